Background: an optimization exercise with open tools, aiming at small area and a short achievable clock period. Do not read the settings as production practice.
RTL that was checked went through simulation tests only; none was proved equivalent to the original.
Order is by start time. A run may have started before the one above it ended, and the first run may already hold edits.
The series may have gaps, and a smaller design here may also do less where the tests do not look.
Only the layout flow was run in runs 2 to 5, 9, 14, 15, 18, 19, 21 and 24; the RTL was not checked for function there.
Power figures rest on the tool's default switching activity, not on a simulated workload.

==> design/flow/design.v <==
module ELM_Mitchw5(
    input [15:0] x,
    input [15:0] y,
    output [31:0] p
    );
    wire [1:0] sign_factor;
    wire [16:0] PP_2;
    wire [14:0] PP_1;
    wire [27:0] PP_0;
    PP_2_gen High(
        .x1(x[15:13]),
        .y(y),
        .sign_factor(sign_factor[1]),
        .PP(PP_2)
        );
    PP_1_gen Middle(
        .x(x[13:0]),
        .y1(y[15:13]),
        .sign_factor(sign_factor[0]),
        .PP(PP_1)
        );
    PP_0_gen Low(
        .x0(x[13:0]),
        .y0(y[13:0]),
        .PP(PP_0)
        );
    PP_add Final(
        .sign_factor(sign_factor),
        .PP_2(PP_2),
        .PP_1(PP_1),
        .PP_0(PP_0),
        .p(p)
        );
endmodule
module PP_2_gen(
    input [2:0] x1,
    input [15:0] y,
    output sign_factor,
    output [16:0] PP
    );
    wire one, two, sign;
    code encode_block(
        .one(one),
        .two(two),
        .sign(sign),
        .y2(x1[2]),
        .y1(x1[1]),
        .y0(x1[0])
        );
    wire [16:0] tmp1_pp; 
    assign tmp1_pp = {y[15],y};  
    wire [17:0] out1;
    assign out1[0] = sign;
    genvar i;
    generate
        for ( i = 0; i < 17; i = i+1 )
            begin : pp_rad4_first 
            product pp_pr(tmp1_pp[i],out1[i],one,two,sign,PP[i],out1[i+1]);
            end
    endgenerate
    sgn_gen sign_gen(one,two,sign,sign_factor);
endmodule
module PP_1_gen(
    input [13:0] x,
    input [2:0] y1,
    output sign_factor,
    output [14:0] PP
    );
    wire one, two, sign;
    code encode_block(
        .one(one),
        .two(two),
        .sign(sign),
        .y2(y1[2]),
        .y1(y1[1]),
        .y0(y1[0])
        );
    wire [14:0] tmp1_pp; 
    assign tmp1_pp = {x[13],x};  
    wire [15:0] out1;
    assign out1[0] = sign;
    genvar i;
    generate
        for ( i = 0; i < 15; i = i+1 )
            begin : pp_rad4_first 
            product pp_pr(tmp1_pp[i],out1[i],one,two,sign,PP[i],out1[i+1]);
            end
    endgenerate
    sgn_gen sign_gen(one,two,sign,sign_factor);
endmodule   
module code(one,two,sign,y2,y1,y0);  
	input y2,y1,y0;                     
	output one,two,sign;                
	wire [1:0]k;                        
	xor x1(one,y0,y1);                  
	xor x2(k[1],y2,y1);                 
	not n1(k[0],one);                   
	and a1(two,k[0],k[1]);              
	assign sign=y2;                     
endmodule       
module product(x1,x0,one,two,sign,p,i);
	input x1,x0,sign,one,two;
	output p,i;
	wire [1:0] k;
	xor xo1(i,x1,sign);
	and a1(k[1],i,one);
	and a0(k[0],x0,two);
	or o1(p,k[1],k[0]);
endmodule
module sgn_gen(one,two,sign,sign_factor);
    input sign,one,two;
    output sign_factor;
    wire k;
    or o1(k,one,two);
    and a1(sign_factor,sign,k);
endmodule
module PP_0_gen(
    input signed [13:0] x0,
    input signed [13:0] y0,
    output signed [27:0] PP
    );
    wire [13:0] x0_abs;
    assign x0_abs = x0 ^ {14{x0[13]}};
    wire [13:0] k_x0;
    wire zero_x0;
    wire [13:0] x0_abs2;
	assign x0_abs2 = x0_abs;
    LOD14 lod_x0(
        .data_i(x0_abs),
        .zero_o(zero_x0),
        .data_o(k_x0));
    wire [3:0] k_x0_enc;
    PriorityEncoder_14v2 PE_x0(
        .data_i(k_x0),
        .code_o(k_x0_enc));
    wire [3:0] x_shift;
    LBarrel Lshift_x0(
        .data_i(x0_abs2),
        .shift_i(k_x0),
        .data_o(x_shift));
    wire [13:0] y0_abs;
    assign y0_abs = y0 ^ {14{y0[13]}};
    wire [13:0] k_y0;
    wire zero_y0;
    LOD14 lod_y0(
        .data_i(y0_abs),
        .zero_o(zero_y0),
        .data_o(k_y0));
	wire [13:0] y0_abs2;
	assign y0_abs2 = y0_abs;  
    wire [3:0] k_y0_enc;
    PriorityEncoder_14v2 PE_y0(
        .data_i(k_y0),
        .code_o(k_y0_enc));
    wire [3:0] y_shift;
    LBarrel Lshift_y0(
        .data_i(y0_abs2),
        .shift_i(k_y0),
        .data_o(y_shift));
    wire [8:0] x_log;
    wire [8:0] y_log;
    wire [8:0] p_log;
    assign x_log = {1'b0,k_x0_enc,x_shift};
    assign y_log = {1'b0,k_y0_enc,y_shift};
    assign p_log = x_log + y_log;
    wire [20:0] p_l1b;
    wire [4:0] l1_input;
    assign l1_input = {1'b1,p_log[3:0]};
    L1Barrel L1swhift_plog(
        .data_i(l1_input),
        .shift_i(p_log[7:4]),
        .data_o(p_l1b));
    wire [11:0] p_low;
    wire not_k_l5 = ~p_log[8];
    assign p_low = p_l1b[15:4] & {12{not_k_l5}};
    wire [4:0] p_med;
    assign p_med = p_log[8] ? p_l1b[4:0] : p_l1b[20:16];
    wire [10:0] p_high;
    assign p_high = p_l1b[15:5] & {11{p_log[8]}};
    wire [27:0] PP_abs;
    assign PP_abs = {p_high,p_med,p_low};
    wire p_sign;
    wire [27:0] PP_temp;
    assign p_sign = x0[13] ^ y0[13];
    assign PP_temp = PP_abs ^ {28{p_sign}};
    wire notZeroA, notZeroB, notZeroD;
    assign notZeroA = ~zero_x0 | x0[13] | x0[0];
    assign notZeroB = ~zero_y0 | y0[13] | y0[0];
    assign notZeroD = notZeroA & notZeroB;
    assign PP = notZeroD? PP_temp : 28'b0;
endmodule
module LOD14(
    input [13:0] data_i,
    output zero_o,
    output [13:0] data_o
    );
	 wire [13:0] z;
	 wire [3:0] zdet;
	 wire [3:0] select;
	 assign zdet[3] = |(data_i[13:12]);
	 assign zdet[2] = |(data_i[11:8]);
	 assign zdet[1] = |(data_i[7:4]);
	 assign zdet[0] = |(data_i[3:0]);
	 assign zero_o = ~( zdet[0]  | zdet[1] );
	 LOD4 lod4_1 (
		.data_i(data_i[3:0]), 
		.data_o(z[3:0])
	 );
	  LOD4 lod4_2 (
            .data_i(data_i[7:4]), 
            .data_o(z[7:4])
         );
      LOD4 lod4_3 (
           .data_i(data_i[11:8]), 
           .data_o(z[11:8])
        );
	 LOD2 lod2_4 (
                .data_i(data_i[13:12]), 
                .data_o(z[13:12])
             );
	 	LOD4 lod4_5 (
                .data_i(zdet), 
                .data_o(select)
             );
	Muxes2in1Array2 Inst_MUX214_3 (
         .data_i(z[13:12]), 
         .select_i(select[3]), 
         .data_o(data_o[13:12])
     );
	Muxes2in1Array4 Inst_MUX214_2 (
        .data_i(z[11:8]), 
        .select_i(select[2]), 
        .data_o(data_o[11:8])
    );
	 Muxes2in1Array4 Inst_MUX214_1 (
        .data_i(z[7:4]), 
        .select_i(select[1]), 
        .data_o(data_o[7:4])
    );
	 Muxes2in1Array4 Inst_MUX214_0 (
		.data_i(z[3:0]), 
		.select_i(select[0]), 
		.data_o(data_o[3:0])
    );
endmodule
module LOD4(
    input [3:0] data_i,
    output [3:0] data_o
    );
	 wire mux0;
	 wire mux1;
	 wire mux2;
	 assign mux2 = (data_i[3]==1) ? 1'b0 : 1'b1;
	 assign mux1 = (data_i[2]==1) ? 1'b0 : mux2;
	 assign mux0 = (data_i[1]==1) ? 1'b0 : mux1;
	 assign data_o[3] = data_i[3];
	 assign data_o[2] =(mux2 & data_i[2]);
	 assign data_o[1] =(mux1 & data_i[1]);
	 assign data_o[0] =(mux0 & data_i[0]);
endmodule
module LOD2(
    input [1:0] data_i,
    output [1:0] data_o
    );
	 assign data_o[1] = data_i[1];
	 assign data_o[0] =(~data_i[1] & data_i[0]);
endmodule
module Muxes2in1Array4(
    input [3:0] data_i,
    input select_i,
    output [3:0] data_o
    );
	assign data_o[3] = select_i ? data_i[3] : 1'b0;
	assign data_o[2] = select_i ? data_i[2] : 1'b0;
	assign data_o[1] = select_i ? data_i[1] : 1'b0;
	assign data_o[0] = select_i ? data_i[0] : 1'b0;
endmodule
module Muxes2in1Array2(
    input [1:0] data_i,
    input select_i,
    output [1:0] data_o
    );
	assign data_o[1] = select_i ? data_i[1] : 1'b0;
	assign data_o[0] = select_i ? data_i[0] : 1'b0;
endmodule
module PriorityEncoder_14(
    input [13:0] data_i,
    output reg [3:0] code_o
    );
	  always @*
		case (data_i)
	     14'b00000000000001 : code_o = 4'b0000;
         14'b00000000000010 : code_o = 4'b0001;
         14'b00000000000100 : code_o = 4'b0010;
         14'b00000000001000 : code_o = 4'b0011;
         14'b00000000010000 : code_o = 4'b0100;
         14'b00000000100000 : code_o = 4'b0101;
         14'b00000001000000 : code_o = 4'b0110;
         14'b00000010000000 : code_o = 4'b0111;
         14'b00000100000000 : code_o = 4'b1000;
         14'b00001000000000 : code_o = 4'b1001;
         14'b00010000000000 : code_o = 4'b1010;
         14'b00100000000000 : code_o = 4'b1011;
		 default  : code_o = 4'b1100;
		endcase		
endmodule
module PriorityEncoder_14v2(
    input [13:0] data_i,
    output [3:0] code_o
    );
	wire tmp10, tmp20,tmp30,tmp40;
	assign tmp10 = ~(~(data_i[1] | data_i[3]) & ~data_i[5]);
	assign tmp20 = ~(~(data_i[7] | data_i[9]) & ~data_i[11]);
	assign code_o[0] = tmp10 | tmp20;
	assign tmp30 = ~(~(data_i[2] | data_i[3]) & ~data_i[6]);
	assign tmp40 = ~(~(data_i[7] | data_i[10]) & ~data_i[11]);
	assign code_o[1] = tmp30 | tmp40;
	wire [1:0] tmp50, tmp60;
	wire tmp70, tmp80;
	assign tmp50 = ~ (data_i[5:4] | data_i[7:6]);
	assign tmp70 = ~&(tmp50);
	assign code_o[2] = tmp70 | data_i[12];
	assign tmp60 = ~ (data_i[9:8] | data_i[11:10]);
	assign tmp80 = ~&(tmp60);
	assign code_o[3] = tmp80 | data_i[12];
endmodule
module LBarrel(
    input [13:0] data_i,
    input [13:0] shift_i,
    output [3:0] data_o);
	wire [11:0] tmp1_l;  
	wire [5:0] tmp2_l;	 
	wire [2:0] tmp3_l;	 
	assign tmp1_l = ~(data_i[11:0] & shift_i[12:1]);
	assign tmp2_l = ~(tmp1_l[11:6] & tmp1_l[5:0]);	
    assign tmp3_l = ~(tmp2_l[5:3] | tmp2_l[2:0]);
	assign data_o[3] = 	~&tmp3_l;
	wire [11:0] tmp1_r;
	wire [5:0] tmp2_r;
	wire [2:0] tmp3_r;
	assign tmp1_r[11] = 1'b1;
	assign tmp1_r[10:0] = ~(data_i[10:0] & shift_i[12:2]);
	assign tmp2_r = ~(tmp1_r[11:6] & tmp1_r[5:0]);	
    assign tmp3_r = ~(tmp2_r[5:3] | tmp2_r[2:0]);
	assign data_o[2] = 	~&tmp3_r;
	wire [11:0] tmp1_u;
	wire [5:0] tmp2_u;
	wire [2:0] tmp3_u;
	assign tmp1_u[11] = 1'b1;
	assign tmp1_u[10] = 1'b1;
	assign tmp1_u[9:0] = ~(data_i[9:0] & shift_i[12:3]);
	assign tmp2_u = ~(tmp1_u[11:6] & tmp1_u[5:0]);	
    assign tmp3_u = ~(tmp2_u[5:3] | tmp2_u[2:0]);
	assign data_o[1] = 	~&tmp3_u;
	wire [11:0] tmp1_d;
	wire [5:0] tmp2_d;
	wire [2:0] tmp3_d;
    assign tmp1_d[11] = 1'b1;
	assign tmp1_d[10] = 1'b1;
	assign tmp1_d[9] = 1'b1;
	assign tmp1_d[8:0] = ~(data_i[8:0] & shift_i[12:4]);
	assign tmp2_d = ~(tmp1_d[11:6] & tmp1_d[5:0]);	
    assign tmp3_d = ~(tmp2_d[5:3] | tmp2_d[2:0]);
	assign data_o[0] = 	~&tmp3_d;
endmodule
module L1Barrel(
    input [4:0] data_i,
    input [3:0] shift_i,
    output reg [20:0] data_o);
    always @*
        case (shift_i)
           4'b0000: data_o = data_i;
           4'b0001: data_o = data_i << 1;
           4'b0010: data_o = data_i << 2;
           4'b0011: data_o = data_i << 3;
           4'b0100: data_o = data_i << 4;
           4'b0101: data_o = data_i << 5;
           4'b0110: data_o = data_i << 6;
           4'b0111: data_o = data_i << 7;
           4'b1000: data_o = data_i << 8;
           4'b1001: data_o = data_i << 9;
           4'b1010: data_o = data_i << 10;
           4'b1011: data_o = data_i << 11;
           4'b1100: data_o = data_i << 12;
           4'b1101: data_o = data_i << 13;
           4'b1110: data_o = data_i << 14;
           default: data_o = data_i << 15;
        endcase
endmodule
module RBarell(
    input data_i,
    input shift_i,
    output [1:0] data_o);
    assign data_o[1] = ~shift_i;
    assign data_o[0] = shift_i | data_i;
endmodule
module PP_add(
    input [1:0] sign_factor,
    input [16:0] PP_2,
    input [14:0] PP_1,
    input [27:0] PP_0,
    output [31:0] p
    );
    wire [2:0] E_MSB;
    assign E_MSB[0] = ~ PP_0[27];
    assign E_MSB[1] = ~ PP_1[14];
    assign E_MSB[2] = ~ PP_2[16];
    wire [15:0] sum00_FA;
    wire [15:0] carry00_FA;
    wire [15:0] tmp001_FA;
    wire [15:0] tmp002_FA;
    wire [15:0] tmp003_FA;
    assign tmp001_FA = {E_MSB[0],PP_0[27],PP_0[27:14]};
    assign tmp002_FA = {E_MSB[1],PP_1};
    assign tmp003_FA = {PP_2[15:0]};
    genvar i001;
    generate
        for (i001 = 0; i001 < 16; i001 = i001 + 1)
            begin : pp_fad00
            FAd pp_fad(tmp001_FA[i001],tmp002_FA[i001], tmp003_FA[i001], carry00_FA[i001],sum00_FA[i001]);
            end
    endgenerate
    wire sum00_HA, carry00_HA;
    assign carry00_HA = PP_2[16];  
    assign sum00_HA = E_MSB[2];  
    wire [31:0] tmp1_add;
    wire [31:0] tmp2_add;
    assign tmp1_add = {E_MSB[2],sum00_HA,sum00_FA,PP_0[13:0]};
    assign tmp2_add = {carry00_HA,carry00_FA,sign_factor[1],{14{sign_factor[0]}}};
    assign p = tmp1_add + tmp2_add;
endmodule
module FAd(a,b,c,cy,sm);
	input a,b,c;
	output cy,sm;
	wire x,y,z;
	xor x1(x,a,b);
	xor x2(sm,x,c);
	and a1(y,a,b);
	and a2(z,x,c);
	or o1(cy,y,z);
endmodule 
module mult_top(
    input clk,
    input  [15:0] x,
    input  [15:0] y,
    output reg [31:0] p_out
    );
    wire [31:0] P_vec;
    reg [15:0] X_vec;
    reg [15:0] Y_vec;
    ELM_Mitchw5 mult(X_vec,Y_vec,P_vec); 
    always @(posedge clk) 
    begin
        p_out <= P_vec;
        X_vec <= x;
        Y_vec <= y;
    end
endmodule 
==> design/flow/run.sh <==
#!/bin/bash
# synth_recipe.tcl (not shown) runs the flow's synth.tcl, then flattens the netlist and writes it again
# the make line also repeats each setting of config.mk as NAME=value (left out here)
make -C /OpenROAD-flow-scripts/flow DESIGN_CONFIG=/design/flow/config.mk WORK_HOME=/design/flow/orfs CLKGATE_MAP_FILE= SYNTH_SCRIPT=/design/flow/synth_recipe.tcl finish
==> design/flow/config.mk <==
export PLATFORM = sky130hd
export DESIGN_NAME = mult_top
export DESIGN_NICKNAME = mult_top
export VERILOG_FILES = /design/flow/design.v
export SDC_FILE = /design/flow/constraint.sdc
export NUM_CORES = 4
export LEC_CHECK = 0
export CAP_MARGIN = 20
export CORE_MARGIN = 2
export CORE_UTILIZATION = 40
export PLACE_DENSITY = 0.6
export SLEW_MARGIN = 20
==> design/flow/constraint.sdc <==
create_clock -name core_clock -period 10.0 [get_ports {clk}]
set_input_delay 2.0000 -clock core_clock [delete_from_list [all_inputs] [get_ports {clk}]]
set_output_delay 2.0000 -clock core_clock [all_outputs]
set_load 0.01 [all_outputs]
==> results.ini, run 1 <==
[status]
status = timing/DRC/antenna clean

[synthesis]
ys_ff_latch = 64
synth_area_per_cell_um2 = 7.36
async_flop_share_pct = 0
synthCells = 989
ys_warn_count = 2
synth-edff-count = 0
synthFlopType = dfxtp_1
syn_area_um2 = 7280
yosysSeqAreaShare_pct = 17.6
synth_nets = 1079
synth_cell_types = 81

[run]
maxCapViolCount = 0

[power_and_ir_drop]
clkPwrFrac_pct = 17.0
powerDensity_nw_per_um2 = 230
switchingPower_mw = 0.823
switching_share_pct = 43.3
power_frac_comb_pct = 63.1
leakagePower_nw = 3.22
p_seq_share_pct = 19.9
internal_power_mw = 1.08
irDropWorstVdd_mv = 0.148

[drt]
first_pass_iters = 6
vias = 7277
drc_errors = 0
drt_iter0_markers = 974
ant_nets = 0
viasPerCell = 5.89
wl_per_cell_um = 16.7
routed_wl_um = 20700

[sta]
setup_viol = 0
max_freq_mhz = 120
hold_viol = 0
period_needed_ns = 8.36
tightest_slew_ns = 0.985
maxSlewViolCount = 0
setup-tns-final_ns = 0
relSlewSlack_pct = 33.9
fin_crit_sh_pct = 83.6
rsz0062_at_grt = no
fin_ws_ns = 1.64
fin_skew_ns = 0.00433

[global_routing]
track_usage_pct = 21.4
grt.overflow.total = 0
antenna_found_initial = 0
grt_pass1_wl_um = 34000
grt_max_degree = 30
grt_pass1_vias = 6471

[worst_setup_path]
slowest_delay_ns = 0.77
crit_type = reg2reg
crit_path_frequent_cell = and2_1
worst_ep_arrival_time_ns = 8.63
cp_slowest_cell = dfxtp_1
path_max_fanout = 22
worst_setup_path_end_kind = flop
required_ns = 10.27
worstSetupStartpointType = flop

[cells_and_area]
drive_gt1_share_pct = 5.16
final_cell_count_no_fill = 1236
diodes = 0
nets = 1092
syn_to_final_growth_pct = 13.7

[floorplanning]
core.rowCount = 49
io_pins = 65
dieArea_um2 = 19300
die_h_um = 139
core_um2 = 17900
die_w_um = 139
initial_core_util_pct = 40.7

[cts]
cts-hold-fix-buffers = 0
cts_buffer_depth = 2
path_clk_slew_ns = 0.05
htreeDepth = 3
cts_setup_buffers = 0
clock-root-buffer = clkbuf_16
cts_num_sinks = 64
cts_tree = done
cts_buffers = 9
clk_latency_ns = 0.34
cts_resized = 0

[place]
placed_cells = 1220
dp_slack_ns = 1.84
dpl.hpwl_um = 15600
gp_congestion = 0.964
port_buffers = 64

[hold_path]
hold_path_class = reg2reg

synth_stat cells, drive strengths merged (19+ instances only):
cell,count,area share [%]
inv,56,2.9
o21ai,48,3.6
xnor2,64,7.8
nand2,89,4.7
mux2i,19,2.7
ha,39,6.7
a211oi,33,3.4
nand3,25,1.7
dfxtp,64,18
clkbuf,46,2.4
a21oi,76,5.4
nor2,129,6.9
buf,22,1.5
layer usage:
| layer | routed length, um | up-vias | GRT usage (%) |
|---|---|---|---|
| li1 | - | 3566 | - |
| met1 | 9490 | 3312 | 30.4 |
| met2 | 9160 | 341 | 33.0 |
| met3 | 1300 | 58 | 2.62 |
| met4 | 704 | 0 | 8.77 |
| met5 | 0 | - | 0 |
layout make-up:
class | instances | area (um^2)
tap | 229 | 287
clock inverter | 3 | 40.0
fill | 1787 | 9630
sequential | 64 | 1280
clock buffer | 13 | 260
timing repair buffer | 70 | 686
inverter | 57 | 214
multi-input combinational | 800 | 5510
power groups by stage:
stage                     clock network, mW  logic (mW)  registers (mW)
after floorplan                           0       0.854           0.393
after global placement                    0        1.19           0.385
after detailed placement                  0        1.19           0.386
after CTS                             0.334        1.20           0.381
after global routing                  0.346        1.34           0.391
final                                 0.323        1.20           0.379
layout by cell type (no fill, tap or decap), types with 6 or more instances in the layout:
cell type        Yosys  final
nor2b_1             17     17
nand2b_1            18     18
nor2_1             126    126
o31ai_1             10     10
dfxtp_1             64     64
o221ai_1            18     18
xor2_1              12     12
and2_1              10     10
inv_1               55     55
buf_4                0      6
mux2i_1             18     18
a31oi_1             12     12
fa_1                18     18
o211ai_1             6      6
a21oi_1             75     75
nand2_1             87     87
o21ai_1              8      8
a221oi_1             7      7
o22ai_1              9      9
clkbuf_16            0      9
o21a_1              12     12
clkdlybuf4s50_1      0     64
nor3_1              14     13
and3_1               9      9
a22oi_1              6      6
o21ai_0             38     38
nand3_1             25     25
nand4_1             11     11
xnor2_1             63     63
a21o_1              12     12
ha_1                39     39
a211oi_1            33     33
through the flow:
step / instance area, um^2 / utilization, % / hold slack, ns / total power, mW
after floorplan: 7280 / - / 0.836 / 1.25
after global placement: 7970 / 44.5 / 1.01 / 1.57
after detailed placement: 7970 / 44.5 / 1.02 / 1.57
after CTS: 8270 / 46.2 / 1.04 / 1.91
after global routing: 8270 / 46.2 / 1.09 / 2.08
final: 8270 / 46.2 / 1.03 / 1.90
registers in the layout (all words and copies together) (netlist names):
| register | flops |
|---|---|
| p_out | 32 |
| X_vec | 16 |
| Y_vec | 16 |
kinds of logic after synthesis:
logic type	count (synthesis)	share of synthesized area [%]
xor gates and xnor gates	78	9.85
and+or+nand+nor	343	22.2
adders and majority gates	57	11.7
DFF	64	17.6
AOI/OAI and AO/OA	299	28.6
muxes	23	3.28
buffers and inverters	125	6.82
path summary, 6_finish.rpt:
path / to / cells after the start / start / slack, ns
worst max-delay path: p_out[30] / 28 / Y_vec[12] / 1.64
worst min-delay path: p_out[14] / 4 / X_vec[14] / 1.03
worst max register to register: p_out[30] / 28 / Y_vec[12] / 1.64
worst min register to register: p_out[14] / 4 / X_vec[14] / 1.03
worst max-delay path, delay by kind of cell (launching register included):
kind | cells | cell delay [ns]
AO/OA/AOI/OAI | 11 | 2.48
AND/OR/NAND/NOR | 10 | 2.20
adder cells (fa/ha/maj) | 3 | 1.18
XOR/XNOR | 3 | 0.96
flip-flops | 1 | 0.77
multiplexers | 1 | 0.68
==> inputs of run 2 (changes only) <==
==> design/flow/design.v (replaced) <==
module ELM_lod(
    input  [13:0] x0,
    output reg [3:0] k
    );
    wire [12:0] a = x0[12:0] ^ {13{x0[13]}};
    integer i;
    always @* begin
        k = 4'd0;
        for (i = 1; i < 13; i = i + 1)
            if (a[i]) k = i;
    end
endmodule
module ELM_add #(parameter N = 18) (
    input  [N-1:0] a,
    input  [N-1:0] b,
    input          cin,
    output [N-1:0] s
    );
    localparam L = $clog2(N + 1);
    wire [N:0] g0 = {a & b, cin};
    wire [N:0] p0 = {a ^ b, 1'b0};
    wire [N:0] g [0:L];
    wire [N:0] p [0:L];
    assign g[0] = g0;
    assign p[0] = p0;
    genvar l, i;
    generate
        for (l = 0; l < L; l = l + 1) begin : lvl
            for (i = 0; i <= N; i = i + 1) begin : bit_
                if ((i >> l) & 1) begin : op
                    localparam integer J = ((i >> l) << l) - 1;
                    assign g[l+1][i] = g[l][i] | (p[l][i] & g[l][J]);
                    assign p[l+1][i] = p[l][i] & p[l][J];
                end else begin : pass
                    assign g[l+1][i] = g[l][i];
                    assign p[l+1][i] = p[l][i];
                end
            end
        end
    endgenerate
    assign s = p0[N:1] ^ g[L][N-1:0];
endmodule
module ELM_back(
    input  [15:0] x,
    input  [15:0] y,
    input  [3:0]  kx,
    input  [3:0]  ky,
    output [31:0] p
    );
    wire [16:0] tx = {x[12:0], {4{x[13]}}} >> kx;
    wire [16:0] ty = {y[12:0], {4{y[13]}}} >> ky;
    wire [3:0]  fx = tx[3:0] ^ {4{x[13]}};
    wire [3:0]  fy = ty[3:0] ^ {4{y[13]}};
    wire [4:0] fs = fx + fy;
    wire [4:0] ks = kx + ky;
    wire [5:0] m  = fs[4] ? {1'b1, fs[3:0], 1'b0} : {2'b01, fs[3:0]};
    wire [3:0] d0;
    wire [6:0] d1;
    genvar j, i;
    generate
        for (i = 0; i < 4; i = i + 1) begin : dec0
            assign d0[i] = (ks[1:0] == i);
        end
        for (i = 0; i < 7; i = i + 1) begin : dec1
            assign d1[i] = (ks[4:2] == i);
        end
    endgenerate
    wire [8:0] m1;       
    generate
        for (j = 0; j < 9; j = j + 1) begin : sh0
            wire [3:0] t;
            for (i = 0; i < 4; i = i + 1) begin : b
                if (j - i >= 0 && j - i <= 5)
                    assign t[i] = d0[i] & m[j - i];
                else
                    assign t[i] = 1'b0;
            end
            assign m1[j] = |t;
        end
    endgenerate
    wire [27:0] pabs;    
    generate
        for (j = 0; j < 28; j = j + 1) begin : sh1
            wire [6:0] t;
            for (i = 0; i < 7; i = i + 1) begin : b
                if (j + 4 - 4*i >= 0 && j + 4 - 4*i <= 8)
                    assign t[i] = d1[i] & m1[j + 4 - 4*i];
                else
                    assign t[i] = 1'b0;
            end
            assign pabs[j] = |t;
        end
    endgenerate
    wire s  = x[13] ^ y[13];
    wire nz = (x[13] | (|x[7:0])) & (y[13] | (|y[7:0]));
    wire [27:0] A = (pabs ^ {28{s}}) & {28{nz}};
    wire x_one = x[14] ^ x[13];
    wire x_two = (x[15] ^ x[14]) & ~x_one;
    wire y_one = y[14] ^ y[13];
    wire y_two = (y[15] ^ y[14]) & ~y_one;
    wire sf1 = x[15] & (x_one | x_two);
    wire sf0 = y[15] & (y_one | y_two);
    wire [16:0] ye = {y[15], y};
    wire [14:0] xe = {x[13], x[13:0]};
    wire [16:0] pp2 = ({17{x_one}} & ye | {17{x_two}} & {ye[15:0], 1'b0}) ^ {17{sf1}};
    wire [14:0] pp1 = ({15{y_one}} & xe | {15{y_two}} & {xe[13:0], 1'b0}) ^ {15{sf0}};
    wire [14:0] z;       
    generate
        for (i = 0; i < 15; i = i + 1) begin : zlo
            if (i == 0) assign z[i] = 1'b1;
            else        assign z[i] = ~|A[i-1:0];
        end
    endgenerate
    assign p[13:0] = A[13:0] ^ ({14{sf0}} & z[13:0]);
    wire cin = sf0 & ~z[14];
    wire [17:0] ha = {{4{A[27]}}, A[27:14]};
    wire [17:0] hb = {pp2[16], pp2};
    wire [17:0] hc = {{3{pp1[14]}}, pp1};
    wire [17:0] cs = ha ^ hb ^ hc;
    wire [17:0] cc = {(ha[16:0] & hb[16:0]) | (ha[16:0] & hc[16:0]) | (hb[16:0] & hc[16:0]), sf1};
    ELM_add #(.N(18)) hi_add(.a(cs), .b(cc), .cin(cin), .s(p[31:14]));
endmodule
module ELM_Mitchw5(
    input  [15:0] x,
    input  [15:0] y,
    output [31:0] p
    );
    wire [3:0] kx, ky;
    ELM_lod  lx(.x0(x[13:0]), .k(kx));
    ELM_lod  ly(.x0(y[13:0]), .k(ky));
    ELM_back b(.x(x), .y(y), .kx(kx), .ky(ky), .p(p));
endmodule
module mult_top(
    input clk,
    input  [15:0] x,
    input  [15:0] y,
    output reg [31:0] p_out
    );
    wire [3:0] kx_d, ky_d;
    reg  [15:0] X_vec, Y_vec;
    reg  [3:0]  KX_vec, KY_vec;
    ELM_lod lod_x(.x0(x[13:0]), .k(kx_d));
    ELM_lod lod_y(.x0(y[13:0]), .k(ky_d));
    wire [31:0] P_vec;
    ELM_back back(.x(X_vec), .y(Y_vec), .kx(KX_vec), .ky(KY_vec), .p(P_vec));
    always @(posedge clk)
    begin
        X_vec  <= x;
        Y_vec  <= y;
        KX_vec <= kx_d;
        KY_vec <= ky_d;
        p_out  <= P_vec;
    end
endmodule
--- a/design/flow/config.mk
+++ b/design/flow/config.mk
@@ -5,8 +5,10 @@
 export SDC_FILE = /design/flow/constraint.sdc
 export NUM_CORES = 4
 export LEC_CHECK = 0
+export ABC_AREA = 1
 export CAP_MARGIN = 20
 export CORE_MARGIN = 2
 export CORE_UTILIZATION = 40
 export PLACE_DENSITY = 0.6
+export SETUP_SLACK_MARGIN = 5
 export SLEW_MARGIN = 20
==> run 2 against run 1 <==
Area after synthesis fell by 15%. Via count decreased by 21%. Flip-flop and latch count up 8. Critical endpoint unchanged. Sequential share of layout area rose by 2.6 points. First-iteration DRC count down 61%. Clock skew increased by 0.0092 ns. Combinational power up 44%. Hold slack worse by 0.089 ns. Die area decreased by 15%. Clock power increased by 6%. Critical path type unchanged. Synthesized cell count shrank 14%. Highest routed layer unchanged.
==> results.ini, run 2 <==
[drt]
first_pass_iters = 5
wl_per_cell_um = 14.0
drc_errors = 0
ant_nets = 0
vias = 5778
viasPerCell = 5.06
routed_wl_um = 16000
drt_iter0_markers = 382

[global_routing]
grt.overflow.total = 0
grt_pass1_wl_um = 26100
grt_pass1_vias = 5386
antenna_found_initial = 0
track_usage_pct = 19.8
grt_max_degree = 27

[cts]
cts_num_sinks = 72
cts_buffer_depth = 2
htreeDepth = 3
cts_tree = done
path_clk_slew_ns = 0.06
cts-hold-fix-buffers = 0
clock-root-buffer = clkbuf_16
clk_latency_ns = 0.35
cts_buffers = 9

[synthesis]
yosysSeqAreaShare_pct = 23.4
ys_ff_latch = 72
synth_area_leader_cell = dfxtp_1
synth_top_family_by_area = simple AND/OR/NAND/NOR gates
synth-compound-area-share_pct = 14.7
async_flop_share_pct = 0
synth_area_per_cell_um2 = 7.24
synthAdderAreaFrac_pct = 12.9
synth_cell_types = 50
synthSimpleGateAreaFrac_pct = 27.7
synthCells = 852
ys_warn_count = 3
synth_xor_area_share_pct = 13.3
synth-edff-count = 0
synthFlopType = dfxtp_1
yosys.area.top_type_share_pct = 23.4
syn_area_um2 = 6170
synth_most_common_cell = nand2_1
synth_nets = 934
muxShareOfSynthArea_pct = 0
ys_top_cells_by_area = dfxtp_1 23%, nand2_1 12%, xor2_1 9.4%
synth_common_cells = 205 x nand2_1, 93 x inv_1, 72 x dfxtp_1

[hold_path]
hold_path_class = reg2reg

[floorplanning]
core_um2 = 15100
io_pins = 65
die_h_um = 128
dieArea_um2 = 16400
initial_core_util_pct = 40.7
die_w_um = 128
core.rowCount = 45

[cells_and_area]
reg_top3 = p_out: 32 flops, X_vec: 16 flops, Y_vec: 16 flops
n_fill_cell = 1452
final_cell_mix = 195 x nand2_1, 86 x inv_1, 65 x xor2_1
utilization_pct = 53.3
largest_reg_flops = 32
nets = 1031
diodes = 0
syn_to_final_growth_pct = 30.9
final_common_cell = nand2_1
top_register = p_out
drive_gt1_share_pct = 20.9

[sta]
period_needed_ns = 5.31
tightest_slew_ns = 0.925
maxSlewViolCount = 0
setup-tns-final_ns = 0
relSlewSlack_pct = 37.9
rsz0062_at_grt = yes
fin_skew_ns = 0.0136
fin_crit_sh_pct = 53.1
max_freq_mhz = 188
hold_viol = 0
setup_viol = 0
fin_ws_ns = 4.69

[worst_setup_path]
worstSetupStartpointType = flop
worst_setup_path_end_kind = flop
slowest_delay_ns = 0.50
required_ns = 10.24
path_max_fanout = 7
cp_top_family = adder cells
crit_path_frequent_cell = nand2_1
cp_slowest_cell = fa_1
worst_ep_arrival_time_ns = 5.54
path_buf_inv = 4
crit_type = reg2reg

[place]
port_buffers = 64
dpl.hpwl_um = 12000
dp_slack_ns = 4.03
gp_congestion = 0.916

[power_and_ir_drop]
leakagePower_nw = 3.68
powerDensity_nw_per_um2 = 305
irDropWorstVdd_mv = 0.136

[run]
maxCapViolCount = 0

[status]
status = timing/DRC/antenna clean

-- run 2: path summary, 6_finish.rpt --
kind	cells past startpoint	slack [ns]	endpoint	start
max	32	4.69	p_out[30]	KY_vec[0]
min	5	0.94	p_out[3]	X_vec[5]
max reg2reg	32	4.69	p_out[30]	KY_vec[0]
min reg2reg	5	0.94	p_out[3]	X_vec[5]
-- run 2: final cells by class --
| type | count | area (um^2) | share of cell area (%) |
|---|---|---|---|
| tap | 188 | 235 | 2.91 |
| sequential | 72 | 1460 | 18.1 |
| inverter | 103 | 403 | 4.99 |
| clock inverter | 6 | 75.1 | 0.929 |
| timing repair buffer | 111 | 1080 | 13.4 |
| clock buffer | 10 | 239 | 2.96 |
| multi-input combinational | 652 | 4580 | 56.7 |
-- run 2: power breakdown --
part / internal, mW / switching, mW
combinational: 0.840 / 0.892
clock: 0.204 / 0.137
sequential: 0.364 / 0.0271
total: 1.41 / 1.06
-- run 2: tightest hold or removal path, stage by stage (launching register included) --
cell	delay, ns
dfxtp_1	0.32
nor2_1	0.09
a31oi_1	0.09
buf_4	0.21
nand3_2	0.11
xor2_1	0.06
-- run 2: through the flow --
| stage | cells | cell area (um^2) | total power [mW] | hold slack (ns) |
|---|---|---|---|---|
| 6_report | 1142 | 8080 | 2.46 | 0.944 |
| 5_1_grt | 1142 | 8080 | 2.66 | 1.01 |
| 4_1_cts | 1131 | 7830 | 2.28 | 0.937 |
| 3_5_place_dp | 1084 | 7070 | 1.65 | 0.927 |
| 3_3_place_gp | 1084 | 7070 | 1.65 | 0.944 |
| 2_1_floorplan | 852 | 6300 | 1.35 | 0.676 |
-- run 2: cell families (layout without fill, tap and decap cells) --
group                    Yosys count  after routing
adder cells (fa/ha/maj)           49             49
AO/OA/AOI/OAI                    151            151
XOR/XNOR                          92             92
buffers and inverters            128            230
flip-flops                        72             72
AND/OR/NAND/NOR                  360            360
-- run 2: repair_timing --
action,in CTS,in global routing
setup buffers,30,11
gates cloned,1,0
setup endpoints to repair,16,14
hold endpoints to repair,0,0
pin swaps,30,25
resized for setup,75,49
-- run 2: per-layer routing --
metal  GRT usage [%]  wire (um)  part of all wire, %
met1            26.8       7370                   46
met2            32.7       7610                   48
met3            2.92        674                  4.2
met4            6.27        320                  2.0
met5               0          0                    0
==> inputs of run 3 (changes only) <==
==> design/flow/flow/run.sh (new file) <==
#!/bin/bash
# Standard layout, but with no full/half-adder cells in synthesis: the adders
# are left as plain gates for abc, which maps them faster than the fa/ha cells.
set -euo pipefail
export ADDER_MAP_FILE=
bash standard.sh > standard_flow.log 2>&1
==> design/flow/standard.sh (new file) <==
#!/bin/bash
# synth_recipe.tcl (not shown) runs the flow's synth.tcl, then flattens the netlist and writes it again
# the make line also repeats each setting of config.mk as NAME=value (left out here)
make -C /OpenROAD-flow-scripts/flow DESIGN_CONFIG=/design/flow/config.mk WORK_HOME=/design/flow/orfs CLKGATE_MAP_FILE= SYNTH_SCRIPT=/design/flow/synth_recipe.tcl "${@:-finish}"
--- a/design/flow/config.mk
+++ b/design/flow/config.mk
@@ -10,5 +10,4 @@
 export CORE_MARGIN = 2
 export CORE_UTILIZATION = 40
 export PLACE_DENSITY = 0.6
-export SETUP_SLACK_MARGIN = 5
 export SLEW_MARGIN = 20
removed: design/flow/run.sh
==> run 3 against run 2 <==
Still clean on timing, DRC and antenna. Cell count increased by 31%. Hold slack lost 0.29 ns. Sequential share of layout area is 0.41 points lower. Non-clock buffer count shrank 45. Power is 28% lower. Register-to-register slack improved by 0.84 ns. Largest power group unchanged. Highest routed layer unchanged.
==> results.ini, run 3 <==
[status]
status = timing/DRC/antenna clean

[worst_setup_path]
crit_path_end = p_out[30]
path_max_fanout = 18
slowest_delay_ns = 0.86
r2r_cells = 36
required_ns = 10.25
worst_setup_path_end_kind = flop
r2r_end = p_out[30]
cp_slowest_cell = dfxtp_1
timing.rr.start = X_vec[13]
worst-r2r-setup-slack_ns = 5.53
worstSetupStartpointType = flop
crit_type = reg2reg
crit_path_start = X_vec[13]
crit_path_frequent_cell = nand2_1
worst_ep_arrival_time_ns = 4.72

[drt]
first_pass_iters = 5
drc_errors = 0
ant_nets = 0
viasPerCell = 4.93
vias = 7372
routed_wl_um = 18300
drt_iter0_markers = 437
wl_per_cell_um = 12.2

[power_and_ir_drop]
powerDensity_nw_per_um2 = 218
irDropWorstVdd_mv = 0.122
leakagePower_nw = 4.33
total_power_mw = 1.78

[floorplanning]
dieArea_um2 = 18700
die_h_um = 137
core_um2 = 17200
io_pins = 65
die_w_um = 137
initial_core_util_pct = 40.9
core.rowCount = 48

[cts]
cts_buffer_depth = 2
cts_buffers = 9
cts-hold-fix-buffers = 0
clock-root-buffer = clkbuf_16
cts_resized = 0
htreeDepth = 3
cts_tree = done
clk_latency_ns = 0.35
cts_setup_buffers = 0
path_clk_slew_ns = 0.06
cts_num_sinks = 72

[synthesis]
ys_ff_latch = 72
synthCells = 1215
synth-edff-count = 0
synth_cell_types = 49
ys_warn_count = 3
synth_common_cells = 466 x nand2_1, 147 x nand3_1, 118 x inv_1
ys_top_cells_by_area = nand2_1 25%, dfxtp_1 20%, nand3_1 10%
synth_area_leader_cell = nand2_1
synth_most_common_cell = nand2_1
yosysSeqAreaShare_pct = 20.4
syn_area_um2 = 7050
async_flop_share_pct = 0
yosys.area.top_type_share_pct = 24.8
synth_area_per_cell_um2 = 5.80
synth_nets = 1248
synthFlopType = dfxtp_1

[cells_and_area]
final_cell_mix = 466 x nand2_1, 147 x nand3_1, 118 x inv_1
drive_gt1_share_pct = 9.85
utilization_pct = 47.2
largest_reg_flops = 32
syn_to_final_growth_pct = 15.4
final_cell_count_no_fill = 1494
nets = 1297
diodes = 0
n_fill_cell = 1880
top_register = p_out
final_common_cell = nand2_1
reg_top3 = p_out: 32 flops, X_vec: 16 flops, Y_vec: 16 flops

[sta]
fin_skew_ns = 0.00940
fin_crit_sh_pct = 44.7
tightest_slew_ns = 0.882
relSlewSlack_pct = 40.8
maxSlewViolCount = 0
setup-tns-final_ns = 0
fin_ws_ns = 5.53
setup_viol = 0
hold_viol = 0
max_freq_mhz = 224
period_needed_ns = 4.47
rsz0062_at_grt = no

[global_routing]
grt.overflow.total = 0
antenna_found_initial = 0
grt_pass1_wl_um = 30400
grt_pass1_vias = 6371
track_usage_pct = 20.2
grt_max_degree = 42

[hold_path]
hold_path_class = reg2reg
min_from = X_vec[15]

[place]
port_buffers = 64
dp_slack_ns = 5.58
placed_cells = 1478
gp_congestion = 0.918
dpl.hpwl_um = 14500

[run]
maxCapViolCount = 0

run 3: final cells by class:
cell class	count	area, um^2	share of cell area [%]
multi-input cells	971	4940	60.7
flip-flops and latches	72	1440	17.7
repair buffers	66	656	8.05
inverters	144	541	6.64
well taps	225	282	3.46
clock buffers	11	243	2.98
clock inverters	5	40.0	0.492
run 3: cells by family after synthesis:
family	synth area share [%]
AND/OR/NAND/NOR	50.1
buffers and inverters	9.90
AO/OA/AOI/OAI	8.32
XOR/XNOR	11.2
flip-flops	20.4
run 3: how the worst min path moves through the flow:
stage | end | slack, ns | cells past startpoint
detailed placement | p_out[31] | 0.65 | 3
finish | p_out[31] | 0.65 | 3
CTS | p_out[31] | 0.66 | 3
global placement | p_out[31] | 0.65 | 3
floorplan | p_out[31] | 0.58 | 3
global route | p_out[31] | 0.72 | 3
run 3: per-stage QoR:
stage          hold slack (ns)  instance area [um^2]
3_5_place_dp             0.650                  7860
2_1_floorplan            0.583                  7050
3_3_place_gp             0.654                  7860
6_report                 0.651                  8140
4_1_cts                  0.661                  8140
5_1_grt                  0.723                  8140
run 3: critical path: cells and delay by family (launching register included):
kind / cells / cell delay, ns
AOI/OAI and AO/OA: 1 / 0.29
DFF: 1 / 0.86
buffers and inverters: 2 / 0.35
and+or+nand+nor: 33 / 2.83
run 3: power breakdown:
part	internal (mW)	switching, mW
Clock	0.177	0.135
Combinational	0.415	0.665
Sequential	0.352	0.0324
run 3: metal layers:
| metal | GRT usage, % | routed length, um | vias up | share of wire, % |
|---|---|---|---|---|
| li1 | - | - | 3944 | - |
| met1 | 27.5 | 8830 | 3213 | 48 |
| met2 | 32.6 | 8130 | 182 | 45 |
| met3 | 3.48 | 869 | 33 | 4.8 |
| met4 | 6.19 | 425 | 0 | 2.3 |
| met5 | 0 | 0 | - | 0 |
==> inputs of run 4 (changes only) <==
--- a/design/flow/design.v
+++ b/design/flow/design.v
@@ -51,6 +51,8 @@
     wire [16:0] ty = {y[12:0], {4{y[13]}}} >> ky;
     wire [3:0]  fx = tx[3:0] ^ {4{x[13]}};
     wire [3:0]  fy = ty[3:0] ^ {4{y[13]}};
+    wire s  = x[13] ^ y[13];
+    wire nz = (x[13] | (|x[7:0])) & (y[13] | (|y[7:0]));
     wire [4:0] fs = fx + fy;
     wire [4:0] ks = kx + ky;
     wire [5:0] m  = fs[4] ? {1'b1, fs[3:0], 1'b0} : {2'b01, fs[3:0]};
@@ -62,7 +64,8 @@
             assign d0[i] = (ks[1:0] == i);
         end
         for (i = 0; i < 7; i = i + 1) begin : dec1
-            assign d1[i] = (ks[4:2] == i);
+            if (i < 6) assign d1[i] = nz & (ks[4:2] == i);
+            else       assign d1[i] = nz & ks[4] & ks[3];
         end
     endgenerate
     wire [8:0] m1;       
@@ -79,11 +82,12 @@
         end
     endgenerate
     wire [27:0] pabs;    
+    assign pabs[27:26] = 2'b00;
     generate
-        for (j = 0; j < 28; j = j + 1) begin : sh1
+        for (j = 0; j < 26; j = j + 1) begin : sh1
             wire [6:0] t;
             for (i = 0; i < 7; i = i + 1) begin : b
-                if (j + 4 - 4*i >= 0 && j + 4 - 4*i <= 8)
+                if (j + 4 - 4*i >= 0 && j + 4 - 4*i <= (i == 6 ? 5 : 8))
                     assign t[i] = d1[i] & m1[j + 4 - 4*i];
                 else
                     assign t[i] = 1'b0;
@@ -91,9 +95,7 @@
             assign pabs[j] = |t;
         end
     endgenerate
-    wire s  = x[13] ^ y[13];
-    wire nz = (x[13] | (|x[7:0])) & (y[13] | (|y[7:0]));
-    wire [27:0] A = (pabs ^ {28{s}}) & {28{nz}};
+    wire [27:0] A = pabs ^ {28{s & nz}};
     wire x_one = x[14] ^ x[13];
     wire x_two = (x[15] ^ x[14]) & ~x_one;
     wire y_one = y[14] ^ y[13];
==> design/flow/flow/run.sh (replaced) <==
#!/bin/bash
set -euo pipefail
export ADDER_MAP_FILE=
export SETUP_SLACK_MARGIN=6.5
bash standard.sh > standard_flow.log 2>&1
==> run 4 against run 3 <==
Still clean on timing, DRC and antenna. Non-clock buffer count grew 60. Power grew 19%. Die area shrank 0.77%. Global-route usage grew 2.2 points. Cell count grew 5.5%. Clock skew shrank 0.0025 ns. Fmax grew 15%. Hold slack gained 0.057 ns. Register-to-register slack gained 0.59 ns. Critical endpoint is now p_out[31].
==> results.ini, run 4 <==
[drt]
viasPerCell = 5.08
vias = 8000
wl_per_cell_um = 13.5
drc_errors = 0
first_pass_iters = 5
ant_nets = 0
routed_wl_um = 21200
drt_iter0_markers = 525

[floorplanning]
initial_core_util_pct = 40.7
die_w_um = 136
die_h_um = 136
dieArea_um2 = 18600
core_um2 = 17200
io_pins = 65
core.rowCount = 48

[synthesis]
ys_top_cells_by_area = nand2_1 26%, dfxtp_1 21%, nand3_1 11%
syn_area_um2 = 7000
async_flop_share_pct = 0
synthCells = 1236
synth_common_cells = 485 x nand2_1, 147 x nand3_1, 122 x inv_1
synth_most_common_cell = nand2_1
synth_area_per_cell_um2 = 5.66
ys_ff_latch = 72
synth_nets = 1269
synth_area_leader_cell = nand2_1
synth-edff-count = 0
synth_cell_types = 47
synthFlopType = dfxtp_1
yosysSeqAreaShare_pct = 20.6
ys_warn_count = 3
yosys.area.top_type_share_pct = 26.0

[hold_path]
hold_path_class = reg2reg
min_to = p_out[31]
hold_depth = 3
min_from = X_vec[15]

[worst_setup_path]
worst_ep_arrival_time_ns = 4.13
required_ns = 10.25
r2r_cells = 34
cp_slowest_cell = dfxtp_4
path_max_fanout = 8
worstSetupStartpointType = flop
timing.rr.start = KX_vec[0]
slowest_delay_ns = 0.44
worst_setup_path_end_kind = flop
r2r_end = p_out[31]
crit_path_frequent_cell = nand2_1
crit_type = reg2reg
worst-r2r-setup-slack_ns = 6.12

[cts]
cts_buffer_depth = 2
path_clk_slew_ns = 0.06
cts_buffers = 9
clk_latency_ns = 0.35
cts_num_sinks = 72
cts-hold-fix-buffers = 0
clock-root-buffer = clkbuf_16
cts_tree = done
htreeDepth = 3

[power_and_ir_drop]
total_power_mw = 2.11
irDropWorstVdd_mv = 0.115
powerDensity_nw_per_um2 = 221
leakagePower_nw = 4.81

[sta]
fin_skew_ns = 0.00692
rsz0062_at_grt = yes
period_needed_ns = 3.88
maxSlewViolCount = 0
max_freq_mhz = 258
hold_viol = 0
tightest_slew_ns = 0.889
setup_viol = 0
setup-tns-final_ns = 0
relSlewSlack_pct = 40.3
fin_crit_sh_pct = 38.8

[global_routing]
grt_max_degree = 37
grt_pass1_vias = 6876
antenna_found_initial = 0
track_usage_pct = 22.4
grt.overflow.total = 0
grt_pass1_wl_um = 33400

[cells_and_area]
largest_reg_flops = 32
n_fill_cell = 1738
drive_gt1_share_pct = 27.0
syn_to_final_growth_pct = 36.7
final_area_um2 = 9570
final_common_cell = nand2_1
reg_top3 = p_out: 32 flops, X_vec: 16 flops, Y_vec: 16 flops
nets = 1379
top_register = p_out
final_cell_mix = 380 x nand2_1, 116 x inv_1, 111 x nand3_1
diodes = 0

[place]
place_area_um2 = 7770
port_buffers = 64
gp_congestion = 0.923
dpl.hpwl_um = 15200

[status]
status = timing/DRC/antenna clean

[run]
maxCapViolCount = 0

run 4: cell types whose count changed in the layout (fill, tap and decap cells not counted), moves of 7 or more:
cell / delta
nand2_1: -86
nand2_2: +69
buf_4: +49
nand3_1: -36
nand2_4: +24
nand3_2: +17
dfxtp_1: -11
nand3_4: +11
nand4_1: -10
dfxtp_4: +8
nor2_2: +8
nor2_4: +8
a21oi_2: +7
o21ai_2: +7
run 4: kinds of logic (layout without fill, tap and decap cells):
group / after synthesis / after routing / share of synthesized area [%]
XOR/XNOR: 84 / 84 / 10.7
buffers and inverters: 175 / 289 / 10.2
AO/OA/AOI/OAI: 113 / 113 / 9.80
AND/OR/NAND/NOR: 792 / 793 / 48.6
flip-flops: 72 / 72 / 20.6
run 4: how the worst max path moves through the flow:
stage / from / end / slack, ns / depth (start not counted)
2_1_floorplan: KY_vec[0] / p_out[24] / 6.68 / 39
3_3_place_gp: Y_vec[13] / p_out[7] / 5.49 / 27
3_5_place_dp: Y_vec[13] / p_out[24] / 5.55 / 35
4_1_cts: Y_vec[13] / p_out[24] / 6.29 / 35
5_1_grt: KY_vec[0] / p_out[31] / 5.85 / 32
6_report: KX_vec[0] / p_out[31] / 6.12 / 34
run 4: layout make-up:
class,instances,area (um^2),area share [%]
multi-input combinational,990,5750,60.2
clock buffer,11,253,2.64
clock inverter,5,40.0,0.419
inverter,147,577,6.03
timing repair buffer,126,1180,12.4
sequential,72,1480,15.4
tap,225,282,2.94
run 4: repair_timing:
item	in CTS	in global routing
buffers inserted	39	21
resized for setup	120	163
endpoints found under the setup margin	33	29
cloned	1	0
pin swaps	37	93
run 4: worst max-delay path: cells and delay by family, from the launching register on:
family | cells | cell delay [ns]
buffers and inverters | 2 | 0.30
flip-flops | 1 | 0.44
AND/OR/NAND/NOR | 29 | 2.57
AO/OA/AOI/OAI | 2 | 0.28
XOR/XNOR | 1 | 0.17
run 4: power by group:
group | internal (mW) | switching [mW]
logic | 0.560 | 0.855
clock network | 0.183 | 0.136
registers | 0.351 | 0.0273
run 4: through the flow:
step / setup slack [ns] / util (%) / hold slack (ns) / instances
after floorplan: 6.68 / - / 0.600 / 1236
after global placement: 5.49 / 45.2 / 0.714 / 1499
after detailed placement: 5.55 / 45.2 / 0.706 / 1499
after CTS: 6.29 / 51.4 / 0.717 / 1555
after global routing: 5.85 / 55.7 / 0.767 / 1576
final: 6.12 / 55.7 / 0.707 / 1576
run 4: routing by layer:
layer | track usage, % | wire length, um
met3 | 3.84 | 1050
met4 | 6.60 | 504
met5 | 0 | 0
met2 | 37.6 | 10200
met1 | 29.5 | 9430
==> inputs of run 5 (changes only) <==
==> design/flow/flow/run.sh (replaced) <==
#!/bin/bash
set -euo pipefail
export ADDER_MAP_FILE=
export SETUP_SLACK_MARGIN=6.0
bash standard.sh > standard_flow.log 2>&1
==> run 5 against run 4 <==
First-iteration DRC count fell by 3.2%. Synthesized cell count did not move. Sequential power barely moved. Largest cell class unchanged. Largest power group unchanged.
==> results.ini, run 5 <==
[status]
status = timing/DRC/antenna clean

[cts]
cts_buffers = 9
clk_latency_ns = 0.35
cts_num_sinks = 72
path_clk_slew_ns = 0.06
clock-root-buffer = clkbuf_16
cts_buffer_depth = 2
cts_tree = done
htreeDepth = 3
cts-hold-fix-buffers = 0

[cells_and_area]
final_cell_mix = 421 x nand2_1, 128 x nand3_1, 118 x inv_1
drive_gt1_share_pct = 20.6
top_register = p_out
n_fill_cell = 1811
syn_to_final_growth_pct = 28.9
largest_reg_flops = 32
nets = 1365
diodes = 0
final_common_cell = nand2_1
reg_top3 = p_out: 32 flops, X_vec: 16 flops, Y_vec: 16 flops

[synthesis]
async_flop_share_pct = 0
ys_ff_latch = 72
ys_warn_count = 3
syn_area_um2 = 7000
synth_area_per_cell_um2 = 5.66
synth_most_common_cell = nand2_1
synthFlopType = dfxtp_1
synth_common_cells = 485 x nand2_1, 147 x nand3_1, 122 x inv_1
synth_area_leader_cell = nand2_1
synth-edff-count = 0
synth_nets = 1269
yosysSeqAreaShare_pct = 20.6
ys_top_cells_by_area = nand2_1 26%, dfxtp_1 21%, nand3_1 11%
synth_cell_types = 47
synthCells = 1236
yosys.area.top_type_share_pct = 26.0

[floorplanning]
core.rowCount = 48
die_h_um = 136
core_um2 = 17200
dieArea_um2 = 18600
die_w_um = 136
io_pins = 65
initial_core_util_pct = 40.7

[sta]
fin_ws_ns = 6.03
setup_viol = 0
fin_skew_ns = 0.00637
fin_crit_sh_pct = 39.7
relSlewSlack_pct = 41.3
tightest_slew_ns = 0.874
maxSlewViolCount = 0
setup-tns-final_ns = 0
period_needed_ns = 3.97
rsz0062_at_grt = yes
max_freq_mhz = 252
hold_viol = 0

[global_routing]
grt_util_met3_pct = 3.58
grt_pass1_vias = 6438
grt_use_met1_pct = 28.9
grt_pass1_wl_um = 31400
grt_use_met2_pct = 34.1
grt.overflow.total = 0
grt_max_degree = 37
antenna_found_initial = 0
track_usage_pct = 21.2
grt_busiest_layer = met2

[worst_setup_path]
cp_slowest_cell = dfxtp_4
slowest_delay_ns = 0.39
path_max_fanout = 7
worst_setup_path_end_kind = flop
worstSetupStartpointType = flop
crit_type = reg2reg
worst_ep_arrival_time_ns = 4.21
r2r_cells = 38
required_ns = 10.24
crit_path_frequent_cell = nand2_1

[power_and_ir_drop]
powerDensity_nw_per_um2 = 216
irDropWorstVdd_mv = 0.109
leakagePower_nw = 4.64

[hold_path]
hold_path_class = reg2reg
hold_depth = 3

[place]
dpl.hpwl_um = 15200
gp_congestion = 0.923
dp_slack_ns = 5.55
port_buffers = 64

[drt]
wl_per_cell_um = 13.0
drt_iter0_markers = 508
first_pass_iters = 7
ant_nets = 0
viasPerCell = 4.98
routed_wl_um = 20300
vias = 7772
drc_errors = 0

[run]
maxCapViolCount = 0

run 5: worst max-delay path, delay by kind of cell (launching register included):
family | cells | cell delay [ns]
buf+inv | 3 | 0.26
compound gates | 1 | 0.23
flops | 1 | 0.39
simple gates | 34 | 2.99
run 5: cell families after synthesis:
family / after synthesis / synth area share, %
buf+inv: 175 / 10.2
compound gates: 113 / 9.80
flops: 72 / 20.6
simple gates: 792 / 48.6
xor+xnor: 84 / 10.7
run 5: cell type report:
class | instances | area (um^2) | area share (%)
multi-input combinational | 990 | 5360 | 59.5
sequential | 72 | 1480 | 16.4
timing repair buffer | 112 | 1030 | 11.4
inverter | 147 | 576 | 6.38
tap | 225 | 282 | 3.12
clock buffer | 11 | 253 | 2.80
clock inverter | 5 | 40.0 | 0.444
run 5: per-stage QoR:
| stage | power [mW] | hold slack (ns) | cells | util (%) | instance area [um^2] |
|---|---|---|---|---|---|
| 2_1_floorplan | 1.17 | 0.600 | 1236 | - | 7000 |
| 3_3_place_gp | 1.43 | 0.714 | 1499 | 45.2 | 7770 |
| 3_5_place_dp | 1.44 | 0.706 | 1499 | 45.2 | 7770 |
| 4_1_cts | 1.76 | 0.717 | 1517 | 47.3 | 8120 |
| 5_1_grt | 2.12 | 0.767 | 1562 | 52.5 | 9020 |
| 6_report | 1.95 | 0.708 | 1562 | 52.5 | 9020 |
run 5: routing by layer:
metal  wire length [um]  vias up
met5                  0        -
met4                424        0
met3                985       31
met2               9460      213
met1               9460     3434
li1                   -     4094
run 5: where the power goes:
part / internal (mW) / leakage (nW) / switching [mW] / total [mW]
Sequential: 0.351 / 0.609 / 0.0280 / 0.379
Clock: 0.183 / 0.134 / 0.134 / 0.317
Combinational: 0.489 / 3.90 / 0.766 / 1.26
Total: 1.02 / 4.64 / 0.929 / 1.95
run 5: timing repair:
action / 4_1_cts / 5_1_grt
setup endpoints to repair: 21 / 22
gates cloned: 0 / 1
pin swaps: 0 / 62
gates resized for setup: 17 / 164
buffers inserted: 2 / 44
run 5: final timing paths:
kind	start	to	slack [ns]
worst min register to register	X_vec[15]	p_out[31]	0.71
worst max register to register	Y_vec[13]	p_out[31]	6.03
worst min-delay path	X_vec[15]	p_out[31]	0.71
worst max-delay path	Y_vec[13]	p_out[31]	6.03
==> inputs of run 6 (changes only) <==
--- a/design/flow/design.v
+++ b/design/flow/design.v
@@ -16,7 +16,7 @@
     input          cin,
     output [N-1:0] s
     );
-    localparam L = $clog2(N + 1);
+    localparam L = 5;    
     wire [N:0] g0 = {a & b, cin};
     wire [N:0] p0 = {a ^ b, 1'b0};
     wire [N:0] g [0:L];
==> design/flow/run.sh (new file) <==
#!/bin/bash
# synth_recipe.tcl (not shown) runs the flow's synth.tcl, then flattens the netlist and writes it again
# the make line also repeats each setting of config.mk as NAME=value (left out here)
make -C /OpenROAD-flow-scripts/flow DESIGN_CONFIG=/design/flow/config.mk WORK_HOME=/design/flow/orfs CLKGATE_MAP_FILE= SYNTH_SCRIPT=/design/flow/synth_recipe.tcl finish
--- a/design/flow/config.mk
+++ b/design/flow/config.mk
@@ -10,4 +10,5 @@
 export CORE_MARGIN = 2
 export CORE_UTILIZATION = 40
 export PLACE_DENSITY = 0.6
+export SETUP_SLACK_MARGIN = 5
 export SLEW_MARGIN = 20
removed: design/flow/flow/run.sh
removed: design/flow/standard.sh
==> run 6 against run 5 <==
Synthesized cell count is 28% lower. Routed wire length is 17% lower. Clock skew is 0.0059 ns higher.
==> results.ini, run 6 <==
[status]
status = timing/DRC/antenna clean

[global_routing]
grt_util_met3_pct = 3.21
grt_use_met1_pct = 28.0
grt_pass1_wl_um = 26800
grt_pass1_vias = 5598
grt_use_met2_pct = 33.3
grt_busiest_layer = met2
track_usage_pct = 20.7
antenna_found_initial = 0
grt_max_degree = 36
grt.overflow.total = 0

[sta]
whs_ns = 0.959
relSlewSlack_pct = 39.4
fin_skew_ns = 0.0123
setup-tns-final_ns = 0
fin_crit_sh_pct = 53.6
period_needed_ns = 5.36
maxSlewViolCount = 0
rsz0062_at_grt = yes
hold_viol = 0
max_freq_mhz = 187
setup_viol = 0
tightest_slew_ns = 0.902
fin_ws_ns = 4.64

[cts]
cts_buffer_depth = 2
cts_buffers = 9
clk_latency_ns = 0.36
path_clk_slew_ns = 0.06
cts_num_sinks = 72
cts_tree = done
htreeDepth = 3
clock-root-buffer = clkbuf_16

[power_and_ir_drop]
powerDensity_nw_per_um2 = 318
power_frac_comb_pct = 72.3
leakagePower_nw = 3.90
irDropWorstVdd_mv = 0.146
switchingPower_mw = 1.12
internal_power_mw = 1.52
clkPwrFrac_pct = 13.0
p_seq_share_pct = 14.7
switching_share_pct = 42.5

[floorplanning]
initial_core_util_pct = 41.2
core_um2 = 14600
core.rowCount = 44
die_w_um = 127
dieArea_um2 = 16100
io_pins = 65
die_h_um = 127

[hold_path]
min_to = p_out[31]
min_from = X_vec[15]
hold_path_class = reg2reg
hold_depth = 5

[cells_and_area]
drive_gt1_share_pct = 20.7
diodes = 0
largest_reg_flops = 32
nets = 1093
reg_top3 = p_out: 32 flops, X_vec: 16 flops, Y_vec: 16 flops
final_common_cell = nand2_1
syn_to_final_growth_pct = 37.1
top_register = p_out
final_cell_mix = 237 x nand2_1, 102 x inv_1, 64 x clkdlybuf4s50_1

[drt]
drc_errors = 0
vias = 5998
viasPerCell = 5.00
wl_per_cell_um = 14.1
routed_wl_um = 16900
drt_iter0_markers = 353
first_pass_iters = 5
ant_nets = 0

[synthesis]
synth_nets = 973
ys_ff_latch = 72
synth_area_leader_cell = dfxtp_1
synth_common_cells = 256 x nand2_1, 115 x inv_1, 72 x dfxtp_1
yosys.area.top_type_share_pct = 23.9
synth-edff-count = 0
syn_area_um2 = 6040
synth_cell_types = 40
ys_top_cells_by_area = dfxtp_1 24%, nand2_1 16%, xor2_1 8.8%
yosysSeqAreaShare_pct = 23.9
synth_area_per_cell_um2 = 6.78
synthFlopType = dfxtp_1
ys_warn_count = 3
async_flop_share_pct = 0
synthCells = 891
synth_most_common_cell = nand2_1

[place]
port_buffers = 64
dp_slack_ns = 4.12
gp_congestion = 0.907
dpl.hpwl_um = 12200

[worst_setup_path]
cp_slowest_cell = fa_1
worst-r2r-setup-slack_ns = 4.64
crit_path_start = KX_vec[0]
path_max_fanout = 7
worstSetupStartpointType = flop
worst_ep_arrival_time_ns = 5.60
r2r_cells = 28
timing.rr.start = KX_vec[0]
required_ns = 10.24
r2r_end = p_out[30]
cp_top_family = adder cells
crit_type = reg2reg
slowest_delay_ns = 0.46
path_buf_inv = 4
worst_setup_path_end_kind = flop

[run]
maxCapViolCount = 0

-- run 6: cell count changes in the layout (fill, tap and decap cells not counted), sizes merged, moves of 25 or more --
cell	previous run	this run
ha	0	25
inv	144	119
nand2	516	259
nand3	151	69
nor2	106	57
o21ai	36	61
-- run 6: cell type report --
| type | instances | area (um^2) |
|---|---|---|
| Fill cell | 1385 | 6360 |
| Clock buffer | 11 | 253 |
| Multi-Input combinational cell | 675 | 4560 |
| Inverter | 122 | 464 |
| Timing Repair Buffer | 131 | 1250 |
| Tap cell | 184 | 230 |
| Sequential cell | 72 | 1470 |
| Clock inverter | 5 | 62.6 |
-- run 6: stage by stage --
step / total power, mW / util [%] / instance area, um^2 / std cells
finish: 2.64 / 56.5 / 8280 / 1200
global route: 2.83 / 56.5 / 8280 / 1200
CTS: 2.25 / 53.7 / 7860 / 1182
detailed placement: 1.59 / 47.5 / 6960 / 1121
global placement: 1.58 / 47.5 / 6960 / 1121
floorplan: 1.29 / - / 6220 / 891
-- run 6: timing repair --
action | 4_1_cts | 5_1_grt
pin swaps | 35 | 44
setup buffers | 44 | 18
gates cloned | 1 | 0
hold buffers | 0 | 0
endpoints found under the setup margin | 13 | 15
resized for setup | 87 | 70
-- run 6: metal layers --
layer | wire, um | part of all wire (%)
met1 | 7900 | 47
met2 | 7820 | 46
met3 | 729 | 4.3
met4 | 415 | 2.5
met5 | 0 | 0
-- run 6: power by group through the flow --
stage / clock network, mW / logic [mW] / registers, mW
finish: 0.342 / 1.91 / 0.388
global route: 0.362 / 2.08 / 0.394
CTS: 0.349 / 1.51 / 0.389
detailed placement: 0 / 1.19 / 0.399
global placement: 0 / 1.18 / 0.399
floorplan: 0 / 0.880 / 0.413
-- run 6: logic make-up (layout without fill, tap and decap cells) --
logic type | after synthesis | count (layout) | synth area share, %
adders and majority gates | 49 | 49 | 13.1
and+or+nand+nor | 394 | 394 | 27.3
DFF | 72 | 72 | 23.9
AOI/OAI and AO/OA | 149 | 149 | 14.4
buffers and inverters | 144 | 269 | 9.30
xor gates and xnor gates | 83 | 83 | 12.0
-- run 6: tightest hold or removal path, delay by kind of cell, from the launching register on --
family	cells	cell delay (ns)
flops	1	0.32
fa+ha+maj	1	0.21
compound gates	1	0.20
simple gates	2	0.10
xor+xnor	1	0.09
-- run 6: how the worst max path moves through the flow --
stage	end	depth (start not counted)
2_1_floorplan	p_out[30]	33
3_3_place_gp	p_out[29]	28
3_5_place_dp	p_out[29]	28
4_1_cts	p_out[29]	32
5_1_grt	p_out[29]	31
6_report	p_out[30]	28
==> inputs of run 7 (changes only) <==
==> design/flow/flow/run.sh (new file) <==
#!/bin/bash
set -euo pipefail
export ADDER_MAP_FILE=
export SETUP_SLACK_MARGIN=6.0
bash standard.sh > standard_flow.log 2>&1
==> design/flow/standard.sh (new file) <==
#!/bin/bash
# synth_recipe.tcl (not shown) runs the flow's synth.tcl, then flattens the netlist and writes it again
# the make line also repeats each setting of config.mk as NAME=value (left out here)
make -C /OpenROAD-flow-scripts/flow DESIGN_CONFIG=/design/flow/config.mk WORK_HOME=/design/flow/orfs CLKGATE_MAP_FILE= SYNTH_SCRIPT=/design/flow/synth_recipe.tcl "${@:-finish}"
--- a/design/flow/config.mk
+++ b/design/flow/config.mk
@@ -10,5 +10,4 @@
 export CORE_MARGIN = 2
 export CORE_UTILIZATION = 40
 export PLACE_DENSITY = 0.6
-export SETUP_SLACK_MARGIN = 5
 export SLEW_MARGIN = 20
removed: design/flow/run.sh
==> run 7 against run 6 <==
Largest power group unchanged. Sequential share of layout area fell by 1.4 points. Clock power fell by 7.3%. Clock skew fell by 0.0059 ns. Utilization fell by 4.0 points. Design area rose by 8.9%. Still clean on timing, DRC and antenna. First-iteration DRC count rose by 44%. Routed wire length rose by 20%. Via count rose by 30%. Largest cell class unchanged. Area after synthesis rose by 16%. Power fell by 26%.
==> results.ini, run 7 <==
[synthesis]
synthFlopType = dfxtp_1
syn_area_um2 = 7000
synth_common_cells = 485 x nand2_1, 147 x nand3_1, 122 x inv_1
synthCells = 1236
ys_warn_count = 3
ys_top_cells_by_area = nand2_1 26%, dfxtp_1 21%, nand3_1 11%
yosysSeqAreaShare_pct = 20.6
synth-edff-count = 0
synth_area_leader_cell = nand2_1
ys_ff_latch = 72
synth_nets = 1269
synth_area_per_cell_um2 = 5.66
yosys.area.top_type_share_pct = 26.0
async_flop_share_pct = 0
synth_most_common_cell = nand2_1
synth_cell_types = 47

[sta]
fin_crit_sh_pct = 39.7
setup-tns-final_ns = 0
setup_viol = 0
max_freq_mhz = 252
tightest_slew_ns = 0.874
period_needed_ns = 3.97
relSlewSlack_pct = 41.3
hold_viol = 0
rsz0062_at_grt = yes
maxSlewViolCount = 0
fin_skew_ns = 0.00637
whs_ns = 0.708

[floorplanning]
die_h_um = 136
die_w_um = 136
initial_core_util_pct = 40.7
core.rowCount = 48
dieArea_um2 = 18600
core_um2 = 17200
io_pins = 65

[cells_and_area]
top_register = p_out
n_fill_cell = 1811
final_cell_mix = 421 x nand2_1, 128 x nand3_1, 118 x inv_1
largest_reg_flops = 32
final_common_cell = nand2_1
nets = 1365
diodes = 0
syn_to_final_growth_pct = 28.9
drive_gt1_share_pct = 20.6
reg_top3 = p_out: 32 flops, X_vec: 16 flops, Y_vec: 16 flops

[hold_path]
hold_path_class = reg2reg
min_to = p_out[31]
hold_depth = 3
min_from = X_vec[15]

[cts]
clock-root-buffer = clkbuf_16
cts_buffers = 9
path_clk_slew_ns = 0.06
cts_tree = done
cts-hold-fix-buffers = 0
cts_num_sinks = 72
clk_latency_ns = 0.35
cts_buffer_depth = 2
htreeDepth = 3

[status]
status = timing/DRC/antenna clean

[worst_setup_path]
crit_type = reg2reg
r2r_end = p_out[31]
worst_setup_path_end_kind = flop
worstSetupStartpointType = flop
required_ns = 10.24
worst_ep_arrival_time_ns = 4.21
path_buf_inv = 3
r2r_cells = 38
slowest_delay_ns = 0.39
crit_path_frequent_cell = nand2_1
timing.rr.start = Y_vec[13]
worst-r2r-setup-slack_ns = 6.03
path_max_fanout = 7
cp_top_family = simple AND/OR/NAND/NOR gates
cp_slowest_cell = dfxtp_4

[global_routing]
track_usage_pct = 21.2
antenna_found_initial = 0
grt_max_degree = 37
grt_pass1_vias = 6438
grt_pass1_wl_um = 31400
grt.overflow.total = 0

[drt]
drt_iter0_markers = 508
routed_wl_um = 20300
viasPerCell = 4.98
vias = 7772
drc_errors = 0
first_pass_iters = 7
ant_nets = 0
wl_per_cell_um = 13.0

[place]
gp_congestion = 0.923
dpl.hpwl_um = 15200
port_buffers = 64

[run]
maxCapViolCount = 0

[power_and_ir_drop]
leakagePower_nw = 4.64
powerDensity_nw_per_um2 = 216
irDropWorstVdd_mv = 0.109

## run 7: timing repair
item / 4_1_cts / 5_1_grt
pin swaps: 0 / 62
gates resized for setup: 17 / 164
buffers inserted: 2 / 44
endpoints found under the setup margin: 21 / 22
cloned: 0 / 1
## run 7: tightest hold or removal path: stages, from the launching register on
cell and delay, ns:
dfxtp_1 0.37, a22oi_1 0.14, nand3_1 0.10, nand2_1 0.05
## run 7: routing by layer
metal  wire, um  vias to the layer above  global-route usage (%)  part of all wire [%]
li1           -                     4094                       -                     -
met1       9460                     3434                    28.9                    47
met2       9460                      213                    34.1                    47
met3        985                       31                    3.58                   4.8
met4        424                        0                    6.77                   2.1
met5          0                        -                       0                     0
## run 7: where the power goes
group | internal (mW) | switching (mW) | total [mW]
logic | 0.489 | 0.766 | 1.26
registers | 0.351 | 0.0280 | 0.379
clock network | 0.183 | 0.134 | 0.317
total | 1.02 | 0.929 | 1.95
## run 7: cell families after synthesis
group | share of synthesized area, %
xor+xnor | 10.7
simple gates | 48.6
flops | 20.6
buf+inv | 10.2
compound gates | 9.80
## run 7: final cells by class
cell class	instances	area [um^2]	area share, %
Clock buffer	11	253	2.80
Clock inverter	5	40.0	0.444
Inverter	147	576	6.38
Multi-Input combinational cell	990	5360	59.5
Sequential cell	72	1480	16.4
Tap cell	225	282	3.12
Timing Repair Buffer	112	1030	11.4
## run 7: stage by stage
step                worst slack, ns  cell area, um^2  utilization, %  instances  total power, mW
floorplan                      6.68             7000               -       1236             1.17
global placement               5.49             7770            45.2       1499             1.43
detailed placement             5.55             7770            45.2       1499             1.44
CTS                            6.01             8120            47.3       1517             1.76
global route                   5.70             9020            52.5       1562             2.12
finish                         6.03             9020            52.5       1562             1.95
## run 7: how the worst max path moves through the flow
stage,start,endpoint,slack [ns],cells past startpoint
4_1_cts,KY_vec[1],p_out[24],6.01,35
3_3_place_gp,Y_vec[13],p_out[7],5.49,27
6_report,Y_vec[13],p_out[31],6.03,38
2_1_floorplan,KY_vec[0],p_out[24],6.68,39
5_1_grt,Y_vec[13],p_out[30],5.70,28
3_5_place_dp,Y_vec[13],p_out[24],5.55,35
==> inputs of run 8 (changes only) <==
--- a/design/flow/design.v
+++ b/design/flow/design.v
@@ -1,6 +1,7 @@
-module ELM_lod(
+module ELM_log(
     input  [13:0] x0,
-    output reg [3:0] k
+    output reg [3:0] k,
+    output [6:0] w
     );
     wire [12:0] a = x0[12:0] ^ {13{x0[13]}};
     integer i;
@@ -9,6 +10,19 @@
         for (i = 1; i < 13; i = i + 1)
             if (a[i]) k = i;
     end
+    wire [18:0] ap = {2'b00, a, 4'b0000};
+    assign w = (k[3:2] == 2'd0) ? ap[6:0] :
+               (k[3:2] == 2'd1) ? ap[10:4] :
+               (k[3:2] == 2'd2) ? ap[14:8] : ap[18:12];
+endmodule
+module ELM_frac(
+    input  [6:0] w,
+    input  [1:0] r,
+    output [3:0] f
+    );
+    assign f = (r == 2'd0) ? w[3:0] :
+               (r == 2'd1) ? w[4:1] :
+               (r == 2'd2) ? w[5:2] : w[6:3];
 endmodule
 module ELM_add #(parameter N = 18) (
     input  [N-1:0] a,
@@ -44,15 +58,17 @@
     input  [15:0] x,
     input  [15:0] y,
     input  [3:0]  kx,
+    input  [6:0]  wx,
     input  [3:0]  ky,
+    input  [6:0]  wy,
     output [31:0] p
     );
-    wire [16:0] tx = {x[12:0], {4{x[13]}}} >> kx;
-    wire [16:0] ty = {y[12:0], {4{y[13]}}} >> ky;
-    wire [3:0]  fx = tx[3:0] ^ {4{x[13]}};
-    wire [3:0]  fy = ty[3:0] ^ {4{y[13]}};
+    wire [3:0] fx, fy;
+    ELM_frac frx(.w(wx), .r(kx[1:0]), .f(fx));
+    ELM_frac fry(.w(wy), .r(ky[1:0]), .f(fy));
     wire s  = x[13] ^ y[13];
     wire nz = (x[13] | (|x[7:0])) & (y[13] | (|y[7:0]));
+    wire sn = s & nz;    
     wire [4:0] fs = fx + fy;
     wire [4:0] ks = kx + ky;
     wire [5:0] m  = fs[4] ? {1'b1, fs[3:0], 1'b0} : {2'b01, fs[3:0]};
@@ -95,7 +111,6 @@
             assign pabs[j] = |t;
         end
     endgenerate
-    wire [27:0] A = pabs ^ {28{s & nz}};
     wire x_one = x[14] ^ x[13];
     wire x_two = (x[15] ^ x[14]) & ~x_one;
     wire y_one = y[14] ^ y[13];
@@ -106,20 +121,25 @@
     wire [14:0] xe = {x[13], x[13:0]};
     wire [16:0] pp2 = ({17{x_one}} & ye | {17{x_two}} & {ye[15:0], 1'b0}) ^ {17{sf1}};
     wire [14:0] pp1 = ({15{y_one}} & xe | {15{y_two}} & {xe[13:0], 1'b0}) ^ {15{sf0}};
-    wire [14:0] z;       
+    wire [13:0] al = pabs[13:0] ^ {14{sn}};
+    wire [13:0] z;       
     generate
-        for (i = 0; i < 15; i = i + 1) begin : zlo
+        for (i = 0; i < 14; i = i + 1) begin : zlo
             if (i == 0) assign z[i] = 1'b1;
-            else        assign z[i] = ~|A[i-1:0];
+            else        assign z[i] = ~|al[i-1:0];
         end
     endgenerate
-    assign p[13:0] = A[13:0] ^ ({14{sf0}} & z[13:0]);
-    wire cin = sf0 & ~z[14];
-    wire [17:0] ha = {{4{A[27]}}, A[27:14]};
+    assign p[13:0] = al ^ ({14{sf0}} & z);
+    wire cin = sf0 & (sn | (|pabs[13:0]));
     wire [17:0] hb = {pp2[16], pp2};
     wire [17:0] hc = {{3{pp1[14]}}, pp1};
-    wire [17:0] cs = ha ^ hb ^ hc;
-    wire [17:0] cc = {(ha[16:0] & hb[16:0]) | (ha[16:0] & hc[16:0]) | (hb[16:0] & hc[16:0]), sf1};
+    wire [17:0] ph = {4'b0000, pabs[27:14]};
+    wire [17:0] ex = hb ^ hc ^ {18{sn}};
+    wire [17:0] eo = sn ? (hb & hc) : (hb | hc);    
+    wire [17:0] ea = sn ? (hb | hc) : (hb & hc);    
+    wire [17:0] cs = ph ^ ex;
+    wire [17:0] cy = (ph & eo) | (~ph & ea);
+    wire [17:0] cc = {cy[16:0], sf1};
     ELM_add #(.N(18)) hi_add(.a(cs), .b(cc), .cin(cin), .s(p[31:14]));
 endmodule
 module ELM_Mitchw5(
@@ -128,9 +148,10 @@
     output [31:0] p
     );
     wire [3:0] kx, ky;
-    ELM_lod  lx(.x0(x[13:0]), .k(kx));
-    ELM_lod  ly(.x0(y[13:0]), .k(ky));
-    ELM_back b(.x(x), .y(y), .kx(kx), .ky(ky), .p(p));
+    wire [6:0] wx, wy;
+    ELM_log  lx(.x0(x[13:0]), .k(kx), .w(wx));
+    ELM_log  ly(.x0(y[13:0]), .k(ky), .w(wy));
+    ELM_back b(.x(x), .y(y), .kx(kx), .wx(wx), .ky(ky), .wy(wy), .p(p));
 endmodule
 module mult_top(
     input clk,
@@ -139,18 +160,22 @@
     output reg [31:0] p_out
     );
     wire [3:0] kx_d, ky_d;
+    wire [6:0] wx_d, wy_d;
     reg  [15:0] X_vec, Y_vec;
     reg  [3:0]  KX_vec, KY_vec;
-    ELM_lod lod_x(.x0(x[13:0]), .k(kx_d));
-    ELM_lod lod_y(.x0(y[13:0]), .k(ky_d));
+    reg  [6:0]  WX_vec, WY_vec;
+    ELM_log log_x(.x0(x[13:0]), .k(kx_d), .w(wx_d));
+    ELM_log log_y(.x0(y[13:0]), .k(ky_d), .w(wy_d));
     wire [31:0] P_vec;
-    ELM_back back(.x(X_vec), .y(Y_vec), .kx(KX_vec), .ky(KY_vec), .p(P_vec));
+    ELM_back back(.x(X_vec), .y(Y_vec), .kx(KX_vec), .wx(WX_vec), .ky(KY_vec), .wy(WY_vec), .p(P_vec));
     always @(posedge clk)
     begin
         X_vec  <= x;
         Y_vec  <= y;
         KX_vec <= kx_d;
+        WX_vec <= wx_d;
         KY_vec <= ky_d;
+        WY_vec <= wy_d;
         p_out  <= P_vec;
     end
 endmodule
==> run 8 against run 7 <==
First-iteration DRC count fell by 27%. Flip-flop and latch count rose by 14. Hold slack improved by 0.016 ns. Worst setup slack improved by 0.32 ns. Critical path depth fell by 20. Utilization fell by 5.5 points. Cell count fell by 12%. Register-to-register slack improved by 0.32 ns. Via count fell by 18%. Count of clock-buffer cells in the layout fell by 1. Sequential share of layout area rose by 5.1 points. Power rose by 2.1%. Critical endpoint unchanged.
==> results.ini, run 8 <==
[place]
port_buffers = 64
gp_congestion = 0.901
place_area_um2 = 7730
dpl.hpwl_um = 13300

[cts]
cts_buffers = 9
htreeDepth = 3
cts_buffer_depth = 2
path_clk_slew_ns = 0.06
clk_latency_ns = 0.35
cts_num_sinks = 86
clock-root-buffer = clkbuf_16
cts_tree = done

[sta]
tightest_slew_ns = 0.790
fin_skew_ns = 0.00628
rsz0062_at_grt = yes
maxSlewViolCount = 0
setup-tns-final_ns = 0
max_freq_mhz = 274
relSlewSlack_pct = 47.0
period_needed_ns = 3.65
setup_viol = 0
fin_crit_sh_pct = 36.5
hold_viol = 0

[cells_and_area]
largest_reg_flops = 32
final_area_um2 = 8050
drive_gt1_share_pct = 11.0
syn_to_final_growth_pct = 16.1
reg_top3 = p_out: 32 flops, X_vec: 16 flops, Y_vec: 16 flops
final_cell_mix = 325 x nand2_1, 139 x inv_1, 92 x xor2_1
nets = 1173
top_register = p_out
diodes = 0
n_fill_cell = 1806
utilization_pct = 47.0
final_common_cell = nand2_1

[worst_setup_path]
crit_type = reg2reg
required_ns = 10.24
worst_setup_path_end_kind = flop
r2r_cells = 18
path_max_fanout = 43
worstSetupStartpointType = flop
worst_ep_arrival_time_ns = 3.90

[global_routing]
track_usage_pct = 18.3
grt_pass1_wl_um = 26900
grt_max_degree = 44
antenna_found_initial = 0
grt.overflow.total = 0
grt_pass1_vias = 5638

[power_and_ir_drop]
powerDensity_nw_per_um2 = 247
leakagePower_nw = 4.05
irDropWorstVdd_mv = 0.128

[drt]
drc_errors = 0
routed_wl_um = 16300
ant_nets = 0
viasPerCell = 4.65
drt_iter0_markers = 369
wl_per_cell_um = 11.9
vias = 6366
first_pass_iters = 5

[synthesis]
synth_area_per_cell_um2 = 6.38
syn_area_um2 = 6940
synthFlopType = dfxtp_1
async_flop_share_pct = 0
yosys.area.top_type_share_pct = 24.8
synth-edff-count = 0
yosysSeqAreaShare_pct = 24.8
synth_common_cells = 325 x nand2_1, 139 x inv_1, 92 x xor2_1
synth_nets = 1120
ys_top_cells_by_area = dfxtp_1 25%, nand2_1 18%, xor2_1 12%
ys_ff_latch = 86
synth_cell_types = 50
synth_most_common_cell = nand2_1
ys_warn_count = 3
synth_area_leader_cell = dfxtp_1
synthCells = 1087

[floorplanning]
core.rowCount = 48
die_w_um = 136
dieArea_um2 = 18400
die_h_um = 136
initial_core_util_pct = 40.5
core_um2 = 17100
io_pins = 65

[hold_path]
hold_path_class = reg2reg
hold_depth = 5

[run]
maxCapViolCount = 0

[status]
status = timing/DRC/antenna clean

-- run 8: cell types whose count changed after synthesis, moves of 9 or more --
cell	change
nand2_1	-160
dfxtp_1	+14
nand2_2	+12
nand3_1	-96
or2_1	+10
o21ai_1	-11
o21ai_0	+30
inv_2	-15
inv_1	+17
o221ai_1	+9
xnor2_1	+9
xor2_1	+34
-- run 8: path summary, 6_finish.rpt --
path / start / to / slack, ns
worst max-delay path: Y_vec[13] / p_out[31] / 6.35
worst min-delay path: X_vec[15] / p_out[31] / 0.72
worst max register to register: Y_vec[13] / p_out[31] / 6.35
worst min register to register: X_vec[15] / p_out[31] / 0.72
-- run 8: critical path: stages (launching register included) --
cell and delay (ns):
dfxtp_1 0.53, nor3_1 0.08, nand4_1 0.10, o31a_1 0.24
nand2_1 0.07, buf_4 0.29, inv_2 0.65, xor2_1 0.23
xor2_1 0.24, nor2_1 0.09, or2_1 0.27, nor2_2 0.12
nand2_1 0.12, nor2_1 0.15, nand2_2 0.07, nand2_2 0.09
nand2_1 0.07, nand3b_1 0.08, nand2_1 0.05
-- run 8: area by class of cell --
type / count / area [um^2] / area share [%]
Multi-Input combinational cell: 827 / 4540 / 56.4
Sequential cell: 86 / 1730 / 21.5
Timing Repair Buffer: 66 / 653 / 8.11
Inverter: 150 / 571 / 7.09
Tap cell: 225 / 282 / 3.50
Clock buffer: 10 / 229 / 2.84
Clock inverter: 6 / 46.3 / 0.575
-- run 8: kinds of logic (layout without fill, tap and decap cells) --
family / count (synthesis) / count (layout) / synth area share, %
and+or+nand+nor: 563 / 563 / 36.1
buffers and inverters: 174 / 232 / 10.2
AOI/OAI and AO/OA: 134 / 134 / 11.9
xor gates and xnor gates: 130 / 130 / 17.0
DFF: 86 / 86 / 24.8
-- run 8: repair_timing --
item	4_1_cts	5_1_grt
pin swaps	0	1
endpoints found under the setup margin	5	30
buffers inserted	0	1
hold buffers	0	0
resized for setup	3	13
-- run 8: layer usage --
metal | up-vias | track usage (%) | share of wire (%)
met5 | - | 0 | 0
met4 | 0 | 5.27 | 1.3
met2 | 130 | 29.2 | 43
met3 | 14 | 2.36 | 4.0
met1 | 2741 | 25.8 | 51
li1 | 3481 | - | -
-- run 8: where the power goes --
part           switching, mW  internal, mW  total, mW  leakage (nW)
Clock                  0.147         0.170      0.317         0.129
Sequential            0.0291         0.424      0.453         0.725
Combinational          0.740         0.482       1.22          3.19
-- run 8: stage by stage --
step	total power, mW	std cells	hold slack [ns]	setup slack, ns
floorplan	1.40	1087	0.652	6.34
global placement	1.67	1353	0.727	5.60
detailed placement	1.68	1353	0.725	5.60
CTS	2.00	1369	0.736	6.01
global route	2.18	1370	0.828	5.97
finish	1.99	1370	0.724	6.35
==> inputs of run 9 (changes only) <==
--- a/design/flow/design.v
+++ b/design/flow/design.v
@@ -54,20 +54,42 @@
     endgenerate
     assign s = p0[N:1] ^ g[L][N-1:0];
 endmodule
-module ELM_back(
+module ELM_cross(
     input  [15:0] x,
     input  [15:0] y,
+    output [17:0] u,     
+    output        sf0,   
+    output        s,     
+    output        nz     
+    );
+    assign s  = x[13] ^ y[13];
+    assign nz = (x[13] | (|x[7:0])) & (y[13] | (|y[7:0]));
+    wire x_one = x[14] ^ x[13];
+    wire x_two = (x[15] ^ x[14]) & ~x_one;
+    wire y_one = y[14] ^ y[13];
+    wire y_two = (y[15] ^ y[14]) & ~y_one;
+    wire sf1 = x[15] & (x_one | x_two);
+    assign sf0 = y[15] & (y_one | y_two);
+    wire [16:0] ye = {y[15], y};
+    wire [14:0] xe = {x[13], x[13:0]};
+    wire [16:0] pp2 = ({17{x_one}} & ye | {17{x_two}} & {ye[15:0], 1'b0}) ^ {17{sf1}};
+    wire [14:0] pp1 = ({15{y_one}} & xe | {15{y_two}} & {xe[13:0], 1'b0}) ^ {15{sf0}};
+    ELM_add #(.N(18)) u_add(.a({pp2[16], pp2}), .b({{3{pp1[14]}}, pp1}), .cin(sf1), .s(u));
+endmodule
+module ELM_back(
     input  [3:0]  kx,
     input  [6:0]  wx,
     input  [3:0]  ky,
     input  [6:0]  wy,
+    input  [17:0] u,
+    input         sf0,
+    input         s,
+    input         nz,
     output [31:0] p
     );
     wire [3:0] fx, fy;
     ELM_frac frx(.w(wx), .r(kx[1:0]), .f(fx));
     ELM_frac fry(.w(wy), .r(ky[1:0]), .f(fy));
-    wire s  = x[13] ^ y[13];
-    wire nz = (x[13] | (|x[7:0])) & (y[13] | (|y[7:0]));
     wire sn = s & nz;    
     wire [4:0] fs = fx + fy;
     wire [4:0] ks = kx + ky;
@@ -111,36 +133,17 @@
             assign pabs[j] = |t;
         end
     endgenerate
-    wire x_one = x[14] ^ x[13];
-    wire x_two = (x[15] ^ x[14]) & ~x_one;
-    wire y_one = y[14] ^ y[13];
-    wire y_two = (y[15] ^ y[14]) & ~y_one;
-    wire sf1 = x[15] & (x_one | x_two);
-    wire sf0 = y[15] & (y_one | y_two);
-    wire [16:0] ye = {y[15], y};
-    wire [14:0] xe = {x[13], x[13:0]};
-    wire [16:0] pp2 = ({17{x_one}} & ye | {17{x_two}} & {ye[15:0], 1'b0}) ^ {17{sf1}};
-    wire [14:0] pp1 = ({15{y_one}} & xe | {15{y_two}} & {xe[13:0], 1'b0}) ^ {15{sf0}};
-    wire [13:0] al = pabs[13:0] ^ {14{sn}};
+    wire [27:0] A = pabs ^ {28{sn}};
     wire [13:0] z;       
     generate
         for (i = 0; i < 14; i = i + 1) begin : zlo
             if (i == 0) assign z[i] = 1'b1;
-            else        assign z[i] = ~|al[i-1:0];
+            else        assign z[i] = ~|A[i-1:0];
         end
     endgenerate
-    assign p[13:0] = al ^ ({14{sf0}} & z);
+    assign p[13:0] = A[13:0] ^ ({14{sf0}} & z);
     wire cin = sf0 & (sn | (|pabs[13:0]));
-    wire [17:0] hb = {pp2[16], pp2};
-    wire [17:0] hc = {{3{pp1[14]}}, pp1};
-    wire [17:0] ph = {4'b0000, pabs[27:14]};
-    wire [17:0] ex = hb ^ hc ^ {18{sn}};
-    wire [17:0] eo = sn ? (hb & hc) : (hb | hc);    
-    wire [17:0] ea = sn ? (hb | hc) : (hb & hc);    
-    wire [17:0] cs = ph ^ ex;
-    wire [17:0] cy = (ph & eo) | (~ph & ea);
-    wire [17:0] cc = {cy[16:0], sf1};
-    ELM_add #(.N(18)) hi_add(.a(cs), .b(cc), .cin(cin), .s(p[31:14]));
+    ELM_add #(.N(18)) hi_add(.a({{4{A[27]}}, A[27:14]}), .b(u), .cin(cin), .s(p[31:14]));
 endmodule
 module ELM_Mitchw5(
     input  [15:0] x,
@@ -149,9 +152,12 @@
     );
     wire [3:0] kx, ky;
     wire [6:0] wx, wy;
-    ELM_log  lx(.x0(x[13:0]), .k(kx), .w(wx));
-    ELM_log  ly(.x0(y[13:0]), .k(ky), .w(wy));
-    ELM_back b(.x(x), .y(y), .kx(kx), .wx(wx), .ky(ky), .wy(wy), .p(p));
+    wire [17:0] u;
+    wire sf0, s, nz;
+    ELM_log   lx(.x0(x[13:0]), .k(kx), .w(wx));
+    ELM_log   ly(.x0(y[13:0]), .k(ky), .w(wy));
+    ELM_cross c(.x(x), .y(y), .u(u), .sf0(sf0), .s(s), .nz(nz));
+    ELM_back  b(.kx(kx), .wx(wx), .ky(ky), .wy(wy), .u(u), .sf0(sf0), .s(s), .nz(nz), .p(p));
 endmodule
 module mult_top(
     input clk,
@@ -159,23 +165,30 @@
     input  [15:0] y,
     output reg [31:0] p_out
     );
-    wire [3:0] kx_d, ky_d;
-    wire [6:0] wx_d, wy_d;
-    reg  [15:0] X_vec, Y_vec;
+    wire [3:0]  kx_d, ky_d;
+    wire [6:0]  wx_d, wy_d;
+    wire [17:0] u_d;
+    wire        sf0_d, s_d, nz_d;
     reg  [3:0]  KX_vec, KY_vec;
     reg  [6:0]  WX_vec, WY_vec;
-    ELM_log log_x(.x0(x[13:0]), .k(kx_d), .w(wx_d));
-    ELM_log log_y(.x0(y[13:0]), .k(ky_d), .w(wy_d));
+    reg  [17:0] U_vec;
+    reg         SF0_vec, S_vec, NZ_vec;
+    ELM_log   log_x(.x0(x[13:0]), .k(kx_d), .w(wx_d));
+    ELM_log   log_y(.x0(y[13:0]), .k(ky_d), .w(wy_d));
+    ELM_cross cross(.x(x), .y(y), .u(u_d), .sf0(sf0_d), .s(s_d), .nz(nz_d));
     wire [31:0] P_vec;
-    ELM_back back(.x(X_vec), .y(Y_vec), .kx(KX_vec), .wx(WX_vec), .ky(KY_vec), .wy(WY_vec), .p(P_vec));
+    ELM_back back(.kx(KX_vec), .wx(WX_vec), .ky(KY_vec), .wy(WY_vec),
+                  .u(U_vec), .sf0(SF0_vec), .s(S_vec), .nz(NZ_vec), .p(P_vec));
     always @(posedge clk)
     begin
-        X_vec  <= x;
-        Y_vec  <= y;
-        KX_vec <= kx_d;
-        WX_vec <= wx_d;
-        KY_vec <= ky_d;
-        WY_vec <= wy_d;
-        p_out  <= P_vec;
+        KX_vec  <= kx_d;
+        WX_vec  <= wx_d;
+        KY_vec  <= ky_d;
+        WY_vec  <= wy_d;
+        U_vec   <= u_d;
+        SF0_vec <= sf0_d;
+        S_vec   <= s_d;
+        NZ_vec  <= nz_d;
+        p_out   <= P_vec;
     end
 endmodule
==> run 9 against run 8 <==
First-iteration DRC count shrank 14%. Critical endpoint is now U_vec[10]. Clock skew grew 0.0033 ns. Still clean. Clock power shrank 5%. Worst setup slack lost 0.66 ns.
==> results.ini, run 9 <==
[sta]
setup_viol = 0
max_freq_mhz = 232
setup-tns-final_ns = 0
rsz0062_at_grt = yes
maxSlewViolCount = 0
fin_skew_ns = 0.00959
fin_crit_sh_pct = 43.1
hold_viol = 0
whs_ns = 0.571
period_needed_ns = 4.31
tightest_slew_ns = 0.737
fin_ws_ns = 5.69
relSlewSlack_pct = 50.8

[cts]
htreeDepth = 3
clock-root-buffer = clkbuf_16
cts_num_sinks = 75
cts_tree = done
cts_buffer_depth = 2
cts_buffers = 9
clk_latency_ns = 0.34
path_clk_slew_ns = 0.06

[cells_and_area]
reg_top3 = p_out: 32 flops, U_vec: 18 flops
nets = 1141
final_cell_count_no_fill = 1324
largest_reg_flops = 32
drive_gt1_share_pct = 17.7
final_cell_mix = 281 x nand2_1, 130 x inv_1, 92 x xor2_1
n_fill_cell = 1523
top_register = p_out
final_common_cell = nand2_1
syn_to_final_growth_pct = 29.5
diodes = 0

[power_and_ir_drop]
irDropWorstVdd_mv = 0.110
powerDensity_nw_per_um2 = 235
total_power_mw = 1.93
leakagePower_nw = 4.11

[synthesis]
yosysSeqAreaShare_pct = 23.7
synth_cell_types = 44
synthSimpleGateAreaFrac_pct = 34.6
ys_ff_latch = 75
synth_top_family_by_area = simple AND/OR/NAND/NOR gates
syn_area_um2 = 6320
async_flop_share_pct = 0
ys_warn_count = 3
synth_nets = 1039
synthAdderAreaFrac_pct = 0.317
muxShareOfSynthArea_pct = 0
synthFlopType = dfxtp_1
yosys.area.top_type_share_pct = 23.7
synth-edff-count = 0
ys_top_cells_by_area = dfxtp_1 24%, nand2_1 18%, xor2_1 13%
synth-compound-area-share_pct = 13.1
synthCells = 1006
synth_area_leader_cell = dfxtp_1
synth_common_cells = 298 x nand2_1, 134 x inv_1, 93 x xor2_1
synth_xor_area_share_pct = 18.3
synth_area_per_cell_um2 = 6.29
synth_most_common_cell = nand2_1

[floorplanning]
die_w_um = 130
die_h_um = 130
core_um2 = 15300
dieArea_um2 = 16800
io_pins = 65
core.rowCount = 45
initial_core_util_pct = 41.3

[global_routing]
track_usage_pct = 18.6
grt.overflow.total = 0
antenna_found_initial = 0
grt_max_degree = 24
grt_pass1_vias = 5451
grt_pass1_wl_um = 25300

[worst_setup_path]
crit_type = in2reg
worst_setup_path_end_kind = flop
path_max_fanout = 8
required_ns = 10.22
worst_ep_arrival_time_ns = 4.53
worstSetupStartpointType = primary input

[place]
port_buffers = 64
placed_cells = 1266
dp_slack_ns = 4.08
dpl.hpwl_um = 11900
gp_congestion = 0.921

[status]
status = timing/DRC/antenna clean

[run]
maxCapViolCount = 0

[drt]
drc_errors = 0
vias = 6164
viasPerCell = 4.66
wl_per_cell_um = 11.8
routed_wl_um = 15600
ant_nets = 0
first_pass_iters = 6
drt_iter0_markers = 317

[hold_path]
hold_path_class = reg2reg

[run 9: repair_timing]
action                     4_1_cts  5_1_grt
resized for setup               77       27
setup endpoints to repair       31       18
gates cloned                     1        0
hold buffers                     0        0
pin swaps                       25       23
buffers inserted                27       14
hold endpoints to repair         0        0
[run 9: cell type report]
cell class | count | area (um^2) | area share, %
timing repair buffer | 107 | 1040 | 12.7
inverter | 148 | 558 | 6.81
sequential | 75 | 1510 | 18.4
tap | 211 | 264 | 3.22
clock inverter | 6 | 50.0 | 0.611
clock buffer | 10 | 229 | 2.80
multi-input combinational | 767 | 4540 | 55.5
[run 9: path summary, 6_finish.rpt]
path / start / end / slack [ns] / depth (start not counted)
min: U_vec[17] / p_out[31] / 0.57 / 3
max reg2reg: KX_vec[1] / p_out[31] / 6.55 / 26
min reg2reg: U_vec[17] / p_out[31] / 0.57 / 3
max: x[14] / U_vec[10] / 5.69 / 21
[run 9: kinds of logic after synthesis]
kind of cell,after synthesis
flops,75
compound gates,133
buf+inv,164
simple gates,501
xor+xnor,131
fa+ha+maj,2
[run 9: critical path: stages]
cell	delay (ns)
buf_12	0.11
or2_4	0.27
nand2_8	0.10
nand2_8	0.08
o22ai_4	0.12
or2_1	0.15
nand3b_1	0.11
a21boi_4	0.16
a21boi_2	0.15
nand3_1	0.09
nand2_1	0.09
nand2_1	0.06
nand2_2	0.09
a21oi_4	0.07
o21ai_4	0.20
buf_4	0.14
buf_6	0.09
nand2_4	0.04
o21ai_2	0.16
o21ai_2	0.08
xor2_1	0.14
[run 9: per-stage QoR]
step / instance area (um^2) / utilization [%]
6_report: 8190 / 53.5
5_1_grt: 8190 / 53.5
4_1_cts: 7980 / 52.1
3_5_place_dp: 7280 / 47.5
3_3_place_gp: 7280 / 47.5
2_1_floorplan: 6480 / -
[run 9: routing by layer]
metal	part of all wire, %	track usage [%]	vias to the layer above
li1	-	-	3354
met1	48	25.6	2621
met2	45	29.4	160
met3	4.3	3.12	29
met4	2.4	6.39	0
met5	0	0	-
[run 9: power breakdown]
| part | switching [mW] | internal (mW) |
|---|---|---|
| Clock | 0.131 | 0.170 |
| Combinational | 0.692 | 0.490 |
| Sequential | 0.0387 | 0.406 |
==> inputs of run 10 (changes only) <==
==> design/flow/design.v: back to that of run 8 <==
==> design/flow/flow/run.sh (replaced) <==
#!/bin/bash
set -euo pipefail
export ADDER_MAP_FILE=
export SETUP_SLACK_MARGIN=6.5
bash standard.sh > standard_flow.log 2>&1
==> run 10 against run 9 <==
Critical endpoint is now p_out[31]. Sequential power is 1% higher. Utilization is 2.0 points lower. Area after synthesis is 9.7% higher. Design area is 7.5% higher. Global-route usage is 0.20 points higher. Largest cell class unchanged. Fmax is 26% higher. Flip-flop and latch count is 11 higher. Still clean. Synthesized cell count is 8.1% higher. Count of clock-buffer cells in the layout is 1 lower. Worst setup slack better by 0.88 ns.
==> results.ini, run 10 <==
[status]
status = timing/DRC/antenna clean

[cts]
clock-root-buffer = clkbuf_16
path_clk_slew_ns = 0.07
cts_num_sinks = 86
htreeDepth = 3
cts_buffer_depth = 2
cts_tree = done
cts_buffers = 9
clk_latency_ns = 0.36

[sta]
fin_skew_ns = 0.00723
rsz0062_at_grt = yes
max_freq_mhz = 292
fin_ws_ns = 6.57
tightest_slew_ns = 0.793
period_needed_ns = 3.43
whs_ns = 0.747
fin_crit_sh_pct = 34.3
hold_viol = 0
setup_viol = 0
setup-tns-final_ns = 0
maxSlewViolCount = 0
relSlewSlack_pct = 47.1

[cells_and_area]
multi_input_area_um2 = 5050
final_common_cell = nand2_1
final_cell_mix = 305 x nand2_1, 135 x inv_1, 84 x xor2_1
nets = 1193
seqCellArea_um2 = 1740
diodes = 0
reg_top3 = p_out: 32 flops, X_vec: 16 flops, Y_vec: 16 flops
top_register = p_out
n_fill_cell = 1733
drive_gt1_share_pct = 19.7
syn_to_final_growth_pct = 26.9
largest_reg_flops = 32
final_cell_count_no_fill = 1390

[global_routing]
track_usage_pct = 18.8
grt_max_degree = 44
antenna_found_initial = 0
grt_pass1_vias = 5813
grt_pass1_wl_um = 27500
grt.overflow.total = 0

[worst_setup_path]
required_ns = 10.25
crit_type = reg2reg
path_max_fanout = 7
worstSetupStartpointType = flop
worst_ep_arrival_time_ns = 3.67
worst_setup_path_end_kind = flop

[synthesis]
syn_area_um2 = 6940
synth-edff-count = 0
synthFlopType = dfxtp_1
ys_ff_latch = 86
synth_common_cells = 325 x nand2_1, 139 x inv_1, 92 x xor2_1
yosysSeqAreaShare_pct = 24.8
ys_warn_count = 3
synth_area_leader_cell = dfxtp_1
synth_cell_types = 50
ys_top_cells_by_area = dfxtp_1 25%, nand2_1 18%, xor2_1 12%
async_flop_share_pct = 0
yosys.area.top_type_share_pct = 24.8
synthCells = 1087
synth_most_common_cell = nand2_1
synth_nets = 1120
synth_area_per_cell_um2 = 6.38

[floorplanning]
die_h_um = 136
die_w_um = 136
initial_core_util_pct = 40.5
core_um2 = 17100
core.rowCount = 48
dieArea_um2 = 18400
io_pins = 65

[power_and_ir_drop]
powerDensity_nw_per_um2 = 254
leakagePower_nw = 4.34
irDropWorstVdd_mv = 0.119

[drt]
met1_length_um = 8540
viasPerCell = 4.72
met3WireLength_um = 613
drc_errors = 0
first_pass_iters = 6
top_layer_used = met4
vias = 6560
ant_nets = 0
routed_wl_um = 17100
drt_iter0_markers = 344
met2WireLength_um = 7660
wl_per_cell_um = 12.3

[place]
port_buffers = 64
gp_congestion = 0.925
dp_slack_ns = 5.59
dpl.hpwl_um = 13300
placed_cells = 1353

[run]
maxCapViolCount = 0

[hold_path]
hold_path_class = reg2reg

-- run 10: cell types whose count changed after synthesis, moves of 5 or more --
cell,previous run,this run
nor2_2,7,12
inv_1,134,139
nor2_1,81,90
or2_2,14,6
nand2_1,298,325
o21ai_0,29,46
inv_2,14,9
dfxtp_1,75,86
o21ai_1,17,6
nand2_2,21,38
nand3_1,45,51
-- run 10: critical path, stage by stage, from the launching register on --
cell and delay (ns):
dfxtp_4 0.37, buf_12 0.14, nor2_4 0.11, nand2_1 0.05, nand2_1 0.06, nor2_1 0.05, nor2_2 0.12, nand2_2 0.10
o21ai_4 0.22, nand2_4 0.11, nand2_8 0.13, buf_4 0.13, nand2_1 0.07, nand3_4 0.15, buf_4 0.13, nand2_1 0.07
nand2_2 0.10, xor2_2 0.17, nor2_1 0.08, or2_1 0.26, nor2_2 0.14, nand2_2 0.11, nor2_2 0.12, nand2_2 0.07
nand2_4 0.07, nand2_1 0.06, nand3b_1 0.07, nand2_1 0.05
-- run 10: per-layer routing --
metal	global-route usage (%)	up-vias
met5	0	-
met3	2.81	19
met1	25.9	2880
li1	-	3515
met2	29.8	146
met4	6.48	0
-- run 10: final timing paths --
path / from / endpoint / slack (ns) / depth (start not counted)
hold reg to reg: X_vec[15] / p_out[31] / 0.75 / 5
hold / removal: X_vec[15] / p_out[31] / 0.75 / 5
setup / recovery: KY_vec[0] / p_out[31] / 6.57 / 27
setup reg to reg: KY_vec[0] / p_out[31] / 6.57 / 27
-- run 10: cells by family after synthesis --
kind of cell / share of synthesized area (%)
AO/OA/AOI/OAI: 11.9
XOR/XNOR: 17.0
buffers and inverters: 10.2
flip-flops: 24.8
AND/OR/NAND/NOR: 36.1
-- run 10: layout make-up --
class	count	share of cell area (%)
multi-input combinational	827	57.4
tap	225	3.20
sequential	86	19.7
inverter	150	6.54
clock buffer	9	2.56
timing repair buffer	86	9.52
clock inverter	7	1.04
-- run 10: where the power goes --
group,leakage [nW],total (mW),switching (mW),internal (mW)
combinational,3.47,1.43,0.851,0.579
clock,0.151,0.359,0.160,0.200
sequential,0.726,0.451,0.0277,0.424
-- run 10: stage by stage --
stage                     instance area [um^2]  utilization, %  power, mW
after floorplan                           6940               -       1.40
after global placement                    7730            45.2       1.67
after detailed placement                  7730            45.2       1.68
after CTS                                 8140            47.6       2.06
after global routing                      8800            51.4       2.44
final                                     8800            51.4       2.24
-- run 10: repair_timing --
item,in CTS,in global routing
pin swaps,1,37
resized for setup,21,135
hold buffers,0,0
buffers inserted,4,17
endpoints found under the setup margin,44,35
cloned,0,0
hold endpoints to repair,0,0
==> inputs of run 11 (changes only) <==
==> design/flow/flow/run.sh (replaced) <==
#!/bin/bash
set -euo pipefail
export ADDER_MAP_FILE=
export SETUP_SLACK_MARGIN=6.0
export BUFFER_PORTS_ARGS="-buffer_cell sky130_fd_sc_hd__buf_1"
bash standard.sh > standard_flow.log 2>&1
--- a/design/flow/config.mk
+++ b/design/flow/config.mk
@@ -8,6 +8,6 @@
 export ABC_AREA = 1
 export CAP_MARGIN = 20
 export CORE_MARGIN = 2
-export CORE_UTILIZATION = 40
-export PLACE_DENSITY = 0.6
+export CORE_UTILIZATION = 60
+export PLACE_DENSITY = 0.75
 export SLEW_MARGIN = 20
==> run 11 against run 10 <==
Still clean. Die area shrank 32%. Routed wire length shrank 7.1%. Hold slack lost 0.0026 ns. Fmax shrank 7.7%. First-iteration DRC count grew 8.1%. Utilization grew 15 points. Count of clock-buffer cells in the layout grew 1. Cell count shrank 7.1%. Non-clock buffer count shrank 17. Critical endpoint is now WY_vec[4]. Largest power group unchanged.
==> results.ini, run 11 <==
[cells_and_area]
reg_top3 = p_out: 32 flops, X_vec: 16 flops, Y_vec: 16 flops
syn_to_final_growth_pct = 9.38
drive_gt1_share_pct = 11.2
final_area_um2 = 7590
nets = 1176
top_register = p_out
largest_reg_flops = 32
final_common_cell = nand2_1
diodes = 0
final_cell_mix = 324 x nand2_1, 139 x inv_1, 92 x xor2_1

[global_routing]
grt_pass1_vias = 5794
grt_max_degree = 44
antenna_found_initial = 0
track_usage_pct = 26.3
grt.overflow.total = 0
grt_pass1_wl_um = 26900

[synthesis]
synth-compound-area-share_pct = 11.9
yosysSeqAreaShare_pct = 24.8
synth_most_common_cell = nand2_1
synth-edff-count = 0
synthCells = 1087
synth_area_leader_cell = dfxtp_1
ys_warn_count = 3
synth_nets = 1120
ys_ff_latch = 86
synth_common_cells = 325 x nand2_1, 139 x inv_1, 92 x xor2_1
synthAdderAreaFrac_pct = 0
syn_area_um2 = 6940
synthFlopType = dfxtp_1
synth_area_per_cell_um2 = 6.38
async_flop_share_pct = 0
synthSimpleGateAreaFrac_pct = 36.1
yosys.area.top_type_share_pct = 24.8
muxShareOfSynthArea_pct = 0
synth_top_family_by_area = simple AND/OR/NAND/NOR gates
ys_top_cells_by_area = dfxtp_1 25%, nand2_1 18%, xor2_1 12%
synth_cell_types = 50
synth_xor_area_share_pct = 17.0

[sta]
rsz0062_at_grt = no
tightest_slew_ns = 0.898
maxSlewViolCount = 0
period_needed_ns = 3.71
relSlewSlack_pct = 40.1
fin_ws_ns = 6.29
fin_skew_ns = 0.00864
setup_viol = 0
hold_viol = 0
max_freq_mhz = 269
setup-tns-final_ns = 0
whs_ns = 0.744
fin_crit_sh_pct = 37.1

[power_and_ir_drop]
leakagePower_nw = 3.89
powerDensity_nw_per_um2 = 259
irDropWorstVdd_mv = 0.299
total_power_mw = 1.96

[cts]
cts_tree = done
cts_buffer_depth = 2
cts-hold-fix-buffers = 0
clk_latency_ns = 0.35
cts_num_sinks = 86
cts_buffers = 9
htreeDepth = 3
path_clk_slew_ns = 0.06
clock-root-buffer = clkbuf_16

[worst_setup_path]
crit_path_end = WY_vec[4]
r2r_cells = 28
worst_ep_arrival_time_ns = 3.97
worst_setup_path_end_kind = flop
worstSetupStartpointType = primary input
r2r_end = p_out[31]
worst-r2r-setup-slack_ns = 6.51
crit_path_start = y[13]
required_ns = 10.25
path_max_fanout = 14
crit_type = in2reg
timing.rr.start = KX_vec[0]

[drt]
routed_wl_um = 15900
wl_per_cell_um = 12.3
viasPerCell = 5.07
vias = 6539
drt_iter0_markers = 372
ant_nets = 0
first_pass_iters = 5
drc_errors = 0

[place]
dpl.hpwl_um = 12800
gp_congestion = 0.896
port_buffers = 64
dp_slack_ns = 5.98
place_area_um2 = 7230

[floorplanning]
dieArea_um2 = 12400
core_um2 = 11400
die_h_um = 112
io_pins = 65
die_w_um = 112
initial_core_util_pct = 61.0
core.rowCount = 39

[run]
maxCapViolCount = 0

[status]
status = timing/DRC/antenna clean

[hold_path]
hold_path_class = reg2reg
min_from = X_vec[15]

## run 11: cell counts after synthesis
Identical to the previous run, type by type.
## run 11: logic make-up (layout without fill, tap and decap cells)
group | count (synthesis) | in the layout
compound gates | 134 | 134
xor+xnor | 130 | 130
simple gates | 563 | 563
flops | 86 | 86
buf+inv | 174 | 235
## run 11: stage by stage
stage | instances | utilization (%)
final | 1291 | 66.7
after detailed placement | 1271 | 63.6
after floorplan | 1087 | -
after CTS | 1287 | 66.3
after global placement | 1271 | 63.6
after global routing | 1291 | 66.7
## run 11: layout make-up
cell class                 instances  area, um^2
multi-input combinational        827        4520
fill                            1071        3780
sequential                        86        1730
inverter                         150         571
timing repair buffer              69         278
clock buffer                      10         239
tap                              143         179
clock inverter                     6        68.8
## run 11: worst max-delay path, stage by stage
cell      delay, ns
buf_1          0.65
xnor2_1        0.25
inv_1          0.10
nor2_1         0.15
nand2_1        0.11
nor2_1         0.09
inv_1          0.07
nor2_1         0.18
inv_1          0.13
o221ai_1       0.23
## run 11: how the worst min path moves through the flow
stage	to	slack [ns]	cells after the start
after global placement	p_out[31]	0.74	5
after CTS	p_out[31]	0.75	5
final	p_out[31]	0.74	5
after global routing	p_out[31]	0.82	5
after floorplan	p_out[31]	0.65	5
after detailed placement	p_out[31]	0.74	5
## run 11: repair_timing
action,CTS,global route
setup buffers,0,4
gates resized for setup,0,11
endpoints found under the setup margin,0,19
## run 11: power breakdown
| part | total, mW | switching (mW) | internal, mW |
|---|---|---|---|
| Combinational | 1.16 | 0.745 | 0.415 |
| Sequential | 0.453 | 0.0291 | 0.424 |
| Clock | 0.350 | 0.148 | 0.202 |
| Total | 1.96 | 0.922 | 1.04 |
## run 11: metal layers
| metal | track usage [%] | routed length, um |
|---|---|---|
| met2 | 43.3 | 7040 |
| met3 | 3.16 | 903 |
| met1 | 35.3 | 7480 |
| met5 | 0 | 0 |
| met4 | 10.5 | 458 |
==> inputs of run 12 (changes only) <==
==> design/flow/flow/run.sh (replaced) <==
#!/bin/bash
# Standard layout with these changes:
# - synthesis leaves the adders as plain gates (no full/half-adder cells) and
#   maps them with flow/abc_map.script (the standard flow's synthesis script otherwise);
# - timing repair aims at a tighter setup slack than the design's settings;
# - the port buffers are plain buf_1 cells rather than delay buffers.
set -euo pipefail
here=$(pwd)
export ADDER_MAP_FILE=
export SETUP_SLACK_MARGIN=6.0
export BUFFER_PORTS_ARGS="-buffer_cell sky130_fd_sc_hd__buf_1"
export FLOW_ABC_SCRIPT=$here/flow/abc_map.script
sed "s#SYNTH_SCRIPT=[^ ]*#SYNTH_SCRIPT=$here/flow/synth_abc.tcl#" standard.sh > standard_abc.sh
bash standard_abc.sh synth > synth_flow.log 2>&1
bash standard.sh > standard_flow.log 2>&1
==> design/flow/flow/abc_map.script (new file) <==
strash
dch
map -a
topo
stime -c
buffer -c
upsize -c
dnsize -c
==> design/flow/flow/synth_abc.tcl (new file) <==
# The standard flow's synthesis script (synth_recipe.tcl) with one change: the final abc
# mapping runs flow/abc_map.script instead of ORFS's abc script.
proc synth {args} { yosys synth -nofsm -noshare {*}$args }
proc abc {args} {
  set i [lsearch -exact $args -script]
  if { $i >= 0 } { lset args [expr { $i + 1 }] $::env(FLOW_ABC_SCRIPT) }
  yosys abc {*}$args
}
source $::env(SCRIPTS_DIR)/synth.tcl
# left out here: clear keep_hierarchy, flatten, clean up, hide names made inside functions, write 1_2_yosys.v
--- a/design/flow/config.mk
+++ b/design/flow/config.mk
@@ -8,6 +8,6 @@
 export ABC_AREA = 1
 export CAP_MARGIN = 20
 export CORE_MARGIN = 2
-export CORE_UTILIZATION = 60
-export PLACE_DENSITY = 0.75
+export CORE_UTILIZATION = 40
+export PLACE_DENSITY = 0.6
 export SLEW_MARGIN = 20
==> run 12 against run 11 <==
Via count shrank 7.4%. Design area grew 6.2%. Hold slack gained 0.0096 ns. First-iteration DRC count shrank 29%. Sequential share of layout area shrank 1.3 points. Worst setup slack lost 0.79 ns. Sequential power shrank 3%. Routed wire length grew 4.8%. Register-to-register slack lost 1.0 ns. Cell count shrank 3.3%. Clock power shrank 2%. Flip-flop and latch count is the same. Critical endpoint is now p_out[26].
==> results.ini, run 12 <==
[status]
status = timing/DRC/antenna clean

[worst_setup_path]
crit_type = reg2reg
worst-r2r-setup-slack_ns = 5.50
slowest_delay_ns = 0.36
required_ns = 10.29
r2r_end = p_out[26]
path_max_fanout = 7
worst_ep_arrival_time_ns = 4.79
worstSetupStartpointType = flop
worst_setup_path_end_kind = flop
timing.rr.start = KY_vec[1]
cp_slowest_cell = dfxtp_4
r2r_cells = 33

[floorplanning]
initial_core_util_pct = 40.8
die_w_um = 128
dieArea_um2 = 16400
die_h_um = 128
core_um2 = 15100
io_pins = 65
core.rowCount = 45

[synthesis]
synthCells = 911
synthFlopType = dfxtp_1
synth_cell_types = 55
synth_area_per_cell_um2 = 6.75
ys_ff_latch = 86
async_flop_share_pct = 0
syn_area_um2 = 6150
yosys.area.top_type_share_pct = 28.0
synth_most_common_cell = nand2_1
ys_warn_count = 3
synth-edff-count = 0
yosysSeqAreaShare_pct = 28.0
synth_common_cells = 171 x nand2_1, 139 x inv_1, 128 x nor2_1
synth_nets = 944
ys_top_cells_by_area = dfxtp_1 28%, xor2_1 11%, nand2_1 10%
synth_area_leader_cell = dfxtp_1

[power_and_ir_drop]
irDropWorstVdd_mv = 0.136
leakagePower_nw = 3.71
powerDensity_nw_per_um2 = 255

[drt]
drc_errors = 0
wl_per_cell_um = 13.3
viasPerCell = 4.85
vias = 6056
ant_nets = 0
routed_wl_um = 16600
drt_iter0_markers = 265
first_pass_iters = 5

[cells_and_area]
final_common_cell = nand2_1
n_fill_cell = 1461
largest_reg_flops = 32
reg_top3 = p_out: 32 flops, X_vec: 16 flops, Y_vec: 16 flops
final_area_um2 = 8060
final_cell_mix = 151 x nand2_1, 134 x inv_1, 112 x nor2_1
seqCellArea_um2 = 1730
diodes = 0
multi_input_area_um2 = 4310
top_register = p_out
nets = 1088
syn_to_final_growth_pct = 31.0
drive_gt1_share_pct = 24.4

[cts]
cts-hold-fix-buffers = 0
cts_buffers = 9
htreeDepth = 3
clock-root-buffer = clkbuf_16
path_clk_slew_ns = 0.07
cts_buffer_depth = 2
cts_num_sinks = 86
clk_latency_ns = 0.36
cts_tree = done

[sta]
fin_crit_sh_pct = 45.0
maxSlewViolCount = 0
hold_viol = 0
fin_skew_ns = 0.0107
period_needed_ns = 4.50
relSlewSlack_pct = 40.2
fin_ws_ns = 5.50
tightest_slew_ns = 0.891
setup-tns-final_ns = 0
setup_viol = 0
rsz0062_at_grt = yes
max_freq_mhz = 222

[hold_path]
hold_depth = 3
min_from = Y_vec[15]
min_to = p_out[31]
hold_path_class = reg2reg

[global_routing]
track_usage_pct = 19.8
grt_pass1_vias = 5392
antenna_found_initial = 0
grt_max_degree = 32
grt.overflow.total = 0
grt_pass1_wl_um = 25600

[place]
dpl.hpwl_um = 11900
port_buffers = 64
gp_congestion = 0.886
dp_slack_ns = 5.39
place_area_um2 = 6650

[run]
maxCapViolCount = 0

[run 12: changes by cell type in the layout (fill, tap and decap cells not counted), moves of 11 or more]
cell,change
buf_4,+73
nand3_1,-44
xor2_1,-19
and2_1,+12
nor2_1,+24
nand2_2,-18
a21oi_1,+11
o21ai_0,-20
a22oi_2,+11
nand2_1,-173
[run 12: worst max-delay path, delay by kind of cell (launching register included)]
family          cells  cell delay [ns]
compound gates      8             1.40
xor+xnor            4             0.76
buf+inv             7             0.69
flops               1             0.36
simple gates       14             1.24
[run 12: final cells by class]
type                       instances  area share (%)
sequential                        86            21.5
multi-input combinational        658            53.5
clock inverter                     7            1.02
timing repair buffer             147            11.0
inverter                         153            7.33
tap                              188            2.92
clock buffer                       9            2.79
[run 12: repair_timing]
item | 4_1_cts | 5_1_grt
gates resized for setup | 60 | 66
pin swaps | 38 | 39
setup buffers | 56 | 22
cloned | 1 | 0
endpoints found under the setup margin | 18 | 35
[run 12: layer usage]
metal	vias to the layer above	global-route usage [%]	wire [um]
li1	3187	-	-
met1	2690	25.6	7530
met2	154	33.8	7950
met3	25	3.63	784
met4	0	5.62	392
met5	-	0	0
[run 12: kinds of logic (layout without fill, tap and decap cells)]
| group | after synthesis | after routing | synth area share [%] |
|---|---|---|---|
| buffers and inverters | 168 | 316 | 10.3 |
| flip-flops | 86 | 86 | 28.0 |
| AND/OR/NAND/NOR | 367 | 367 | 25.2 |
| AO/OA/AOI/OAI | 170 | 171 | 19.0 |
| XOR/XNOR | 120 | 120 | 17.6 |
[run 12: worst max path at each step]
| stage | slack [ns] | cells past startpoint | startpoint | end |
|---|---|---|---|---|
| floorplan | 5.93 | 31 | KX_vec[1] | p_out[30] |
| global placement | 5.48 | 30 | KX_vec[0] | p_out[13] |
| detailed placement | 5.39 | 33 | KX_vec[1] | p_out[13] |
| CTS | 5.62 | 34 | KX_vec[1] | p_out[13] |
| global route | 5.21 | 33 | KX_vec[1] | p_out[26] |
| finish | 5.50 | 33 | KY_vec[1] | p_out[26] |
[run 12: power breakdown]
part / internal (mW) / total [mW] / leakage, nW / switching [mW]
sequential: 0.417 / 0.438 / 0.726 / 0.0215
clock: 0.197 / 0.343 / 0.144 / 0.147
combinational: 0.541 / 1.27 / 2.84 / 0.730
[run 12: per-stage QoR]
stage | std cells | util (%) | hold slack (ns) | total power [mW]
final | 1248 | 53.4 | 0.754 | 2.05
after global routing | 1248 | 53.4 | 0.804 | 2.20
after CTS | 1226 | 50.7 | 0.753 | 1.91
after detailed placement | 1153 | 44.0 | 0.750 | 1.34
after global placement | 1153 | 44.0 | 0.746 | 1.34
after floorplan | 911 | - | 0.589 | 1.16
==> inputs of run 13 (changes only) <==
==> design/flow/flow/abc_map.script (replaced) <==
strash
dch
map -a
topo
stime -c
==> run 13 against run 12 <==
Global-route usage up 0.050 points. Area after synthesis shrank 3.8%. Clock power decreased by 6.1%. Synthesized cell count fell by 1.6%. Count of clock-buffer cells in the layout grew 2. Highest routed layer unchanged. Design area decreased by 0.85%. Largest cell class unchanged. Fmax is 2.1% lower. Combinational power about the same. Critical path depth fell by 1. Power decreased by 1.8%. Clock skew grew 0.0011 ns. Worst setup slack worse by 0.098 ns.
==> results.ini, run 13 <==
[status]
status = timing/DRC/antenna clean

[drt]
vias = 6013
viasPerCell = 4.83
ant_nets = 0
drt_iter0_markers = 303
drc_errors = 0
first_pass_iters = 5
wl_per_cell_um = 12.7
routed_wl_um = 15800

[cts]
cts_num_sinks = 86
clock-root-buffer = clkbuf_16
path_clk_slew_ns = 0.07
cts_buffer_depth = 2
clk_latency_ns = 0.35
cts-hold-fix-buffers = 0
cts_tree = done
htreeDepth = 3
cts_buffers = 9

[sta]
rsz0062_at_grt = yes
maxSlewViolCount = 0
setup-tns-final_ns = 0
period_needed_ns = 4.60
tightest_slew_ns = 0.973
whs_ns = 0.685
setup_viol = 0
hold_viol = 0
relSlewSlack_pct = 34.3
max_freq_mhz = 218
fin_skew_ns = 0.0119
fin_crit_sh_pct = 46.0

[power_and_ir_drop]
leakagePower_nw = 3.24
switchingPower_mw = 0.859
switching_share_pct = 42.6
internal_power_mw = 1.16
p_seq_share_pct = 21.9
clkPwrFrac_pct = 16.0
total_power_mw = 2.02
powerDensity_nw_per_um2 = 252
irDropWorstVdd_mv = 0.0982
power_frac_comb_pct = 62.2

[hold_path]
hold_path_class = reg2reg
min_from = X_vec[15]

[synthesis]
ys_warn_count = 3
synth_area_leader_cell = dfxtp_1
yosysSeqAreaShare_pct = 29.1
synth_cell_types = 33
synth_common_cells = 176 x nand2_1, 153 x clkinv_1, 136 x nor2_1
synthCells = 896
synth-edff-count = 0
synthFlopType = dfxtp_1
async_flop_share_pct = 0
synth_most_common_cell = nand2_1
synth_nets = 929
ys_top_cells_by_area = dfxtp_1 29%, xor2_1 12%, nand2_1 11%
synth_area_per_cell_um2 = 6.61
yosys.area.top_type_share_pct = 29.1
ys_ff_latch = 86
syn_area_um2 = 5920

[floorplanning]
initial_core_util_pct = 40.9
core.rowCount = 44
io_pins = 65
die_h_um = 126
dieArea_um2 = 15800
die_w_um = 126
core_um2 = 14500

[place]
gp_congestion = 0.930
port_buffers = 64
place_area_um2 = 6600
dpl.hpwl_um = 11600

[cells_and_area]
largest_reg_flops = 32
utilization_pct = 55.2
nets = 1089
final_cell_mix = 160 x nand2_1, 130 x clkinv_1, 106 x nor2_1
reg_top3 = p_out: 32 flops, X_vec: 16 flops, Y_vec: 16 flops
drive_gt1_share_pct = 24.7
top_register = p_out
final_common_cell = nand2_1
final_area_um2 = 7990
syn_to_final_growth_pct = 35.0
n_fill_cell = 1424
diodes = 0

[worst_setup_path]
path_max_fanout = 8
required_ns = 10.23
cp_top_family = compound AO/OA/AOI/OAI gates
worst-r2r-setup-slack_ns = 5.40
crit_type = reg2reg
worst_setup_path_end_kind = flop
crit_cells = 32
worst_ep_arrival_time_ns = 4.82
r2r_end = p_out[30]
worstSetupStartpointType = flop
slowest_delay_ns = 0.40
crit_path_end = p_out[30]
cp_slowest_cell = a221o_2
path_buf_inv = 9
r2r_cells = 32
crit_path_start = KX_vec[1]
crit_path_frequent_cell = buf_4
timing.rr.start = KX_vec[1]

[global_routing]
grt_pass1_vias = 5447
grt.overflow.total = 0
grt_pass1_wl_um = 25600
grt_max_degree = 32
track_usage_pct = 19.8
antenna_found_initial = 0

[run]
maxCapViolCount = 0

## run 13: cell count changes in the layout (fill, tap and decap cells not counted), moves of 5 or more
cell / delta
nand2_1: +9
nor2_1: -6
and2_2: +13
inv_2: -5
clkinv_2: +6
nor2_2: +6
and2_1: -12
nand2_2: -10
inv_1: -134
clkinv_1: +130
## run 13: how the worst min path moves through the flow
stage,to,slack [ns],depth (start not counted)
floorplan,p_out[31],0.60,3
global placement,p_out[31],0.70,3
detailed placement,p_out[31],0.68,3
CTS,p_out[31],0.70,3
global route,p_out[31],0.76,3
finish,p_out[31],0.68,3
## run 13: kinds of logic (layout without fill, tap and decap cells)
kind of cell	Yosys count	in the layout	share of synthesized area [%]
buf+inv	153	318	9.70
compound gates	170	170	17.9
flops	86	86	29.1
simple gates	367	367	25.5
xor+xnor	120	120	17.8
## run 13: repair_timing
action                                  CTS  global route
gates resized for setup                  51            84
pin swaps                                35            50
buffers inserted                         60            21
endpoints found under the setup margin   23            42
## run 13: area by class of cell
type,count,area [um^2],area share [%]
Tap cell,184,230,2.88
Sequential cell,86,1730,21.7
Multi-Input combinational cell,657,4220,52.9
Timing Repair Buffer,149,912,11.4
Clock inverter,5,41.3,0.517
Clock buffer,11,243,3.04
Inverter,153,606,7.58
## run 13: power groups by stage
stage	logic (mW)	registers, mW	clock network (mW)
after floorplan	0.673	0.471	0
after global placement	0.860	0.449	0
after detailed placement	0.865	0.449	0
after CTS	1.09	0.441	0.330
after global routing	1.38	0.446	0.343
final	1.25	0.441	0.322
## run 13: metrics by stage
step | std cells | setup slack, ns
finish | 1245 | 5.40
global route | 1245 | 5.07
global placement | 1148 | 5.08
floorplan | 896 | 5.58
detailed placement | 1148 | 4.99
CTS | 1224 | 5.33
## run 13: worst reg2reg max path: cells and delay by family, from the launching register on
kind	cells	cell delay, ns
xor+xnor	3	0.53
flops	1	0.36
compound gates	11	1.75
buf+inv	9	1.02
simple gates	9	0.80
## run 13: layer usage
layer  up-vias  track usage [%]  routed length, um
met5         -                0                  0
met4         0             7.65                450
met3        25             3.57                590
met2       127             32.5               7430
met1      2652             26.1               7300
li1       3209                -                  -
==> inputs of run 14 (changes only) <==
--- a/design/flow/design.v
+++ b/design/flow/design.v
@@ -3,26 +3,28 @@
     output reg [3:0] k,
     output [6:0] w
     );
-    wire [12:0] a = x0[12:0] ^ {13{x0[13]}};
+    wire [12:0] t = x0[12:0] ^ x0[13:1];
     integer i;
     always @* begin
         k = 4'd0;
         for (i = 1; i < 13; i = i + 1)
-            if (a[i]) k = i;
+            if (t[i]) k = i;
     end
-    wire [18:0] ap = {2'b00, a, 4'b0000};
-    assign w = (k[3:2] == 2'd0) ? ap[6:0] :
-               (k[3:2] == 2'd1) ? ap[10:4] :
-               (k[3:2] == 2'd2) ? ap[14:8] : ap[18:12];
+    wire [18:0] rb = {{2{x0[13]}}, x0[12:0], {4{x0[13]}}};
+    assign w = (k[3:2] == 2'd0) ? rb[6:0] :
+               (k[3:2] == 2'd1) ? rb[10:4] :
+               (k[3:2] == 2'd2) ? rb[14:8] : rb[18:12];
 endmodule
 module ELM_frac(
     input  [6:0] w,
     input  [1:0] r,
+    input        sgn,
     output [3:0] f
     );
-    assign f = (r == 2'd0) ? w[3:0] :
-               (r == 2'd1) ? w[4:1] :
-               (r == 2'd2) ? w[5:2] : w[6:3];
+    wire [3:0] fr = (r == 2'd0) ? w[3:0] :
+                    (r == 2'd1) ? w[4:1] :
+                    (r == 2'd2) ? w[5:2] : w[6:3];
+    assign f = fr ^ {4{sgn}};
 endmodule
 module ELM_add #(parameter N = 18) (
     input  [N-1:0] a,
@@ -64,8 +66,8 @@
     output [31:0] p
     );
     wire [3:0] fx, fy;
-    ELM_frac frx(.w(wx), .r(kx[1:0]), .f(fx));
-    ELM_frac fry(.w(wy), .r(ky[1:0]), .f(fy));
+    ELM_frac frx(.w(wx), .r(kx[1:0]), .sgn(x[13]), .f(fx));
+    ELM_frac fry(.w(wy), .r(ky[1:0]), .sgn(y[13]), .f(fy));
     wire s  = x[13] ^ y[13];
     wire nz = (x[13] | (|x[7:0])) & (y[13] | (|y[7:0]));
     wire sn = s & nz;    
==> design/flow/flow/run.sh (replaced) <==
#!/bin/bash
set -euo pipefail
export ADDER_MAP_FILE=
export SETUP_SLACK_MARGIN=6.3
export BUFFER_PORTS_ARGS="-buffer_cell sky130_fd_sc_hd__buf_1"
bash standard.sh > standard_flow.log 2>&1
removed: design/flow/flow/abc_map.script
removed: design/flow/flow/synth_abc.tcl
==> run 14 against run 13 <==
Critical path depth down 2. Still clean. Synthesized cell count is 26% higher. Routed wire length rose by 15%. Combinational power increased by 8%. Sequential power is 3% higher. Die area up 18%. Flip-flop and latch count is the same. First-iteration DRC count rose by 39%. Largest cell class unchanged. Fmax rose by 34%.
==> results.ini, run 14 <==
[synthesis]
synth_most_common_cell = nand2_1
synthFlopType = dfxtp_1
synth_area_leader_cell = dfxtp_1
synth_area_per_cell_um2 = 6.18
async_flop_share_pct = 0
synthCells = 1133
yosysSeqAreaShare_pct = 24.6
synth_cell_types = 45
ys_top_cells_by_area = dfxtp_1 25%, nand2_1 21%, xor2_1 12%
ys_ff_latch = 86
synth_nets = 1166
synth-edff-count = 0
synth_common_cells = 396 x nand2_1, 115 x inv_1, 98 x xor2_1
yosys.area.top_type_share_pct = 24.6
syn_area_um2 = 7010
ys_warn_count = 3

[cells_and_area]
top_register = p_out
n_fill_cell = 1766
nets = 1233
diodes = 0
final_common_cell = nand2_1
final_cell_mix = 359 x nand2_1, 113 x inv_1, 89 x xor2_1
largest_reg_flops = 32
syn_to_final_growth_pct = 19.4
reg_top3 = p_out: 32 flops, X_vec: 16 flops, Y_vec: 16 flops
drive_gt1_share_pct = 16.4

[sta]
fin_skew_ns = 0.0130
relSlewSlack_pct = 55.8
tightest_slew_ns = 0.661
setup-tns-final_ns = 0
rsz0062_at_grt = yes
period_needed_ns = 3.44
max_freq_mhz = 291
setup_viol = 0
hold_viol = 0
fin_ws_ns = 6.56
maxSlewViolCount = 0
fin_crit_sh_pct = 34.4

[cts]
path_clk_slew_ns = 0.08
htreeDepth = 3
clock-root-buffer = clkbuf_16
cts_num_sinks = 86
clk_latency_ns = 0.36
cts_buffers = 9
cts_tree = done
cts-hold-fix-buffers = 0
cts_buffer_depth = 2

[power_and_ir_drop]
powerDensity_nw_per_um2 = 258
irDropWorstVdd_mv = 0.137
leakagePower_nw = 4.14

[floorplanning]
core_um2 = 17200
initial_core_util_pct = 40.6
core.rowCount = 48
die_w_um = 136
dieArea_um2 = 18600
io_pins = 65
die_h_um = 136

[worst_setup_path]
crit_type = reg2reg
worst_ep_arrival_time_ns = 3.70
worst-r2r-setup-slack_ns = 6.56
path_max_fanout = 7
worstSetupStartpointType = flop
slowest_delay_ns = 0.38
r2r_cells = 30
crit_path_start = KX_vec[1]
crit_path_frequent_cell = nand2_2
timing.rr.start = KX_vec[1]
required_ns = 10.26
worst_setup_path_end_kind = flop
cp_slowest_cell = dfxtp_4
r2r_end = p_out[22]
crit_path_end = p_out[22]

[drt]
vias = 6902
viasPerCell = 4.83
first_pass_iters = 7
wl_per_cell_um = 12.7
routed_wl_um = 18200
drt_iter0_markers = 420
drc_errors = 0
ant_nets = 0

[global_routing]
grt.overflow.total = 0
grt_pass1_wl_um = 28300
grt_max_degree = 45
grt_pass1_vias = 5870
track_usage_pct = 19.3
antenna_found_initial = 0

[place]
gp_congestion = 0.891
dpl.hpwl_um = 14500
dp_slack_ns = 5.99
port_buffers = 64

[run]
maxCapViolCount = 0

[hold_path]
min_from = Y_vec[15]
hold_path_class = reg2reg

[status]
status = timing/DRC/antenna clean

run 14: cell count changes after synthesis, sizes merged, moves of 29 or more:
cell    change
inv       +135
nand3      +64
clkinv    -152
nor2       -37
nand2     +235
o21ai      +29
run 14: power by group:
| part | switching (mW) | leakage, nW | internal, mW |
|---|---|---|---|
| logic | 0.860 | 3.26 | 0.493 |
| clock network | 0.167 | 0.152 | 0.180 |
| registers | 0.0305 | 0.727 | 0.425 |
| total | 1.06 | 4.14 | 1.10 |
run 14: worst min path at each step:
stage,endpoint,cells after the start
2_1_floorplan,p_out[31],5
5_1_grt,p_out[14],4
4_1_cts,p_out[14],4
3_3_place_gp,p_out[14],4
3_5_place_dp,p_out[14],4
6_report,p_out[14],4
run 14: cell type report:
type | instances | area [um^2] | area share [%]
Multi-Input combinational cell | 893 | 5190 | 62.1
Sequential cell | 86 | 1740 | 20.8
Clock inverter | 7 | 83.8 | 1.00
Tap cell | 225 | 282 | 3.37
Timing Repair Buffer | 74 | 319 | 3.81
Clock buffer | 9 | 225 | 2.69
Inverter | 136 | 522 | 6.24
run 14: critical path, delay by kind of cell (launching register included):
family | cells | cell delay, ns
compound gates | 1 | 0.21
xor+xnor | 1 | 0.14
buf+inv | 2 | 0.22
flops | 1 | 0.38
simple gates | 26 | 2.37
run 14: metal layers:
layer	routed length, um	vias to the layer above	global-route usage (%)
met1	8750	3022	26.0
met4	248	0	6.02
met3	684	18	2.61
met2	8490	167	32.1
li1	-	3695	-
met5	0	-	0
run 14: logic make-up (layout without fill, tap and decap cells):
logic type                 count (synthesis)  count (layout)  synth area share [%]
xor gates and xnor gates                 127             127                  16.3
AOI/OAI and AO/OA                        142             142                  11.8
DFF                                       86              86                  24.6
adders and majority gates                  1               1                 0.161
and+or+nand+nor                          623             623                  38.6
buffers and inverters                    154             226                  8.61
run 14: through the flow:
| stage | hold slack, ns | std cells | utilization (%) | cell area, um^2 | power [mW] |
|---|---|---|---|---|---|
| 6_report | 0.807 | 1430 | 48.5 | 8360 | 2.16 |
| 5_1_grt | 0.855 | 1430 | 48.5 | 8360 | 2.35 |
| 4_1_cts | 0.804 | 1421 | 45.0 | 7760 | 1.96 |
| 3_5_place_dp | 0.784 | 1405 | 43.2 | 7440 | 1.61 |
| 3_3_place_gp | 0.781 | 1405 | 43.2 | 7440 | 1.60 |
| 2_1_floorplan | 0.652 | 1133 | - | 7010 | 1.36 |
run 14: timing repair:
action | CTS | global route
endpoints found under the setup margin | 18 | 23
buffers inserted | 0 | 9
resized for setup | 5 | 131
pin swaps | 0 | 42
==> inputs of run 15 (changes only) <==
==> design/flow/flow/run.sh (replaced) <==
#!/bin/bash
set -euo pipefail
export ADDER_MAP_FILE=
export SETUP_SLACK_MARGIN=6.0
export BUFFER_PORTS_ARGS="-buffer_cell sky130_fd_sc_hd__buf_1"
bash standard.sh > standard_flow.log 2>&1
==> run 15 against run 14 <==
Still clean on timing, DRC and antenna. Clock skew increased by 0.00083 ns. Area after synthesis unchanged. Global-route usage about the same. Die area unchanged.
==> results.ini, run 15 <==
[run]
maxCapViolCount = 0

[cells_and_area]
drive_gt1_share_pct = 9.20
syn_to_final_growth_pct = 11.5
top_register = p_out
seqCellArea_um2 = 1730
reg_top3 = p_out: 32 flops, X_vec: 16 flops, Y_vec: 16 flops
multi_input_area_um2 = 4720
final_cell_mix = 395 x nand2_1, 114 x inv_1, 95 x xor2_1
largest_reg_flops = 32
diodes = 0
utilization_pct = 45.3
nets = 1224
final_common_cell = nand2_1
n_fill_cell = 1806
final_cell_count_no_fill = 1421

[floorplanning]
core_um2 = 17200
die_h_um = 136
dieArea_um2 = 18600
core.rowCount = 48
die_w_um = 136
io_pins = 65
initial_core_util_pct = 40.6

[synthesis]
ys_top_cells_by_area = dfxtp_1 25%, nand2_1 21%, xor2_1 12%
synthSimpleGateAreaFrac_pct = 38.6
synth_xor_area_share_pct = 16.3
syn_area_um2 = 7010
async_flop_share_pct = 0
synthFlopType = dfxtp_1
muxShareOfSynthArea_pct = 0
synth-compound-area-share_pct = 11.8
synth_top_family_by_area = simple AND/OR/NAND/NOR gates
synth_area_leader_cell = dfxtp_1
ys_warn_count = 3
synth_cell_types = 45
synth_most_common_cell = nand2_1
synth_common_cells = 396 x nand2_1, 115 x inv_1, 98 x xor2_1
yosys.area.top_type_share_pct = 24.6
synthCells = 1133
ys_ff_latch = 86
synth_nets = 1166
synth_area_per_cell_um2 = 6.18
synth-edff-count = 0
synthAdderAreaFrac_pct = 0.161
yosysSeqAreaShare_pct = 24.6

[cts]
cts-hold-fix-buffers = 0
htreeDepth = 3
cts_tree = done
cts_num_sinks = 86
cts_buffer_depth = 2
clock-root-buffer = clkbuf_16
cts_buffers = 9
cts_setup_buffers = 0
path_clk_slew_ns = 0.08
clk_latency_ns = 0.36

[global_routing]
antenna_found_initial = 0
grt_pass1_vias = 5870
grt.overflow.total = 0
grt_max_degree = 45
track_usage_pct = 19.3
grt_pass1_wl_um = 28300

[drt]
vias = 6831
ant_nets = 0
wl_per_cell_um = 12.4
drc_errors = 0
routed_wl_um = 17600
first_pass_iters = 6
drt_iter0_markers = 409
viasPerCell = 4.81

[worst_setup_path]
worst_setup_path_end_kind = flop
worst_ep_arrival_time_ns = 3.88
required_ns = 10.26
path_max_fanout = 8
crit_path_frequent_cell = nand2_1
crit_type = reg2reg
slowest_delay_ns = 0.40
worstSetupStartpointType = flop
cp_slowest_cell = dfxtp_4

[sta]
period_needed_ns = 3.62
tightest_slew_ns = 0.559
maxSlewViolCount = 0
fin_skew_ns = 0.0138
setup_viol = 0
rsz0062_at_grt = no
setup-tns-final_ns = 0
hold_viol = 0
whs_ns = 0.806
fin_crit_sh_pct = 36.2
relSlewSlack_pct = 62.5
max_freq_mhz = 277

[place]
gp_congestion = 0.891
dpl.hpwl_um = 14500
placed_cells = 1405
port_buffers = 64

[status]
status = timing/DRC/antenna clean

[power_and_ir_drop]
irDropWorstVdd_mv = 0.129
leakagePower_nw = 3.98
powerDensity_nw_per_um2 = 249

[hold_path]
hold_path_class = reg2reg

## run 15: cell counts after synthesis
No cell type changed its count.
## run 15: logic make-up after synthesis
family,Yosys count
and+or+nand+nor,623
buffers and inverters,154
AOI/OAI and AO/OA,142
xor gates and xnor gates,127
DFF,86
adders and majority gates,1
## run 15: report_power, final
part | total, mW | switching [mW] | internal, mW | leakage [nW]
clock network | 0.345 | 0.165 | 0.180 | 0.152
registers | 0.454 | 0.0293 | 0.425 | 0.726
logic | 1.15 | 0.750 | 0.399 | 3.10
## run 15: per-stage QoR
step	setup slack (ns)	instance area (um^2)	power (mW)
2_1_floorplan	6.65	7010	1.36
3_3_place_gp	6.09	7440	1.60
3_5_place_dp	5.99	7440	1.61
4_1_cts	6.15	7750	1.96
5_1_grt	6.00	7810	2.14
6_report	6.38	7810	1.95
## run 15: worst paths after layout
path	depth (start not counted)	slack (ns)	from	to
max reg2reg	30	6.38	KX_vec[1]	p_out[30]
min reg2reg	4	0.81	Y_vec[15]	p_out[14]
min	4	0.81	Y_vec[15]	p_out[14]
max	30	6.38	KX_vec[1]	p_out[30]
## run 15: layer usage
| layer | wire, um | GRT usage, % | part of all wire (%) |
|---|---|---|---|
| met5 | 0 | 0 | 0 |
| met4 | 269 | 6.02 | 1.5 |
| met3 | 690 | 2.61 | 3.9 |
| met2 | 8020 | 32.1 | 46 |
| met1 | 8620 | 26.0 | 49 |
## run 15: layout make-up
cell class,instances,share of cell area [%]
multi-input combinational,893,60.5
sequential,86,22.2
clock buffer,9,2.88
inverter,136,6.59
clock inverter,7,1.07
tap,225,3.61
timing repair buffer,65,3.17
## run 15: timing repair
item	in CTS	in global routing
hold endpoints to repair	0	0
setup endpoints to repair	2	18
resized for setup	1	18
## run 15: worst max-delay path, delay by kind of cell (launching register included)
family | cells | cell delay (ns)
AO/OA/AOI/OAI | 3 | 0.38
flip-flops | 1 | 0.40
AND/OR/NAND/NOR | 26 | 2.69
buffers and inverters | 1 | 0.05
==> inputs of run 16 (changes only) <==
--- a/design/flow/design.v
+++ b/design/flow/design.v
@@ -3,28 +3,26 @@
     output reg [3:0] k,
     output [6:0] w
     );
-    wire [12:0] t = x0[12:0] ^ x0[13:1];
+    wire [12:0] a = x0[12:0] ^ {13{x0[13]}};
     integer i;
     always @* begin
         k = 4'd0;
         for (i = 1; i < 13; i = i + 1)
-            if (t[i]) k = i;
+            if (a[i]) k = i;
     end
-    wire [18:0] rb = {{2{x0[13]}}, x0[12:0], {4{x0[13]}}};
-    assign w = (k[3:2] == 2'd0) ? rb[6:0] :
-               (k[3:2] == 2'd1) ? rb[10:4] :
-               (k[3:2] == 2'd2) ? rb[14:8] : rb[18:12];
+    wire [18:0] ap = {2'b00, a, 4'b0000};
+    assign w = (k[3:2] == 2'd0) ? ap[6:0] :
+               (k[3:2] == 2'd1) ? ap[10:4] :
+               (k[3:2] == 2'd2) ? ap[14:8] : ap[18:12];
 endmodule
 module ELM_frac(
     input  [6:0] w,
     input  [1:0] r,
-    input        sgn,
     output [3:0] f
     );
-    wire [3:0] fr = (r == 2'd0) ? w[3:0] :
-                    (r == 2'd1) ? w[4:1] :
-                    (r == 2'd2) ? w[5:2] : w[6:3];
-    assign f = fr ^ {4{sgn}};
+    assign f = (r == 2'd0) ? w[3:0] :
+               (r == 2'd1) ? w[4:1] :
+               (r == 2'd2) ? w[5:2] : w[6:3];
 endmodule
 module ELM_add #(parameter N = 18) (
     input  [N-1:0] a,
@@ -66,8 +64,8 @@
     output [31:0] p
     );
     wire [3:0] fx, fy;
-    ELM_frac frx(.w(wx), .r(kx[1:0]), .sgn(x[13]), .f(fx));
-    ELM_frac fry(.w(wy), .r(ky[1:0]), .sgn(y[13]), .f(fy));
+    ELM_frac frx(.w(wx), .r(kx[1:0]), .f(fx));
+    ELM_frac fry(.w(wy), .r(ky[1:0]), .f(fy));
     wire s  = x[13] ^ y[13];
     wire nz = (x[13] | (|x[7:0])) & (y[13] | (|y[7:0]));
     wire sn = s & nz;    
==> run 16 against run 15 <==
Fmax is 1.2% lower. Critical path depth is 20 lower. Flip-flop and latch count stayed put. Area after synthesis is 0.98% lower. Hold slack worse by 0.086 ns. Count of clock-buffer cells in the layout is 1 higher. Utilization is 0.62 points lower. Clock power is 3% lower. Combinational power hardly changed. Register-to-register slack worse by 0.03 ns. Non-clock buffer count is 1 higher. Synthesized cell count is 4.1% lower. Largest power group unchanged. Highest routed layer unchanged.
==> results.ini, run 16 <==
[status]
status = timing/DRC/antenna clean

[power_and_ir_drop]
irDropWorstVdd_mv = 0.119
p_seq_share_pct = 23.4
power_frac_comb_pct = 59.3
switchingPower_mw = 0.921
clkPwrFrac_pct = 17.3
internal_power_mw = 1.01
switching_share_pct = 47.6
leakagePower_nw = 3.86
powerDensity_nw_per_um2 = 253

[floorplanning]
die_w_um = 136
initial_core_util_pct = 40.5
dieArea_um2 = 18400
die_h_um = 136
io_pins = 65
core.rowCount = 48
core_um2 = 17100

[sta]
fin_skew_ns = 0.00803
relSlewSlack_pct = 39.7
max_freq_mhz = 273
period_needed_ns = 3.66
hold_viol = 0
rsz0062_at_grt = no
setup-tns-final_ns = 0
setup_viol = 0
maxSlewViolCount = 0
fin_crit_sh_pct = 36.6
tightest_slew_ns = 0.905

[global_routing]
grt.overflow.total = 0
track_usage_pct = 18.4
grt_pass1_wl_um = 27000
antenna_found_initial = 0
grt_pass1_vias = 5688
grt_max_degree = 44

[synthesis]
yosysSeqAreaShare_pct = 24.8
synth_area_leader_cell = dfxtp_1
ys_ff_latch = 86
synth_nets = 1120
synthFlopType = dfxtp_1
synth_area_per_cell_um2 = 6.38
yosys.area.top_type_share_pct = 24.8
synth_common_cells = 325 x nand2_1, 139 x inv_1, 92 x xor2_1
async_flop_share_pct = 0
synthCells = 1087
ys_top_cells_by_area = dfxtp_1 25%, nand2_1 18%, xor2_1 12%
ys_warn_count = 3
synth_cell_types = 50
synth-edff-count = 0
synth_most_common_cell = nand2_1
syn_area_um2 = 6940

[cts]
cts-hold-fix-buffers = 0
htreeDepth = 3
cts_tree = done
path_clk_slew_ns = 0.07
cts_num_sinks = 86
clk_latency_ns = 0.36
cts_buffers = 9
clock-root-buffer = clkbuf_16
cts_buffer_depth = 2

[place]
dpl.hpwl_um = 13300
gp_congestion = 0.899
place_area_um2 = 7330
port_buffers = 64

[worst_setup_path]
worst_setup_path_end_kind = flop
worstSetupStartpointType = primary input
worst_ep_arrival_time_ns = 3.94
timing.rr.start = Y_vec[13]
crit_type = in2reg
crit_path_start = y[13]
path_max_fanout = 14
required_ns = 10.28

[cells_and_area]
final_cell_mix = 325 x nand2_1, 139 x inv_1, 92 x xor2_1
top_register = p_out
final_common_cell = nand2_1
reg_top3 = p_out: 32 flops, X_vec: 16 flops, Y_vec: 16 flops
syn_to_final_growth_pct = 10.2
final_area_um2 = 7650
diodes = 0
nets = 1173
drive_gt1_share_pct = 10.8
largest_reg_flops = 32

[drt]
drc_errors = 0
wl_per_cell_um = 12.0
routed_wl_um = 16400
ant_nets = 0
drt_iter0_markers = 401
viasPerCell = 4.70
first_pass_iters = 5
vias = 6436

[run]
maxCapViolCount = 0

[hold_path]
hold_path_class = reg2reg
min_from = X_vec[15]

## run 16: cell count changes after synthesis, sizes merged, moves of 9 or more
cell	delta
nand2	-44
o22ai	-9
nor2	+9
inv	+15
o221ai	+9
nand3	-22
## run 16: kinds of logic after synthesis
family | share of synthesized area [%]
flops | 24.8
xor+xnor | 17.0
simple gates | 36.1
buf+inv | 10.2
compound gates | 11.9
## run 16: path summary, 6_finish.rpt
| check | endpoint | slack [ns] | cells after the start |
|---|---|---|---|
| max reg2reg | p_out[31] | 6.35 | 21 |
| min | p_out[31] | 0.72 | 5 |
| min reg2reg | p_out[31] | 0.72 | 5 |
| max | WY_vec[4] | 6.34 | 10 |
## run 16: layout make-up
cell class	instances	area [um^2]
inverters	150	573
flip-flops and latches	86	1730
multi-input cells	827	4520
well taps	225	282
fillers	1837	9470
clock buffers	10	239
repair buffers	66	255
clock inverters	6	52.6
## run 16: worst max-delay path, cell delays in order
cell and delay [ns]:
buf_1 0.66, xnor2_1 0.26, inv_1 0.09, nor2_1 0.14, nand2_1 0.10, nor2_1 0.09, inv_1 0.08, nor2_1 0.19
inv_1 0.13, o221ai_1 0.19
## run 16: power groups by stage
stage          registers [mW]  clock network (mW)  logic [mW]
2_1_floorplan           0.476                   0       0.921
3_5_place_dp            0.460                   0        1.15
4_1_cts                 0.452               0.344        1.15
3_3_place_gp            0.459                   0        1.14
5_1_grt                 0.460               0.354        1.31
6_report                0.452               0.335        1.15
## run 16: through the flow
step | util (%) | instances | total power [mW] | setup slack (ns) | hold slack (ns)
floorplan | - | 1087 | 1.40 | 6.34 | 0.652
global placement | 42.8 | 1353 | 1.60 | 6.04 | 0.728
detailed placement | 42.8 | 1353 | 1.61 | 6.01 | 0.721
CTS | 44.5 | 1369 | 1.95 | 6.16 | 0.729
global route | 44.7 | 1370 | 2.12 | 6.01 | 0.805
finish | 44.7 | 1370 | 1.94 | 6.34 | 0.720
## run 16: repair_timing
action | CTS | global route
buffers inserted | 0 | 1
endpoints found under the setup margin | 0 | 20
gates resized for setup | 0 | 10
hold endpoints to repair | 0 | 0
## run 16: routing by layer
metal  GRT usage [%]  part of all wire, %
met3            3.85                  4.6
met1            25.2                   50
met2            29.4                   43
met4            4.75                  1.8
met5               0                    0
==> inputs of run 17 (changes only) <==
==> design/flow/flow/run.sh (replaced) <==
#!/bin/bash
# Standard layout with these changes:
# - synthesis leaves the adders as plain gates (no full/half-adder cells) and
#   maps them with flow/abc_map.script (the standard flow's synthesis script otherwise);
# - timing repair aims at a tighter setup slack than the design's settings;
# - the port buffers are plain buf_1 cells rather than delay buffers.
set -euo pipefail
here=$(pwd)
export ADDER_MAP_FILE=
export SETUP_SLACK_MARGIN=6.0
export BUFFER_PORTS_ARGS="-buffer_cell sky130_fd_sc_hd__buf_1"
export FLOW_ABC_SCRIPT=$here/flow/abc_map.script
sed "s#SYNTH_SCRIPT=[^ ]*#SYNTH_SCRIPT=$here/flow/synth_abc.tcl#" standard.sh > standard_abc.sh
bash standard_abc.sh synth > synth_flow.log 2>&1
bash standard.sh > standard_flow.log 2>&1
==> design/flow/flow/abc_map.script (new file) <==
strash
dch
map -B 0.5
topo
stime -c
buffer -c
upsize -c
dnsize -c
==> design/flow/flow/synth_abc.tcl (new file) <==
# The standard flow's synthesis script (synth_recipe.tcl) with one change: the final abc
# mapping runs flow/abc_map.script instead of ORFS's abc script.
proc synth {args} { yosys synth -nofsm -noshare {*}$args }
proc abc {args} {
  set i [lsearch -exact $args -script]
  if { $i >= 0 } { lset args [expr { $i + 1 }] $::env(FLOW_ABC_SCRIPT) }
  yosys abc {*}$args
}
source $::env(SCRIPTS_DIR)/synth.tcl
# left out here: clear keep_hierarchy, flatten, clean up, hide names made inside functions, write 1_2_yosys.v
==> run 17 against run 16 <==
Combinational power hardly changed. Sequential share of layout area is 0.18 points higher. Clock power is 2% higher. First-iteration DRC count is 11% higher. Still clean. Worst setup slack worse by 0.12 ns. Area after synthesis is 2.5% lower. Fmax is 3.1% lower. Design area is 0.34% lower. Largest cell class unchanged. Count of clock-buffer cells in the layout is 1 lower.
==> results.ini, run 17 <==
[cells_and_area]
top_register = p_out
largest_reg_flops = 32
drive_gt1_share_pct = 9.16
final_common_cell = nand2_1
reg_top3 = p_out: 32 flops, X_vec: 16 flops, Y_vec: 16 flops
final_cell_count_no_fill = 1333
diodes = 0
nets = 1141
syn_to_final_growth_pct = 12.7
final_cell_mix = 316 x nand2_1, 127 x inv_1, 87 x xor2_1

[sta]
fin_crit_sh_pct = 37.8
relSlewSlack_pct = 33.0
setup_viol = 0
maxSlewViolCount = 0
max_freq_mhz = 265
tightest_slew_ns = 1.00
period_needed_ns = 3.78
setup-tns-final_ns = 0
hold_viol = 0
fin_skew_ns = 0.0119
rsz0062_at_grt = yes

[synthesis]
synth_nets = 1083
synth_area_leader_cell = dfxtp_1
ys_warn_count = 3
yosysSeqAreaShare_pct = 25.5
syn_area_um2 = 6760
synthFlopType = dfxtp_1
synth_xor_area_share_pct = 15.9
synth-edff-count = 0
synth-compound-area-share_pct = 13.3
synthAdderAreaFrac_pct = 0
ys_ff_latch = 86
synth_area_per_cell_um2 = 6.44
synthSimpleGateAreaFrac_pct = 36.3
ys_top_cells_by_area = dfxtp_1 25%, nand2_1 18%, xor2_1 11%
synth_common_cells = 318 x nand2_1, 127 x inv_1, 87 x xor2_1
yosys.area.top_type_share_pct = 25.5
muxShareOfSynthArea_pct = 0
synth_most_common_cell = nand2_1
synth_cell_types = 52
async_flop_share_pct = 0
synthCells = 1050
synth_top_family_by_area = simple AND/OR/NAND/NOR gates

[hold_path]
min_from = Y_vec[15]
min_to = p_out[31]
hold_depth = 5
hold_path_class = reg2reg

[floorplanning]
initial_core_util_pct = 40.9
core.rowCount = 47
io_pins = 65
die_h_um = 134
die_w_um = 134
dieArea_um2 = 18000
core_um2 = 16500

[drt]
vias = 6516
drt_iter0_markers = 446
first_pass_iters = 6
wl_per_cell_um = 12.6
drc_errors = 0
ant_nets = 0
viasPerCell = 4.89
routed_wl_um = 16800

[global_routing]
grt_max_degree = 49
antenna_found_initial = 0
track_usage_pct = 19.2
grt.overflow.total = 0
grt_pass1_wl_um = 27800
grt_pass1_vias = 5803

[power_and_ir_drop]
irDropWorstVdd_mv = 0.132
powerDensity_nw_per_um2 = 252
total_power_mw = 1.92
leakagePower_nw = 3.77

[worst_setup_path]
worst_ep_arrival_time_ns = 4.05
cp_top_family = buffers and inverters
path_max_fanout = 14
cp_slowest_cell = buf_1
required_ns = 10.27
r2r_cells = 21
crit_path_frequent_cell = inv_1
path_buf_inv = 4
path_cells = buf_1, xnor2_1, inv_1, nor2_1, nand2_1, inv_1, nor2_1, inv_1, o221ai_1
timing.rr.start = KY_vec[1]
slowest_delay_ns = 0.72
worstSetupStartpointType = primary input
crit_type = in2reg
r2r_end = p_out[30]
worst_setup_path_end_kind = flop
worst-r2r-setup-slack_ns = 6.38

[cts]
clock-root-buffer = clkbuf_16
htreeDepth = 3
path_clk_slew_ns = 0.07
cts_tree = done
cts-hold-fix-buffers = 0
cts_num_sinks = 86
clk_latency_ns = 0.36
cts_buffer_depth = 2
cts_buffers = 9

[run]
maxCapViolCount = 0

[place]
dpl.hpwl_um = 13400
gp_congestion = 0.954
port_buffers = 64
placed_cells = 1314

[status]
status = timing/DRC/antenna clean

==> run 17: timing repair <==
item                                    in CTS  in global routing
gates resized for setup                      0                 27
buffers inserted                             0                  3
endpoints found under the setup margin       0                 17
==> run 17: per-stage QoR <==
stage / hold WS (ns) / setup slack (ns) / area (um^2) / utilization, %
finish: 0.739 / 6.22 / 7620 / 46.1
CTS: 0.747 / 6.15 / 7490 / 45.3
global route: 0.795 / 5.97 / 7620 / 46.1
global placement: 0.727 / 5.93 / 7190 / 43.5
detailed placement: 0.727 / 5.91 / 7190 / 43.5
floorplan: 0.633 / 6.28 / 6760 / -
==> run 17: power by group <==
| part | total, mW | internal [mW] | switching (mW) |
|---|---|---|---|
| Sequential | 0.449 | 0.423 | 0.0261 |
| Combinational | 1.13 | 0.399 | 0.730 |
| Clock | 0.341 | 0.177 | 0.163 |
==> run 17: area by class of cell <==
class,instances,area (um^2)
Clock inverter,7,73.8
Tap cell,220,275
Clock buffer,9,225
Timing Repair Buffer,70,285
Fill cell,1736,8900
Sequential cell,86,1740
Inverter,134,503
Multi-Input combinational cell,807,4520
==> run 17: cells by family (layout without fill, tap and decap cells) <==
logic type / Yosys count / count (layout)
AND/OR/NAND/NOR: 541 / 541
buffers and inverters: 157 / 220
AO/OA/AOI/OAI: 146 / 146
XOR/XNOR: 120 / 120
flip-flops: 86 / 86
==> run 17: worst max path at each step <==
stage / start / end / slack [ns] / cells past startpoint
floorplan: y[13] / WY_vec[1] / 6.28 / 9
global placement: y[13] / WY_vec[3] / 5.93 / 9
detailed placement: y[13] / WY_vec[3] / 5.91 / 9
CTS: X_vec[13] / p_out[30] / 6.15 / 20
global route: KX_vec[1] / p_out[30] / 5.97 / 30
finish: y[13] / WY_vec[3] / 6.22 / 9
==> run 17: routing by layer <==
metal,GRT usage [%],part of all wire [%]
met2,30.1,43
met1,26.5,49
met3,3.36,5.2
met5,0,0
met4,6.91,2.4
==> run 17: worst reg2reg max path: stages, from the launching register on <==
cell	delay, ns
dfxtp_4	0.37
nor2_1	0.19
nor2_1	0.10
xnor2_1	0.14
a21oi_1	0.65
nand3_1	0.27
nand2_1	0.21
nand2_1	0.08
nand2_1	0.13
xor2_1	0.24
or2_1	0.21
nand2_1	0.07
nand2_1	0.10
nor2_1	0.06
nor2_1	0.16
nand2_4	0.12
nand2_1	0.08
nand2_1	0.10
nand2_1	0.10
nand2_1	0.05
nand2_1	0.05
nand2_1	0.04
==> inputs of run 18 (changes only) <==
--- a/design/flow/design.v
+++ b/design/flow/design.v
@@ -1,7 +1,6 @@
-module ELM_log(
+module ELM_lod(
     input  [13:0] x0,
-    output reg [3:0] k,
-    output [6:0] w
+    output reg [3:0] k
     );
     wire [12:0] a = x0[12:0] ^ {13{x0[13]}};
     integer i;
@@ -10,25 +9,30 @@
         for (i = 1; i < 13; i = i + 1)
             if (a[i]) k = i;
     end
-    wire [18:0] ap = {2'b00, a, 4'b0000};
-    assign w = (k[3:2] == 2'd0) ? ap[6:0] :
-               (k[3:2] == 2'd1) ? ap[10:4] :
-               (k[3:2] == 2'd2) ? ap[14:8] : ap[18:12];
 endmodule
 module ELM_frac(
-    input  [6:0] w,
-    input  [1:0] r,
-    output [3:0] f
-    );
-    assign f = (r == 2'd0) ? w[3:0] :
-               (r == 2'd1) ? w[4:1] :
-               (r == 2'd2) ? w[5:2] : w[6:3];
+    input  [12:0] a,
+    input  [3:0]  k,
+    output [3:0]  f
+    );
+    wire [16:0] ap = {a, 4'b0000};
+    wire [12:0] sel;
+    genvar i, j;
+    generate
+        for (i = 0; i < 13; i = i + 1) begin : dec
+            assign sel[i] = (k == i);
+        end
+        for (j = 0; j < 4; j = j + 1) begin : frac
+            assign f[j] = |(sel & ap[12+j:j]);
+        end
+    endgenerate
 endmodule
 module ELM_add #(parameter N = 18) (
     input  [N-1:0] a,
     input  [N-1:0] b,
     input          cin,
-    output [N-1:0] s
+    output [N-1:0] s,
+    output         cout
     );
     localparam L = 5;    
     wire [N:0] g0 = {a & b, cin};
@@ -53,19 +57,20 @@
         end
     endgenerate
     assign s = p0[N:1] ^ g[L][N-1:0];
+    assign cout = g[L][N];
 endmodule
 module ELM_back(
     input  [15:0] x,
     input  [15:0] y,
     input  [3:0]  kx,
-    input  [6:0]  wx,
     input  [3:0]  ky,
-    input  [6:0]  wy,
-    output [31:0] p
+    output [22:0] pl,    
+    output        c23,   
+    output [8:0]  ph     
     );
     wire [3:0] fx, fy;
-    ELM_frac frx(.w(wx), .r(kx[1:0]), .f(fx));
-    ELM_frac fry(.w(wy), .r(ky[1:0]), .f(fy));
+    ELM_frac frx(.a(x[12:0] ^ {13{x[13]}}), .k(kx), .f(fx));
+    ELM_frac fry(.a(y[12:0] ^ {13{y[13]}}), .k(ky), .f(fy));
     wire s  = x[13] ^ y[13];
     wire nz = (x[13] | (|x[7:0])) & (y[13] | (|y[7:0]));
     wire sn = s & nz;    
@@ -129,18 +134,41 @@
             else        assign z[i] = ~|al[i-1:0];
         end
     endgenerate
-    assign p[13:0] = al ^ ({14{sf0}} & z);
+    assign pl[13:0] = al ^ ({14{sf0}} & z);
     wire cin = sf0 & (sn | (|pabs[13:0]));
     wire [17:0] hb = {pp2[16], pp2};
     wire [17:0] hc = {{3{pp1[14]}}, pp1};
-    wire [17:0] ph = {4'b0000, pabs[27:14]};
+    wire [17:0] pa = {4'b0000, pabs[27:14]};
     wire [17:0] ex = hb ^ hc ^ {18{sn}};
     wire [17:0] eo = sn ? (hb & hc) : (hb | hc);    
     wire [17:0] ea = sn ? (hb | hc) : (hb & hc);    
-    wire [17:0] cs = ph ^ ex;
-    wire [17:0] cy = (ph & eo) | (~ph & ea);
+    wire [17:0] cs = pa ^ ex;
+    wire [17:0] cy = (pa & eo) | (~pa & ea);
     wire [17:0] cc = {cy[16:0], sf1};
-    ELM_add #(.N(18)) hi_add(.a(cs), .b(cc), .cin(cin), .s(p[31:14]));
+    wire nc;
+    ELM_add #(.N(9)) add_l(.a(cs[8:0]),  .b(cc[8:0]),  .cin(cin),  .s(pl[22:14]), .cout(c23));
+    ELM_add #(.N(9)) add_h(.a(cs[17:9]), .b(cc[17:9]), .cin(1'b0), .s(ph),        .cout(nc));
+endmodule
+module ELM_inc(
+    input  [8:0] ph,
+    input        c23,
+    output [8:0] p
+    );
+    wire [8:0] a [0:4];
+    assign a[0] = {ph[7:0], 1'b1};
+    genvar l, i;
+    generate
+        for (l = 0; l < 4; l = l + 1) begin : lvl
+            for (i = 0; i < 9; i = i + 1) begin : bit_
+                if ((i >> l) & 1) begin : op
+                    assign a[l+1][i] = a[l][i] & a[l][((i >> l) << l) - 1];
+                end else begin : pass
+                    assign a[l+1][i] = a[l][i];
+                end
+            end
+        end
+    endgenerate
+    assign p = ph ^ ({9{c23}} & a[4]);
 endmodule
 module ELM_Mitchw5(
     input  [15:0] x,
@@ -148,34 +176,42 @@
     output [31:0] p
     );
     wire [3:0] kx, ky;
-    wire [6:0] wx, wy;
-    ELM_log  lx(.x0(x[13:0]), .k(kx), .w(wx));
-    ELM_log  ly(.x0(y[13:0]), .k(ky), .w(wy));
-    ELM_back b(.x(x), .y(y), .kx(kx), .wx(wx), .ky(ky), .wy(wy), .p(p));
+    wire [8:0] ph;
+    wire c23;
+    ELM_lod  lx(.x0(x[13:0]), .k(kx));
+    ELM_lod  ly(.x0(y[13:0]), .k(ky));
+    ELM_back b(.x(x), .y(y), .kx(kx), .ky(ky), .pl(p[22:0]), .c23(c23), .ph(ph));
+    ELM_inc  i(.ph(ph), .c23(c23), .p(p[31:23]));
 endmodule
 module mult_top(
     input clk,
     input  [15:0] x,
     input  [15:0] y,
-    output reg [31:0] p_out
+    output [31:0] p_out
     );
     wire [3:0] kx_d, ky_d;
-    wire [6:0] wx_d, wy_d;
     reg  [15:0] X_vec, Y_vec;
     reg  [3:0]  KX_vec, KY_vec;
-    reg  [6:0]  WX_vec, WY_vec;
-    ELM_log log_x(.x0(x[13:0]), .k(kx_d), .w(wx_d));
-    ELM_log log_y(.x0(y[13:0]), .k(ky_d), .w(wy_d));
-    wire [31:0] P_vec;
-    ELM_back back(.x(X_vec), .y(Y_vec), .kx(KX_vec), .wx(WX_vec), .ky(KY_vec), .wy(WY_vec), .p(P_vec));
+    ELM_lod lod_x(.x0(x[13:0]), .k(kx_d));
+    ELM_lod lod_y(.x0(y[13:0]), .k(ky_d));
+    wire [22:0] pl_d;
+    wire [8:0]  ph_d;
+    wire        c23_d;
+    reg  [22:0] PL_vec;
+    reg  [8:0]  PH_vec;
+    reg         C23_vec;
+    ELM_back back(.x(X_vec), .y(Y_vec), .kx(KX_vec), .ky(KY_vec),
+                  .pl(pl_d), .c23(c23_d), .ph(ph_d));
+    ELM_inc inc(.ph(PH_vec), .c23(C23_vec), .p(p_out[31:23]));
+    assign p_out[22:0] = PL_vec;
     always @(posedge clk)
     begin
-        X_vec  <= x;
-        Y_vec  <= y;
-        KX_vec <= kx_d;
-        WX_vec <= wx_d;
-        KY_vec <= ky_d;
-        WY_vec <= wy_d;
-        p_out  <= P_vec;
+        X_vec   <= x;
+        Y_vec   <= y;
+        KX_vec  <= kx_d;
+        KY_vec  <= ky_d;
+        PL_vec  <= pl_d;
+        PH_vec  <= ph_d;
+        C23_vec <= c23_d;
     end
 endmodule
==> design/flow/flow/run.sh (replaced) <==
#!/bin/bash
set -euo pipefail
export ADDER_MAP_FILE=
export SETUP_SLACK_MARGIN=6.0
export BUFFER_PORTS_ARGS="-buffer_cell sky130_fd_sc_hd__buf_1"
bash standard.sh > standard_flow.log 2>&1
--- a/design/flow/config.mk
+++ b/design/flow/config.mk
@@ -9,5 +9,6 @@
 export CAP_MARGIN = 20
 export CORE_MARGIN = 2
 export CORE_UTILIZATION = 40
+export CTS_BUF_LIST = sky130_fd_sc_hd__clkbuf_4 sky130_fd_sc_hd__clkbuf_8
 export PLACE_DENSITY = 0.6
 export SLEW_MARGIN = 20
removed: design/flow/flow/abc_map.script
removed: design/flow/flow/synth_abc.tcl
==> run 18 against run 17 <==
Routed wire length rose by 4.0%. Hold slack improved by 0.040 ns. Non-clock buffer count rose by 5. Area after synthesis rose by 4.4%. Count of clock-buffer cells in the layout did not move. Largest power group unchanged. Synthesized cell count rose by 14%. Still clean. Clock skew fell by 0.0042 ns. Design area rose by 3.4%. Clock power fell by 26%. Flip-flop and latch count fell by 13.
==> results.ini, run 18 <==
[status]
status = timing/DRC/antenna clean

[synthesis]
synth_common_cells = 465 x nand2_1, 133 x nor2_1, 116 x inv_1
synth_nets = 1233
synth_most_common_cell = nand2_1
ys_warn_count = 4
yosysSeqAreaShare_pct = 20.7
synth_area_per_cell_um2 = 5.88
synth-edff-count = 0
ys_top_cells_by_area = nand2_1 25%, dfxtp_1 21%, xor2_1 12%
synthFlopType = dfxtp_1
yosys.area.top_type_share_pct = 24.7
ys_ff_latch = 73
synthCells = 1200
synth_area_leader_cell = nand2_1
syn_area_um2 = 7060
async_flop_share_pct = 0
synth_cell_types = 44

[cells_and_area]
final_cell_mix = 463 x nand2_1, 118 x nor2_1, 115 x inv_1
syn_to_final_growth_pct = 11.6
n_fill_cell = 1870
reg_top3 = PL_vec: 23 flops, X_vec: 16 flops, Y_vec: 16 flops
multi_input_area_um2 = 5110
final_area_um2 = 7880
nets = 1298
diodes = 0
largest_reg_flops = 23
final_common_cell = nand2_1
seqCellArea_um2 = 1480
drive_gt1_share_pct = 11.5
top_register = PL_vec

[power_and_ir_drop]
leakagePower_nw = 4.17
powerDensity_nw_per_um2 = 205
total_power_mw = 1.61
irDropWorstVdd_mv = 0.146
switchingPower_mw = 0.752
switching_share_pct = 46.6
power_frac_comb_pct = 59.9
p_seq_share_pct = 24.6
clkPwrFrac_pct = 15.6
internal_power_mw = 0.862

[sta]
setup-tns-final_ns = 0
fin_skew_ns = 0.00773
fin_crit_sh_pct = 38.4
rsz0062_at_grt = no
period_needed_ns = 3.84
fin_ws_ns = 6.16
hold_viol = 0
max_freq_mhz = 261
whs_ns = 0.779
setup_viol = 0
tightest_slew_ns = 0.781
maxSlewViolCount = 0
relSlewSlack_pct = 47.6

[global_routing]
antenna_found_initial = 0
grt_max_degree = 41
track_usage_pct = 19.1
grt_pass1_wl_um = 28400
grt.overflow.total = 0
grt_pass1_vias = 5975

[drt]
routed_wl_um = 17500
drc_errors = 0
vias = 6949
drt_iter0_markers = 365
wl_per_cell_um = 11.7
ant_nets = 0
viasPerCell = 4.65
first_pass_iters = 5

[run]
maxCapViolCount = 0

[hold_path]
min_to = PH_vec[8]
hold_depth = 5
hold_path_class = reg2reg
min_from = X_vec[15]

[worst_setup_path]
worst-r2r-setup-slack_ns = 6.39
crit_type = reg2out
r2r_cells = 28
path_max_fanout = 3
timing.rr.start = Y_vec[13]
worstSetupStartpointType = flop
worst_setup_path_end_kind = output pin
required_ns = 8.00
r2r_end = C23_vec
worst_ep_arrival_time_ns = 1.84

[place]
port_buffers = 64
place_area_um2 = 7470
dp_slack_ns = 5.90
dpl.hpwl_um = 14500
gp_congestion = 0.905

[floorplanning]
core_um2 = 17300
initial_core_util_pct = 40.8
io_pins = 65
die_h_um = 137
die_w_um = 137
core.rowCount = 48
dieArea_um2 = 18700

[cts]
path_clk_slew_ns = 0.07
clock-root-buffer = clkbuf_8
cts_tree = done
cts_num_sinks = 73
clk_latency_ns = 0.37
htreeDepth = 3
cts_buffers = 9
cts_buffer_depth = 2

[run 18: cell types whose count changed after synthesis, sizes merged, moves of 11 or more]
cell,change
nand4,-22
dfxtp,-13
inv,-11
xor2,+14
a21oi,-17
nand2,+164
nor2,+57
[run 18: power groups by stage]
| stage | logic, mW | registers [mW] | clock network [mW] |
|---|---|---|---|
| 6_report | 0.966 | 0.396 | 0.251 |
| 2_1_floorplan | 0.745 | 0.406 | 0 |
| 5_1_grt | 1.10 | 0.404 | 0.274 |
| 4_1_cts | 0.939 | 0.391 | 0.262 |
| 3_5_place_dp | 0.936 | 0.398 | 0 |
| 3_3_place_gp | 0.930 | 0.398 | 0 |
[run 18: final cells by class]
cell class,count,share of cell area (%)
Timing Repair Buffer,75,4.11
Sequential cell,73,18.8
Inverter,123,5.89
Multi-Input combinational cell,983,64.9
Clock buffer,9,1.57
Clock inverter,7,1.19
Tap cell,225,3.57
[run 18: worst max path at each step]
stage / slack, ns / cells past startpoint / to / from
finish: 6.16 / 10 / p_out[31] / C23_vec
global route: 5.99 / 10 / p_out[31] / PH_vec[0]
CTS: 6.02 / 10 / p_out[31] / PH_vec[0]
detailed placement: 5.90 / 26 / PL_vec[12] / X_vec[13]
global placement: 5.96 / 25 / PL_vec[7] / X_vec[13]
floorplan: 6.51 / 9 / p_out[31] / C23_vec
[run 18: cells by family after synthesis]
family	count (synthesis)	share of synthesized area (%)
flops	73	20.7
buf+inv	144	8.51
compound gates	100	8.21
xor+xnor	135	17.6
simple gates	748	45.0
[run 18: metrics by stage]
stage	std cells	utilization, %
floorplan	1200	-
global placement	1470	43.2
detailed placement	1470	43.2
CTS	1486	44.5
global route	1495	45.6
finish	1495	45.6
[run 18: worst max-delay path, cell delays in order (launching register included)]
cell	delay, ns
dfxtp_4	0.37
nand3_4	0.08
nor2_4	0.12
inv_2	0.04
nor2_2	0.13
and2_4	0.16
nand2_1	0.05
nor2_2	0.16
nand2_1	0.08
xnor2_1	0.14
buf_2	0.14
[run 18: routing by layer]
| metal | GRT usage [%] | part of all wire [%] | up-vias |
|---|---|---|---|
| met5 | 0 | 0 | - |
| met4 | 7.10 | 2.3 | 0 |
| met3 | 3.15 | 4.2 | 26 |
| met2 | 30.6 | 44 | 167 |
| met1 | 25.8 | 49 | 2931 |
| li1 | - | - | 3825 |
[run 18: repair_timing]
| action | in CTS | in global routing |
|---|---|---|
| pin swaps | 0 | 8 |
| gates resized for setup | 5 | 37 |
| endpoints found under the setup margin | 17 | 25 |
| hold buffers | 0 | 0 |
| buffers inserted | 0 | 9 |
==> inputs of run 19 (changes only) <==
--- a/design/flow/design.v
+++ b/design/flow/design.v
@@ -1,31 +1,30 @@
-module ELM_lod(
+module ELM_log(
     input  [13:0] x0,
-    output reg [3:0] k
-    );
-    wire [12:0] a = x0[12:0] ^ {13{x0[13]}};
+    output reg [3:0] k,
+    output [6:0] w
+    );
+    wire [12:0] t = x0[12:0] ^ x0[13:1];
     integer i;
     always @* begin
         k = 4'd0;
         for (i = 1; i < 13; i = i + 1)
-            if (a[i]) k = i;
+            if (t[i]) k = i;
     end
+    wire [18:0] rb = {{2{x0[13]}}, x0[12:0], {4{x0[13]}}};
+    assign w = (k[3:2] == 2'd0) ? rb[6:0] :
+               (k[3:2] == 2'd1) ? rb[10:4] :
+               (k[3:2] == 2'd2) ? rb[14:8] : rb[18:12];
 endmodule
 module ELM_frac(
-    input  [12:0] a,
-    input  [3:0]  k,
-    output [3:0]  f
-    );
-    wire [16:0] ap = {a, 4'b0000};
-    wire [12:0] sel;
-    genvar i, j;
-    generate
-        for (i = 0; i < 13; i = i + 1) begin : dec
-            assign sel[i] = (k == i);
-        end
-        for (j = 0; j < 4; j = j + 1) begin : frac
-            assign f[j] = |(sel & ap[12+j:j]);
-        end
-    endgenerate
+    input  [6:0] w,
+    input  [1:0] r,
+    input        sgn,
+    output [3:0] f
+    );
+    wire [3:0] fr = (r == 2'd0) ? w[3:0] :
+                    (r == 2'd1) ? w[4:1] :
+                    (r == 2'd2) ? w[5:2] : w[6:3];
+    assign f = fr ^ {4{sgn}};
 endmodule
 module ELM_add #(parameter N = 18) (
     input  [N-1:0] a,
@@ -63,14 +62,16 @@
     input  [15:0] x,
     input  [15:0] y,
     input  [3:0]  kx,
+    input  [6:0]  wx,
     input  [3:0]  ky,
+    input  [6:0]  wy,
     output [22:0] pl,    
     output        c23,   
     output [8:0]  ph     
     );
     wire [3:0] fx, fy;
-    ELM_frac frx(.a(x[12:0] ^ {13{x[13]}}), .k(kx), .f(fx));
-    ELM_frac fry(.a(y[12:0] ^ {13{y[13]}}), .k(ky), .f(fy));
+    ELM_frac frx(.w(wx), .r(kx[1:0]), .sgn(x[13]), .f(fx));
+    ELM_frac fry(.w(wy), .r(ky[1:0]), .sgn(y[13]), .f(fy));
     wire s  = x[13] ^ y[13];
     wire nz = (x[13] | (|x[7:0])) & (y[13] | (|y[7:0]));
     wire sn = s & nz;    
@@ -176,11 +177,12 @@
     output [31:0] p
     );
     wire [3:0] kx, ky;
+    wire [6:0] wx, wy;
     wire [8:0] ph;
     wire c23;
-    ELM_lod  lx(.x0(x[13:0]), .k(kx));
-    ELM_lod  ly(.x0(y[13:0]), .k(ky));
-    ELM_back b(.x(x), .y(y), .kx(kx), .ky(ky), .pl(p[22:0]), .c23(c23), .ph(ph));
+    ELM_log  lx(.x0(x[13:0]), .k(kx), .w(wx));
+    ELM_log  ly(.x0(y[13:0]), .k(ky), .w(wy));
+    ELM_back b(.x(x), .y(y), .kx(kx), .wx(wx), .ky(ky), .wy(wy), .pl(p[22:0]), .c23(c23), .ph(ph));
     ELM_inc  i(.ph(ph), .c23(c23), .p(p[31:23]));
 endmodule
 module mult_top(
@@ -190,17 +192,19 @@
     output [31:0] p_out
     );
     wire [3:0] kx_d, ky_d;
+    wire [6:0] wx_d, wy_d;
     reg  [15:0] X_vec, Y_vec;
     reg  [3:0]  KX_vec, KY_vec;
-    ELM_lod lod_x(.x0(x[13:0]), .k(kx_d));
-    ELM_lod lod_y(.x0(y[13:0]), .k(ky_d));
+    reg  [6:0]  WX_vec, WY_vec;
+    ELM_log log_x(.x0(x[13:0]), .k(kx_d), .w(wx_d));
+    ELM_log log_y(.x0(y[13:0]), .k(ky_d), .w(wy_d));
     wire [22:0] pl_d;
     wire [8:0]  ph_d;
     wire        c23_d;
     reg  [22:0] PL_vec;
     reg  [8:0]  PH_vec;
     reg         C23_vec;
-    ELM_back back(.x(X_vec), .y(Y_vec), .kx(KX_vec), .ky(KY_vec),
+    ELM_back back(.x(X_vec), .y(Y_vec), .kx(KX_vec), .wx(WX_vec), .ky(KY_vec), .wy(WY_vec),
                   .pl(pl_d), .c23(c23_d), .ph(ph_d));
     ELM_inc inc(.ph(PH_vec), .c23(C23_vec), .p(p_out[31:23]));
     assign p_out[22:0] = PL_vec;
@@ -209,7 +213,9 @@
         X_vec   <= x;
         Y_vec   <= y;
         KX_vec  <= kx_d;
+        WX_vec  <= wx_d;
         KY_vec  <= ky_d;
+        WY_vec  <= wy_d;
         PL_vec  <= pl_d;
         PH_vec  <= ph_d;
         C23_vec <= c23_d;
==> run 19 against run 18 <==
Cell count fell by 8.3%. Routed wire length fell by 6.8%. Power rose by 8.1%. Count of clock-buffer cells in the layout did not move. Design area fell by 3.5%. Critical path type unchanged. Die area fell by 2.6%. Register-to-register slack improved by 0.03 ns. Area after synthesis fell by 2.7%. Largest cell class unchanged. Fmax barely moved. Flip-flop and latch count rose by 14. First-iteration DRC count rose by 1.4%. Clock skew rose by 0.0051 ns.
==> results.ini, run 19 <==
[drt]
met1_length_um = 8080
routed_wl_um = 16300
met2WireLength_um = 7380
viasPerCell = 4.76
ant_nets = 0
drt_iter0_markers = 370
first_pass_iters = 6
wl_per_cell_um = 11.9
met3WireLength_um = 609
drc_errors = 0
top_layer_used = met4
vias = 6521

[synthesis]
synth-edff-count = 0
synth_xor_area_share_pct = 17.8
yosys.area.top_type_share_pct = 25.3
synthCells = 1084
ys_ff_latch = 87
synth_area_leader_cell = dfxtp_1
async_flop_share_pct = 0
muxShareOfSynthArea_pct = 0
synthSimpleGateAreaFrac_pct = 36.7
syn_area_um2 = 6870
synth_top_family_by_area = simple AND/OR/NAND/NOR gates
yosysSeqAreaShare_pct = 25.3
synth_common_cells = 348 x nand2_1, 113 x inv_1, 100 x nor2_1
synth_nets = 1117
synth_most_common_cell = nand2_1
ys_top_cells_by_area = dfxtp_1 25%, nand2_1 19%, xor2_1 12%
synth_area_per_cell_um2 = 6.34
synth_cell_types = 47
synth-compound-area-share_pct = 12.2
synthFlopType = dfxtp_1
ys_warn_count = 4
synthAdderAreaFrac_pct = 0

[worst_setup_path]
r2r_end = C23_vec
worst_ep_arrival_time_ns = 1.83
required_ns = 8.00
slowest_delay_ns = 0.36
worstSetupStartpointType = flop
path_cells = nand3_2, nor2_2, inv_1, nor2_2, and2_4, nand2_4, nor2_4, nand2_1, xnor2_1, buf_2
path_max_fanout = 4
cp_slowest_cell = dfxtp_2
cp_top_family = simple AND/OR/NAND/NOR gates
worst_setup_path_end_kind = output pin
crit_path_frequent_cell = nor2_2
r2r_cells = 18
crit_type = reg2out
timing.rr.start = X_vec[13]
worst-r2r-setup-slack_ns = 6.42
path_buf_inv = 2

[power_and_ir_drop]
irDropWorstVdd_mv = 0.120
powerDensity_nw_per_um2 = 230
leakagePower_nw = 3.85

[global_routing]
grt_pass1_vias = 5730
grt_pass1_wl_um = 26800
track_usage_pct = 18.2
grt.overflow.total = 0
antenna_found_initial = 0
grt_max_degree = 43

[sta]
hold_viol = 0
setup_viol = 0
fin_crit_sh_pct = 38.3
tightest_slew_ns = 0.942
fin_ws_ns = 6.17
maxSlewViolCount = 0
period_needed_ns = 3.83
relSlewSlack_pct = 37.1
fin_skew_ns = 0.0128
setup-tns-final_ns = 0
rsz0062_at_grt = no
max_freq_mhz = 261

[cts]
cts_tree = done
cts-hold-fix-buffers = 0
path_clk_slew_ns = 0.10
cts_buffers = 9
clock-root-buffer = clkbuf_8
cts_buffer_depth = 2
cts_num_sinks = 87
clk_latency_ns = 0.39
htreeDepth = 3

[place]
port_buffers = 64
gp_congestion = 0.866
dpl.hpwl_um = 13200
place_area_um2 = 7330
dp_slack_ns = 6.09

[floorplanning]
dieArea_um2 = 18200
core.rowCount = 47
core_um2 = 16700
die_h_um = 135
die_w_um = 135
initial_core_util_pct = 41.1
io_pins = 65

[hold_path]
min_to = PH_vec[8]
hold_depth = 5
hold_path_class = reg2reg
min_from = X_vec[15]

[cells_and_area]
diodes = 0
syn_to_final_growth_pct = 10.7
seqCellArea_um2 = 1760
final_cell_mix = 347 x nand2_1, 113 x inv_1, 97 x nor2_1
nets = 1179
top_register = PL_vec
largest_reg_flops = 23
n_fill_cell = 1824
reg_top3 = PL_vec: 23 flops, X_vec: 16 flops, Y_vec: 16 flops
drive_gt1_share_pct = 10.3
final_common_cell = nand2_1
final_area_um2 = 7600
multi_input_area_um2 = 4620

[run]
maxCapViolCount = 0

[status]
status = timing/DRC/antenna clean

-- run 19: cell types whose count changed in the layout (fill, tap and decap cells not counted), moves of 8 or more --
cell / change
buf_4: -8
dfxtp_1: +13
nand2_1: -116
nand2_2: -16
nor2_1: -21
nor2_2: -13
o21ai_0: +15
o22ai_1: +11
-- run 19: kinds of logic (layout without fill, tap and decap cells) --
group | count (synthesis) | after routing
xor+xnor | 132 | 132
simple gates | 581 | 581
flops | 87 | 87
buf+inv | 143 | 210
compound gates | 141 | 141
-- run 19: worst min-delay path: stages (launching register included) --
cell,delay [ns]
dfxtp_1,0.35
a22oi_1,0.08
inv_1,0.07
nor2_1,0.07
nand3_1,0.08
nand2_1,0.06
-- run 19: where the power goes --
group / leakage [nW] / switching (mW) / total [mW] / internal (mW)
clock: 0.0977 / 0.147 / 0.246 / 0.0984
sequential: 0.735 / 0.0376 / 0.466 / 0.429
combinational: 3.02 / 0.655 / 1.03 / 0.378
-- run 19: per-layer routing --
layer  GRT usage [%]  vias to the layer above
met3            3.15                       19
met4            4.98                        0
met2            29.6                      123
li1                -                     3540
met5               0                        -
met1            24.9                     2839
-- run 19: timing repair --
action / 4_1_cts / 5_1_grt
setup buffers: 0 / 2
hold endpoints to repair: 0 / 0
endpoints found under the setup margin: 2 / 25
gates cloned: 0 / 0
gates resized for setup: 3 / 21
pin swaps: 0 / 2
-- run 19: cell type report --
class / instances / area share [%]
Sequential cell: 87 / 23.1
Clock inverter: 7 / 0.922
Multi-Input combinational cell: 854 / 60.8
Timing Repair Buffer: 68 / 3.62
Inverter: 126 / 6.32
Clock buffer: 9 / 1.63
Tap cell: 220 / 3.62
-- run 19: worst max path at each step --
stage	cells past startpoint	from	to	slack (ns)
floorplan	9	PH_vec[0]	p_out[31]	6.52
global placement	26	X_vec[13]	C23_vec	6.09
detailed placement	25	X_vec[13]	PL_vec[20]	6.09
CTS	10	PH_vec[0]	p_out[31]	6.01
global route	10	PH_vec[0]	p_out[31]	5.97
finish	10	PH_vec[0]	p_out[31]	6.17
-- run 19: per-stage QoR --
stage | util (%) | total power [mW] | hold slack [ns] | instances
finish | 45.5 | 1.75 | 0.752 | 1371
global route | 45.5 | 1.93 | 0.853 | 1371
CTS | 45.1 | 1.75 | 0.749 | 1369
detailed placement | 43.9 | 1.50 | 0.733 | 1353
global placement | 43.9 | 1.49 | 0.723 | 1353
floorplan | - | 1.29 | 0.655 | 1084
==> inputs of run 20 (changes only) <==
==> design/flow/design.v: back to that of run 8 <==
==> run 20 against run 19 <==
Still clean on timing, DRC and antenna. Clock power is essentially flat. Cell count about the same. Flip-flop and latch count fell by 1. First-iteration DRC count up 9.7%. Hold slack worse by 0.028 ns. Global-route usage is 0.094 points higher. Synthesized cell count grew 0.28%. Design area down 0.76%. Sequential power decreased by 3%. Critical path depth is 11 higher. Power rose by 5.7%. Sequential share of layout area fell by 0.21 points. Largest cell class unchanged.
==> results.ini, run 20 <==
[cells_and_area]
nets = 1173
diodes = 0
reg_top3 = p_out: 32 flops, X_vec: 16 flops, Y_vec: 16 flops
largest_reg_flops = 32
final_common_cell = nand2_1
top_register = p_out
syn_to_final_growth_pct = 8.78
final_cell_mix = 325 x nand2_1, 139 x inv_1, 92 x xor2_1
drive_gt1_share_pct = 10.8
utilization_pct = 44.1

[synthesis]
syn_area_um2 = 6940
ys_top_cells_by_area = dfxtp_1 25%, nand2_1 18%, xor2_1 12%
synth_most_common_cell = nand2_1
synth_nets = 1120
synthCells = 1087
synthFlopType = dfxtp_1
ys_ff_latch = 86
synth_area_per_cell_um2 = 6.38
ys_warn_count = 3
synth_area_leader_cell = dfxtp_1
synth_common_cells = 325 x nand2_1, 139 x inv_1, 92 x xor2_1
yosysSeqAreaShare_pct = 24.8
async_flop_share_pct = 0
yosys.area.top_type_share_pct = 24.8
synth-edff-count = 0
synth_cell_types = 50

[power_and_ir_drop]
leakagePower_nw = 3.81
powerDensity_nw_per_um2 = 244
irDropWorstVdd_mv = 0.111

[cts]
htreeDepth = 3
clk_latency_ns = 0.39
cts-hold-fix-buffers = 0
clock-root-buffer = clkbuf_8
cts_tree = done
cts_buffers = 9
cts_num_sinks = 86
cts_buffer_depth = 2
path_clk_slew_ns = 0.09

[floorplanning]
dieArea_um2 = 18400
core_um2 = 17100
io_pins = 65
die_h_um = 136
core.rowCount = 48
die_w_um = 136
initial_core_util_pct = 40.5

[drt]
wl_per_cell_um = 11.9
routed_wl_um = 16300
vias = 6438
ant_nets = 0
drc_errors = 0
first_pass_iters = 5
drt_iter0_markers = 406
viasPerCell = 4.70

[worst_setup_path]
worstSetupStartpointType = flop
path_buf_inv = 1
path_max_fanout = 13
required_ns = 10.29
crit_path_frequent_cell = nand2_1
path_cells = nor2_1, o21ai_1, o22ai_1, xor2_1, or2_2, nand2_1, xor2_1, xor2_1, inv_1, nand2_1, nand2_1, nor2_1, nand2_1, nand2_2, nand2_2, nand2_4, nand2_2, nand2_2, nand2_1, nand3b_1, nand2_1
cp_slowest_cell = o21ai_1
slowest_delay_ns = 0.64
worst_setup_path_end_kind = flop
crit_type = reg2reg
worst_ep_arrival_time_ns = 3.94
cp_top_family = simple AND/OR/NAND/NOR gates

[global_routing]
grt_pass1_wl_um = 26900
grt_max_degree = 44
antenna_found_initial = 0
grt.overflow.total = 0
grt_pass1_vias = 5668
track_usage_pct = 18.3

[sta]
setup-tns-final_ns = 0
tightest_slew_ns = 0.908
relSlewSlack_pct = 39.5
hold_viol = 0
setup_viol = 0
period_needed_ns = 3.65
rsz0062_at_grt = no
maxSlewViolCount = 0
fin_crit_sh_pct = 36.5
fin_skew_ns = 0.0121
max_freq_mhz = 274

[place]
dpl.hpwl_um = 13300
gp_congestion = 0.899
port_buffers = 64

[hold_path]
hold_path_class = reg2reg

[status]
status = timing/DRC/antenna clean

[run]
maxCapViolCount = 0

## run 20: cell count changes after synthesis, sizes merged, moves of 6 or more
cell / delta
buf: +6
inv: +27
nand3: -19
o21ai: +11
o221ai: +9
o22ai: -12
## run 20: repair_timing
item / CTS / global route
endpoints found under the hold margin: 0 / 0
gates resized for setup: 0 / 10
endpoints found under the setup margin: 0 / 21
buffers inserted: 0 / 1
## run 20: final timing paths
path              from   endpoint  slack [ns]  cells after the start
max          Y_vec[13]  p_out[31]        6.35                     21
min          X_vec[15]  p_out[31]        0.72                      5
max reg2reg  Y_vec[13]  p_out[31]        6.35                     21
min reg2reg  X_vec[15]  p_out[31]        0.72                      5
## run 20: tightest hold or removal path, stage by stage, from the launching register on
cell     delay (ns)
dfxtp_1        0.35
a22oi_1        0.09
inv_1          0.07
nor2_1         0.05
nand3_1        0.08
nand2_1        0.05
## run 20: logic make-up (layout without fill, tap and decap cells)
logic type / Yosys count / in the layout / synth area share [%]
simple gates: 563 / 563 / 36.1
buf+inv: 174 / 232 / 10.2
flops: 86 / 86 / 24.8
compound gates: 134 / 134 / 11.9
xor+xnor: 130 / 130 / 17.0
## run 20: cell type report
class                           instances  area, um^2
Fill cell                            1847        9570
Multi-Input combinational cell        827        4520
Sequential cell                        86        1730
Inverter                              150         573
Tap cell                              225         282
Timing Repair Buffer                   66         255
Clock buffer                           10         138
Clock inverter                          6        52.6
## run 20: where the power goes
part           switching (mW)  internal, mW  leakage (nW)
Clock                   0.143         0.101        0.0914
Combinational           0.737         0.412          3.00
Sequential             0.0286         0.423         0.725
## run 20: through the flow
stage          power, mW  std cells  cell area (um^2)  worst slack, ns  hold WS [ns]
6_report            1.84       1370              7550             6.35         0.725
5_1_grt             2.03       1370              7550             6.01         0.810
4_1_cts             1.86       1369              7520             6.17         0.733
3_5_place_dp        1.61       1353              7330             6.01         0.721
3_3_place_gp        1.60       1353              7330             6.04         0.728
2_1_floorplan       1.40       1087              6940             6.34         0.652
## run 20: routing by layer
layer  global-route usage, %  share of wire [%]  vias up
li1                        -                  -     3489
met1                    25.1                 50     2766
met2                    29.2                 43      162
met3                    3.85                5.0       21
met4                    4.75                1.9        0
met5                       0                  0        -
==> inputs of run 21 (changes only) <==
--- a/design/flow/design.v
+++ b/design/flow/design.v
@@ -53,6 +53,17 @@
         end
     endgenerate
     assign s = p0[N:1] ^ g[L][N-1:0];
+endmodule
+module ELM_csa(
+    input  [17:0] a,
+    input  [17:0] b,
+    input  [17:0] c,
+    input         cin,
+    output [17:0] s,
+    output [17:0] cy
+    );
+    assign s  = a ^ b ^ c;
+    assign cy = {(a[16:0] & b[16:0]) | (a[16:0] & c[16:0]) | (b[16:0] & c[16:0]), cin};
 endmodule
 module ELM_back(
     input  [15:0] x,
@@ -131,15 +142,9 @@
     endgenerate
     assign p[13:0] = al ^ ({14{sf0}} & z);
     wire cin = sf0 & (sn | (|pabs[13:0]));
-    wire [17:0] hb = {pp2[16], pp2};
-    wire [17:0] hc = {{3{pp1[14]}}, pp1};
-    wire [17:0] ph = {4'b0000, pabs[27:14]};
-    wire [17:0] ex = hb ^ hc ^ {18{sn}};
-    wire [17:0] eo = sn ? (hb & hc) : (hb | hc);    
-    wire [17:0] ea = sn ? (hb | hc) : (hb & hc);    
-    wire [17:0] cs = ph ^ ex;
-    wire [17:0] cy = (ph & eo) | (~ph & ea);
-    wire [17:0] cc = {cy[16:0], sf1};
+    wire [17:0] cs, cc;
+    ELM_csa hi_csa(.a({{4{sn}}, pabs[27:14] ^ {14{sn}}}), .b({pp2[16], pp2}), .c({{3{pp1[14]}}, pp1}),
+                   .cin(sf1), .s(cs), .cy(cc));
     ELM_add #(.N(18)) hi_add(.a(cs), .b(cc), .cin(cin), .s(p[31:14]));
 endmodule
 module ELM_Mitchw5(
==> design/flow/flow/run.sh (replaced) <==
#!/bin/bash
# Standard layout with these changes:
# - synthesis keeps the module hierarchy until mapping and extracts full/half
#   adder cells only in the carry-save adder (ELM_csa); the other adders are
#   left as plain gates for abc (the standard flow's synthesis script otherwise);
# - timing repair aims at a tighter setup slack than the design's settings;
# - the port buffers are plain buf_1 cells rather than delay buffers.
set -euo pipefail
here=$(pwd)
export SYNTH_HIERARCHICAL=1
export SETUP_SLACK_MARGIN=6.0
export BUFFER_PORTS_ARGS="-buffer_cell sky130_fd_sc_hd__buf_1"
sed "s#SYNTH_SCRIPT=[^ ]*#SYNTH_SCRIPT=$here/flow/synth_fa.tcl#" standard.sh > standard_fa.sh
bash standard_fa.sh synth > synth_flow.log 2>&1
bash standard.sh > standard_flow.log 2>&1
==> design/flow/flow/synth_fa.tcl (new file) <==
# The standard flow's synthesis script (synth_recipe.tcl) with one change: full/half adder
# cells are extracted only in the carry-save adder module ELM_csa; every other
# adder is left as plain gates for abc.
proc synth {args} { yosys synth -nofsm -noshare {*}$args }
proc extract_fa {args} { yosys extract_fa {*}$args ELM_csa }
source $::env(SCRIPTS_DIR)/synth.tcl
# left out here: clear keep_hierarchy, flatten, clean up, hide names made inside functions, write 1_2_yosys.v
==> run 21 against run 20 <==
Design area grew 7.9%. Highest routed layer unchanged. Hold slack better by 0.17 ns. Power is 15% higher. Global-route usage is 0.21 points lower. Combinational power grew 19%. First-iteration DRC count is 28% lower. Routed wire length rose by 1.3%.
==> results.ini, run 21 <==
[status]
status = timing/DRC/antenna clean

[worst_setup_path]
slowest_delay_ns = 0.45
required_ns = 10.30
crit_type = reg2reg
r2r_cells = 28
crit_path_frequent_cell = nand2_1
worst_ep_arrival_time_ns = 4.22
crit_cells = 28
worst_setup_path_end_kind = flop
worstSetupStartpointType = flop
cp_slowest_cell = fa_1
cp_top_family = simple AND/OR/NAND/NOR gates
path_max_fanout = 7
path_buf_inv = 3

[place]
dpl.hpwl_um = 13300
gp_congestion = 0.918
port_buffers = 64
place_area_um2 = 7350
placed_cells = 1276

[cells_and_area]
reg_top3 = p_out: 32 flops, X_vec: 16 flops, Y_vec: 16 flops
largest_reg_flops = 32
diodes = 0
utilization_pct = 47.7
final_area_um2 = 8140
final_cell_count_no_fill = 1306
top_register = p_out
final_common_cell = nand2_1
nets = 1126
final_cell_mix = 254 x nand2_1, 124 x inv_1, 82 x dfxtp_1
syn_to_final_growth_pct = 17.9
drive_gt1_share_pct = 22.8

[floorplanning]
initial_core_util_pct = 40.5
die_h_um = 135
core_um2 = 17100
core.rowCount = 48
dieArea_um2 = 18300
die_w_um = 135
io_pins = 65

[cts]
htreeDepth = 3
cts_num_sinks = 86
cts_tree = done
clk_latency_ns = 0.39
cts_buffer_depth = 2
clock-root-buffer = clkbuf_8
cts_buffers = 9
path_clk_slew_ns = 0.10

[global_routing]
track_usage_pct = 18.1
grt_max_degree = 31
grt_pass1_wl_um = 26200
grt.overflow.total = 0
grt_pass1_vias = 5429
antenna_found_initial = 0

[drt]
viasPerCell = 4.72
drc_errors = 0
wl_per_cell_um = 12.6
drt_iter0_markers = 293
routed_wl_um = 16500
ant_nets = 0
vias = 6164
first_pass_iters = 5

[power_and_ir_drop]
clkPwrFrac_pct = 14.0
switchingPower_mw = 1.02
leakagePower_nw = 4.04
internal_power_mw = 1.09
irDropWorstVdd_mv = 0.132
total_power_mw = 2.12
powerDensity_nw_per_um2 = 260
p_seq_share_pct = 21.0
power_frac_comb_pct = 65.0
switching_share_pct = 48.4

[hold_path]
hold_depth = 7
hold_path_class = reg2reg

[synthesis]
synth_common_cells = 274 x nand2_1, 129 x inv_1, 94 x nor2_1
yosysSeqAreaShare_pct = 24.9
async_flop_share_pct = 0
synthFlopType = dfxtp_1
syn_area_um2 = 6910
ys_warn_count = 9
synth_cell_types = 52
synth-edff-count = 0
synthCells = 998
synth_nets = 1048
synth_area_leader_cell = dfxtp_1
synth_most_common_cell = nand2_1
synth_area_per_cell_um2 = 6.92
yosys.area.top_type_share_pct = 24.9
ys_ff_latch = 86
ys_top_cells_by_area = dfxtp_1 25%, nand2_1 15%, xor2_1 7.2%

[sta]
hold_viol = 0
maxSlewViolCount = 0
setup_viol = 0
relSlewSlack_pct = 40.7
fin_skew_ns = 0.0102
period_needed_ns = 3.92
fin_crit_sh_pct = 39.2
tightest_slew_ns = 0.883
max_freq_mhz = 255
rsz0062_at_grt = yes
setup-tns-final_ns = 0

[run]
maxCapViolCount = 0

==> run 21: cell types whose count changed after synthesis, sizes merged, moves of 4 or more <==
cell | before | now
o21ai | 60 | 18
xor2 | 96 | 64
fa | 0 | 17
nand2 | 367 | 313
xnor2 | 33 | 20
nand3 | 54 | 76
nor2 | 108 | 123
buf | 18 | 10
or2 | 18 | 1
a21oi | 24 | 28
inv | 150 | 157
==> run 21: what timing repair did <==
action                                 CTS  global route
endpoints found under the hold margin    0             0
pin swaps                                7            46
cloned                                   0             1
setup endpoints to repair               13            14
gates resized for setup                 33            85
hold buffers                             0             0
setup buffers                            2            11
==> run 21: final timing paths <==
check | startpoint | endpoint | slack [ns]
max | KY_vec[1] | p_out[30] | 6.08
min | X_vec[15] | p_out[31] | 0.89
max reg2reg | KY_vec[1] | p_out[30] | 6.08
min reg2reg | X_vec[15] | p_out[31] | 0.89
==> run 21: power by group through the flow <==
stage / clock network, mW / logic [mW] / registers, mW
after floorplan: 0 / 0.895 / 0.476
after global placement: 0 / 1.13 / 0.454
after detailed placement: 0 / 1.13 / 0.455
after CTS: 0.304 / 1.19 / 0.447
after global routing: 0.318 / 1.53 / 0.452
final: 0.297 / 1.37 / 0.445
==> run 21: kinds of logic (layout without fill, tap and decap cells) <==
group	after synthesis	count (layout)	share of synthesized area (%)
AOI/OAI and AO/OA	104	104	10.0
buffers and inverters	176	258	10.4
adders and majority gates	17	17	4.93
and+or+nand+nor	531	532	36.5
DFF	86	86	24.9
xor gates and xnor gates	84	84	13.2
==> run 21: layer usage <==
metal / routed length, um / track usage, %
met1: 7930 / 24.6
met2: 7600 / 28.9
met3: 744 / 4.23
met4: 239 / 4.75
met5: 0 / 0
==> run 21: cell type report <==
cell class,count,area (um^2)
Clock inverter,6,97.6
Multi-Input combinational cell,737,4910
Sequential cell,86,1740
Tap cell,225,282
Fill cell,1802,8910
Inverter,160,608
Clock buffer,10,138
Timing Repair Buffer,82,372
==> run 21: Yosys stat by module, one instance, submodules excluded, a selection <==
module / flops+latches / cells inside / cell area (um^2) / copies in the design
ELM_log: 0 / 79 / 554 / 2
ELM_back: 0 / 484 / 2520 / 1
mult_top: 86 / 86 / 1720 / 1
ELM_frac: 0 / 38 / 158 / 2
ELM_csa: 0 / 27 / 383 / 1
==> run 21: worst register-to-register path, delay by kind of cell, from the launching register on <==
family	cells	cell delay, ns
AO/OA/AOI/OAI	3	0.61
XOR/XNOR	1	0.21
adder cells (fa/ha/maj)	1	0.45
buffers and inverters	3	0.29
flip-flops	1	0.39
AND/OR/NAND/NOR	20	1.87
==> run 21: per-stage QoR <==
stage / setup WS [ns] / hold slack [ns]
global route: 5.78 / 1.02
floorplan: 6.18 / 0.683
CTS: 6.00 / 0.919
detailed placement: 5.65 / 0.918
global placement: 5.70 / 0.890
finish: 6.08 / 0.894
==> inputs of run 22 (changes only) <==
--- a/design/flow/design.v
+++ b/design/flow/design.v
@@ -53,17 +53,6 @@
         end
     endgenerate
     assign s = p0[N:1] ^ g[L][N-1:0];
-endmodule
-module ELM_csa(
-    input  [17:0] a,
-    input  [17:0] b,
-    input  [17:0] c,
-    input         cin,
-    output [17:0] s,
-    output [17:0] cy
-    );
-    assign s  = a ^ b ^ c;
-    assign cy = {(a[16:0] & b[16:0]) | (a[16:0] & c[16:0]) | (b[16:0] & c[16:0]), cin};
 endmodule
 module ELM_back(
     input  [15:0] x,
@@ -142,9 +131,15 @@
     endgenerate
     assign p[13:0] = al ^ ({14{sf0}} & z);
     wire cin = sf0 & (sn | (|pabs[13:0]));
-    wire [17:0] cs, cc;
-    ELM_csa hi_csa(.a({{4{sn}}, pabs[27:14] ^ {14{sn}}}), .b({pp2[16], pp2}), .c({{3{pp1[14]}}, pp1}),
-                   .cin(sf1), .s(cs), .cy(cc));
+    wire [17:0] hb = {pp2[16], pp2};
+    wire [17:0] hc = {{3{pp1[14]}}, pp1};
+    wire [17:0] ph = {4'b0000, pabs[27:14]};
+    wire [17:0] ex = hb ^ hc ^ {18{sn}};
+    wire [17:0] eo = sn ? (hb & hc) : (hb | hc);    
+    wire [17:0] ea = sn ? (hb | hc) : (hb & hc);    
+    wire [17:0] cs = ph ^ ex;
+    wire [17:0] cy = (ph & eo) | (~ph & ea);
+    wire [17:0] cc = {cy[16:0], sf1};
     ELM_add #(.N(18)) hi_add(.a(cs), .b(cc), .cin(cin), .s(p[31:14]));
 endmodule
 module ELM_Mitchw5(
==> design/flow/flow/run.sh (replaced) <==
#!/bin/bash
set -euo pipefail
export ADDER_MAP_FILE=
export SETUP_SLACK_MARGIN=6.0
export BUFFER_PORTS_ARGS="-buffer_cell sky130_fd_sc_hd__buf_1"
bash standard.sh > standard_flow.log 2>&1
--- a/design/flow/config.mk
+++ b/design/flow/config.mk
@@ -10,5 +10,5 @@
 export CORE_MARGIN = 2
 export CORE_UTILIZATION = 40
 export CTS_BUF_LIST = sky130_fd_sc_hd__clkbuf_4 sky130_fd_sc_hd__clkbuf_8
-export PLACE_DENSITY = 0.6
+export PLACE_DENSITY = 0.7
 export SLEW_MARGIN = 20
removed: design/flow/flow/synth_fa.tcl
==> run 22 against run 21 <==
Power decreased by 13%. Still clean. Critical path type is now in2reg. Via count rose by 4.8%. Largest power group unchanged. Die area grew 0.44%. Non-clock buffer count decreased by 16.
==> results.ini, run 22 <==
[worst_setup_path]
path_cells = buf_1, xnor2_1, inv_1, nor2_1, nand2_1, nor2_1, inv_1, nor2_1, inv_1, o221ai_1
cp_top_family = buffers and inverters
path_buf_inv = 4
cp_slowest_cell = buf_1
required_ns = 10.30
worst_setup_path_end_kind = flop
worst_ep_arrival_time_ns = 4.00
slowest_delay_ns = 0.66
path_max_fanout = 14
worstSetupStartpointType = primary input
crit_type = in2reg

[synthesis]
ys_warn_count = 3
ys_ff_latch = 86
yosys.area.top_type_share_pct = 24.8
synth_common_cells = 325 x nand2_1, 139 x inv_1, 92 x xor2_1
syn_area_um2 = 6940
ys_top_cells_by_area = dfxtp_1 25%, nand2_1 18%, xor2_1 12%
async_flop_share_pct = 0
yosysSeqAreaShare_pct = 24.8
synthFlopType = dfxtp_1
synthCells = 1087
synth_nets = 1120
synth_area_per_cell_um2 = 6.38
synth_area_leader_cell = dfxtp_1
synth_most_common_cell = nand2_1
synth_cell_types = 50
synth-edff-count = 0

[cts]
cts-hold-fix-buffers = 0
cts_buffers = 9
htreeDepth = 3
cts_tree = done
path_clk_slew_ns = 0.10
clk_latency_ns = 0.38
cts_buffer_depth = 2
clock-root-buffer = clkbuf_8
cts_num_sinks = 86

[cells_and_area]
nets = 1173
largest_reg_flops = 32
top_register = p_out
diodes = 0
reg_top3 = p_out: 32 flops, X_vec: 16 flops, Y_vec: 16 flops
drive_gt1_share_pct = 10.8
final_cell_mix = 325 x nand2_1, 139 x inv_1, 92 x xor2_1
final_common_cell = nand2_1
syn_to_final_growth_pct = 8.62

[sta]
period_needed_ns = 3.70
relSlewSlack_pct = 39.7
maxSlewViolCount = 0
rsz0062_at_grt = yes
tightest_slew_ns = 0.904
max_freq_mhz = 270
whs_ns = 0.724
setup-tns-final_ns = 0
setup_viol = 0
fin_skew_ns = 0.0126
fin_crit_sh_pct = 37.0
hold_viol = 0

[power_and_ir_drop]
leakagePower_nw = 3.82
internal_power_mw = 0.929
switching_share_pct = 49.4
clkPwrFrac_pct = 12.7
total_power_mw = 1.84
p_seq_share_pct = 24.6
switchingPower_mw = 0.907
powerDensity_nw_per_um2 = 244
power_frac_comb_pct = 62.7
irDropWorstVdd_mv = 0.110

[place]
dpl.hpwl_um = 13000
port_buffers = 64
gp_congestion = 0.912

[drt]
wl_per_cell_um = 11.7
drc_errors = 0
viasPerCell = 4.72
first_pass_iters = 6
routed_wl_um = 16000
drt_iter0_markers = 553
vias = 6460
ant_nets = 0

[floorplanning]
io_pins = 65
die_w_um = 136
core_um2 = 17100
core.rowCount = 48
dieArea_um2 = 18400
initial_core_util_pct = 40.5
die_h_um = 136

[global_routing]
track_usage_pct = 17.7
grt_max_degree = 44
grt_pass1_vias = 5557
antenna_found_initial = 0
grt.overflow.total = 0
grt_pass1_wl_um = 26000

[run]
maxCapViolCount = 0

[status]
status = timing/DRC/antenna clean

[hold_path]
hold_path_class = reg2reg

[run 22: changes by cell type after synthesis, moves of 9 or more]
cell,before,now
nand3_1,70,51
nand2_1,274,325
xnor2_1,14,33
o21ai_0,8,46
xor2_1,57,92
or2_1,1,10
inv_2,26,9
fa_1,17,0
inv_1,129,139
nor2_4,14,5
[run 22: cells by family after synthesis]
family | Yosys count | share of synthesized area [%]
compound gates | 134 | 11.9
buf+inv | 174 | 10.2
simple gates | 563 | 36.1
xor+xnor | 130 | 17.0
flops | 86 | 24.8
[run 22: stage by stage]
step | instances | util (%) | instance area (um^2) | worst slack, ns
2_1_floorplan | 1087 | - | 6940 | 6.34
3_3_place_gp | 1353 | 42.8 | 7330 | 5.99
3_5_place_dp | 1353 | 42.8 | 7330 | 5.96
4_1_cts | 1369 | 43.9 | 7510 | 6.10
5_1_grt | 1370 | 44.0 | 7530 | 5.98
6_report | 1370 | 44.0 | 7530 | 6.30
[run 22: area by class of cell]
type                       count  area, um^2
inverter                     150         573
clock inverter                 7        55.1
clock buffer                   9         124
multi-input combinational    827        4520
fill                        1830        9580
timing repair buffer          66         255
tap                          225         282
sequential                    86        1730
[run 22: worst paths after layout]
kind | start | to | slack, ns | cells past startpoint
setup / recovery | x[13] | WX_vec[2] | 6.30 | 10
hold / removal | X_vec[15] | p_out[31] | 0.72 | 5
setup reg to reg | Y_vec[13] | p_out[31] | 6.45 | 21
hold reg to reg | X_vec[15] | p_out[31] | 0.72 | 5
[run 22: per-layer routing]
layer	up-vias	wire [um]	track usage (%)
met4	0	359	6.31
met5	-	0	0
met1	2762	7860	24.0
li1	3488	-	-
met3	28	926	3.55
met2	182	6890	27.9
[run 22: power by group through the flow]
| stage | registers (mW) | logic [mW] | clock network [mW] |
|---|---|---|---|
| floorplan | 0.476 | 0.921 | 0 |
| detailed placement | 0.460 | 1.15 | 0 |
| CTS | 0.452 | 1.15 | 0.243 |
| finish | 0.452 | 1.15 | 0.233 |
| global placement | 0.459 | 1.13 | 0 |
| global route | 0.459 | 1.30 | 0.256 |
[run 22: timing repair]
item | 4_1_cts | 5_1_grt
setup endpoints to repair | 0 | 17
resized for setup | 0 | 10
setup buffers | 0 | 1
[run 22: worst min-delay path, cell delays in order, from the launching register on]
cell and delay [ns]:
dfxtp_1 0.35, a22oi_1 0.09, inv_1 0.07, nor2_1 0.06, nand3_1 0.08, nand2_1 0.05
==> inputs of run 23 (changes only) <==
==> design/flow/flow/run.sh (replaced) <==
#!/bin/bash
set -euo pipefail
export ADDER_MAP_FILE=
export BUFFER_PORTS_ARGS="-buffer_cell sky130_fd_sc_hd__buf_1"
bash standard.sh > standard_flow.log 2>&1
--- a/design/flow/config.mk
+++ b/design/flow/config.mk
@@ -10,5 +10,5 @@
 export CORE_MARGIN = 2
 export CORE_UTILIZATION = 40
 export CTS_BUF_LIST = sky130_fd_sc_hd__clkbuf_4 sky130_fd_sc_hd__clkbuf_8
-export PLACE_DENSITY = 0.7
+export PLACE_DENSITY = 0.6
 export SLEW_MARGIN = 20
==> run 23 against run 22 <==
Still clean on timing, DRC and antenna. Count of clock-buffer cells in the layout up 1. Sequential power about the same. Via count down 0.79%. Critical path depth up 11. Cell count about the same. Synthesized cell count unchanged. Fmax down 2.9%. Utilization down 0.088 points. Critical path type is now reg2reg.
==> results.ini, run 23 <==
[drt]
vias = 6409
routed_wl_um = 16300
drc_errors = 0
first_pass_iters = 5
wl_per_cell_um = 11.9
drt_iter0_markers = 386
viasPerCell = 4.68
ant_nets = 0

[cts]
cts_buffer_depth = 2
clk_latency_ns = 0.39
cts_setup_buffers = 0
clock-root-buffer = clkbuf_8
cts-hold-fix-buffers = 0
htreeDepth = 3
cts_num_sinks = 86
path_clk_slew_ns = 0.09
cts_tree = done
cts_resized = 0
cts_buffers = 9

[power_and_ir_drop]
power_frac_comb_pct = 62.2
powerDensity_nw_per_um2 = 244
total_power_mw = 1.84
internal_power_mw = 0.931
p_seq_share_pct = 24.5
leakagePower_nw = 3.81
irDropWorstVdd_mv = 0.109
switching_share_pct = 49.3
switchingPower_mw = 0.906
clkPwrFrac_pct = 13.2

[worst_setup_path]
worst_setup_path_end_kind = flop
worst_ep_arrival_time_ns = 4.10
crit_path_start = X_vec[13]
worstSetupStartpointType = flop
crit_type = reg2reg
path_max_fanout = 15
r2r_cells = 21
r2r_end = p_out[31]
worst-r2r-setup-slack_ns = 6.19
crit_path_end = p_out[31]
crit_path_frequent_cell = nand2_1
slowest_delay_ns = 0.82
path_cells = nor2_1, o21ai_1, o22ai_1, xor2_1, or2_2, nand2_1, xor2_1, xor2_1, inv_1, nand2_1, nand2_1, nor2_1, nand2_1, nand2_2, nand2_2, nand2_4, nand2_2, nand2_2, nand2_1, nand3b_1, nand2_1
cp_slowest_cell = o21ai_1
required_ns = 10.29
timing.rr.start = X_vec[13]

[place]
port_buffers = 64
dp_slack_ns = 6.01
place_area_um2 = 7330
gp_congestion = 0.899
placed_cells = 1353
dpl.hpwl_um = 13300

[sta]
whs_ns = 0.722
max_freq_mhz = 263
fin_ws_ns = 6.19
hold_viol = 0
fin_skew_ns = 0.0106
maxSlewViolCount = 0
period_needed_ns = 3.81
tightest_slew_ns = 1.05
setup-tns-final_ns = 0
fin_crit_sh_pct = 38.1
relSlewSlack_pct = 29.5
rsz0062_at_grt = no
setup_viol = 0

[floorplanning]
io_pins = 65
core.rowCount = 48
initial_core_util_pct = 40.5
die_h_um = 136
core_um2 = 17100
die_w_um = 136
dieArea_um2 = 18400

[cells_and_area]
reg_top3 = p_out: 32 flops, X_vec: 16 flops, Y_vec: 16 flops
final_cell_count_no_fill = 1369
final_cell_mix = 325 x nand2_1, 139 x inv_1, 92 x xor2_1
nets = 1172
utilization_pct = 43.9
syn_to_final_growth_pct = 8.41
diodes = 0
top_register = p_out
drive_gt1_share_pct = 10.1
final_area_um2 = 7520
largest_reg_flops = 32
final_common_cell = nand2_1

[synthesis]
ys_warn_count = 3
synth_common_cells = 325 x nand2_1, 139 x inv_1, 92 x xor2_1
ys_ff_latch = 86
yosysSeqAreaShare_pct = 24.8
syn_area_um2 = 6940
synthFlopType = dfxtp_1
synth_nets = 1120
synth_area_per_cell_um2 = 6.38
synth_area_leader_cell = dfxtp_1
yosys.area.top_type_share_pct = 24.8
synthCells = 1087
ys_top_cells_by_area = dfxtp_1 25%, nand2_1 18%, xor2_1 12%
synth_most_common_cell = nand2_1
async_flop_share_pct = 0
synth_cell_types = 50
synth-edff-count = 0

[global_routing]
antenna_found_initial = 0
grt_max_degree = 44
track_usage_pct = 18.3
grt.overflow.total = 0
grt_pass1_wl_um = 26900
grt_pass1_vias = 5668

[hold_path]
hold_path_class = reg2reg
hold_depth = 5

[status]
status = timing/DRC/antenna clean

[run]
maxCapViolCount = 0

## run 23: cell counts after synthesis
Identical to the previous run, type by type.
## run 23: logic make-up after synthesis
logic type	share of synthesized area [%]
buf+inv	10.2
simple gates	36.1
flops	24.8
compound gates	11.9
xor+xnor	17.0
## run 23: worst min-delay path by stage
| stage | slack (ns) | from | end |
|---|---|---|---|
| 6_report | 0.72 | X_vec[15] | p_out[31] |
| 5_1_grt | 0.81 | X_vec[15] | p_out[31] |
| 4_1_cts | 0.73 | X_vec[15] | p_out[31] |
| 3_5_place_dp | 0.72 | X_vec[15] | p_out[31] |
| 3_3_place_gp | 0.73 | X_vec[15] | p_out[31] |
| 2_1_floorplan | 0.65 | X_vec[15] | p_out[31] |
## run 23: final cells by class
cell class	count	area [um^2]
well taps	225	282
multi-input cells	827	4510
fillers	1846	9600
repair buffers	65	248
flip-flops and latches	86	1720
clock inverters	6	52.6
clock buffers	10	138
inverters	150	571
## run 23: routing by layer
metal,global-route usage [%],wire length [um],up-vias
met5,0,0,-
met4,4.75,308,0
met3,3.85,780,21
met2,29.2,7030,154
met1,25.1,8190,2746
li1,-,-,3488
## run 23: critical path, delay by kind of cell, from the launching register on
family	cells	cell delay, ns
AOI/OAI and AO/OA	2	1.03
and+or+nand+nor	15	1.50
xor gates and xnor gates	3	0.62
buffers and inverters	1	0.08
DFF	1	0.49
## run 23: power groups by stage
| stage | registers [mW] | clock network, mW | logic (mW) |
|---|---|---|---|
| detailed placement | 0.460 | 0 | 1.15 |
| global placement | 0.459 | 0 | 1.14 |
| finish | 0.451 | 0.243 | 1.14 |
| floorplan | 0.476 | 0 | 0.921 |
| CTS | 0.452 | 0.254 | 1.15 |
| global route | 0.459 | 0.265 | 1.30 |
==> inputs of run 24 (changes only) <==
--- a/design/flow/design.v
+++ b/design/flow/design.v
@@ -53,6 +53,31 @@
         end
     endgenerate
     assign s = p0[N:1] ^ g[L][N-1:0];
+endmodule
+module ELM_csel(
+    input  [17:0] a,
+    input  [17:0] b,
+    input         cin,
+    output [17:0] s
+    );
+    wire [9:0] cl;       
+    wire [9:0] c0, c1;   
+    wire [8:0] s0, s1;
+    assign cl[0] = cin;
+    assign c0[0] = 1'b0;
+    assign c1[0] = 1'b1;
+    genvar i;
+    generate
+        for (i = 0; i < 9; i = i + 1) begin : rip
+            assign s[i]    = a[i] ^ b[i] ^ cl[i];
+            assign cl[i+1] = (a[i] & b[i]) | (cl[i] & (a[i] ^ b[i]));
+            assign s0[i]   = a[i+9] ^ b[i+9] ^ c0[i];
+            assign c0[i+1] = (a[i+9] & b[i+9]) | (c0[i] & (a[i+9] ^ b[i+9]));
+            assign s1[i]   = a[i+9] ^ b[i+9] ^ c1[i];
+            assign c1[i+1] = (a[i+9] & b[i+9]) | (c1[i] & (a[i+9] ^ b[i+9]));
+        end
+    endgenerate
+    assign s[17:9] = cl[9] ? s1 : s0;
 endmodule
 module ELM_back(
     input  [15:0] x,
@@ -131,15 +156,10 @@
     endgenerate
     assign p[13:0] = al ^ ({14{sf0}} & z);
     wire cin = sf0 & (sn | (|pabs[13:0]));
-    wire [17:0] hb = {pp2[16], pp2};
-    wire [17:0] hc = {{3{pp1[14]}}, pp1};
-    wire [17:0] ph = {4'b0000, pabs[27:14]};
-    wire [17:0] ex = hb ^ hc ^ {18{sn}};
-    wire [17:0] eo = sn ? (hb & hc) : (hb | hc);    
-    wire [17:0] ea = sn ? (hb | hc) : (hb & hc);    
-    wire [17:0] cs = ph ^ ex;
-    wire [17:0] cy = (ph & eo) | (~ph & ea);
-    wire [17:0] cc = {cy[16:0], sf1};
+    wire [17:0] u;
+    ELM_csel u_add(.a({pp2[16], pp2}), .b({{3{pp1[14]}}, pp1}), .cin(sf1), .s(u));
+    wire [17:0] cs = {{4{sn}}, pabs[27:14] ^ {14{sn}}};
+    wire [17:0] cc = u;
     ELM_add #(.N(18)) hi_add(.a(cs), .b(cc), .cin(cin), .s(p[31:14]));
 endmodule
 module ELM_Mitchw5(
==> design/flow/flow/run.sh (replaced) <==
#!/bin/bash
set -euo pipefail
export ADDER_MAP_FILE=
export SETUP_SLACK_MARGIN=6.0
export BUFFER_PORTS_ARGS="-buffer_cell sky130_fd_sc_hd__buf_1"
bash standard.sh > standard_flow.log 2>&1
==> run 24 against run 23 <==
Still clean on timing, DRC and antenna. Area after synthesis down 10%. Non-clock buffer count increased by 47. Utilization rose by 7.7 points. First-iteration DRC count shrank 27%. Critical path depth is 9 higher. Critical endpoint is now p_out[13]. Largest power group unchanged. Highest routed layer unchanged.
==> results.ini, run 24 <==
[sta]
setup-tns-final_ns = 0
setup_viol = 0
relSlewSlack_pct = 38.8
hold_viol = 0
tightest_slew_ns = 0.917
maxSlewViolCount = 0
fin_ws_ns = 6.11
fin_skew_ns = 0.0180
rsz0062_at_grt = yes
max_freq_mhz = 257
fin_crit_sh_pct = 38.9
period_needed_ns = 3.89

[cts]
cts_buffers = 9
cts-hold-fix-buffers = 0
htreeDepth = 3
cts_tree = done
cts_num_sinks = 86
path_clk_slew_ns = 0.11
cts_buffer_depth = 2
clk_latency_ns = 0.38
clock-root-buffer = clkbuf_8

[global_routing]
grt.overflow.total = 0
grt_pass1_wl_um = 24000
antenna_found_initial = 0
grt_pass1_vias = 5139
grt_max_degree = 25
track_usage_pct = 18.1

[drt]
vias = 6080
routed_wl_um = 15700
drt_iter0_markers = 283
viasPerCell = 4.76
ant_nets = 0
first_pass_iters = 7
wl_per_cell_um = 12.3
drc_errors = 0

[synthesis]
yosysSeqAreaShare_pct = 27.6
async_flop_share_pct = 0
synth_area_leader_cell = dfxtp_1
ys_top_cells_by_area = dfxtp_1 28%, nand2_1 19%, xor2_1 10%
synth_common_cells = 318 x nand2_1, 118 x inv_1, 86 x dfxtp_1
synthCells = 971
ys_warn_count = 3
synth_most_common_cell = nand2_1
synth_nets = 1004
yosys.area.top_type_share_pct = 27.6
synthFlopType = dfxtp_1
synth_cell_types = 45
ys_ff_latch = 86
syn_area_um2 = 6230
synth-edff-count = 0
synth_area_per_cell_um2 = 6.42

[worst_setup_path]
r2r_cells = 30
required_ns = 10.27
crit_type = reg2reg
worst_ep_arrival_time_ns = 4.16
worstSetupStartpointType = flop
crit_path_frequent_cell = nand2_2
cp_slowest_cell = dfxtp_4
worst_setup_path_end_kind = flop
slowest_delay_ns = 0.39
path_max_fanout = 8

[status]
status = timing/DRC/antenna clean

[hold_path]
hold_depth = 6
hold_path_class = reg2reg

[cells_and_area]
reg_top3 = p_out: 32 flops, X_vec: 16 flops, Y_vec: 16 flops
diodes = 0
utilization_pct = 51.6
nets = 1116
top_register = p_out
largest_reg_flops = 32
final_cell_mix = 281 x nand2_1, 110 x inv_1, 76 x dfxtp_1
syn_to_final_growth_pct = 25.9
drive_gt1_share_pct = 21.8
final_common_cell = nand2_1

[run]
maxCapViolCount = 0

[floorplanning]
core.rowCount = 45
die_w_um = 129
io_pins = 65
die_h_um = 129
initial_core_util_pct = 41.0
dieArea_um2 = 16600
core_um2 = 15200

[power_and_ir_drop]
powerDensity_nw_per_um2 = 230
leakagePower_nw = 3.94
irDropWorstVdd_mv = 0.0839

[place]
port_buffers = 64
dpl.hpwl_um = 11800
dp_slack_ns = 5.54
gp_congestion = 0.893

## run 24: cell count changes after synthesis, moves of 12 or more
cell / before / now
nor2_1: 90 / 64
o21ai_0: 46 / 22
inv_1: 139 / 118
xor2_1: 92 / 74
nand2_2: 38 / 26
## run 24: metrics by stage
stage / power, mW / area [um^2] / instances / hold WS (ns)
detailed placement: 1.32 / 6670 / 1212 / 0.844
global route: 1.96 / 7840 / 1276 / 0.888
global placement: 1.31 / 6670 / 1212 / 0.842
floorplan: 1.14 / 6230 / 971 / 0.722
CTS: 1.58 / 6930 / 1230 / 0.872
finish: 1.81 / 7840 / 1276 / 0.842
## run 24: final cells by class
cell class,instances,area [um^2]
Clock buffer,9,124
Clock inverter,7,86.3
Inverter,135,534
Sequential cell,86,1750
Multi-Input combinational cell,739,4480
Timing Repair Buffer,112,638
Fill cell,1545,7360
Tap cell,188,235
## run 24: report_power, final
group,internal [mW],switching (mW)
Clock,0.101,0.149
Sequential,0.418,0.0256
Combinational,0.445,0.668
Total,0.964,0.843
## run 24: what timing repair did
action | 4_1_cts | 5_1_grt
resized for setup | 10 | 158
endpoints found under the setup margin | 10 | 19
pin swaps | 1 | 45
buffers inserted | 2 | 45
hold endpoints to repair | 0 | 0
cloned | 0 | 1
## run 24: cells by family (layout without fill, tap and decap cells)
| family | count (synthesis) | count (layout) | share of synthesized area [%] |
|---|---|---|---|
| XOR/XNOR | 119 | 119 | 16.8 |
| flip-flops | 86 | 86 | 27.6 |
| adder cells (fa/ha/maj) | 1 | 1 | 0.181 |
| buffers and inverters | 147 | 263 | 8.90 |
| AND/OR/NAND/NOR | 519 | 520 | 36.5 |
| AO/OA/AOI/OAI | 99 | 99 | 9.96 |
## run 24: critical path, delay by kind of cell (launching register included)
family / cells / cell delay [ns]
AO/OA/AOI/OAI: 3 / 0.29
XOR/XNOR: 2 / 0.31
flip-flops: 1 / 0.39
buffers and inverters: 4 / 0.42
AND/OR/NAND/NOR: 21 / 2.35
## run 24: path summary, 6_finish.rpt
| path | endpoint | slack, ns | startpoint |
|---|---|---|---|
| worst max-delay path | p_out[13] | 6.11 | KX_vec[0] |
| worst min-delay path | p_out[15] | 0.84 | Y_vec[0] |
| worst max register to register | p_out[13] | 6.11 | KX_vec[0] |
| worst min register to register | p_out[15] | 0.84 | Y_vec[0] |
## run 24: per-layer routing
| metal | share of wire (%) | GRT usage, % |
|---|---|---|
| met5 | 0 | 0 |
| met4 | 2.7 | 6.52 |
| met3 | 2.9 | 2.45 |
| met2 | 47 | 29.3 |
| met1 | 47 | 24.6 |
==> inputs of run 25 (changes only) <==
--- a/design/flow/design.v
+++ b/design/flow/design.v
@@ -53,31 +53,6 @@
         end
     endgenerate
     assign s = p0[N:1] ^ g[L][N-1:0];
-endmodule
-module ELM_csel(
-    input  [17:0] a,
-    input  [17:0] b,
-    input         cin,
-    output [17:0] s
-    );
-    wire [9:0] cl;       
-    wire [9:0] c0, c1;   
-    wire [8:0] s0, s1;
-    assign cl[0] = cin;
-    assign c0[0] = 1'b0;
-    assign c1[0] = 1'b1;
-    genvar i;
-    generate
-        for (i = 0; i < 9; i = i + 1) begin : rip
-            assign s[i]    = a[i] ^ b[i] ^ cl[i];
-            assign cl[i+1] = (a[i] & b[i]) | (cl[i] & (a[i] ^ b[i]));
-            assign s0[i]   = a[i+9] ^ b[i+9] ^ c0[i];
-            assign c0[i+1] = (a[i+9] & b[i+9]) | (c0[i] & (a[i+9] ^ b[i+9]));
-            assign s1[i]   = a[i+9] ^ b[i+9] ^ c1[i];
-            assign c1[i+1] = (a[i+9] & b[i+9]) | (c1[i] & (a[i+9] ^ b[i+9]));
-        end
-    endgenerate
-    assign s[17:9] = cl[9] ? s1 : s0;
 endmodule
 module ELM_back(
     input  [15:0] x,
@@ -156,10 +131,15 @@
     endgenerate
     assign p[13:0] = al ^ ({14{sf0}} & z);
     wire cin = sf0 & (sn | (|pabs[13:0]));
-    wire [17:0] u;
-    ELM_csel u_add(.a({pp2[16], pp2}), .b({{3{pp1[14]}}, pp1}), .cin(sf1), .s(u));
-    wire [17:0] cs = {{4{sn}}, pabs[27:14] ^ {14{sn}}};
-    wire [17:0] cc = u;
+    wire [17:0] hb = {pp2[16], pp2};
+    wire [17:0] hc = {{3{pp1[14]}}, pp1};
+    wire [17:0] ph = {4'b0000, pabs[27:14]};
+    wire [17:0] ex = hb ^ hc ^ {18{sn}};
+    wire [17:0] eo = sn ? (hb & hc) : (hb | hc);    
+    wire [17:0] ea = sn ? (hb | hc) : (hb & hc);    
+    wire [17:0] cs = ph ^ ex;
+    wire [17:0] cy = (ph & eo) | (~ph & ea);
+    wire [17:0] cc = {cy[16:0], sf1};
     ELM_add #(.N(18)) hi_add(.a(cs), .b(cc), .cin(cin), .s(p[31:14]));
 endmodule
 module ELM_Mitchw5(
==> design/flow/flow/run.sh (replaced) <==
#!/bin/bash
set -euo pipefail
export ADDER_MAP_FILE=
export SETUP_SLACK_MARGIN=6.4
export BUFFER_PORTS_ARGS="-buffer_cell sky130_fd_sc_hd__buf_1"
bash standard.sh > standard_flow.log 2>&1
==> run 25 against run 24 <==
Still clean. Largest power group unchanged. Critical path type unchanged. Flip-flop and latch count unchanged. Power increased by 24%. Register-to-register slack improved by 0.44 ns. Highest routed layer unchanged.
==> results.ini, run 25 <==
[worst_setup_path]
worstSetupStartpointType = flop
r2r_cells = 29
timing.rr.start = KY_vec[1]
worst_ep_arrival_time_ns = 3.73
path_max_fanout = 7
cp_slowest_cell = dfxtp_4
r2r_end = p_out[31]
worst-r2r-setup-slack_ns = 6.55
required_ns = 10.28
crit_type = reg2reg
worst_setup_path_end_kind = flop
slowest_delay_ns = 0.40

[synthesis]
synth_nets = 1120
yosysSeqAreaShare_pct = 24.8
yosys.area.top_type_share_pct = 24.8
synthCells = 1087
syn_area_um2 = 6940
synth_most_common_cell = nand2_1
ys_warn_count = 3
async_flop_share_pct = 0
synth_area_leader_cell = dfxtp_1
ys_ff_latch = 86
synthFlopType = dfxtp_1
ys_top_cells_by_area = dfxtp_1 25%, nand2_1 18%, xor2_1 12%
synth_area_per_cell_um2 = 6.38
synth_cell_types = 50
synth-edff-count = 0
synth_common_cells = 325 x nand2_1, 139 x inv_1, 92 x xor2_1

[sta]
setup-tns-final_ns = 0
fin_skew_ns = 0.0196
fin_ws_ns = 6.55
tightest_slew_ns = 0.710
setup_viol = 0
maxSlewViolCount = 0
rsz0062_at_grt = yes
hold_viol = 0
period_needed_ns = 3.45
max_freq_mhz = 290
fin_crit_sh_pct = 34.5
relSlewSlack_pct = 52.5
whs_ns = 0.734

[cts]
path_clk_slew_ns = 0.09
cts_buffer_depth = 2
cts_buffers = 9
cts_tree = done
clk_latency_ns = 0.39
cts-hold-fix-buffers = 0
cts_num_sinks = 86
clock-root-buffer = clkbuf_8
htreeDepth = 3

[floorplanning]
core.rowCount = 48
core_um2 = 17100
dieArea_um2 = 18400
die_w_um = 136
die_h_um = 136
io_pins = 65
initial_core_util_pct = 40.5

[cells_and_area]
final_area_um2 = 8590
syn_to_final_growth_pct = 23.8
drive_gt1_share_pct = 23.1
final_common_cell = nand2_1
final_cell_mix = 280 x nand2_1, 135 x inv_1, 82 x xor2_1
reg_top3 = p_out: 32 flops, X_vec: 16 flops, Y_vec: 16 flops
diodes = 0
largest_reg_flops = 32
top_register = p_out
nets = 1211

[power_and_ir_drop]
internal_power_mw = 1.15
p_seq_share_pct = 20.2
switching_share_pct = 48.3
switchingPower_mw = 1.08
powerDensity_nw_per_um2 = 260
power_frac_comb_pct = 68.5
clkPwrFrac_pct = 11.3
irDropWorstVdd_mv = 0.118
leakagePower_nw = 4.20

[global_routing]
grt_pass1_vias = 5598
grt_pass1_wl_um = 26600
grt.overflow.total = 0
grt_max_degree = 44
grt_use_met2_pct = 28.9
track_usage_pct = 18.3
antenna_found_initial = 0
grt_busiest_layer = met2
grt_use_met1_pct = 24.8
grt_util_met3_pct = 3.74

[drt]
wl_per_cell_um = 12.3
drt_iter0_markers = 330
viasPerCell = 4.70
vias = 6606
drc_errors = 0
ant_nets = 0
routed_wl_um = 17400
first_pass_iters = 5

[place]
dp_slack_ns = 6.06
place_area_um2 = 7330
gp_congestion = 0.914
dpl.hpwl_um = 13300
port_buffers = 64

[hold_path]
min_from = X_vec[15]
hold_path_class = reg2reg
hold_depth = 5
min_to = p_out[31]

[run]
maxCapViolCount = 0

[status]
status = timing/DRC/antenna clean

## run 25: what timing repair did
item                                    CTS  global route
endpoints found under the setup margin   15            36
setup buffers                             1            37
pin swaps                                 1            51
cloned                                    0             1
resized for setup                         7           194
## run 25: cell type report
class,instances,area [um^2]
multi-input combinational,828,5210
inverter,150,576
clock inverter,6,68.8
fill,1765,8530
tap,225,282
timing repair buffer,103,593
clock buffer,9,124
sequential,86,1740
## run 25: metal layers
metal  part of all wire, %  up-vias
met5                     0        -
met4                   1.9        0
li1                      -     3558
met2                    46      134
met1                    48     2890
met3                   4.0       24
## run 25: worst max-delay path, delay by kind of cell, from the launching register on
family                    cells  cell delay [ns]
AOI/OAI and AO/OA             1             0.21
xor gates and xnor gates      1             0.16
and+or+nand+nor              23             2.14
buffers and inverters         4             0.44
DFF                           1             0.40
## run 25: worst max-delay path by stage
| stage | startpoint | end | depth (start not counted) |
|---|---|---|---|
| detailed placement | x[13] | WX_vec[2] | 10 |
| global route | KY_vec[1] | p_out[30] | 30 |
| CTS | KY_vec[0] | p_out[31] | 26 |
| global placement | y[13] | WY_vec[4] | 10 |
| floorplan | y[13] | WY_vec[1] | 9 |
| finish | KY_vec[1] | p_out[31] | 29 |
## run 25: metrics by stage
| stage | power (mW) | instances | utilization (%) |
|---|---|---|---|
| floorplan | 1.40 | 1087 | - |
| global placement | 1.60 | 1353 | 42.8 |
| detailed placement | 1.61 | 1353 | 42.8 |
| CTS | 1.87 | 1369 | 44.1 |
| global route | 2.43 | 1407 | 50.2 |
| finish | 2.23 | 1407 | 50.2 |
## run 25: power by group through the flow
stage | Combinational, mW | Sequential, mW | Clock, mW
4_1_cts | 1.16 | 0.453 | 0.262
3_3_place_gp | 1.14 | 0.459 | 0
5_1_grt | 1.70 | 0.457 | 0.273
3_5_place_dp | 1.15 | 0.461 | 0
6_report | 1.53 | 0.450 | 0.253
2_1_floorplan | 0.921 | 0.476 | 0
## run 25: kinds of logic (layout without fill, tap and decap cells)
| kind of cell | Yosys count | after routing | share of synthesized area (%) |
|---|---|---|---|
| compound gates | 134 | 134 | 11.9 |
| xor+xnor | 130 | 130 | 17.0 |
| flops | 86 | 86 | 24.8 |
| simple gates | 563 | 564 | 36.1 |
| buf+inv | 174 | 268 | 10.2 |
==> inputs of run 26 (changes only) <==
==> design/flow/flow/run.sh (replaced) <==
#!/bin/bash
set -euo pipefail
export ADDER_MAP_FILE=
export SETUP_SLACK_MARGIN=6.2
export BUFFER_PORTS_ARGS="-buffer_cell sky130_fd_sc_hd__buf_1"
bash standard.sh > standard_flow.log 2>&1
==> run 26 against run 25 <==
Hold slack got worse by 0.014 ns. Routed wire length fell by 5.1%. Power fell by 16%. Global-route usage barely moved. Sequential share of layout area rose by 2.3 points. Cell count fell by 2.3%.
==> results.ini, run 26 <==
[global_routing]
grt_max_degree = 44
track_usage_pct = 18.3
grt_pass1_vias = 5668
grt_pass1_wl_um = 26900
grt.overflow.total = 0
antenna_found_initial = 0

[worst_setup_path]
worst_setup_path_end_kind = flop
timing.rr.start = KX_vec[0]
cp_slowest_cell = dfxtp_4
path_max_fanout = 10
r2r_end = p_out[31]
required_ns = 10.29
worst_ep_arrival_time_ns = 3.76
slowest_delay_ns = 0.39
crit_path_frequent_cell = nand2_1
r2r_cells = 28
worst-r2r-setup-slack_ns = 6.53
worstSetupStartpointType = flop
crit_type = reg2reg

[synthesis]
synth-edff-count = 0
synth_most_common_cell = nand2_1
synth_area_leader_cell = dfxtp_1
synth_nets = 1120
synth_common_cells = 325 x nand2_1, 139 x inv_1, 92 x xor2_1
synthCells = 1087
synthFlopType = dfxtp_1
async_flop_share_pct = 0
ys_ff_latch = 86
ys_top_cells_by_area = dfxtp_1 25%, nand2_1 18%, xor2_1 12%
synth_cell_types = 50
synth_area_per_cell_um2 = 6.38
ys_warn_count = 3
syn_area_um2 = 6940
yosysSeqAreaShare_pct = 24.8
yosys.area.top_type_share_pct = 24.8

[drt]
viasPerCell = 4.70
ant_nets = 0
routed_wl_um = 16500
drt_iter0_markers = 403
vias = 6461
wl_per_cell_um = 12.0
first_pass_iters = 5
drc_errors = 0

[place]
gp_congestion = 0.899
dp_slack_ns = 6.01
dpl.hpwl_um = 13300
port_buffers = 64

[sta]
max_freq_mhz = 289
tightest_slew_ns = 0.588
fin_ws_ns = 6.53
setup-tns-final_ns = 0
hold_viol = 0
fin_skew_ns = 0.0111
relSlewSlack_pct = 60.6
whs_ns = 0.721
setup_viol = 0
rsz0062_at_grt = yes
maxSlewViolCount = 0
period_needed_ns = 3.47
fin_crit_sh_pct = 34.7

[floorplanning]
die_h_um = 136
die_w_um = 136
core_um2 = 17100
core.rowCount = 48
initial_core_util_pct = 40.5
dieArea_um2 = 18400
io_pins = 65

[cts]
cts_buffers = 9
cts_tree = done
clk_latency_ns = 0.39
cts-hold-fix-buffers = 0
cts_num_sinks = 86
htreeDepth = 3
cts_buffer_depth = 2
clock-root-buffer = clkbuf_8
path_clk_slew_ns = 0.10

[run]
maxCapViolCount = 0

[power_and_ir_drop]
powerDensity_nw_per_um2 = 243
irDropWorstVdd_mv = 0.111
leakagePower_nw = 3.88

[cells_and_area]
largest_reg_flops = 32
drive_gt1_share_pct = 12.3
final_common_cell = nand2_1
syn_to_final_growth_pct = 10.9
top_register = p_out
nets = 1178
reg_top3 = p_out: 32 flops, X_vec: 16 flops, Y_vec: 16 flops
diodes = 0
final_cell_mix = 325 x nand2_1, 139 x inv_1, 91 x xor2_1

[hold_path]
hold_path_class = reg2reg
min_to = p_out[31]
hold_depth = 5
min_from = X_vec[15]

[status]
status = timing/DRC/antenna clean

-- run 26: changes by cell type in the layout (fill, tap and decap cells not counted), sizes merged --
cell	previous run	this run
buf	100	68
nand2	368	367
clkinvlp	1	2
clkbuf	12	13
bufinv	1	0
-- run 26: worst max-delay path by stage --
stage	start	to	slack (ns)	cells past startpoint
after floorplan	y[13]	WY_vec[1]	6.34	9
after global placement	y[13]	WY_vec[4]	6.04	10
after detailed placement	y[13]	WY_vec[4]	6.01	10
after CTS	KX_vec[0]	p_out[31]	6.23	29
after global routing	KX_vec[0]	p_out[13]	6.13	27
final	KX_vec[0]	p_out[31]	6.53	28
-- run 26: layout make-up --
| type | count | area, um^2 |
|---|---|---|
| clock buffers | 10 | 138 |
| clock inverters | 6 | 52.6 |
| fillers | 1844 | 9430 |
| inverters | 150 | 573 |
| multi-input cells | 827 | 4610 |
| flip-flops and latches | 86 | 1730 |
| well taps | 225 | 282 |
| repair buffers | 71 | 299 |
-- run 26: through the flow --
stage | util (%) | total power [mW] | instances | cell area [um^2]
floorplan | - | 1.40 | 1087 | 6940
global placement | 42.8 | 1.60 | 1353 | 7330
detailed placement | 42.8 | 1.61 | 1353 | 7330
CTS | 43.9 | 1.86 | 1369 | 7520
global route | 44.9 | 2.06 | 1375 | 7690
finish | 44.9 | 1.87 | 1375 | 7690
-- run 26: where the power goes --
| group | switching [mW] | internal [mW] | leakage [nW] |
|---|---|---|---|
| logic | 0.751 | 0.425 | 3.06 |
| clock network | 0.143 | 0.101 | 0.0914 |
| registers | 0.0266 | 0.423 | 0.726 |
-- run 26: critical path: cells and delay by family, from the launching register on --
kind	cells	cell delay, ns
AND/OR/NAND/NOR	22	2.11
flip-flops	1	0.39
buffers and inverters	3	0.36
AO/OA/AOI/OAI	3	0.51
-- run 26: cell families after synthesis --
family / after synthesis / synth area share [%]
AOI/OAI and AO/OA: 134 / 11.9
xor gates and xnor gates: 130 / 17.0
buffers and inverters: 174 / 10.2
DFF: 86 / 24.8
and+or+nand+nor: 563 / 36.1
-- run 26: what timing repair did --
action / CTS / global route
resized for setup: 1 / 34
gates cloned: 0 / 0
buffers inserted: 0 / 6
endpoints found under the setup margin: 5 / 29
pin swaps: 0 / 2
-- run 26: routing by layer --
| layer | global-route usage (%) | vias up | wire length (um) |
|---|---|---|---|
| met5 | 0 | - | 0 |
| li1 | - | 3508 | - |
| met4 | 4.75 | 0 | 297 |
| met2 | 29.2 | 141 | 7150 |
| met1 | 25.1 | 2791 | 8290 |
| met3 | 3.85 | 21 | 733 |
==> inputs of run 27 (changes only) <==
==> design/flow/flow/run.sh (replaced) <==
#!/bin/bash
set -euo pipefail
export ADDER_MAP_FILE=
export SETUP_SLACK_MARGIN=6.3
export BUFFER_PORTS_ARGS="-buffer_cell sky130_fd_sc_hd__buf_1"
bash standard.sh > standard_flow.log 2>&1
==> run 27 against run 26 <==
Synthesized cell count is the same. First-iteration DRC count decreased by 2.5%. Fmax is 0.93% higher. Worst setup slack gained 0.032 ns. Critical path depth is 6 lower. Design area rose by 1.0%. Die area unchanged. Sequential power barely moved. Critical path type unchanged. Largest cell class unchanged. Highest routed layer unchanged.
==> results.ini, run 27 <==
[status]
status = timing/DRC/antenna clean

[synthesis]
muxShareOfSynthArea_pct = 0
synthSimpleGateAreaFrac_pct = 36.1
syn_area_um2 = 6940
synth_area_per_cell_um2 = 6.38
synthAdderAreaFrac_pct = 0
ys_warn_count = 3
synth_area_leader_cell = dfxtp_1
synth_cell_types = 50
synth_common_cells = 325 x nand2_1, 139 x inv_1, 92 x xor2_1
synth_top_family_by_area = simple AND/OR/NAND/NOR gates
synth-compound-area-share_pct = 11.9
yosysSeqAreaShare_pct = 24.8
ys_top_cells_by_area = dfxtp_1 25%, nand2_1 18%, xor2_1 12%
ys_ff_latch = 86
yosys.area.top_type_share_pct = 24.8
synthFlopType = dfxtp_1
async_flop_share_pct = 0
synth_xor_area_share_pct = 17.0
synth-edff-count = 0
synth_nets = 1120
synth_most_common_cell = nand2_1
synthCells = 1087

[drt]
viasPerCell = 4.72
routed_wl_um = 16600
drc_errors = 0
drt_iter0_markers = 393
ant_nets = 0
first_pass_iters = 5
vias = 6504
wl_per_cell_um = 12.0

[cts]
htreeDepth = 3
clk_latency_ns = 0.38
cts_buffer_depth = 2
clock-root-buffer = clkbuf_8
cts_tree = done
cts_num_sinks = 86
cts_buffers = 9
path_clk_slew_ns = 0.09
cts-hold-fix-buffers = 0

[worst_setup_path]
path_max_fanout = 12
worst-r2r-setup-slack_ns = 6.57
required_ns = 10.29
cp_top_family = simple AND/OR/NAND/NOR gates
worst_ep_arrival_time_ns = 3.72
timing.rr.start = Y_vec[13]
path_cells = nor2_1, nor2_1, inv_1, o22ai_1, xor2_1, or2_2, nand2_1, xor2_1, xor2_1, inv_1, nand2_1, nand2_1, nor2_1, nand2_1, nand2_2, nand2_2, nand2_4, nand2_2, nand2_2, nand2_1, nand3b_1, nand2_1
worst_setup_path_end_kind = flop
slowest_delay_ns = 0.51
path_buf_inv = 2
crit_type = reg2reg
cp_slowest_cell = dfxtp_1
worstSetupStartpointType = flop
crit_path_frequent_cell = nand2_1
crit_path_start = Y_vec[13]

[sta]
rsz0062_at_grt = yes
fin_skew_ns = 0.0111
setup_viol = 0
fin_crit_sh_pct = 34.3
max_freq_mhz = 291
setup-tns-final_ns = 0
period_needed_ns = 3.43
hold_viol = 0
tightest_slew_ns = 0.578
fin_ws_ns = 6.57
relSlewSlack_pct = 61.2
maxSlewViolCount = 0

[floorplanning]
die_h_um = 136
initial_core_util_pct = 40.5
dieArea_um2 = 18400
core_um2 = 17100
core.rowCount = 48
io_pins = 65
die_w_um = 136

[cells_and_area]
largest_reg_flops = 32
syn_to_final_growth_pct = 12.0
nets = 1180
final_common_cell = nand2_1
reg_top3 = p_out: 32 flops, X_vec: 16 flops, Y_vec: 16 flops
top_register = p_out
diodes = 0
final_cell_mix = 321 x nand2_1, 138 x inv_1, 90 x xor2_1
drive_gt1_share_pct = 13.3

[place]
dp_slack_ns = 6.01
gp_congestion = 0.899
port_buffers = 64
dpl.hpwl_um = 13300

[run]
maxCapViolCount = 0

[power_and_ir_drop]
powerDensity_nw_per_um2 = 243
leakagePower_nw = 3.90
total_power_mw = 1.89
irDropWorstVdd_mv = 0.110

[hold_path]
hold_path_class = reg2reg
min_from = X_vec[15]

[global_routing]
grt_pass1_vias = 5678
antenna_found_initial = 0
grt.overflow.total = 0
grt_pass1_wl_um = 26900
grt_max_degree = 44
track_usage_pct = 18.3

## run 27: final timing paths
kind / to / depth (start not counted)
worst min-delay path: p_out[31] / 5
worst max-delay path: p_out[31] / 22
worst min register to register: p_out[31] / 5
worst max register to register: p_out[31] / 22
## run 27: kinds of logic after synthesis
family / after synthesis
xor gates and xnor gates: 130
buffers and inverters: 174
and+or+nand+nor: 563
AOI/OAI and AO/OA: 134
DFF: 86
## run 27: where the power goes
group	internal [mW]	switching (mW)	total, mW
logic	0.434	0.763	1.20
clock network	0.101	0.143	0.244
registers	0.423	0.0264	0.450
## run 27: what timing repair did
item / 4_1_cts / 5_1_grt
setup buffers: 0 / 7
resized for setup: 4 / 48
gates cloned: 0 / 1
endpoints found under the setup margin: 14 / 36
pin swaps: 0 / 2
## run 27: worst min-delay path, stage by stage (launching register included)
cell     delay [ns]
dfxtp_1        0.35
a22oi_1        0.09
inv_1          0.07
nor2_1         0.05
nand3_1        0.08
nand2_1        0.05
## run 27: area by class of cell
type | instances | area, um^2
Fill cell | 1833 | 9350
Multi-Input combinational cell | 828 | 4680
Sequential cell | 86 | 1730
Inverter | 150 | 576
Timing Repair Buffer | 72 | 307
Tap cell | 225 | 282
Clock buffer | 10 | 138
Clock inverter | 6 | 52.6
## run 27: layer usage
layer	share of wire, %	vias up	global-route usage, %
li1	-	3509	-
met4	1.8	0	4.75
met2	44	145	29.2
met1	50	2831	25.2
met3	4.4	19	3.85
met5	0	-	0
## run 27: metrics by stage
step	area (um^2)	utilization (%)	std cells	hold slack [ns]
after CTS	7530	44.0	1369	0.733
after detailed placement	7330	42.8	1353	0.721
after floorplan	6940	-	1087	0.652
after global placement	7330	42.8	1353	0.728
after global routing	7770	45.4	1377	0.810
final	7770	45.4	1377	0.720
==> inputs of run 28 (changes only) <==
==> design/flow/flow/run.sh (replaced) <==
#!/bin/bash
# Standard layout with these changes:
# - synthesis leaves the adders as plain gates (no full/half-adder cells) and
#   maps them with flow/abc_map.script (the standard flow's synthesis script otherwise);
# - timing repair aims at a tighter setup slack than the design's settings;
# - the port buffers are plain buf_1 cells rather than delay buffers.
set -euo pipefail
here=$(pwd)
export ADDER_MAP_FILE=
export SETUP_SLACK_MARGIN=6.2
export BUFFER_PORTS_ARGS="-buffer_cell sky130_fd_sc_hd__buf_1"
export FLOW_ABC_SCRIPT=$here/flow/abc_map.script
sed "s#SYNTH_SCRIPT=[^ ]*#SYNTH_SCRIPT=$here/flow/synth_abc.tcl#" standard.sh > standard_abc.sh
bash standard_abc.sh synth > synth_flow.log 2>&1
bash standard.sh > standard_flow.log 2>&1
==> design/flow/flow/abc_map.script (new file) <==
strash
dch
map -B 0.9
strash
dch
map -B 0.9
topo
stime -c
buffer -c
upsize -c
dnsize -c
==> design/flow/flow/synth_abc.tcl (new file) <==
# The standard flow's synthesis script (synth_recipe.tcl) with one change: the final abc
# mapping runs flow/abc_map.script instead of ORFS's abc script.
proc synth {args} { yosys synth -nofsm -noshare {*}$args }
proc abc {args} {
  set i [lsearch -exact $args -script]
  if { $i >= 0 } { lset args [expr { $i + 1 }] $::env(FLOW_ABC_SCRIPT) }
  yosys abc {*}$args
}
source $::env(SCRIPTS_DIR)/synth.tcl
# left out here: clear keep_hierarchy, flatten, clean up, hide names made inside functions, write 1_2_yosys.v
==> run 28 against run 27 <==
Register-to-register slack about the same. Die area down 1.0%. Count of clock-buffer cells in the layout unchanged. Highest routed layer unchanged. Utilization down 0.59 points. Design area down 3.7%. First-iteration DRC count up 8.7%. Synthesized cell count down 1.1%. Hold slack better by 0.059 ns. Sequential power about the same. Combinational power down 6%. Worst setup slack worse by 0.14 ns. Non-clock buffer count down 7.
==> results.ini, run 28 <==
[synthesis]
ys_top_cells_by_area = dfxtp_1 25%, nand2_1 19%, xor2_1 12%
ys_warn_count = 3
yosys.area.top_type_share_pct = 25.1
ys_ff_latch = 86
async_flop_share_pct = 0
synth_area_per_cell_um2 = 6.39
synthFlopType = dfxtp_1
synth-edff-count = 0
yosysSeqAreaShare_pct = 25.1
synth_area_leader_cell = dfxtp_1
synthCells = 1075
syn_area_um2 = 6860
synth_common_cells = 349 x nand2_1, 110 x inv_1, 93 x xor2_1
synth_cell_types = 50
synth_nets = 1108
synth_most_common_cell = nand2_1

[worst_setup_path]
required_ns = 10.30
r2r_end = p_out[30]
crit_path_start = y[13]
crit_type = in2reg
path_max_fanout = 14
r2r_cells = 21
crit_path_end = WY_vec[3]
worst_ep_arrival_time_ns = 3.87
worstSetupStartpointType = primary input
worst_setup_path_end_kind = flop
worst-r2r-setup-slack_ns = 6.57
timing.rr.start = Y_vec[13]

[sta]
max_freq_mhz = 280
relSlewSlack_pct = 43.9
period_needed_ns = 3.57
fin_ws_ns = 6.43
fin_skew_ns = 0.0110
setup_viol = 0
setup-tns-final_ns = 0
maxSlewViolCount = 0
fin_crit_sh_pct = 35.7
whs_ns = 0.779
rsz0062_at_grt = yes
hold_viol = 0
tightest_slew_ns = 0.841

[place]
port_buffers = 64
placed_cells = 1338
gp_congestion = 0.917
dpl.hpwl_um = 13300
dp_slack_ns = 5.97

[power_and_ir_drop]
power_frac_comb_pct = 61.9
powerDensity_nw_per_um2 = 243
irDropWorstVdd_mv = 0.0985
clkPwrFrac_pct = 13.2
internal_power_mw = 0.917
switching_share_pct = 49.6
leakagePower_nw = 3.79
p_seq_share_pct = 24.9
switchingPower_mw = 0.902

[drt]
vias = 6364
routed_wl_um = 16200
wl_per_cell_um = 12.0
ant_nets = 0
drt_iter0_markers = 427
first_pass_iters = 5
viasPerCell = 4.70
drc_errors = 0

[global_routing]
grt_max_degree = 44
antenna_found_initial = 0
grt_pass1_wl_um = 27000
grt_pass1_vias = 5667
grt.overflow.total = 0
track_usage_pct = 18.5

[cts]
cts_buffers = 9
cts_setup_buffers = 0
cts_buffer_depth = 2
clock-root-buffer = clkbuf_8
cts_num_sinks = 86
clk_latency_ns = 0.39
path_clk_slew_ns = 0.09
cts_resized = 0
cts_tree = done
cts-hold-fix-buffers = 0
htreeDepth = 3

[status]
status = timing/DRC/antenna clean

[cells_and_area]
top_register = p_out
nets = 1162
reg_top3 = p_out: 32 flops, X_vec: 16 flops, Y_vec: 16 flops
syn_to_final_growth_pct = 9.02
n_fill_cell = 1841
final_common_cell = nand2_1
largest_reg_flops = 32
diodes = 0
drive_gt1_share_pct = 10.8
final_cell_count_no_fill = 1354
final_cell_mix = 349 x nand2_1, 110 x inv_1, 93 x xor2_1

[floorplanning]
dieArea_um2 = 18200
initial_core_util_pct = 41.1
die_w_um = 135
die_h_um = 135
io_pins = 65
core.rowCount = 47
core_um2 = 16700

[run]
maxCapViolCount = 0

[hold_path]
hold_path_class = reg2reg
hold_depth = 5

[run 28: changes by cell type after synthesis, moves of 7 or more]
cell / previous run / this run
o21ai_0: 46 / 32
inv_2: 9 / 26
nand2_2: 38 / 24
nand2_1: 325 / 349
nand3_1: 51 / 58
inv_1: 139 / 110
[run 28: kinds of logic after synthesis]
logic type	synth area share, %
simple gates	38.0
compound gates	9.88
flops	25.1
xor+xnor	17.5
fa+ha+maj	0.164
buf+inv	9.46
[run 28: worst max-delay path, stage by stage]
cell	delay [ns]
buf_1	0.62
xnor2_1	0.30
and2_1	0.21
nand2_1	0.05
inv_1	0.08
nand2_1	0.09
nor2_1	0.22
inv_1	0.11
o221ai_1	0.19
[run 28: cell type report]
type / instances / area, um^2 / share of cell area (%)
clock inverter: 6 / 52.6 / 0.702
inverter: 138 / 526 / 7.02
sequential: 86 / 1730 / 23.2
timing repair buffer: 65 / 253 / 3.38
tap: 220 / 275 / 3.68
multi-input combinational: 829 / 4510 / 60.2
clock buffer: 10 / 138 / 1.84
[run 28: how the worst min path moves through the flow]
stage	to	startpoint
final	p_out[31]	X_vec[15]
after global routing	p_out[31]	X_vec[15]
after CTS	p_out[31]	X_vec[15]
after detailed placement	p_out[31]	X_vec[15]
after global placement	p_out[31]	X_vec[15]
after floorplan	p_out[31]	X_vec[15]
[run 28: routing by layer]
layer / track usage, % / wire (um)
met4: 5.61 / 286
met3: 3.34 / 807
met5: 0 / 0
met1: 26.0 / 8180
met2: 29.0 / 6940
[run 28: through the flow]
| stage | utilization, % | power [mW] | instance area [um^2] |
|---|---|---|---|
| floorplan | - | 1.37 | 6860 |
| global placement | 43.5 | 1.58 | 7260 |
| detailed placement | 43.5 | 1.59 | 7260 |
| CTS | 44.6 | 1.83 | 7450 |
| global route | 44.8 | 2.01 | 7480 |
| finish | 44.8 | 1.82 | 7480 |
[run 28: power groups by stage]
stage                     Clock (mW)  Combinational [mW]  Sequential, mW
after global routing           0.264                1.29           0.460
after detailed placement           0                1.13           0.461
after floorplan                    0               0.894           0.477
after global placement             0                1.12           0.460
after CTS                      0.252                1.13           0.452
final                          0.240                1.13           0.452

## what the ideal ports hide
How much do the figures lean on ideal ports? The routed layouts below were timed once more, with nothing changed but the port constraints. Step 1, drivers: a clkbuf_16 drives clk and a buf_2 each remaining input, both assumed. Step 2 also shifts input and output timing later by t, the mid clock arrival at the registers, as if the neighbouring blocks saw the same clock. Three values: ideal ports, drivers, drivers and shift; two values: the first two.
| run | t (ns) | setup WS [ns] | clock arrival spread, ns | worst register clock-pin slew, ns |
|---|---|---|---|---|
| run 1 | 0.386 | 1.641 / 1.641 / 1.641 | 0.004 / 0.005 | 0.05 / 0.05 |
| run 2 | 0.390 | 4.692 / 4.692 / 4.692 | 0.015 / 0.015 | 0.07 / 0.07 |
| run 3 | 0.394 | 5.531 / 5.531 / 5.531 | 0.011 / 0.011 | 0.06 / 0.06 |
| run 4 | 0.395 | 6.119 / 6.119 / 6.119 | 0.007 / 0.007 | 0.06 / 0.06 |
| run 5 | 0.394 | 6.031 / 6.031 / 6.031 | 0.007 / 0.007 | 0.06 / 0.06 |
| run 6 | 0.392 | 4.642 / 4.642 / 4.642 | 0.013 / 0.013 | 0.07 / 0.07 |
| run 7 | 0.394 | 6.031 / 6.031 / 6.031 | 0.007 / 0.007 | 0.06 / 0.06 |
| run 8 | 0.388 | 6.347 / 6.347 / 6.097 | 0.006 / 0.006 | 0.07 / 0.07 |
| run 9 | 0.379 | 5.691 / 5.661 / 5.282 | 0.010 / 0.010 | 0.06 / 0.06 |
| run 10 | 0.394 | 6.572 / 6.572 / 6.214 | 0.008 / 0.008 | 0.07 / 0.07 |
| run 11 | 0.391 | 6.288 / 6.305 / 5.914 | 0.010 / 0.010 | 0.07 / 0.07 |
| run 12 | 0.392 | 5.502 / 5.502 / 5.502 | 0.012 / 0.012 | 0.07 / 0.07 |
| run 13 | 0.390 | 5.405 / 5.405 / 5.405 | 0.012 / 0.012 | 0.07 / 0.07 |
| run 14 | 0.397 | 6.561 / 6.561 / 6.220 | 0.013 / 0.013 | 0.08 / 0.08 |
| run 15 | 0.395 | 6.384 / 6.384 / 6.055 | 0.014 / 0.014 | 0.08 / 0.08 |
| run 16 | 0.395 | 6.340 / 6.349 / 5.961 | 0.008 / 0.008 | 0.07 / 0.07 |
| run 17 | 0.395 | 6.224 / 6.238 / 5.843 | 0.012 / 0.012 | 0.07 / 0.07 |
| run 18 | 0.403 | 6.161 / 6.126 / 6.387 | 0.007 / 0.007 | 0.08 / 0.08 |
| run 19 | 0.424 | 6.165 / 6.120 / 6.341 | 0.013 / 0.013 | 0.10 / 0.10 |
| run 20 | 0.419 | 6.347 / 6.347 / 5.965 | 0.013 / 0.012 | 0.10 / 0.10 |
| run 21 | 0.426 | 6.083 / 6.083 / 6.083 | 0.010 / 0.010 | 0.10 / 0.10 |
| run 22 | 0.415 | 6.301 / 6.316 / 5.900 | 0.012 / 0.013 | 0.10 / 0.10 |
| run 23 | 0.417 | 6.192 / 6.192 / 5.963 | 0.010 / 0.011 | 0.10 / 0.10 |
| run 24 | 0.411 | 6.113 / 6.113 / 5.868 | 0.020 / 0.020 | 0.11 / 0.11 |
| run 25 | 0.413 | 6.548 / 6.548 / 6.313 | 0.020 / 0.021 | 0.10 / 0.10 |
| run 26 | 0.417 | 6.534 / 6.534 / 6.254 | 0.011 / 0.011 | 0.10 / 0.10 |
| run 27 | 0.416 | 6.566 / 6.566 / 6.246 | 0.011 / 0.011 | 0.10 / 0.10 |
| run 28 | 0.419 | 6.430 / 6.434 / 6.015 | 0.011 / 0.011 | 0.09 / 0.09 |
After both steps every run listed still meets setup and hold. For run 28, which loses most, drivers alone change the setup slack by +0.004 ns; drivers and shift together by -0.415 ns.
